This design comes from an exercise in tuning for small area, a short achievable clock period and few clock cycles on the open sky130 flow, not from production work.
Only simulation tests tie the RTL to the original design; equivalence was not proved.
Order is by start time. A run may have started before the one above it ended, and the first run may already hold edits.
Not every run is shown, and edits may drop behaviour that the tests do not exercise.

File: flow/design.v
`default_nettype none
module alu (
    input wire [31:0] rs1,
    input wire [31:0] rs2,
    input wire [31:0] imm,
    input wire [ 5:0] instr_id,
    input wire [31:0] pc_input,
    output reg [31:0] ALUoutput
);
localparam [5:0] INSTR_ADD   = 6'h01;
localparam [5:0] INSTR_SUB   = 6'h02;
localparam [5:0] INSTR_XOR   = 6'h03;
localparam [5:0] INSTR_OR    = 6'h04;
localparam [5:0] INSTR_AND   = 6'h05;
localparam [5:0] INSTR_SLL   = 6'h06;
localparam [5:0] INSTR_SRL   = 6'h07;
localparam [5:0] INSTR_SRA   = 6'h08;
localparam [5:0] INSTR_SLT   = 6'h09;
localparam [5:0] INSTR_SLTU  = 6'h0A;
localparam [5:0] INSTR_ADDI  = 6'h0B;
localparam [5:0] INSTR_XORI  = 6'h0C;
localparam [5:0] INSTR_ORI   = 6'h0D;
localparam [5:0] INSTR_ANDI  = 6'h0E;
localparam [5:0] INSTR_SLLI  = 6'h0F;
localparam [5:0] INSTR_SRLI  = 6'h10;
localparam [5:0] INSTR_SRAI  = 6'h11;
localparam [5:0] INSTR_SLTI  = 6'h12;
localparam [5:0] INSTR_SLTIU = 6'h13;
localparam [5:0] INSTR_LB    = 6'h14;
localparam [5:0] INSTR_LH    = 6'h15;
localparam [5:0] INSTR_LW    = 6'h16;
localparam [5:0] INSTR_LBU   = 6'h17;
localparam [5:0] INSTR_LHU   = 6'h18;
localparam [5:0] INSTR_SB    = 6'h19;
localparam [5:0] INSTR_SH    = 6'h1A;
localparam [5:0] INSTR_SW    = 6'h1B;
localparam [5:0] INSTR_BEQ   = 6'h1C;
localparam [5:0] INSTR_BNE   = 6'h1D;
localparam [5:0] INSTR_BLT   = 6'h1E;
localparam [5:0] INSTR_BGE   = 6'h1F;
localparam [5:0] INSTR_BLTU  = 6'h20;
localparam [5:0] INSTR_BGEU  = 6'h21;
localparam [5:0] INSTR_JAL   = 6'h22;
localparam [5:0] INSTR_JALR  = 6'h23;
localparam [5:0] INSTR_LUI   = 6'h24;
localparam [5:0] INSTR_AUIPC = 6'h25;
localparam [5:0] INSTR_FENCE_I = 6'h26;
localparam [5:0] INSTR_CSRRW  = 6'h27;
localparam [5:0] INSTR_CSRRS  = 6'h28;
localparam [5:0] INSTR_CSRRC  = 6'h29;
localparam [5:0] INSTR_CSRRWI = 6'h2A;
localparam [5:0] INSTR_CSRRSI = 6'h2B;
localparam [5:0] INSTR_CSRRCI = 6'h2C;
localparam [5:0] INSTR_MRET    = 6'h2D;
localparam [5:0] INSTR_ECALL   = 6'h2E;
localparam [5:0] INSTR_EBREAK  = 6'h2F;
localparam [5:0] INSTR_INVALID = 6'h00;
    always @(*) begin
        case (instr_id)
            INSTR_ADD:   ALUoutput = $signed(rs1) + $signed(rs2);    
            INSTR_SUB:   ALUoutput = $signed(rs1) - $signed(rs2);    
            INSTR_XOR:   ALUoutput = rs1 ^ rs2;    
            INSTR_OR:    ALUoutput = rs1 | rs2;    
            INSTR_AND:   ALUoutput = rs1 & rs2;    
            INSTR_SLL:   ALUoutput = rs1 << rs2[4:0];   
            INSTR_SRL:   ALUoutput = rs1 >> rs2[4:0];   
            INSTR_SRA:   ALUoutput = $signed(rs1) >>> rs2[4:0];   
            INSTR_SLT:   ALUoutput = {31'b0, $signed(rs1) < $signed(rs2)};   
            INSTR_SLTU:  ALUoutput = {31'b0, rs1 < rs2};   
            INSTR_ADDI:  ALUoutput = $signed(rs1) + $signed(imm);   
            INSTR_XORI:  ALUoutput = rs1 ^ imm;   
            INSTR_ORI:   ALUoutput = rs1 | imm;   
            INSTR_ANDI:  ALUoutput = rs1 & imm;   
            INSTR_SLLI:  ALUoutput = rs1 << imm[4:0];   
            INSTR_SRLI:  ALUoutput = rs1 >> imm[4:0];   
            INSTR_SRAI:  ALUoutput = $signed(rs1) >>> imm[4:0];   
            INSTR_SLTI:  ALUoutput = {31'b0, $signed(rs1) < $signed(imm)};   
            INSTR_SLTIU: ALUoutput = {31'b0, rs1 < imm};   
            default:     ALUoutput = 0;   
        endcase
    end
endmodule
`default_nettype none
module csr_exec (
    input wire [5:0] instr_id,
    input wire [31:0] rs1_value,
    input wire [4:0] rs1_addr,      
    input wire [31:0] csr_read_data,
    output reg [31:0] csr_write_data,
    output reg csr_write_enable,
    output reg [31:0] rd_value
);
localparam [5:0] INSTR_ADD   = 6'h01;
localparam [5:0] INSTR_SUB   = 6'h02;
localparam [5:0] INSTR_XOR   = 6'h03;
localparam [5:0] INSTR_OR    = 6'h04;
localparam [5:0] INSTR_AND   = 6'h05;
localparam [5:0] INSTR_SLL   = 6'h06;
localparam [5:0] INSTR_SRL   = 6'h07;
localparam [5:0] INSTR_SRA   = 6'h08;
localparam [5:0] INSTR_SLT   = 6'h09;
localparam [5:0] INSTR_SLTU  = 6'h0A;
localparam [5:0] INSTR_ADDI  = 6'h0B;
localparam [5:0] INSTR_XORI  = 6'h0C;
localparam [5:0] INSTR_ORI   = 6'h0D;
localparam [5:0] INSTR_ANDI  = 6'h0E;
localparam [5:0] INSTR_SLLI  = 6'h0F;
localparam [5:0] INSTR_SRLI  = 6'h10;
localparam [5:0] INSTR_SRAI  = 6'h11;
localparam [5:0] INSTR_SLTI  = 6'h12;
localparam [5:0] INSTR_SLTIU = 6'h13;
localparam [5:0] INSTR_LB    = 6'h14;
localparam [5:0] INSTR_LH    = 6'h15;
localparam [5:0] INSTR_LW    = 6'h16;
localparam [5:0] INSTR_LBU   = 6'h17;
localparam [5:0] INSTR_LHU   = 6'h18;
localparam [5:0] INSTR_SB    = 6'h19;
localparam [5:0] INSTR_SH    = 6'h1A;
localparam [5:0] INSTR_SW    = 6'h1B;
localparam [5:0] INSTR_BEQ   = 6'h1C;
localparam [5:0] INSTR_BNE   = 6'h1D;
localparam [5:0] INSTR_BLT   = 6'h1E;
localparam [5:0] INSTR_BGE   = 6'h1F;
localparam [5:0] INSTR_BLTU  = 6'h20;
localparam [5:0] INSTR_BGEU  = 6'h21;
localparam [5:0] INSTR_JAL   = 6'h22;
localparam [5:0] INSTR_JALR  = 6'h23;
localparam [5:0] INSTR_LUI   = 6'h24;
localparam [5:0] INSTR_AUIPC = 6'h25;
localparam [5:0] INSTR_FENCE_I = 6'h26;
localparam [5:0] INSTR_CSRRW  = 6'h27;
localparam [5:0] INSTR_CSRRS  = 6'h28;
localparam [5:0] INSTR_CSRRC  = 6'h29;
localparam [5:0] INSTR_CSRRWI = 6'h2A;
localparam [5:0] INSTR_CSRRSI = 6'h2B;
localparam [5:0] INSTR_CSRRCI = 6'h2C;
localparam [5:0] INSTR_MRET    = 6'h2D;
localparam [5:0] INSTR_ECALL   = 6'h2E;
localparam [5:0] INSTR_EBREAK  = 6'h2F;
localparam [5:0] INSTR_INVALID = 6'h00;
    wire [31:0] uimm = {27'b0, rs1_addr};  
    always @(*) begin
        csr_write_data = 32'b0;
        csr_write_enable = 1'b0;
        rd_value = csr_read_data;  
        case (instr_id)
            INSTR_CSRRW: begin
                csr_write_data = rs1_value;
                csr_write_enable = 1'b1;
            end
            INSTR_CSRRS: begin
                csr_write_data = csr_read_data | rs1_value;
                csr_write_enable = (rs1_addr != 5'b0);  
            end
            INSTR_CSRRC: begin
                csr_write_data = csr_read_data & (~rs1_value);
                csr_write_enable = (rs1_addr != 5'b0);  
            end
            INSTR_CSRRWI: begin
                csr_write_data = uimm;
                csr_write_enable = 1'b1;
            end
            INSTR_CSRRSI: begin
                csr_write_data = csr_read_data | uimm;
                csr_write_enable = (rs1_addr != 5'b0);  
            end
            INSTR_CSRRCI: begin
                csr_write_data = csr_read_data & (~uimm);
                csr_write_enable = (rs1_addr != 5'b0);  
            end
            default: begin
                csr_write_data = 32'b0;  
                csr_write_enable = 1'b0;  
            end
        endcase
    end
endmodule
`default_nettype none
module csr_file (
    input wire clk,
    input wire rst,
    input wire [11:0] csr_addr,
    input wire [31:0] write_data,
    input wire write_enable,
    input wire read_enable,
    output reg [31:0] read_data,
    output wire csr_valid,
    input wire [31:0] exception_pc_in,
    input wire mret_instruction,
    input wire ecall_exception,
    input wire ebreak_exception,
    output wire [31:0] mtvec_out,
    output wire [31:0] mepc_out
);
    localparam CSR_MSTATUS   = 12'h300;
    localparam CSR_MISA      = 12'h301;
    localparam CSR_MIE       = 12'h304;
    localparam CSR_MTVEC     = 12'h305;
    localparam CSR_MSCRATCH  = 12'h340;
    localparam CSR_MEPC      = 12'h341;
    localparam CSR_MCAUSE    = 12'h342;
    localparam CSR_MTVAL     = 12'h343;
    localparam CSR_MIP       = 12'h344;
    reg [31:0] mstatus;
    reg [31:0] misa;
    reg [31:0] mie;
    reg [31:0] mtvec;
    reg [31:0] mscratch;
    reg [31:0] mepc;
    reg [31:0] mcause;
    reg [31:0] mtval;
    reg [31:0] mip;
    assign mtvec_out = mtvec;
    assign mepc_out = mepc;
    assign csr_valid = (csr_addr == CSR_MSTATUS) || (csr_addr == CSR_MISA) ||
                       (csr_addr == CSR_MIE) || (csr_addr == CSR_MTVEC) ||
                       (csr_addr == CSR_MSCRATCH) || (csr_addr == CSR_MEPC) ||
                       (csr_addr == CSR_MCAUSE) || (csr_addr == CSR_MTVAL) ||
                       (csr_addr == CSR_MIP);
    always @(posedge clk or posedge rst) begin
        if (rst) begin
            mstatus <= 32'h00001800;   
            misa <= 32'h40000100;      
            mie <= 32'h0;
            mtvec <= 32'h0;
            mscratch <= 32'h0;
            mepc <= 32'h0;
            mcause <= 32'h0;
            mtval <= 32'h0;
            mip <= 32'h0;
        end else begin
            if (mret_instruction) begin
                mstatus[3] <= mstatus[7];         
                mstatus[7] <= 1'b1;               
            end
            else if (ecall_exception) begin
                mepc <= exception_pc_in;          
                mcause <= 32'h0000000B;           
                mstatus[7] <= mstatus[3];         
                mstatus[3] <= 1'b0;               
            end
            else if (ebreak_exception) begin
                mepc <= exception_pc_in;          
                mcause <= 32'h00000003;           
                mstatus[7] <= mstatus[3];         
                mstatus[3] <= 1'b0;               
            end
            else if (write_enable && csr_valid) begin
                case (csr_addr)
                    CSR_MSTATUS:  mstatus <= write_data;
                    CSR_MIE:      mie <= write_data;
                    CSR_MTVEC:    mtvec <= write_data;
                    CSR_MSCRATCH: mscratch <= write_data;
                    CSR_MEPC:     mepc <= write_data;
                    CSR_MCAUSE:   mcause <= write_data;
                    CSR_MTVAL:    mtval <= write_data;
                    CSR_MIP:      mip <= (mip & 32'h888) | (write_data & 32'h777);
                    default: ;
                endcase
            end
        end
    end
    always @(*) begin
        if (read_enable && csr_valid) begin
            case (csr_addr)
                CSR_MSTATUS:  read_data = mstatus;
                CSR_MISA:     read_data = misa;
                CSR_MIE:      read_data = mie;
                CSR_MTVEC:    read_data = mtvec;
                CSR_MSCRATCH: read_data = mscratch;
                CSR_MEPC:     read_data = mepc;
                CSR_MCAUSE:   read_data = mcause;
                CSR_MTVAL:    read_data = mtval;
                CSR_MIP:      read_data = mip;
                default:      read_data = 32'h0;
            endcase
        end else begin
            read_data = 32'h0;
        end
    end
endmodule
`default_nettype none
module decoder (
    input  wire [31:0] instr,
    output wire [ 4:0] rs2,
    output wire [ 4:0] rs1,
    output wire [31:0] imm,
    output wire [ 4:0] rd,
    output wire rs1_valid,
    output wire rs2_valid,
    output wire rd_valid,
    output wire [6:0] opcode,
    output reg  [5:0] instr_id   
);
localparam [5:0] INSTR_ADD   = 6'h01;
localparam [5:0] INSTR_SUB   = 6'h02;
localparam [5:0] INSTR_XOR   = 6'h03;
localparam [5:0] INSTR_OR    = 6'h04;
localparam [5:0] INSTR_AND   = 6'h05;
localparam [5:0] INSTR_SLL   = 6'h06;
localparam [5:0] INSTR_SRL   = 6'h07;
localparam [5:0] INSTR_SRA   = 6'h08;
localparam [5:0] INSTR_SLT   = 6'h09;
localparam [5:0] INSTR_SLTU  = 6'h0A;
localparam [5:0] INSTR_ADDI  = 6'h0B;
localparam [5:0] INSTR_XORI  = 6'h0C;
localparam [5:0] INSTR_ORI   = 6'h0D;
localparam [5:0] INSTR_ANDI  = 6'h0E;
localparam [5:0] INSTR_SLLI  = 6'h0F;
localparam [5:0] INSTR_SRLI  = 6'h10;
localparam [5:0] INSTR_SRAI  = 6'h11;
localparam [5:0] INSTR_SLTI  = 6'h12;
localparam [5:0] INSTR_SLTIU = 6'h13;
localparam [5:0] INSTR_LB    = 6'h14;
localparam [5:0] INSTR_LH    = 6'h15;
localparam [5:0] INSTR_LW    = 6'h16;
localparam [5:0] INSTR_LBU   = 6'h17;
localparam [5:0] INSTR_LHU   = 6'h18;
localparam [5:0] INSTR_SB    = 6'h19;
localparam [5:0] INSTR_SH    = 6'h1A;
localparam [5:0] INSTR_SW    = 6'h1B;
localparam [5:0] INSTR_BEQ   = 6'h1C;
localparam [5:0] INSTR_BNE   = 6'h1D;
localparam [5:0] INSTR_BLT   = 6'h1E;
localparam [5:0] INSTR_BGE   = 6'h1F;
localparam [5:0] INSTR_BLTU  = 6'h20;
localparam [5:0] INSTR_BGEU  = 6'h21;
localparam [5:0] INSTR_JAL   = 6'h22;
localparam [5:0] INSTR_JALR  = 6'h23;
localparam [5:0] INSTR_LUI   = 6'h24;
localparam [5:0] INSTR_AUIPC = 6'h25;
localparam [5:0] INSTR_FENCE_I = 6'h26;
localparam [5:0] INSTR_CSRRW  = 6'h27;
localparam [5:0] INSTR_CSRRS  = 6'h28;
localparam [5:0] INSTR_CSRRC  = 6'h29;
localparam [5:0] INSTR_CSRRWI = 6'h2A;
localparam [5:0] INSTR_CSRRSI = 6'h2B;
localparam [5:0] INSTR_CSRRCI = 6'h2C;
localparam [5:0] INSTR_MRET    = 6'h2D;
localparam [5:0] INSTR_ECALL   = 6'h2E;
localparam [5:0] INSTR_EBREAK  = 6'h2F;
localparam [5:0] INSTR_INVALID = 6'h00;
    wire is_r_instr, is_u_instr, is_s_instr, is_b_instr, is_j_instr, is_i_instr, is_csr_instr;
    wire [2:0] func3;
    wire [6:0] func7;
    assign opcode = instr[6:0];
    assign is_i_instr = (opcode == 7'b0000011) || (opcode == 7'b0010011) || (opcode == 7'b1100111) ? 1'b1 : 1'b0;
    assign is_u_instr = (opcode == 7'b0010111) || (opcode == 7'b0110111) ? 1'b1 : 1'b0;
    assign is_b_instr = (opcode == 7'b1100011) ? 1'b1 : 1'b0;
    assign is_j_instr = (opcode == 7'b1101111) ? 1'b1 : 1'b0;
    assign is_s_instr = (opcode == 7'b0100011) ? 1'b1 : 1'b0;
    assign is_r_instr = (opcode == 7'b0110011) || (opcode == 7'b0100111) || (opcode == 7'b1010011) ? 1'b1 : 1'b0;
    assign is_csr_instr = (opcode == 7'b1110011) ? 1'b1 : 1'b0;   
    assign rs2 = (is_r_instr || is_s_instr || is_b_instr) ? instr[24:20] : 5'b0;
    assign rs1 = (is_r_instr || is_s_instr || is_b_instr || is_i_instr || is_csr_instr) ? instr[19:15] : 5'b0;
    assign rd = (is_r_instr || is_u_instr || is_j_instr || is_i_instr || is_csr_instr) ? instr[11:7] : 5'b0;
    assign func3 = instr[14:12];
    assign func7 = is_r_instr ? instr[31:25] : 7'b0;
    assign rs1_valid = is_r_instr || is_i_instr || is_s_instr || is_b_instr || 
                      (is_csr_instr && (func3[2] == 1'b0));   
    assign rs2_valid = is_r_instr || is_s_instr || is_b_instr;   
    assign rd_valid = is_r_instr || is_u_instr || is_j_instr || is_i_instr || is_csr_instr;   
    assign imm = 
        is_i_instr ? { {21{instr[31]}}, instr[30:20] } :
        is_s_instr ? { {21{instr[31]}}, instr[30:25], instr[11:7] } :
        is_b_instr ? { {20{instr[31]}}, instr[7], instr[30:25], instr[11:8], 1'b0 } :
        is_u_instr ? { instr[31:12], 12'b0 } :
        is_j_instr ? { {12{instr[31]}}, instr[19:12], instr[20], instr[30:25], instr[24:21], 1'b0 } :
        is_csr_instr ? { 20'b0, instr[31:20] } :   
        32'b0;
    always @(*) begin
        case (opcode)
            7'b0110011: begin   
                case ({
                    func7, func3
                })
                    {7'h00, 3'h0} : instr_id = INSTR_ADD;
                    {7'h20, 3'h0} : instr_id = INSTR_SUB;
                    {7'h00, 3'h4} : instr_id = INSTR_XOR;
                    {7'h00, 3'h6} : instr_id = INSTR_OR;
                    {7'h00, 3'h7} : instr_id = INSTR_AND;
                    {7'h00, 3'h1} : instr_id = INSTR_SLL;
                    {7'h00, 3'h5} : instr_id = INSTR_SRL;
                    {7'h20, 3'h5} : instr_id = INSTR_SRA;
                    {7'h00, 3'h2} : instr_id = INSTR_SLT;
                    {7'h00, 3'h3} : instr_id = INSTR_SLTU;
                    default:        instr_id = INSTR_INVALID;
                endcase
            end
            7'b0010011: begin   
                case (func3)
                    3'h0: instr_id = INSTR_ADDI;
                    3'h4: instr_id = INSTR_XORI;
                    3'h6: instr_id = INSTR_ORI;
                    3'h7: instr_id = INSTR_ANDI;
                    3'h1: instr_id = (imm[11:5] == 7'h00) ? INSTR_SLLI : INSTR_INVALID;
                    3'h5:
                    instr_id = (imm[11:5] == 7'h00) ? INSTR_SRLI : 
                              (imm[11:5] == 7'h20) ? INSTR_SRAI : INSTR_INVALID;
                    3'h2: instr_id = INSTR_SLTI;
                    3'h3: instr_id = INSTR_SLTIU;
                    default: instr_id = INSTR_INVALID;
                endcase
            end
            7'b0000011: begin   
                case (func3)
                    3'h0: instr_id = INSTR_LB;
                    3'h1: instr_id = INSTR_LH;
                    3'h2: instr_id = INSTR_LW;
                    3'h4: instr_id = INSTR_LBU;
                    3'h5: instr_id = INSTR_LHU;
                    default: instr_id = INSTR_INVALID;
                endcase
            end
            7'b0100011: begin   
                case (func3)
                    3'h0: instr_id = INSTR_SB;
                    3'h1: instr_id = INSTR_SH;
                    3'h2: instr_id = INSTR_SW;
                    default: instr_id = INSTR_INVALID;
                endcase
            end
            7'b1100011: begin   
                case (func3)
                    3'h0: instr_id = INSTR_BEQ;
                    3'h1: instr_id = INSTR_BNE;
                    3'h4: instr_id = INSTR_BLT;
                    3'h5: instr_id = INSTR_BGE;
                    3'h6: instr_id = INSTR_BLTU;
                    3'h7: instr_id = INSTR_BGEU;
                    default: instr_id = INSTR_INVALID;
                endcase
            end
            7'b1101111: instr_id = INSTR_JAL;
            7'b1100111: instr_id = INSTR_JALR;
            7'b0110111: instr_id = INSTR_LUI;
            7'b0010111: instr_id = INSTR_AUIPC;
            7'b0001111: begin
                case (func3)
                    3'h1: instr_id = INSTR_FENCE_I;
                    default: instr_id = INSTR_INVALID;
                endcase
            end
            7'b1110011: begin   
                if (instr == 32'h30200073) begin       
                    instr_id = INSTR_MRET;
                end else if (instr == 32'h00000073) begin   
                    instr_id = INSTR_ECALL;
                end else if (instr == 32'h00100073) begin   
                    instr_id = INSTR_EBREAK;
                end else begin
                    case (func3)
                        3'h1: instr_id = INSTR_CSRRW;
                        3'h2: instr_id = INSTR_CSRRS;
                        3'h3: instr_id = INSTR_CSRRC;
                        3'h5: instr_id = INSTR_CSRRWI;
                        3'h6: instr_id = INSTR_CSRRSI;
                        3'h7: instr_id = INSTR_CSRRCI;
                        default: instr_id = INSTR_INVALID;
                    endcase
                end
            end
            default:    instr_id = INSTR_INVALID;
        endcase
    end
endmodule
module pc(
   input clk,
   input rst,
   input j_signal,
   input stall,          
   input [31:0] jump,
   output[31:0] out
);
   reg [31:0] next_pc;
    always @ (posedge clk) begin
        if(rst)
            next_pc <= 32'b0;
        else if(j_signal) begin
            next_pc <= jump;
        end
        else if(stall) begin
            next_pc <= next_pc;
        end
        else begin
            next_pc <= next_pc + 32'h4;
        end
    end
    assign out = next_pc;
endmodule
module registerfile (
    input clk,
    input [4:0] rs1,
    input [4:0] rs2,
    input rs1_valid,
    input rs2_valid,
    input [4:0] rd,
    input wr_en,
    input [31:0] rd_value,
    output reg [31:0] rs1_value,
    output reg [31:0] rs2_value
);
    reg [31:0] register_file[31:0];
    always @(*) begin
        if (rs1_valid) begin
            if(rs1 == rd && wr_en && rd != 5'b0) begin
                rs1_value = rd_value;  
            end else begin
                rs1_value = register_file[rs1];
            end
        end else begin
            rs1_value = 32'b0;  
        end
        if (rs2_valid) begin
            if(rs2 == rd && wr_en && rd != 5'b0) begin
                rs2_value = rd_value;  
            end else begin
                rs2_value = register_file[rs2];
            end
        end else begin
            rs2_value = 32'b0;  
        end
    end
    always @(posedge clk) begin
        register_file[0] <= 0;
        if (wr_en && rd[4:0] != 0) begin
            register_file[rd[4:0]] <= rd_value;
        end
    end
endmodule
`default_nettype none
module execution_unit(
    input wire [31:0] rs1,
    input wire [31:0] rs2,
    input wire [31:0] imm,
    input wire [4:0] rs1_addr,
    input wire [4:0] rs2_addr,
    input wire [6:0] opcode,
    input wire [5:0] instr_id,
    input wire rs1_valid,
    input wire rs2_valid,
    input wire [31:0] pc_input,
    input wire [1:0] forward_a,
    input wire [1:0] forward_b,
    input wire [31:0] ex_mem_result,
    input wire [31:0] mem_wb_result,
    input wire [31:0] csr_read_data,
    input wire csr_valid,
    output wire [11:0] csr_addr,
    output wire csr_read_enable,
    output wire [31:0] csr_write_data,
    output wire csr_write_enable,
    output reg [31:0] exec_output,
    output reg jump_signal,
    output reg [31:0] jump_addr,
    output reg [31:0] mem_addr,
    output wire [31:0] rs1_value_out,
    output wire [31:0] rs2_value_out,
    output reg flush_pipeline,
    input wire [31:0] mtvec,
    input wire [31:0] mepc,
    output reg mret_instruction,
    output reg ecall_exception,
    output reg ebreak_exception
);
localparam [5:0] INSTR_ADD   = 6'h01;
localparam [5:0] INSTR_SUB   = 6'h02;
localparam [5:0] INSTR_XOR   = 6'h03;
localparam [5:0] INSTR_OR    = 6'h04;
localparam [5:0] INSTR_AND   = 6'h05;
localparam [5:0] INSTR_SLL   = 6'h06;
localparam [5:0] INSTR_SRL   = 6'h07;
localparam [5:0] INSTR_SRA   = 6'h08;
localparam [5:0] INSTR_SLT   = 6'h09;
localparam [5:0] INSTR_SLTU  = 6'h0A;
localparam [5:0] INSTR_ADDI  = 6'h0B;
localparam [5:0] INSTR_XORI  = 6'h0C;
localparam [5:0] INSTR_ORI   = 6'h0D;
localparam [5:0] INSTR_ANDI  = 6'h0E;
localparam [5:0] INSTR_SLLI  = 6'h0F;
localparam [5:0] INSTR_SRLI  = 6'h10;
localparam [5:0] INSTR_SRAI  = 6'h11;
localparam [5:0] INSTR_SLTI  = 6'h12;
localparam [5:0] INSTR_SLTIU = 6'h13;
localparam [5:0] INSTR_LB    = 6'h14;
localparam [5:0] INSTR_LH    = 6'h15;
localparam [5:0] INSTR_LW    = 6'h16;
localparam [5:0] INSTR_LBU   = 6'h17;
localparam [5:0] INSTR_LHU   = 6'h18;
localparam [5:0] INSTR_SB    = 6'h19;
localparam [5:0] INSTR_SH    = 6'h1A;
localparam [5:0] INSTR_SW    = 6'h1B;
localparam [5:0] INSTR_BEQ   = 6'h1C;
localparam [5:0] INSTR_BNE   = 6'h1D;
localparam [5:0] INSTR_BLT   = 6'h1E;
localparam [5:0] INSTR_BGE   = 6'h1F;
localparam [5:0] INSTR_BLTU  = 6'h20;
localparam [5:0] INSTR_BGEU  = 6'h21;
localparam [5:0] INSTR_JAL   = 6'h22;
localparam [5:0] INSTR_JALR  = 6'h23;
localparam [5:0] INSTR_LUI   = 6'h24;
localparam [5:0] INSTR_AUIPC = 6'h25;
localparam [5:0] INSTR_FENCE_I = 6'h26;
localparam [5:0] INSTR_CSRRW  = 6'h27;
localparam [5:0] INSTR_CSRRS  = 6'h28;
localparam [5:0] INSTR_CSRRC  = 6'h29;
localparam [5:0] INSTR_CSRRWI = 6'h2A;
localparam [5:0] INSTR_CSRRSI = 6'h2B;
localparam [5:0] INSTR_CSRRCI = 6'h2C;
localparam [5:0] INSTR_MRET    = 6'h2D;
localparam [5:0] INSTR_ECALL   = 6'h2E;
localparam [5:0] INSTR_EBREAK  = 6'h2F;
localparam [5:0] INSTR_INVALID = 6'h00;
reg [31:0] rs1_value;
reg [31:0] rs2_value;
assign rs1_value_out = rs1_value;
assign rs2_value_out = rs2_value;
localparam NO_FORWARDING = 2'b00;
localparam FORWARD_FROM_MEM = 2'b01;
localparam FORWARD_FROM_WB = 2'b10;
assign csr_addr = imm[11:0];   
assign csr_read_enable = (instr_id == INSTR_CSRRW) || (instr_id == INSTR_CSRRS) || 
                        (instr_id == INSTR_CSRRC) || (instr_id == INSTR_CSRRWI) || 
                        (instr_id == INSTR_CSRRSI) || (instr_id == INSTR_CSRRCI);
wire [31:0] csr_rd_value;
csr_exec csr_exec_inst (
    .instr_id(instr_id),
    .rs1_value(rs1_value),
    .rs1_addr(rs1_addr),
    .csr_read_data(csr_read_data),
    .csr_write_data(csr_write_data),
    .csr_write_enable(csr_write_enable),
    .rd_value(csr_rd_value)
);
always @(*) begin
    case (forward_a)
        NO_FORWARDING: rs1_value = rs1;
        FORWARD_FROM_MEM: rs1_value = ex_mem_result;
        FORWARD_FROM_WB: rs1_value = mem_wb_result;
        default: rs1_value = rs1;
    endcase
    case (forward_b)
        NO_FORWARDING: rs2_value = rs2;
        FORWARD_FROM_MEM: rs2_value = ex_mem_result;
        FORWARD_FROM_WB: rs2_value = mem_wb_result;
        default: rs2_value = rs2;
    endcase
end
wire [31:0] alu_output;
alu alu_inst(
    .rs1(rs1_value),
    .rs2(rs2_value),
    .imm(imm),
    .instr_id(instr_id),
    .pc_input(jump_addr),
    .ALUoutput(alu_output)
);
always @(*) begin
    exec_output = 0;
    jump_signal = 0;
    jump_addr = 0;
    mem_addr = 0;
    flush_pipeline = 0;
    mret_instruction = 0;
    ecall_exception = 0;
    ebreak_exception = 0;
    begin
        case (opcode)
            7'b0110011: begin  
            exec_output = alu_output;
            end
            7'b0010011: begin  
            exec_output = alu_output;
            end
            7'b0000011: begin  
            mem_addr = rs1_value + imm;
            end
            7'b0100011: begin  
            mem_addr = rs1_value + imm;
            end
            7'b1100011: begin  
            case (instr_id)
                6'h1C: begin  
                    if (rs1_value == rs2_value) begin
                        jump_signal = 1;
                        jump_addr = pc_input + imm;
                        flush_pipeline = 1;
                    end
                end
                6'h1D: begin  
                    if (rs1_value != rs2_value) begin
                        jump_signal = 1;
                        jump_addr = pc_input + imm;
                        flush_pipeline = 1;
                    end
                end
                6'h1E: begin  
                    if ($signed(rs1_value) < $signed(rs2_value)) begin
                        jump_signal = 1;
                        jump_addr = pc_input + imm;
                        flush_pipeline = 1;
                    end
                end
                6'h1F: begin  
                    if ($signed(rs1_value) >= $signed(rs2_value)) begin
                        jump_signal = 1;
                        jump_addr = pc_input + imm;
                        flush_pipeline = 1;
                    end
                end
                6'h20: begin  
                    if (rs1_value < rs2_value) begin
                        jump_signal = 1;
                        jump_addr = pc_input + imm;
                        flush_pipeline = 1;
                    end
                end
                6'h21: begin  
                    if (rs1_value >= rs2_value) begin
                        jump_signal = 1;
                        jump_addr = pc_input + imm;
                        flush_pipeline = 1;
                    end
                end
                default: begin
                end
            endcase
            end
            7'b1101111: begin  
            jump_signal = 1;
            jump_addr = pc_input + imm;
            exec_output = pc_input + 4;
            flush_pipeline = 1;
            end
            7'b1100111: begin  
            jump_signal = 1;
            jump_addr = (rs1_value + imm) & 32'hFFFFFFFE;
            exec_output = pc_input + 4;
            flush_pipeline = 1;
            end
            7'b0110111: begin  
            exec_output = imm;
            end
            7'b0010111: begin  
            exec_output = pc_input + imm;
            end
            7'b1110011: begin  
            case (instr_id)
                INSTR_MRET: begin
                    jump_signal = 1;
                    jump_addr = mepc;   
                    flush_pipeline = 1;
                    mret_instruction = 1;
                end
                INSTR_ECALL: begin
                    jump_signal = 1;
                    jump_addr = mtvec;   
                    flush_pipeline = 1;
                    ecall_exception = 1;
                end
                INSTR_EBREAK: begin
                    jump_signal = 1;
                    jump_addr = mtvec;   
                    flush_pipeline = 1;
                    ebreak_exception = 1;
                end
                default: begin
                    exec_output = csr_rd_value;   
                end
            endcase
            end
            7'b0001111: begin  
            end
            default: begin
            end
        endcase
    end
end
endmodule
`default_nettype none
module memory_unit (
    input wire [5:0] instr_id,
    input wire [31:0] rs2_value,
    input wire [31:0] mem_addr,
    output wire wr_enable,
    output wire read_enable,
    output wire [31:0] wr_data,
    output wire [31:0] read_addr,
    output wire [31:0] wr_addr,
    output wire [3:0] write_byte_enable,   
    output wire [2:0] load_type            
);
localparam [5:0] INSTR_ADD   = 6'h01;
localparam [5:0] INSTR_SUB   = 6'h02;
localparam [5:0] INSTR_XOR   = 6'h03;
localparam [5:0] INSTR_OR    = 6'h04;
localparam [5:0] INSTR_AND   = 6'h05;
localparam [5:0] INSTR_SLL   = 6'h06;
localparam [5:0] INSTR_SRL   = 6'h07;
localparam [5:0] INSTR_SRA   = 6'h08;
localparam [5:0] INSTR_SLT   = 6'h09;
localparam [5:0] INSTR_SLTU  = 6'h0A;
localparam [5:0] INSTR_ADDI  = 6'h0B;
localparam [5:0] INSTR_XORI  = 6'h0C;
localparam [5:0] INSTR_ORI   = 6'h0D;
localparam [5:0] INSTR_ANDI  = 6'h0E;
localparam [5:0] INSTR_SLLI  = 6'h0F;
localparam [5:0] INSTR_SRLI  = 6'h10;
localparam [5:0] INSTR_SRAI  = 6'h11;
localparam [5:0] INSTR_SLTI  = 6'h12;
localparam [5:0] INSTR_SLTIU = 6'h13;
localparam [5:0] INSTR_LB    = 6'h14;
localparam [5:0] INSTR_LH    = 6'h15;
localparam [5:0] INSTR_LW    = 6'h16;
localparam [5:0] INSTR_LBU   = 6'h17;
localparam [5:0] INSTR_LHU   = 6'h18;
localparam [5:0] INSTR_SB    = 6'h19;
localparam [5:0] INSTR_SH    = 6'h1A;
localparam [5:0] INSTR_SW    = 6'h1B;
localparam [5:0] INSTR_BEQ   = 6'h1C;
localparam [5:0] INSTR_BNE   = 6'h1D;
localparam [5:0] INSTR_BLT   = 6'h1E;
localparam [5:0] INSTR_BGE   = 6'h1F;
localparam [5:0] INSTR_BLTU  = 6'h20;
localparam [5:0] INSTR_BGEU  = 6'h21;
localparam [5:0] INSTR_JAL   = 6'h22;
localparam [5:0] INSTR_JALR  = 6'h23;
localparam [5:0] INSTR_LUI   = 6'h24;
localparam [5:0] INSTR_AUIPC = 6'h25;
localparam [5:0] INSTR_FENCE_I = 6'h26;
localparam [5:0] INSTR_CSRRW  = 6'h27;
localparam [5:0] INSTR_CSRRS  = 6'h28;
localparam [5:0] INSTR_CSRRC  = 6'h29;
localparam [5:0] INSTR_CSRRWI = 6'h2A;
localparam [5:0] INSTR_CSRRSI = 6'h2B;
localparam [5:0] INSTR_CSRRCI = 6'h2C;
localparam [5:0] INSTR_MRET    = 6'h2D;
localparam [5:0] INSTR_ECALL   = 6'h2E;
localparam [5:0] INSTR_EBREAK  = 6'h2F;
localparam [5:0] INSTR_INVALID = 6'h00;
assign read_enable = (instr_id == INSTR_LB) || (instr_id == INSTR_LH) || (instr_id == INSTR_LW) || (instr_id == INSTR_LBU) || (instr_id == INSTR_LHU) ? 1'b1 : 1'b0;
assign wr_enable = (instr_id == INSTR_SB) || (instr_id == INSTR_SH) || (instr_id == INSTR_SW) ? 1'b1 : 1'b0;
assign wr_addr = mem_addr;
assign read_addr = mem_addr;
assign write_byte_enable = 
    (instr_id == INSTR_SB) ? 4'b0001 :   
    (instr_id == INSTR_SH) ? (
        (mem_addr[0] == 1'b0) ? 4'b0011 : 4'b0000   
    ) :
    (instr_id == INSTR_SW) ? (
        (mem_addr[1:0] == 2'b00) ? 4'b1111 : 4'b0000   
    ) : 4'b0000;
assign load_type = 
    (instr_id == INSTR_LB)  ? 3'b000 :
    (instr_id == INSTR_LH)  ? 3'b001 :
    (instr_id == INSTR_LW)  ? 3'b010 :
    (instr_id == INSTR_LBU) ? 3'b100 :
    (instr_id == INSTR_LHU) ? 3'b101 :
    3'b111;
assign wr_data = 
    (instr_id == INSTR_SB) ? {24'b0, rs2_value[7:0]} :
    (instr_id == INSTR_SH) ? {16'b0, rs2_value[15:0]} :
    (instr_id == INSTR_SW) ? rs2_value :
    32'b0;
endmodule
`default_nettype none
module writeback (
    input wire rd_valid_in,
    input wire [4:0] rd_addr_in,
    input wire [31:0] rd_value_in,         
    input wire [31:0] mem_data_in,         
    input wire [5:0] instr_id_in,          
    output wire [4:0] rd_addr_out,
    output wire [31:0] rd_value_out,
    output wire wr_en_out
);
localparam [5:0] INSTR_ADD   = 6'h01;
localparam [5:0] INSTR_SUB   = 6'h02;
localparam [5:0] INSTR_XOR   = 6'h03;
localparam [5:0] INSTR_OR    = 6'h04;
localparam [5:0] INSTR_AND   = 6'h05;
localparam [5:0] INSTR_SLL   = 6'h06;
localparam [5:0] INSTR_SRL   = 6'h07;
localparam [5:0] INSTR_SRA   = 6'h08;
localparam [5:0] INSTR_SLT   = 6'h09;
localparam [5:0] INSTR_SLTU  = 6'h0A;
localparam [5:0] INSTR_ADDI  = 6'h0B;
localparam [5:0] INSTR_XORI  = 6'h0C;
localparam [5:0] INSTR_ORI   = 6'h0D;
localparam [5:0] INSTR_ANDI  = 6'h0E;
localparam [5:0] INSTR_SLLI  = 6'h0F;
localparam [5:0] INSTR_SRLI  = 6'h10;
localparam [5:0] INSTR_SRAI  = 6'h11;
localparam [5:0] INSTR_SLTI  = 6'h12;
localparam [5:0] INSTR_SLTIU = 6'h13;
localparam [5:0] INSTR_LB    = 6'h14;
localparam [5:0] INSTR_LH    = 6'h15;
localparam [5:0] INSTR_LW    = 6'h16;
localparam [5:0] INSTR_LBU   = 6'h17;
localparam [5:0] INSTR_LHU   = 6'h18;
localparam [5:0] INSTR_SB    = 6'h19;
localparam [5:0] INSTR_SH    = 6'h1A;
localparam [5:0] INSTR_SW    = 6'h1B;
localparam [5:0] INSTR_BEQ   = 6'h1C;
localparam [5:0] INSTR_BNE   = 6'h1D;
localparam [5:0] INSTR_BLT   = 6'h1E;
localparam [5:0] INSTR_BGE   = 6'h1F;
localparam [5:0] INSTR_BLTU  = 6'h20;
localparam [5:0] INSTR_BGEU  = 6'h21;
localparam [5:0] INSTR_JAL   = 6'h22;
localparam [5:0] INSTR_JALR  = 6'h23;
localparam [5:0] INSTR_LUI   = 6'h24;
localparam [5:0] INSTR_AUIPC = 6'h25;
localparam [5:0] INSTR_FENCE_I = 6'h26;
localparam [5:0] INSTR_CSRRW  = 6'h27;
localparam [5:0] INSTR_CSRRS  = 6'h28;
localparam [5:0] INSTR_CSRRC  = 6'h29;
localparam [5:0] INSTR_CSRRWI = 6'h2A;
localparam [5:0] INSTR_CSRRSI = 6'h2B;
localparam [5:0] INSTR_CSRRCI = 6'h2C;
localparam [5:0] INSTR_MRET    = 6'h2D;
localparam [5:0] INSTR_ECALL   = 6'h2E;
localparam [5:0] INSTR_EBREAK  = 6'h2F;
localparam [5:0] INSTR_INVALID = 6'h00;
    wire is_load_instr;
    assign is_load_instr = (instr_id_in == INSTR_LB) || 
                           (instr_id_in == INSTR_LH) || 
                           (instr_id_in == INSTR_LW) || 
                           (instr_id_in == INSTR_LBU) || 
                           (instr_id_in == INSTR_LHU);
    assign rd_addr_out = rd_addr_in;
    assign rd_value_out = is_load_instr ? mem_data_in : rd_value_in;
    assign wr_en_out = rd_valid_in;
endmodule
module EX_MEM (
    input wire clk,
    input wire rst,
    input wire [4:0] rs1_addr_in,
    input wire [4:0] rs2_addr_in,
    input wire [4:0] rd_addr_in,
    input wire [31:0] rs1_value_in,
    input wire [31:0] rs2_value_in,
    input wire [31:0] pc_in,
    input wire [31:0] mem_addr_in,
    input wire [31:0] exec_output_in,
    input wire jump_signal_in,
    input wire [31:0] jump_addr_in,
    input wire [5:0] instr_id_in,
    input wire rd_valid_in,
    output reg [4:0] rs1_addr_out,
    output reg [4:0] rs2_addr_out,
    output reg [4:0] rd_addr_out,
    output reg [31:0] rs1_value_out,
    output reg [31:0] rs2_value_out,
    output reg [31:0] pc_out,
    output reg [31:0] mem_addr_out,
    output reg [31:0] exec_output_out,
    output reg jump_signal_out,
    output reg [31:0] jump_addr_out,
    output reg [5:0] instr_id_out,
    output reg rd_valid_out
);
    always @(posedge clk or posedge rst) begin
        if (rst) begin
            rs1_addr_out <= 5'b0;
            rs2_addr_out <= 5'b0;
            rd_addr_out <= 5'b0;
            rs1_value_out <= 32'b0;
            rs2_value_out <= 32'b0;
            pc_out <= 32'b0;
            mem_addr_out <= 32'b0;
            exec_output_out <= 32'b0;
            jump_signal_out <= 1'b0;
            jump_addr_out <= 32'b0;
            instr_id_out <= 6'b0;
            rd_valid_out <= 1'b0;
        end else begin
            rs1_addr_out <= rs1_addr_in;
            rs2_addr_out <= rs2_addr_in;
            rd_addr_out <= rd_addr_in;
            rs1_value_out <= rs1_value_in;
            rs2_value_out <= rs2_value_in;
            pc_out <= pc_in;
            mem_addr_out <= mem_addr_in;
            exec_output_out <= exec_output_in;
            jump_signal_out <= jump_signal_in;
            jump_addr_out <= jump_addr_in;
            instr_id_out <= instr_id_in;    
            rd_valid_out <= rd_valid_in;   
        end
    end
endmodule
module ID_EX(
    input wire clk,
    input wire rst,
    input wire rs1_valid_in,
    input wire rs2_valid_in,
    input wire rd_valid_in,
    input wire [31:0] imm_in,
    input wire [4:0] rs1_addr_in,
    input wire [4:0] rs2_addr_in,
    input wire [4:0] rd_addr_in,
    input wire [6:0] opcode_in,
    input wire [5:0] instr_id_in,
    input wire [31:0] pc_in,
    input wire [31:0] rs1_value_in,
    input wire [31:0] rs2_value_in,
    input wire stall,                
    output reg rs1_valid_out,
    output reg rs2_valid_out,
    output reg rd_valid_out,
    output reg [31:0] imm_out,
    output reg [4:0] rs1_addr_out,
    output reg [4:0] rs2_addr_out,
    output reg [4:0] rd_addr_out,
    output reg [6:0] opcode_out,
    output reg [5:0] instr_id_out,
    output reg [31:0] pc_out,
    output reg [31:0] rs1_value_out,
    output reg [31:0] rs2_value_out
);
    always @(posedge clk or posedge rst) begin
        if (rst) begin
            rs1_valid_out <= 1'b0;
            rs2_valid_out <= 1'b0;
            rd_valid_out <= 1'b0;
            imm_out <= 32'b0;
            rs1_addr_out <= 5'b0;
            rs2_addr_out <= 5'b0;
            rd_addr_out <= 5'b0;
            opcode_out <= 7'b0;
            instr_id_out <= 6'b0;
            pc_out <= 32'b0;
            rs1_value_out <= 32'b0;
            rs2_value_out <= 32'b0;
        end else if (stall) begin
            rs1_valid_out <= 1'b0;
            rs2_valid_out <= 1'b0;
            rd_valid_out <= 1'b0;
            imm_out <= 32'b0;
            rs1_addr_out <= 5'b0;
            rs2_addr_out <= 5'b0;
            rd_addr_out <= 5'b0;
            opcode_out <= 7'b0;
            instr_id_out <= 6'b0;
            pc_out <= pc_in;         
            rs1_value_out <= 32'b0;
            rs2_value_out <= 32'b0;
        end else begin
            rs1_valid_out <= rs1_valid_in;
            rs2_valid_out <= rs2_valid_in;
            rd_valid_out <= rd_valid_in;
            imm_out <= imm_in;
            rs1_addr_out <= rs1_addr_in;
            rs2_addr_out <= rs2_addr_in;
            rd_addr_out <= rd_addr_in;
            opcode_out <= opcode_in;
            instr_id_out <= instr_id_in;
            pc_out <= pc_in;
            rs1_value_out <= rs1_value_in;
            rs2_value_out <= rs2_value_in;
        end
    end
endmodule
module IF_ID(
    input wire clk,
    input wire rst,
    input wire [31:0] pc_in,
    input wire [31:0] instruction_in,
    input wire stall,                    
    output reg [31:0] pc_out,
    output reg [31:0] instruction_out
);
    always @(posedge clk or posedge rst) begin
        if (rst) begin
            pc_out <= 32'b0;
            instruction_out <= 32'b0;
        end else if (stall) begin
            pc_out <= pc_out;
            instruction_out <= instruction_out;
        end else begin
            pc_out <= pc_in;
            instruction_out <= instruction_in;
        end
    end
endmodule
`default_nettype none
module MEM_WB (
    input wire clk,
    input wire rst,
    input wire [4:0] rs1_addr_in,
    input wire [4:0] rs2_addr_in,
    input wire [4:0] rd_addr_in,
    input wire [31:0] rs1_value_in,
    input wire [31:0] rs2_value_in,
    input wire [31:0] pc_in,
    input wire [31:0] mem_addr_in,
    input wire [31:0] exec_output_in,
    input wire jump_signal_in,
    input wire [31:0] jump_addr_in,
    input wire [5:0] instr_id_in,
    input wire rd_valid_in,
    input wire [31:0] mem_data_in,   
    input wire store_load_hazard,     
    input wire [31:0] store_data,     
    output reg [4:0] rs1_addr_out,
    output reg [4:0] rs2_addr_out,
    output reg [4:0] rd_addr_out,
    output reg [31:0] rs1_value_out,
    output reg [31:0] rs2_value_out,
    output reg [31:0] pc_out,
    output reg [31:0] mem_addr_out,
    output reg [31:0] exec_output_out,
    output reg jump_signal_out,
    output reg [31:0] jump_addr_out,
    output reg [5:0] instr_id_out,
    output reg rd_valid_out,
    output reg [31:0] mem_data_out    
);
    always @(posedge clk or posedge rst) begin
        if (rst) begin
            rs1_addr_out <= 5'b0;
            rs2_addr_out <= 5'b0;
            rd_addr_out <= 5'b0;
            rs1_value_out <= 32'b0;
            rs2_value_out <= 32'b0;
            pc_out <= 32'b0;
            mem_addr_out <= 32'b0;
            exec_output_out <= 32'b0;
            jump_signal_out <= 1'b0;
            jump_addr_out <= 32'b0;
            instr_id_out <= 6'b0;
            rd_valid_out <= 1'b0;
            mem_data_out <= 32'b0;
        end
        else begin
            rs1_addr_out <= rs1_addr_in;
            rs2_addr_out <= rs2_addr_in;
            rd_addr_out <= rd_addr_in;
            rs1_value_out <= rs1_value_in;
            rs2_value_out <= rs2_value_in;
            pc_out <= pc_in;
            mem_addr_out <= mem_addr_in;
            exec_output_out <= exec_output_in;
            jump_signal_out <= jump_signal_in;
            jump_addr_out <= jump_addr_in;
            instr_id_out <= instr_id_in;
            rd_valid_out <= rd_valid_in;
            mem_data_out <= store_load_hazard ? store_data : mem_data_in;
        end
    end
endmodule
`default_nettype none
module forwarding_unit (
    input wire [4:0] rs1_addr_ex,
    input wire [4:0] rs2_addr_ex,
    input wire rs1_valid_ex,
    input wire rs2_valid_ex,
    input wire [4:0] rd_addr_mem,
    input wire rd_valid_mem,
    input wire [5:0] instr_id_mem,
    input wire [4:0] rd_addr_wb,
    input wire rd_valid_wb,
    input wire wr_en_wb,
    output reg [1:0] forward_a,  
    output reg [1:0] forward_b   
);
localparam [5:0] INSTR_ADD   = 6'h01;
localparam [5:0] INSTR_SUB   = 6'h02;
localparam [5:0] INSTR_XOR   = 6'h03;
localparam [5:0] INSTR_OR    = 6'h04;
localparam [5:0] INSTR_AND   = 6'h05;
localparam [5:0] INSTR_SLL   = 6'h06;
localparam [5:0] INSTR_SRL   = 6'h07;
localparam [5:0] INSTR_SRA   = 6'h08;
localparam [5:0] INSTR_SLT   = 6'h09;
localparam [5:0] INSTR_SLTU  = 6'h0A;
localparam [5:0] INSTR_ADDI  = 6'h0B;
localparam [5:0] INSTR_XORI  = 6'h0C;
localparam [5:0] INSTR_ORI   = 6'h0D;
localparam [5:0] INSTR_ANDI  = 6'h0E;
localparam [5:0] INSTR_SLLI  = 6'h0F;
localparam [5:0] INSTR_SRLI  = 6'h10;
localparam [5:0] INSTR_SRAI  = 6'h11;
localparam [5:0] INSTR_SLTI  = 6'h12;
localparam [5:0] INSTR_SLTIU = 6'h13;
localparam [5:0] INSTR_LB    = 6'h14;
localparam [5:0] INSTR_LH    = 6'h15;
localparam [5:0] INSTR_LW    = 6'h16;
localparam [5:0] INSTR_LBU   = 6'h17;
localparam [5:0] INSTR_LHU   = 6'h18;
localparam [5:0] INSTR_SB    = 6'h19;
localparam [5:0] INSTR_SH    = 6'h1A;
localparam [5:0] INSTR_SW    = 6'h1B;
localparam [5:0] INSTR_BEQ   = 6'h1C;
localparam [5:0] INSTR_BNE   = 6'h1D;
localparam [5:0] INSTR_BLT   = 6'h1E;
localparam [5:0] INSTR_BGE   = 6'h1F;
localparam [5:0] INSTR_BLTU  = 6'h20;
localparam [5:0] INSTR_BGEU  = 6'h21;
localparam [5:0] INSTR_JAL   = 6'h22;
localparam [5:0] INSTR_JALR  = 6'h23;
localparam [5:0] INSTR_LUI   = 6'h24;
localparam [5:0] INSTR_AUIPC = 6'h25;
localparam [5:0] INSTR_FENCE_I = 6'h26;
localparam [5:0] INSTR_CSRRW  = 6'h27;
localparam [5:0] INSTR_CSRRS  = 6'h28;
localparam [5:0] INSTR_CSRRC  = 6'h29;
localparam [5:0] INSTR_CSRRWI = 6'h2A;
localparam [5:0] INSTR_CSRRSI = 6'h2B;
localparam [5:0] INSTR_CSRRCI = 6'h2C;
localparam [5:0] INSTR_MRET    = 6'h2D;
localparam [5:0] INSTR_ECALL   = 6'h2E;
localparam [5:0] INSTR_EBREAK  = 6'h2F;
localparam [5:0] INSTR_INVALID = 6'h00;
    localparam NO_FORWARDING = 2'b00;    
    localparam FORWARD_FROM_MEM = 2'b01;  
    localparam FORWARD_FROM_WB = 2'b10;   
    wire is_mem_load;
    assign is_mem_load = (instr_id_mem == INSTR_LB) || 
                         (instr_id_mem == INSTR_LH) || 
                         (instr_id_mem == INSTR_LW) || 
                         (instr_id_mem == INSTR_LBU) || 
                         (instr_id_mem == INSTR_LHU);
    always @(*) begin
        forward_a = NO_FORWARDING;
        forward_b = NO_FORWARDING;
        if (rs1_valid_ex) begin
            if (rd_valid_mem && (rd_addr_mem != 5'b0) && (rd_addr_mem == rs1_addr_ex) && !is_mem_load) begin
                forward_a = FORWARD_FROM_MEM;
            end
            else if (rd_valid_wb && wr_en_wb && (rd_addr_wb != 5'b0) && (rd_addr_wb == rs1_addr_ex)) begin
                forward_a = FORWARD_FROM_WB;
            end
        end
        if (rs2_valid_ex) begin
            if (rd_valid_mem && (rd_addr_mem != 5'b0) && (rd_addr_mem == rs2_addr_ex) && !is_mem_load) begin
                forward_b = FORWARD_FROM_MEM;
            end
            else if (rd_valid_wb && wr_en_wb && (rd_addr_wb != 5'b0) && (rd_addr_wb == rs2_addr_ex)) begin
                forward_b = FORWARD_FROM_WB;
            end
        end
    end
endmodule
`default_nettype none
module load_use_detector (
    input wire [4:0] rs1_id,
    input wire [4:0] rs2_id,
    input wire rs1_valid_id,
    input wire rs2_valid_id,
    input wire [5:0] instr_id_ex,
    input wire [4:0] rd_ex,
    input wire rd_valid_ex,
    output reg stall_pipeline
);
localparam [5:0] INSTR_ADD   = 6'h01;
localparam [5:0] INSTR_SUB   = 6'h02;
localparam [5:0] INSTR_XOR   = 6'h03;
localparam [5:0] INSTR_OR    = 6'h04;
localparam [5:0] INSTR_AND   = 6'h05;
localparam [5:0] INSTR_SLL   = 6'h06;
localparam [5:0] INSTR_SRL   = 6'h07;
localparam [5:0] INSTR_SRA   = 6'h08;
localparam [5:0] INSTR_SLT   = 6'h09;
localparam [5:0] INSTR_SLTU  = 6'h0A;
localparam [5:0] INSTR_ADDI  = 6'h0B;
localparam [5:0] INSTR_XORI  = 6'h0C;
localparam [5:0] INSTR_ORI   = 6'h0D;
localparam [5:0] INSTR_ANDI  = 6'h0E;
localparam [5:0] INSTR_SLLI  = 6'h0F;
localparam [5:0] INSTR_SRLI  = 6'h10;
localparam [5:0] INSTR_SRAI  = 6'h11;
localparam [5:0] INSTR_SLTI  = 6'h12;
localparam [5:0] INSTR_SLTIU = 6'h13;
localparam [5:0] INSTR_LB    = 6'h14;
localparam [5:0] INSTR_LH    = 6'h15;
localparam [5:0] INSTR_LW    = 6'h16;
localparam [5:0] INSTR_LBU   = 6'h17;
localparam [5:0] INSTR_LHU   = 6'h18;
localparam [5:0] INSTR_SB    = 6'h19;
localparam [5:0] INSTR_SH    = 6'h1A;
localparam [5:0] INSTR_SW    = 6'h1B;
localparam [5:0] INSTR_BEQ   = 6'h1C;
localparam [5:0] INSTR_BNE   = 6'h1D;
localparam [5:0] INSTR_BLT   = 6'h1E;
localparam [5:0] INSTR_BGE   = 6'h1F;
localparam [5:0] INSTR_BLTU  = 6'h20;
localparam [5:0] INSTR_BGEU  = 6'h21;
localparam [5:0] INSTR_JAL   = 6'h22;
localparam [5:0] INSTR_JALR  = 6'h23;
localparam [5:0] INSTR_LUI   = 6'h24;
localparam [5:0] INSTR_AUIPC = 6'h25;
localparam [5:0] INSTR_FENCE_I = 6'h26;
localparam [5:0] INSTR_CSRRW  = 6'h27;
localparam [5:0] INSTR_CSRRS  = 6'h28;
localparam [5:0] INSTR_CSRRC  = 6'h29;
localparam [5:0] INSTR_CSRRWI = 6'h2A;
localparam [5:0] INSTR_CSRRSI = 6'h2B;
localparam [5:0] INSTR_CSRRCI = 6'h2C;
localparam [5:0] INSTR_MRET    = 6'h2D;
localparam [5:0] INSTR_ECALL   = 6'h2E;
localparam [5:0] INSTR_EBREAK  = 6'h2F;
localparam [5:0] INSTR_INVALID = 6'h00;
    wire is_load_in_ex;
    assign is_load_in_ex = (instr_id_ex == INSTR_LB) || 
                           (instr_id_ex == INSTR_LH) || 
                           (instr_id_ex == INSTR_LW) || 
                           (instr_id_ex == INSTR_LBU) || 
                           (instr_id_ex == INSTR_LHU);
    always @(*) begin
        stall_pipeline = 1'b0;
        if (is_load_in_ex && rd_valid_ex && (rd_ex != 5'b0)) begin
            if ((rs1_valid_id && (rs1_id == rd_ex)) || 
                (rs2_valid_id && (rs2_id == rd_ex))) begin
                stall_pipeline = 1'b1;
            end
        end
    end
endmodule
`default_nettype none
module riscv_cpu (
    input wire clk,
    input wire rst,
    input wire [31:0] module_instr_in,
    input wire [31:0] module_read_data_in,
    output wire [31:0] module_pc_out,
    output wire [31:0] module_wr_data_out,
    output wire module_mem_wr_en,
    output wire module_mem_rd_en,
    output wire [31:0] module_read_addr,
    output wire [31:0] module_write_addr,
    output wire [3:0] module_write_byte_enable,   
    output wire [2:0] module_load_type            
);
    wire [31:0] pc_inst0_out;
    wire pc_inst0_j_signal;
    wire [31:0] pc_inst0_jump;
    wire stall_pipeline;  
    assign pc_inst0_j_signal = ex_inst0_jump_signal_out;
    assign pc_inst0_jump = ex_inst0_jump_addr_out;
    pc pc_inst0 (
        .clk(clk),
        .rst(rst),
        .j_signal(pc_inst0_j_signal),
        .jump(pc_inst0_jump),
        .stall(stall_pipeline),  
        .out(pc_inst0_out)
    );
    assign module_pc_out = pc_inst0_out;
    wire [31:0] if_id_pc_out;
    wire [31:0] if_id_instr_out;
    wire branch_flush;
    assign branch_flush = ex_inst0_jump_signal_out;  
    IF_ID if_id_inst0 (
        .clk(clk),
        .rst(rst),
        .pc_in(pc_inst0_out),
        .instruction_in(branch_flush ? 32'h13 : module_instr_in),
        .stall(stall_pipeline),  
        .pc_out(if_id_pc_out),
        .instruction_out(if_id_instr_out)
    );
    wire [4:0] decoder_inst0_rs1_out;
    wire [4:0] decoder_inst0_rs2_out;
    wire [4:0] decoder_inst0_rd_out;
    wire [31:0] decoder_inst0_imm_out;
    wire decoder_inst0_rs1_valid_out;
    wire decoder_inst0_rs2_valid_out;
    wire decoder_inst0_rd_valid_out;
    wire [6:0] decoder_inst0_opcode_out;
    wire [5:0] decoder_inst0_instr_id_out;
    decoder decoder_inst0 (
        .instr(if_id_instr_out),
        .rs2(decoder_inst0_rs2_out),
        .rs1(decoder_inst0_rs1_out),
        .imm(decoder_inst0_imm_out),
        .rd(decoder_inst0_rd_out),
        .rs1_valid(decoder_inst0_rs1_valid_out),
        .rs2_valid(decoder_inst0_rs2_valid_out),
        .rd_valid(decoder_inst0_rd_valid_out),
        .opcode(decoder_inst0_opcode_out),
        .instr_id(decoder_inst0_instr_id_out)
    );
    load_use_detector load_use_detector_inst0 (
        .rs1_id(decoder_inst0_rs1_out),
        .rs2_id(decoder_inst0_rs2_out),
        .rs1_valid_id(decoder_inst0_rs1_valid_out),
        .rs2_valid_id(decoder_inst0_rs2_valid_out),
        .instr_id_ex(id_ex_inst0_instr_id_out),
        .rd_ex(id_ex_inst0_rd_addr_out),
        .rd_valid_ex(id_ex_inst0_rd_valid_out),
        .stall_pipeline(stall_pipeline)
    );
    wire [31:0] rf_inst0_rs1_value_out;
    wire [31:0] rf_inst0_rs2_value_out;
    wire [4:0] rf_inst0_rd_in;
    wire rf_inst0_wr_en;
    wire [31:0] rf_inst0_rd_value_in;
    registerfile rf_inst0 (
        .clk(clk),
        .rs1(decoder_inst0_rs1_out),
        .rs2(decoder_inst0_rs2_out),
        .rs1_valid(decoder_inst0_rs1_valid_out),
        .rs2_valid(decoder_inst0_rs2_valid_out),
        .rd(rf_inst0_rd_in),
        .wr_en(rf_inst0_wr_en),
        .rd_value(rf_inst0_rd_value_in),
        .rs1_value(rf_inst0_rs1_value_out),
        .rs2_value(rf_inst0_rs2_value_out)
    );
    wire id_ex_inst0_rs1_valid_out;
    wire id_ex_inst0_rs2_valid_out;
    wire id_ex_inst0_rd_valid_out;
    wire [31:0] id_ex_inst0_imm_out;
    wire [4:0] id_ex_inst0_rs1_addr_out;
    wire [4:0] id_ex_inst0_rs2_addr_out;
    wire [4:0] id_ex_inst0_rd_addr_out;
    wire [6:0] id_ex_inst0_opcode_out;
    wire [5:0] id_ex_inst0_instr_id_out;
    wire [31:0] id_ex_inst0_pc_out;
    wire [31:0] id_ex_inst0_rs1_value_out;
    wire [31:0] id_ex_inst0_rs2_value_out;
    wire execution_flush;
    wire pipeline_flush;
    assign pipeline_flush = branch_flush || execution_flush;
    ID_EX id_ex_inst0 (
        .clk(clk),
        .rst(rst),
        .rs1_valid_in(decoder_inst0_rs1_valid_out),
        .rs2_valid_in(decoder_inst0_rs2_valid_out),
        .rd_valid_in(decoder_inst0_rd_valid_out),
        .imm_in(decoder_inst0_imm_out),
        .rs1_addr_in(decoder_inst0_rs1_out),
        .rs2_addr_in(decoder_inst0_rs2_out),
        .rd_addr_in(decoder_inst0_rd_out),
        .opcode_in(decoder_inst0_opcode_out),
        .instr_id_in(decoder_inst0_instr_id_out),
        .pc_in(if_id_pc_out),
        .rs1_value_in(rf_inst0_rs1_value_out),
        .rs2_value_in(rf_inst0_rs2_value_out),
        .stall(pipeline_flush || stall_pipeline),  
        .rs1_valid_out(id_ex_inst0_rs1_valid_out),
        .rs2_valid_out(id_ex_inst0_rs2_valid_out),
        .rd_valid_out(id_ex_inst0_rd_valid_out),
        .imm_out(id_ex_inst0_imm_out),
        .rs1_addr_out(id_ex_inst0_rs1_addr_out),
        .rs2_addr_out(id_ex_inst0_rs2_addr_out),
        .rd_addr_out(id_ex_inst0_rd_addr_out),
        .opcode_out(id_ex_inst0_opcode_out),
        .instr_id_out(id_ex_inst0_instr_id_out),
        .pc_out(id_ex_inst0_pc_out),
        .rs1_value_out(id_ex_inst0_rs1_value_out),
        .rs2_value_out(id_ex_inst0_rs2_value_out)
    );
    wire [31:0] ex_inst0_exec_output_out;
    wire ex_inst0_jump_signal_out;
    wire [31:0] ex_inst0_jump_addr_out;
    wire [31:0] ex_inst0_mem_addr_out;
    wire [31:0] ex_inst0_rs1_value_out;
    wire [31:0] ex_inst0_rs2_value_out;
    wire [1:0] forward_a;
    wire [1:0] forward_b;
    forwarding_unit forwarding_unit_inst0 (
        .rs1_addr_ex(id_ex_inst0_rs1_addr_out),
        .rs2_addr_ex(id_ex_inst0_rs2_addr_out),
        .rs1_valid_ex(id_ex_inst0_rs1_valid_out),
        .rs2_valid_ex(id_ex_inst0_rs2_valid_out),
        .rd_addr_mem(ex_mem_inst0_rd_addr_out),
        .rd_valid_mem(ex_mem_inst0_rd_valid_out),
        .instr_id_mem(ex_mem_inst0_instr_id_out),
        .rd_addr_wb(mem_wb_inst0_rd_addr_out),
        .rd_valid_wb(mem_wb_inst0_rd_valid_out),
        .wr_en_wb(wb_inst0_wr_en_out),
        .forward_a(forward_a),
        .forward_b(forward_b)
    );
    wire [11:0] csr_addr;
    wire [31:0] csr_read_data;
    wire [31:0] csr_write_data;
    wire csr_write_enable;
    wire csr_read_enable;
    wire csr_valid;
    wire mret_instruction;
    wire ecall_exception;
    wire ebreak_exception;
    wire [31:0] csr_mtvec;
    wire [31:0] csr_mepc;
    csr_file csr_file_inst (
        .clk(clk),
        .rst(rst),
        .csr_addr(csr_addr),
        .write_data(csr_write_data),
        .write_enable(csr_write_enable),
        .read_enable(csr_read_enable),
        .read_data(csr_read_data),
        .csr_valid(csr_valid),
        .exception_pc_in(id_ex_inst0_pc_out),
        .mret_instruction(mret_instruction),
        .ecall_exception(ecall_exception),
        .ebreak_exception(ebreak_exception),
        .mtvec_out(csr_mtvec),
        .mepc_out(csr_mepc)
    );
    execution_unit ex_unit_inst0 (
        .rs1(id_ex_inst0_rs1_value_out),
        .rs2(id_ex_inst0_rs2_value_out),
        .imm(id_ex_inst0_imm_out),
        .rs1_addr(id_ex_inst0_rs1_addr_out),
        .rs2_addr(id_ex_inst0_rs2_addr_out),
        .opcode(id_ex_inst0_opcode_out),
        .instr_id(id_ex_inst0_instr_id_out),
        .rs1_valid(id_ex_inst0_rs1_valid_out),
        .rs2_valid(id_ex_inst0_rs2_valid_out),
        .pc_input(id_ex_inst0_pc_out),
        .forward_a(forward_a),
        .forward_b(forward_b),
        .ex_mem_result(ex_mem_inst0_exec_output_out),
        .mem_wb_result(wb_inst0_rd_value_out),
        .csr_read_data(csr_read_data),
        .csr_valid(csr_valid),
        .csr_addr(csr_addr),
        .csr_read_enable(csr_read_enable),
        .csr_write_data(csr_write_data),
        .csr_write_enable(csr_write_enable),
        .exec_output(ex_inst0_exec_output_out),
        .jump_signal(ex_inst0_jump_signal_out),
        .jump_addr(ex_inst0_jump_addr_out),
        .mem_addr(ex_inst0_mem_addr_out),
        .rs1_value_out(ex_inst0_rs1_value_out),
        .rs2_value_out(ex_inst0_rs2_value_out),
        .flush_pipeline(execution_flush),
        .mtvec(csr_mtvec),
        .mepc(csr_mepc),
        .mret_instruction(mret_instruction),
        .ecall_exception(ecall_exception),
        .ebreak_exception(ebreak_exception)
    );
    wire [4:0] ex_mem_inst0_rs1_addr_out;
    wire [4:0] ex_mem_inst0_rs2_addr_out;
    wire [4:0] ex_mem_inst0_rd_addr_out;
    wire [31:0] ex_mem_inst0_rs1_value_out;
    wire [31:0] ex_mem_inst0_rs2_value_out;
    wire [31:0] ex_mem_inst0_pc_out;
    wire [31:0] ex_mem_inst0_mem_addr_out;
    wire [31:0] ex_mem_inst0_exec_output_out;
    wire ex_mem_inst0_jump_signal_out;
    wire [31:0] ex_mem_inst0_jump_addr_out;
    wire [5:0] ex_mem_inst0_instr_id_out;
    wire ex_mem_inst0_rd_valid_out;
    EX_MEM ex_mem_inst0 (
        .clk(clk),
        .rst(rst),
        .rs1_addr_in(id_ex_inst0_rs1_addr_out),
        .rs2_addr_in(id_ex_inst0_rs2_addr_out),
        .rd_addr_in(id_ex_inst0_rd_addr_out),
        .rs1_value_in(ex_inst0_rs1_value_out),
        .rs2_value_in(ex_inst0_rs2_value_out),
        .pc_in(id_ex_inst0_pc_out),
        .mem_addr_in(ex_inst0_mem_addr_out),
        .exec_output_in(ex_inst0_exec_output_out),
        .jump_signal_in(ex_inst0_jump_signal_out),
        .jump_addr_in(ex_inst0_jump_addr_out),
        .instr_id_in(id_ex_inst0_instr_id_out),
        .rd_valid_in(id_ex_inst0_rd_valid_out),
        .rs1_addr_out(ex_mem_inst0_rs1_addr_out),
        .rs2_addr_out(ex_mem_inst0_rs2_addr_out),
        .rd_addr_out(ex_mem_inst0_rd_addr_out),
        .rs1_value_out(ex_mem_inst0_rs1_value_out),
        .rs2_value_out(ex_mem_inst0_rs2_value_out),
        .pc_out(ex_mem_inst0_pc_out),
        .mem_addr_out(ex_mem_inst0_mem_addr_out),
        .exec_output_out(ex_mem_inst0_exec_output_out),
        .jump_signal_out(ex_mem_inst0_jump_signal_out),
        .jump_addr_out(ex_mem_inst0_jump_addr_out),
        .instr_id_out(ex_mem_inst0_instr_id_out),
        .rd_valid_out(ex_mem_inst0_rd_valid_out)
    );
    wire mem_unit_inst0_wr_enable_out;
    wire mem_unit_inst0_read_enable_out;
    wire [31:0] mem_unit_inst0_wr_data_out;
    wire [31:0] mem_unit_inst0_read_addr_out;
    wire [31:0] mem_unit_inst0_wr_addr_out;
    wire [3:0] mem_unit_inst0_write_byte_enable_out;   
    wire [2:0] mem_unit_inst0_load_type_out;           
    assign module_mem_wr_en = mem_unit_inst0_wr_enable_out;
    assign module_mem_rd_en = mem_unit_inst0_read_enable_out;
    assign module_write_addr = mem_unit_inst0_wr_addr_out;
    assign module_read_addr = mem_unit_inst0_read_addr_out;
    assign module_wr_data_out = mem_unit_inst0_wr_data_out;
    assign module_write_byte_enable = mem_unit_inst0_write_byte_enable_out;
    assign module_load_type = mem_unit_inst0_load_type_out;
    memory_unit mem_unit_inst0 (
        .instr_id(ex_mem_inst0_instr_id_out),
        .rs2_value(ex_mem_inst0_rs2_value_out),
        .mem_addr(ex_mem_inst0_mem_addr_out),
        .wr_enable(mem_unit_inst0_wr_enable_out),
        .read_enable(mem_unit_inst0_read_enable_out),
        .wr_data(mem_unit_inst0_wr_data_out),
        .read_addr(mem_unit_inst0_read_addr_out),
        .wr_addr(mem_unit_inst0_wr_addr_out),
        .write_byte_enable(mem_unit_inst0_write_byte_enable_out),
        .load_type(mem_unit_inst0_load_type_out)
    );
    wire [4:0] mem_wb_inst0_rs1_addr_out;
    wire [4:0] mem_wb_inst0_rs2_addr_out;
    wire [4:0] mem_wb_inst0_rd_addr_out;
    wire [31:0] mem_wb_inst0_rs1_value_out;
    wire [31:0] mem_wb_inst0_rs2_value_out;
    wire [31:0] mem_wb_inst0_pc_out;
    wire [31:0] mem_wb_inst0_mem_addr_out;
    wire [31:0] mem_wb_inst0_exec_output_out;
    wire mem_wb_inst0_jump_signal_out;
    wire [31:0] mem_wb_inst0_jump_addr_out;
    wire [5:0] mem_wb_inst0_instr_id_out;
    wire mem_wb_inst0_rd_valid_out;
    wire [31:0] mem_wb_inst0_mem_data_out;
    wire store_load_hazard = 1'b0;
    wire [31:0] forwarded_store_data = 32'b0;
    MEM_WB mem_wb_inst0 (
        .clk(clk),
        .rst(rst),
        .rs1_addr_in(ex_mem_inst0_rs1_addr_out),
        .rs2_addr_in(ex_mem_inst0_rs2_addr_out),
        .rd_addr_in(ex_mem_inst0_rd_addr_out),
        .rs1_value_in(ex_mem_inst0_rs1_value_out),
        .rs2_value_in(ex_mem_inst0_rs2_value_out),
        .pc_in(ex_mem_inst0_pc_out),
        .mem_addr_in(ex_mem_inst0_mem_addr_out),
        .exec_output_in(ex_mem_inst0_exec_output_out),
        .jump_signal_in(ex_mem_inst0_jump_signal_out),
        .jump_addr_in(ex_mem_inst0_jump_addr_out),
        .instr_id_in(ex_mem_inst0_instr_id_out),
        .rd_valid_in(ex_mem_inst0_rd_valid_out),
        .mem_data_in(module_read_data_in),   
        .store_load_hazard(store_load_hazard),
        .store_data(forwarded_store_data),
        .rs1_addr_out(mem_wb_inst0_rs1_addr_out),
        .rs2_addr_out(mem_wb_inst0_rs2_addr_out),
        .rd_addr_out(mem_wb_inst0_rd_addr_out),
        .rs1_value_out(mem_wb_inst0_rs1_value_out),
        .rs2_value_out(mem_wb_inst0_rs2_value_out),
        .pc_out(mem_wb_inst0_pc_out),
        .mem_addr_out(mem_wb_inst0_mem_addr_out),
        .exec_output_out(mem_wb_inst0_exec_output_out),
        .jump_signal_out(mem_wb_inst0_jump_signal_out),
        .jump_addr_out(mem_wb_inst0_jump_addr_out),
        .instr_id_out(mem_wb_inst0_instr_id_out),
        .rd_valid_out(mem_wb_inst0_rd_valid_out),
        .mem_data_out(mem_wb_inst0_mem_data_out)   
    );
    wire wb_inst0_wr_en_out;
    wire [4:0] wb_inst0_rd_addr_out;
    wire [31:0] wb_inst0_rd_value_out;
    assign rf_inst0_rd_in = wb_inst0_rd_addr_out;
    assign rf_inst0_wr_en = wb_inst0_wr_en_out;
    assign rf_inst0_rd_value_in = wb_inst0_rd_value_out;
    writeback wb_inst0 (
        .rd_valid_in(mem_wb_inst0_rd_valid_out),
        .rd_addr_in(mem_wb_inst0_rd_addr_out),
        .rd_value_in(mem_wb_inst0_exec_output_out),
        .mem_data_in(mem_wb_inst0_mem_data_out),   
        .instr_id_in(mem_wb_inst0_instr_id_out),
        .rd_addr_out(wb_inst0_rd_addr_out),
        .rd_value_out(wb_inst0_rd_value_out),
        .wr_en_out(wb_inst0_wr_en_out)
    );
endmodule
localparam [5:0] INSTR_ADD   = 6'h01;
localparam [5:0] INSTR_SUB   = 6'h02;
localparam [5:0] INSTR_XOR   = 6'h03;
localparam [5:0] INSTR_OR    = 6'h04;
localparam [5:0] INSTR_AND   = 6'h05;
localparam [5:0] INSTR_SLL   = 6'h06;
localparam [5:0] INSTR_SRL   = 6'h07;
localparam [5:0] INSTR_SRA   = 6'h08;
localparam [5:0] INSTR_SLT   = 6'h09;
localparam [5:0] INSTR_SLTU  = 6'h0A;
localparam [5:0] INSTR_ADDI  = 6'h0B;
localparam [5:0] INSTR_XORI  = 6'h0C;
localparam [5:0] INSTR_ORI   = 6'h0D;
localparam [5:0] INSTR_ANDI  = 6'h0E;
localparam [5:0] INSTR_SLLI  = 6'h0F;
localparam [5:0] INSTR_SRLI  = 6'h10;
localparam [5:0] INSTR_SRAI  = 6'h11;
localparam [5:0] INSTR_SLTI  = 6'h12;
localparam [5:0] INSTR_SLTIU = 6'h13;
localparam [5:0] INSTR_LB    = 6'h14;
localparam [5:0] INSTR_LH    = 6'h15;
localparam [5:0] INSTR_LW    = 6'h16;
localparam [5:0] INSTR_LBU   = 6'h17;
localparam [5:0] INSTR_LHU   = 6'h18;
localparam [5:0] INSTR_SB    = 6'h19;
localparam [5:0] INSTR_SH    = 6'h1A;
localparam [5:0] INSTR_SW    = 6'h1B;
localparam [5:0] INSTR_BEQ   = 6'h1C;
localparam [5:0] INSTR_BNE   = 6'h1D;
localparam [5:0] INSTR_BLT   = 6'h1E;
localparam [5:0] INSTR_BGE   = 6'h1F;
localparam [5:0] INSTR_BLTU  = 6'h20;
localparam [5:0] INSTR_BGEU  = 6'h21;
localparam [5:0] INSTR_JAL   = 6'h22;
localparam [5:0] INSTR_JALR  = 6'h23;
localparam [5:0] INSTR_LUI   = 6'h24;
localparam [5:0] INSTR_AUIPC = 6'h25;
localparam [5:0] INSTR_FENCE_I = 6'h26;
localparam [5:0] INSTR_CSRRW  = 6'h27;
localparam [5:0] INSTR_CSRRS  = 6'h28;
localparam [5:0] INSTR_CSRRC  = 6'h29;
localparam [5:0] INSTR_CSRRWI = 6'h2A;
localparam [5:0] INSTR_CSRRSI = 6'h2B;
localparam [5:0] INSTR_CSRRCI = 6'h2C;
localparam [5:0] INSTR_MRET    = 6'h2D;
localparam [5:0] INSTR_ECALL   = 6'h2E;
localparam [5:0] INSTR_EBREAK  = 6'h2F;
localparam [5:0] INSTR_INVALID = 6'h00;
File: flow/run.sh
#!/bin/bash
# synth_recipe.tcl (not shown) runs the flow's synth.tcl, then flattens the netlist and writes it again
# the make line also repeats each setting of config.mk as NAME=value (left out here)
make -C /OpenROAD-flow-scripts/flow DESIGN_CONFIG=/design/flow/config.mk WORK_HOME=/design/flow/orfs CLKGATE_MAP_FILE= SYNTH_SCRIPT=/design/flow/synth_recipe.tcl finish
File: flow/config.mk
export PLATFORM = sky130hd
export DESIGN_NAME = riscv_cpu
export DESIGN_NICKNAME = riscv_cpu
export VERILOG_FILES = /design/flow/design.v
export SDC_FILE = /design/flow/constraint.sdc
export NUM_CORES = 4
export LEC_CHECK = 0
export CAP_MARGIN = 20
export CORE_MARGIN = 2
export CORE_UTILIZATION = 40
export SLEW_MARGIN = 20
File: flow/constraint.sdc
create_clock -name core_clock -period 11.0 [get_ports {clk}]
set_input_delay 2.2000 -clock core_clock [delete_from_list [all_inputs] [get_ports {clk}]]
set_output_delay 2.2000 -clock core_clock [all_outputs]
set_load 0.01 [all_outputs]
==> results.json, run 1 <==
{
  "status": "timing/DRC/antenna clean",
  "die_area_um2": 248000,
  "maxSlewViolCount": 0,
  "ant_nets": 0,
  "crit-reg2reg-launch": "ex_mem_inst0.rd_addr_out[1]",
  "rsz0062_at_grt": "false",
  "die_w_um": 498.0,
  "rrSetupSlack_ns": 1.46,
  "hpwl_mm": 339.5,
  "drt_first_pass_iters": 10,
  "slew_headroom_pct": 8.138,
  "synth_area_leader_cell": "edfxtp_1",
  "cp_data_required_time_ns": 11.76,
  "grt_pass1_wl_mm": 667.7,
  "end_kind": "flip-flop",
  "antenna_found_initial": 34,
  "cts_resized": 0,
  "regArea_um2": 47110,
  "syn_area_um2": 97620,
  "crit_type": "reg2reg",
  "ios": 203,
  "cp_slowest_cell": "nand2_1",
  "coreArea_um2": 243000,
  "synth_top_area_share_pct": 30.52,
  "yosys_warnings": 13,
  "grtUsageTotal_pct": 38.19,
  "globalplace.congestion": 1.051,
  "drtIter0Drc": 11630,
  "cts_tree": "yes",
  "vias": 86030,
  "path_clk_slew_ns": 0.06,
  "post-cts-setup-buffer-count": 0,
  "synth_edf_count": 992,
  "numCtsBuffers": 185,
  "htree_levels": 4,
  "multi_input_area_um2": 47550,
  "drc": 0,
  "final_core_util_pct": 45.53,
  "area_growth_pct": 13.35,
  "yosysUniqueCellTypes": 118,
  "crit_path_end": "id_ex_inst0.rd_addr_out[4]",
  "first_global_vias": 81490,
  "root_buffer": "clkbuf_16",
  "finalClockSkew_ns": 0.06637,
  "worstPathMaxFanout": 63,
  "arrival_ns": 10.29,
  "largest_register_ffs": 1024,
  "start_util_pct": 40.17,
  "cp_top_family": "simple AND/OR/NAND/NOR gates",
  "drive_gt1_share_pct": 12.07,
  "setup_viol": 0,
  "min_from": "if_id_inst0.pc_out[12]",
  "max_freq_mhz": 104.9,
  "n_fill_cell": 22740,
  "numPortBuffers": 202,
  "r2r_cells": 25,
  "postSynthRegisterBits": 1696,
  "crit_cells": 25,
  "ctsHoldBuffers": 0,
  "crit_start": "ex_mem_inst0.rd_addr_out[1]",
  "cap_violations": 0,
  "hold_violations": 0,
  "wl_per_cell_um": 37.89,
  "period_share_pct": 86.70,
  "worst_pin_slew_ns": 1.364,
  "synth_area_leaders": "edfxtp_1 31%, dfrtp_1 16%, mux2i_1 6.9%",
  "fp-row-count": 181,
  "grt_max_degree": 165,
  "min_period_ns": 9.537,
  "clkSinkCount": 1696,
  "synth_area_per_cell_um2": 10.24,
  "syn_inst": 9532,
  "worstHoldPathType": "reg2reg",
  "grt_overflow": 0,
  "nets": 9753,
  "cp-start-kind": "flip-flop",
  "largest-register": "rf_inst0.register_file",
  "synth_ff_type": "edfxtp_1",
  "yosysMostFrequentCell": "nand2_1",
  "yosys-top-cells-count": "1332 x nand2_1, 992 x edfxtp_1, 675 x mux2i_1",
  "ys_seq_area_share_pct": 48.24,
  "cp_slowest_stage_delay_ns": 0.73,
  "synthArstFlopShare_pct": 37.74,
  "die_h_um": 498.0,
  "routed_wl_mm": 489.3,
  "vias_per_cell": 6.663,
  "r2r_end": "id_ex_inst0.rd_addr_out[4]",
  "cp.buffers_inverters": 3,
  "clk_path_buf_depth": 3,
  "clk-insertion-delay-late_ns": 0.87
}
-- logic make-up (layout without fill, tap and decap cells) --
logic type | count (synthesis) | after routing | share of synthesized area, %
buf+inv | 948 | 1069 | 3.873
simple gates | 2822 | 2822 | 13.04
flops | 1696 | 1696 | 48.24
other cells | 1 | 58 | 0.003842
compound gates | 2717 | 2717 | 18.93
fa+ha+maj | 165 | 165 | 2.146
xor+xnor | 208 | 208 | 1.866
mux | 975 | 975 | 11.90
-- metrics by stage --
step	cell area [um2]	std cells	TNS (ns)	hold slack [ns]	setup slack, ns
after detailed placement	104000	12540	0	0.3522	1.750
final	110600	12910	0	0.3429	1.463
after global placement	103900	12530	0	0.3528	1.878
after floorplan	97740	9563	-102.08	0.3465	-1.195
after CTS	110600	12880	0	0.3325	1.673
after global routing	110600	12890	0	0.3553	0.9533
-- layer usage --
| metal | global-route usage (%) | vias up | routed length [um] |
|---|---|---|---|
| met5 | 0 | - | 112 |
| met1 | 47.85 | 43500 | 187600 |
| met3 | 6.931 | 1302 | 40830 |
| met2 | 59.84 | 5087 | 220100 |
| met4 | 26.58 | 18 | 40550 |
| li1 | - | 36120 | - |
-- layout by cell type (no fill, tap or decap), drive strengths merged, types with 105 or more instances in the layout --
master,synthesis,layout
a211oi,262,262
a21oi,530,530
a221oi,217,217
a31oi,232,232
and3,172,172
buf,179,338
clkbuf,590,250
clkdlybuf4s50,0,202
dfrtp,638,638
edfxtp,992,992
ha,161,161
inv,175,179
mux2,168,168
mux2i,678,678
mux4,129,129
nand2,1332,1332
nand3,260,260
nor2,537,537
nor3,105,105
o21ai,624,624
xnor2,135,135
-- worst min path at each step --
stage                              endpoint  cells after the start  slack [ns]
4_1_cts              id_ex_inst0.pc_out[25]                      0        0.33
3_3_place_gp          id_ex_inst0.pc_out[2]                      0        0.35
2_1_floorplan  mem_wb_inst0.instr_id_out[4]                      0        0.35
5_1_grt              id_ex_inst0.pc_out[25]                      0        0.36
6_report             id_ex_inst0.pc_out[12]                      0        0.34
3_5_place_dp   mem_wb_inst0.instr_id_out[4]                      0        0.35
-- cell type report --
class,instances,share of cell area [%]
clock buffers,249,4.711
multi-input cells,6919,42.98
repair buffers,541,4.245
flip-flops and latches,1696,42.57
diodes,26,0.05880
clock inverters,100,1.202
inverters,179,0.6118
well taps,3202,3.621
Testbench counts, summed over its fixed seeds: cycles 68,030.
Power of run 1 is not shown: the default activity estimate is doubtful for this run.
==> run 2: changes to the inputs <==
==> flow/design.v (replaced) <==
`default_nettype none
module riscv_cpu (
    input wire clk,
    input wire rst,
    input wire [31:0] module_instr_in,
    input wire [31:0] module_read_data_in,
    output wire [31:0] module_pc_out,
    output wire [31:0] module_wr_data_out,
    output wire module_mem_wr_en,
    output wire module_mem_rd_en,
    output wire [31:0] module_read_addr,
    output wire [31:0] module_write_addr,
    output wire [3:0] module_write_byte_enable,
    output wire [2:0] module_load_type
);
    reg        d_valid;
    reg [31:0] d_ins;
    reg [31:2] d_pc;
    reg [31:2] f_pc;      
    reg [31:0] e_a;       
    reg [31:0] e_b;       
    reg [11:0] e_imm;     
    reg [31:2] e_aux;     
    reg [4:0]  e_rd;
    reg        e_wen;     
    reg        e_load, e_store, e_branch, e_jalr, e_trap, e_mret, e_csr;
    reg        e_pred;    
    reg        e_ebreak;
    reg        e_auxres;  
    reg        e_alt;     
    reg        e_csr_nz;  
    reg [2:0]  e_f3;
    reg [31:0] mstatus, mie, mtvec, mscratch, mepc, mcause, mtval;
    reg [10:0] mip_r;
    reg [31:0] rf [1:31];
    wire [31:0] imm_x = {{20{e_imm[11]}}, e_imm};
    wire [31:0] addr = e_a + imm_x;
    wire eq   = (e_a == e_b);
    wire lt_s = ($signed(e_a) < $signed(e_b));
    wire lt_u = (e_a < e_b);
    wire cond = e_f3[2] ? (e_f3[1] ? lt_u : lt_s) : eq;
    wire taken = cond ^ e_f3[0];
    wire br_redirect = e_branch & (taken ^ e_pred);
    wire ex_redirect = br_redirect | e_jalr | e_trap | e_mret;
    wire [31:2] ex_target = e_jalr ? addr[31:2] :
                            e_trap ? mtvec[31:2] :
                            e_mret ? mepc[31:2] : e_aux;
    wire [31:0] addsub = e_alt ? (e_a - e_b) : (e_a + e_b);
    wire [31:0] sll = e_a << e_b[4:0];
    wire [32:0] srx_w = $signed({e_alt & e_a[31], e_a}) >>> e_b[4:0];
    wire [31:0] srx = srx_w[31:0];
    reg  [31:0] alu;
    always @(*) begin
        case (e_f3)
            3'd0: alu = addsub;
            3'd1: alu = sll;
            3'd2: alu = {31'b0, lt_s};
            3'd3: alu = {31'b0, lt_u};
            3'd4: alu = e_a ^ e_b;
            3'd5: alu = srx;
            3'd6: alu = e_a | e_b;
            default: alu = e_a & e_b;
        endcase
    end
    reg [31:0] csr_rd;
    always @(*) begin
        case (e_imm)
            12'h300: csr_rd = mstatus;
            12'h301: csr_rd = 32'h40000100;
            12'h304: csr_rd = mie;
            12'h305: csr_rd = mtvec;
            12'h340: csr_rd = mscratch;
            12'h341: csr_rd = mepc;
            12'h342: csr_rd = mcause;
            12'h343: csr_rd = mtval;
            12'h344: csr_rd = {21'b0, mip_r};
            default: csr_rd = 32'b0;
        endcase
    end
    wire [31:0] csr_wd = (e_f3[1:0] == 2'b01) ? e_a :
                         (e_f3[1:0] == 2'b10) ? (csr_rd | e_a) : (csr_rd & ~e_a);
    wire csr_we = e_csr & ((e_f3[1:0] == 2'b01) | e_csr_nz);
    wire [31:0] ex_result = e_load ? module_read_data_in :
                            e_csr ? csr_rd :
                            e_auxres ? {e_aux, 2'b00} : alu;
    assign module_mem_rd_en = e_load;
    assign module_mem_wr_en = e_store;
    assign module_read_addr = addr;
    assign module_write_addr = addr;
    assign module_load_type = e_f3;
    assign module_wr_data_out = e_b;
    assign module_write_byte_enable =
        (e_f3[1:0] == 2'b00) ? 4'b0001 :
        (e_f3[1:0] == 2'b01) ? (addr[0] ? 4'b0000 : 4'b0011) :
        ((addr[1:0] == 2'b00) ? 4'b1111 : 4'b0000);
    wire [4:0] op = d_ins[6:2];
    wire [2:0] f3 = d_ins[14:12];
    wire [4:0] rs1 = d_ins[19:15];
    wire [4:0] rs2 = d_ins[24:20];
    wire [4:0] rd  = d_ins[11:7];
    wire is_load   = (op == 5'b00000);
    wire is_store  = (op == 5'b01000);
    wire is_branch = (op == 5'b11000);
    wire is_jalr   = (op == 5'b11001);
    wire is_jal    = (op == 5'b11011);
    wire is_opimm  = (op == 5'b00100);
    wire is_op     = (op == 5'b01100);
    wire is_lui    = (op == 5'b01101);
    wire is_auipc  = (op == 5'b00101);
    wire is_sys    = (op == 5'b11100);
    wire is_priv   = is_sys & (f3 == 3'b000);
    wire is_csr    = is_sys & (f3 != 3'b000);
    wire [31:0] imm_i = {{20{d_ins[31]}}, d_ins[31:20]};
    wire [11:0] imm_s = {d_ins[31:25], d_ins[11:7]};
    wire [31:2] imm_b = {{20{d_ins[31]}}, d_ins[7], d_ins[30:25], d_ins[11:9]};
    wire [31:2] imm_j = {{12{d_ins[31]}}, d_ins[19:12], d_ins[20], d_ins[30:22]};
    wire [31:2] imm_u = {d_ins[31:12], 10'b0};
    wire [31:2] id_target = d_pc + (is_jal ? imm_j : is_branch ? imm_b : imm_u);
    wire id_pred = d_valid & (is_jal | (is_branch & d_ins[31]));
    wire id_wen = (rd != 5'b0) & (is_op | is_opimm | is_load | is_lui | is_auipc |
                                  is_jal | is_jalr | is_csr);
    wire [31:0] rf1 = (rs1 == 5'b0) ? 32'b0 : rf[rs1];
    wire [31:0] rf2 = (rs2 == 5'b0) ? 32'b0 : rf[rs2];
    wire byp1 = e_wen & (e_rd == rs1);
    wire byp2 = e_wen & (e_rd == rs2);
    wire [31:0] id_a = (is_csr & f3[2]) ? {27'b0, rs1} : byp1 ? ex_result : rf1;
    wire [31:0] id_b = (is_opimm | is_load) ? imm_i : byp2 ? ex_result : rf2;
    wire id_go = d_valid & ~ex_redirect;
    wire [31:2] next_pc = ex_redirect ? ex_target : id_pred ? id_target : f_pc;
    assign module_pc_out = {next_pc, 2'b00};
    always @(posedge clk or posedge rst) begin
        if (rst) begin
            d_valid <= 1'b0;
            f_pc <= 30'b0;
        end else begin
            d_valid <= 1'b1;
            f_pc <= next_pc + 30'd1;
        end
    end
    always @(posedge clk) begin
        d_ins <= module_instr_in;
        d_pc <= next_pc;
    end
    always @(posedge clk or posedge rst) begin
        if (rst) begin
            e_wen <= 1'b0;
            e_load <= 1'b0;
            e_store <= 1'b0;
            e_branch <= 1'b0;
            e_jalr <= 1'b0;
            e_trap <= 1'b0;
            e_mret <= 1'b0;
            e_csr <= 1'b0;
        end else begin
            e_wen <= id_go & id_wen;
            e_load <= id_go & is_load;
            e_store <= id_go & is_store;
            e_branch <= id_go & is_branch;
            e_jalr <= id_go & is_jalr;
            e_trap <= id_go & is_priv & ~d_ins[29];
            e_mret <= id_go & is_priv & d_ins[29];
            e_csr <= id_go & is_csr;
        end
    end
    always @(posedge clk) begin
        e_a <= id_a;
        e_b <= id_b;
        e_imm <= is_store ? imm_s : imm_i[11:0];
        e_rd <= rd;
        e_pred <= d_ins[31];
        e_ebreak <= d_ins[20];
        e_auxres <= is_lui | is_auipc | is_jal | is_jalr;
        e_alt <= d_ins[30] & (is_op | (f3 == 3'b101));
        e_csr_nz <= (rs1 != 5'b0);
        e_f3 <= f3;
        e_aux <= is_lui ? imm_u :
                 is_auipc ? id_target :
                 is_branch ? (d_ins[31] ? f_pc : id_target) :
                 is_priv ? d_pc : f_pc;
    end
    always @(posedge clk) begin
        if (e_wen)
            rf[e_rd] <= ex_result;
    end
    always @(posedge clk or posedge rst) begin
        if (rst) begin
            mstatus <= 32'h00001800;
            mie <= 32'b0;
            mtvec <= 32'b0;
            mscratch <= 32'b0;
            mepc <= 32'b0;
            mcause <= 32'b0;
            mtval <= 32'b0;
            mip_r <= 11'b0;
        end else if (e_mret) begin
            mstatus[3] <= mstatus[7];
            mstatus[7] <= 1'b1;
        end else if (e_trap) begin
            mepc <= {e_aux, 2'b00};
            mcause <= e_ebreak ? 32'd3 : 32'd11;
            mstatus[7] <= mstatus[3];
            mstatus[3] <= 1'b0;
        end else if (csr_we) begin
            case (e_imm)
                12'h300: mstatus <= csr_wd;
                12'h304: mie <= csr_wd;
                12'h305: mtvec <= csr_wd;
                12'h340: mscratch <= csr_wd;
                12'h341: mepc <= csr_wd;
                12'h342: mcause <= csr_wd;
                12'h343: mtval <= csr_wd;
                12'h344: mip_r <= csr_wd[10:0] & 11'h777;
                default: ;
            endcase
        end
    end
endmodule
==> results.json, run 2 <==
{
  "wl_met1_mm": 109.6,
  "cap_violations": 0,
  "slew_headroom_pct": 15.37,
  "routed_wl_mm": 288.1,
  "root_buffer": "clkbuf_16",
  "maxSlewViolCount": 0,
  "coreArea_um2": 194600,
  "met2_length_mm": 134.6,
  "wl_per_cell_um": 32.51,
  "postSynthRegisterBits": 1442,
  "synth_area_leader_cell": "edfxtp_1",
  "drc": 0,
  "setup_viol": 0,
  "syn_area_um2": 78260,
  "end_kind": "primary output",
  "n_fill_cell": 17270,
  "hold_violations": 0,
  "worstPathMaxFanout": 35,
  "post-cts-setup-buffer-count": 0,
  "yosys-top-cells-count": "992 x edfxtp_1, 618 x mux4_2, 516 x nand2_1",
  "placed_cell_area_um2": 83230,
  "die_w_um": 446.3,
  "synth_top_area_share_pct": 38.06,
  "postLayoutCellArea_um2": 88600,
  "cts_resized": 0,
  "clk_path_buf_depth": 3,
  "yosysMostFrequentCell": "edfxtp_1",
  "ant_nets": 0,
  "largest_register_ffs": 992,
  "vias": 57610,
  "cp_slowest_stage_delay_ns": 0.82,
  "clkSinkCount": 1442,
  "worstPathCellList": "inv_1, ha_1, inv_1, a221oi_1, a31oi_1, o21a_1, o31a_1, o21ai_2, nand2_2, and3_1, a21oi_1, clkdlybuf4s50_1",
  "crit_type": "reg2out",
  "synth_edf_count": 992,
  "wl_met3_mm": 26.86,
  "max_freq_mhz": 108.7,
  "antenna_found_initial": 15,
  "grtUsageTotal_pct": 28.52,
  "cp-start-kind": "flip-flop",
  "maxUsedRoutingLayer": "met5",
  "cp.buffers_inverters": 3,
  "numPortBuffers": 198,
  "grt_overflow": 0,
  "final_cell_mix": "992 x edfxtp_1, 618 x mux4_2, 512 x nand2_1",
  "drive_gt1_share_pct": 19.23,
  "cts_tree": "yes",
  "globalplace.congestion": 0.9615,
  "fp-row-count": 162,
  "die_area_um2": 199200,
  "period_share_pct": 83.64,
  "vias_per_cell": 6.499,
  "finalClockSkew_ns": 0.05410,
  "rsz0062_at_grt": "false",
  "rrSetupSlack_ns": 3.84,
  "timing.hold.ws_ns": 0.4501,
  "fin_ws_ns": 1.799,
  "preCtsSetupSlack_ns": 2.778,
  "hpwl_mm": 183.1,
  "worst_pin_slew_ns": 1.267,
  "first_global_vias": 55090,
  "ctsHoldBuffers": 0,
  "syn_inst": 6169,
  "multi_input_area_um2": 35940,
  "cp_data_required_time_ns": 8.80,
  "start_util_pct": 40.22,
  "status": "timing/DRC/antenna clean",
  "min_period_ns": 9.201,
  "drt_first_pass_iters": 6,
  "numCtsBuffers": 158,
  "synth_ff_type": "edfxtp_1",
  "drtIter0Drc": 7837,
  "regArea_um2": 40220,
  "worstHoldPathType": "reg2reg",
  "synth_area_leaders": "edfxtp_1 38%, mux4_2 18%, dfrtp_1 8.6%",
  "cp_top_family": "compound AO/OA/AOI/OAI gates",
  "fin_tns_setup_ns": 0,
  "synth_area_per_cell_um2": 12.69,
  "largest-register": "rf",
  "cp_slowest_cell": "dfxtp_1",
  "layout_commonest_cell": "edfxtp_1",
  "htree_levels": 4,
  "yosysUniqueCellTypes": 100,
  "clk-insertion-delay-late_ns": 0.84,
  "synthArstFlopShare_pct": 18.86,
  "area_growth_pct": 13.21,
  "yosys_warnings": 1,
  "arrival_ns": 7.00,
  "ys_seq_area_share_pct": 51.31,
  "critPathMostFrequentCell": "inv_1",
  "nets": 6413,
  "grt_pass1_wl_mm": 407.1,
  "die_h_um": 446.3,
  "grt_max_degree": 153,
  "path_clk_slew_ns": 0.06,
  "ios": 203
}
run 2: changes by cell type after synthesis, sizes merged, moves of 186 or more:
cell,before,now
a31oi,232,46
nand3,260,54
dfrtp,638,270
mux2i,678,195
o21ai,624,434
mux4,129,618
nand2,1332,517
a211oi,262,64
clkbuf,590,379
run 2: cell type report:
class                           instances  share of cell area, %
Sequential cell                      1442                  45.39
Antenna cell                           10                0.02824
Multi-Input combinational cell       4067                  40.56
Tap cell                             2542                  3.590
Clock inverter                         80                  1.087
Timing Repair Buffer                  376                  3.845
Inverter                              140                 0.6072
Clock buffer                          207                  4.889
run 2: cell families (layout without fill, tap and decap cells):
group | count (synthesis) | count (layout) | synth area share (%)
muxes | 856 | 856 | 20.90
other | 2 | 13 | 0.009596
DFF | 1442 | 1442 | 51.31
xor gates and xnor gates | 145 | 145 | 1.623
AOI/OAI and AO/OA | 1550 | 1550 | 12.55
buffers and inverters | 661 | 803 | 3.372
and+or+nand+nor | 1351 | 1351 | 7.605
adders and majority gates | 162 | 162 | 2.628
run 2: final timing paths:
path / cells after the start / from / endpoint
setup / recovery: 12 / e_a[14] / module_pc_out[18]
hold / removal: 0 / d_ins[8] / e_rd[1]
setup reg to reg: 18 / e_a[14] / f_pc[18]
hold reg to reg: 0 / d_ins[8] / e_rd[1]
max in group asynchronous: 3 / rst / mepc[27]
min in group asynchronous: 2 / rst / f_pc[8]
run 2: layer usage:
metal	vias to the layer above	global-route usage (%)
li1	24090	-
met4	8	14.74
met3	679	5.155
met2	3427	45.36
met5	-	0
met1	29400	37.36
run 2: through the flow:
step                      instances  util (%)
after global routing           8859     45.53
final                          8864     45.53
after floorplan                6170         -
after global placement         8565     42.77
after detailed placement       8565     42.77
after CTS                      8852     45.49
Testbench counts for the RTL of run 2, summed over its fixed seeds: cycles 49,076.
Power of run 2 is not shown: the default activity estimate is doubtful for this run.
==> run 3: changes to the inputs <==
--- a/flow/design.v
+++ b/flow/design.v
@@ -13,12 +13,15 @@
     output wire [3:0] module_write_byte_enable,
     output wire [2:0] module_load_type
 );
+    reg [31:2] pc;
     reg        d_valid;
     reg [31:0] d_ins;
     reg [31:2] d_pc;
-    reg [31:2] f_pc;      
+    reg [31:2] d_tgt;     
+    reg        d_pred;    
     reg [31:0] e_a;       
     reg [31:0] e_b;       
+    reg        e_fa, e_fb;  
     reg [11:0] e_imm;     
     reg [31:2] e_aux;     
     reg [4:0]  e_rd;
@@ -30,14 +33,34 @@
     reg        e_alt;     
     reg        e_csr_nz;  
     reg [2:0]  e_f3;
+    reg        m_load, m_store, m_wen;
+    reg [4:0]  m_rd;
+    reg [31:0] m_res;
+    reg [31:0] m_addr;
+    reg [31:0] m_wdata;
+    reg [3:0]  m_be;
+    reg [2:0]  m_lt;
     reg [31:0] mstatus, mie, mtvec, mscratch, mepc, mcause, mtval;
     reg [10:0] mip_r;
     reg [31:0] rf [1:31];
-    wire [31:0] imm_x = {{20{e_imm[11]}}, e_imm};
-    wire [31:0] addr = e_a + imm_x;
-    wire eq   = (e_a == e_b);
-    wire lt_s = ($signed(e_a) < $signed(e_b));
-    wire lt_u = (e_a < e_b);
+    assign module_mem_rd_en = m_load;
+    assign module_mem_wr_en = m_store;
+    assign module_read_addr = m_addr;
+    assign module_write_addr = m_addr;
+    assign module_load_type = m_lt;
+    assign module_wr_data_out = m_wdata;
+    assign module_write_byte_enable = m_be;
+    wire [31:0] mem_result = m_load ? module_read_data_in : m_res;
+    always @(posedge clk) begin
+        if (m_wen)
+            rf[m_rd] <= mem_result;
+    end
+    wire [31:0] a = e_fa ? module_read_data_in : e_a;
+    wire [31:0] b = e_fb ? module_read_data_in : e_b;
+    wire [31:0] addr = a + {{20{e_imm[11]}}, e_imm};
+    wire eq   = (a == b);
+    wire lt_s = ($signed(a) < $signed(b));
+    wire lt_u = (a < b);
     wire cond = e_f3[2] ? (e_f3[1] ? lt_u : lt_s) : eq;
     wire taken = cond ^ e_f3[0];
     wire br_redirect = e_branch & (taken ^ e_pred);
@@ -45,9 +68,9 @@
     wire [31:2] ex_target = e_jalr ? addr[31:2] :
                             e_trap ? mtvec[31:2] :
                             e_mret ? mepc[31:2] : e_aux;
-    wire [31:0] addsub = e_alt ? (e_a - e_b) : (e_a + e_b);
-    wire [31:0] sll = e_a << e_b[4:0];
-    wire [32:0] srx_w = $signed({e_alt & e_a[31], e_a}) >>> e_b[4:0];
+    wire [31:0] addsub = e_alt ? (a - b) : (a + b);
+    wire [31:0] sll = a << b[4:0];
+    wire [32:0] srx_w = $signed({e_alt & a[31], a}) >>> b[4:0];
     wire [31:0] srx = srx_w[31:0];
     reg  [31:0] alu;
     always @(*) begin
@@ -56,10 +79,10 @@
             3'd1: alu = sll;
             3'd2: alu = {31'b0, lt_s};
             3'd3: alu = {31'b0, lt_u};
-            3'd4: alu = e_a ^ e_b;
+            3'd4: alu = a ^ b;
             3'd5: alu = srx;
-            3'd6: alu = e_a | e_b;
-            default: alu = e_a & e_b;
+            3'd6: alu = a | b;
+            default: alu = a & b;
         endcase
     end
     reg [31:0] csr_rd;
@@ -77,22 +100,34 @@
             default: csr_rd = 32'b0;
         endcase
     end
-    wire [31:0] csr_wd = (e_f3[1:0] == 2'b01) ? e_a :
-                         (e_f3[1:0] == 2'b10) ? (csr_rd | e_a) : (csr_rd & ~e_a);
+    wire [31:0] csr_wd = (e_f3[1:0] == 2'b01) ? a :
+                         (e_f3[1:0] == 2'b10) ? (csr_rd | a) : (csr_rd & ~a);
     wire csr_we = e_csr & ((e_f3[1:0] == 2'b01) | e_csr_nz);
-    wire [31:0] ex_result = e_load ? module_read_data_in :
-                            e_csr ? csr_rd :
+    wire [31:0] ex_result = e_csr ? csr_rd :
                             e_auxres ? {e_aux, 2'b00} : alu;
-    assign module_mem_rd_en = e_load;
-    assign module_mem_wr_en = e_store;
-    assign module_read_addr = addr;
-    assign module_write_addr = addr;
-    assign module_load_type = e_f3;
-    assign module_wr_data_out = e_b;
-    assign module_write_byte_enable =
+    wire [3:0] ex_be =
         (e_f3[1:0] == 2'b00) ? 4'b0001 :
         (e_f3[1:0] == 2'b01) ? (addr[0] ? 4'b0000 : 4'b0011) :
         ((addr[1:0] == 2'b00) ? 4'b1111 : 4'b0000);
+    always @(posedge clk or posedge rst) begin
+        if (rst) begin
+            m_load <= 1'b0;
+            m_store <= 1'b0;
+            m_wen <= 1'b0;
+        end else begin
+            m_load <= e_load;
+            m_store <= e_store;
+            m_wen <= e_wen;
+        end
+    end
+    always @(posedge clk) begin
+        m_rd <= e_rd;
+        m_res <= ex_result;
+        m_addr <= addr;
+        m_wdata <= b;
+        m_be <= ex_be;
+        m_lt <= e_f3;
+    end
     wire [4:0] op = d_ins[6:2];
     wire [2:0] f3 = d_ins[14:12];
     wire [4:0] rs1 = d_ins[19:15];
@@ -112,35 +147,30 @@
     wire is_csr    = is_sys & (f3 != 3'b000);
     wire [31:0] imm_i = {{20{d_ins[31]}}, d_ins[31:20]};
     wire [11:0] imm_s = {d_ins[31:25], d_ins[11:7]};
-    wire [31:2] imm_b = {{20{d_ins[31]}}, d_ins[7], d_ins[30:25], d_ins[11:9]};
-    wire [31:2] imm_j = {{12{d_ins[31]}}, d_ins[19:12], d_ins[20], d_ins[30:22]};
     wire [31:2] imm_u = {d_ins[31:12], 10'b0};
-    wire [31:2] id_target = d_pc + (is_jal ? imm_j : is_branch ? imm_b : imm_u);
-    wire id_pred = d_valid & (is_jal | (is_branch & d_ins[31]));
     wire id_wen = (rd != 5'b0) & (is_op | is_opimm | is_load | is_lui | is_auipc |
                                   is_jal | is_jalr | is_csr);
-    wire [31:0] rf1 = (rs1 == 5'b0) ? 32'b0 : rf[rs1];
-    wire [31:0] rf2 = (rs2 == 5'b0) ? 32'b0 : rf[rs2];
-    wire byp1 = e_wen & (e_rd == rs1);
-    wire byp2 = e_wen & (e_rd == rs2);
-    wire [31:0] id_a = (is_csr & f3[2]) ? {27'b0, rs1} : byp1 ? ex_result : rf1;
-    wire [31:0] id_b = (is_opimm | is_load) ? imm_i : byp2 ? ex_result : rf2;
+    wire uses_rs2 = is_op | is_store | is_branch;
+    wire [31:2] d_pc1 = d_pc + 30'd1;
+    reg [31:0] rf1, rf2;
+    integer k;
+    always @(*) begin
+        rf1 = 32'b0;
+        rf2 = 32'b0;
+        for (k = 1; k < 32; k = k + 1) begin
+            rf1 = rf1 | (rf[k] & {32{rs1 == k[4:0]}});
+            rf2 = rf2 | (rf[k] & {32{rs2 == k[4:0]}});
+        end
+    end
+    wire ex1 = e_wen & (e_rd == rs1);
+    wire ex2 = e_wen & (e_rd == rs2);
+    wire mem1 = m_wen & (m_rd == rs1);
+    wire mem2 = m_wen & (m_rd == rs2);
+    wire [31:0] id_a = (is_csr & f3[2]) ? {27'b0, rs1} :
+                       ex1 ? ex_result : mem1 ? mem_result : rf1;
+    wire [31:0] id_b = (is_opimm | is_load) ? imm_i :
+                       ex2 ? ex_result : mem2 ? mem_result : rf2;
     wire id_go = d_valid & ~ex_redirect;
-    wire [31:2] next_pc = ex_redirect ? ex_target : id_pred ? id_target : f_pc;
-    assign module_pc_out = {next_pc, 2'b00};
-    always @(posedge clk or posedge rst) begin
-        if (rst) begin
-            d_valid <= 1'b0;
-            f_pc <= 30'b0;
-        end else begin
-            d_valid <= 1'b1;
-            f_pc <= next_pc + 30'd1;
-        end
-    end
-    always @(posedge clk) begin
-        d_ins <= module_instr_in;
-        d_pc <= next_pc;
-    end
     always @(posedge clk or posedge rst) begin
         if (rst) begin
             e_wen <= 1'b0;
@@ -165,22 +195,45 @@
     always @(posedge clk) begin
         e_a <= id_a;
         e_b <= id_b;
+        e_fa <= e_load & ex1 & ~(is_csr & f3[2]);
+        e_fb <= e_load & ex2 & uses_rs2;
         e_imm <= is_store ? imm_s : imm_i[11:0];
         e_rd <= rd;
-        e_pred <= d_ins[31];
+        e_pred <= d_pred;
         e_ebreak <= d_ins[20];
         e_auxres <= is_lui | is_auipc | is_jal | is_jalr;
         e_alt <= d_ins[30] & (is_op | (f3 == 3'b101));
         e_csr_nz <= (rs1 != 5'b0);
         e_f3 <= f3;
         e_aux <= is_lui ? imm_u :
-                 is_auipc ? id_target :
-                 is_branch ? (d_ins[31] ? f_pc : id_target) :
-                 is_priv ? d_pc : f_pc;
-    end
-    always @(posedge clk) begin
-        if (e_wen)
-            rf[e_rd] <= ex_result;
+                 is_auipc ? d_tgt :
+                 is_branch ? (d_pred ? d_pc1 : d_tgt) :
+                 is_priv ? d_pc : d_pc1;
+    end
+    assign module_pc_out = {pc, 2'b00};
+    wire [31:0] fi = module_instr_in;
+    wire [4:0]  f_op = fi[6:2];
+    wire f_jal = (f_op == 5'b11011);
+    wire f_br  = (f_op == 5'b11000);
+    wire [31:2] f_imm_b = {{20{fi[31]}}, fi[7], fi[30:25], fi[11:9]};
+    wire [31:2] f_imm_j = {{12{fi[31]}}, fi[19:12], fi[20], fi[30:22]};
+    wire [31:2] f_imm_u = {fi[31:12], 10'b0};
+    wire [31:2] f_tgt = pc + (f_jal ? f_imm_j : f_br ? f_imm_b : f_imm_u);
+    wire f_pred = f_jal | (f_br & fi[31]);
+    always @(posedge clk or posedge rst) begin
+        if (rst) begin
+            pc <= 30'b0;
+            d_valid <= 1'b0;
+        end else begin
+            pc <= ex_redirect ? ex_target : f_pred ? f_tgt : pc + 30'd1;
+            d_valid <= ~ex_redirect;
+        end
+    end
+    always @(posedge clk) begin
+        d_ins <= fi;
+        d_pc <= pc;
+        d_tgt <= f_tgt;
+        d_pred <= f_pred;
     end
     always @(posedge clk or posedge rst) begin
         if (rst) begin
--- a/flow/config.mk
+++ b/flow/config.mk
@@ -5,7 +5,9 @@
 export SDC_FILE = /design/flow/constraint.sdc
 export NUM_CORES = 4
 export LEC_CHECK = 0
+export ABC_CLOCK_PERIOD_IN_PS = 4000
 export CAP_MARGIN = 20
 export CORE_MARGIN = 2
 export CORE_UTILIZATION = 40
+export SETUP_SLACK_MARGIN = 5
 export SLEW_MARGIN = 20
==> results.json, run 3 <==
{
  "synth_ff_type": "edfxtp_1",
  "drt_first_pass_iters": 14,
  "worstPathMaxFanout": 54,
  "maxSlewViolCount": 0,
  "die_area_um2": 198000,
  "preCtsSetupSlack_ns": 2.873,
  "regArea_um2": 43080,
  "cp_top_family": "buffers and inverters",
  "hold_depth": 0,
  "drc": 0,
  "fin_tns_setup_ns": 0,
  "min_period_ns": 6.036,
  "status": "timing/DRC/antenna clean",
  "cts_tree": "yes",
  "r2r_cells": 13,
  "cp_slowest_cell": "clkdlybuf4s50_1",
  "setup_viol": 0,
  "synth_edf_count": 992,
  "coreArea_um2": 193000,
  "grt_overflow": 0,
  "end_kind": "flip-flop",
  "period_share_pct": 54.88,
  "hold_violations": 0,
  "antenna_found_initial": 16,
  "largest_register_ffs": 992,
  "max_freq_mhz": 165.7,
  "ios": 203,
  "worst_pin_slew_ns": 1.219,
  "yosys-top-cells-count": "992 x edfxtp_1, 601 x nand2_1, 472 x a22oi_1",
  "cp-start-kind": "primary input",
  "final_cell_mix": "992 x edfxtp_1, 597 x nand2_1, 472 x a22oi_1",
  "yosysUniqueCellTypes": 101,
  "syn_area_um2": 77790,
  "area_growth_pct": 15.46,
  "ys_seq_area_share_pct": 55.35,
  "start_util_pct": 40.31,
  "clkSinkCount": 1586,
  "path_clk_slew_ns": 0.06,
  "synthArstFlopShare_pct": 17.34,
  "vias_per_cell": 7.092,
  "synth_area_per_cell_um2": 11.08,
  "cap_violations": 0,
  "cp_data_required_time_ns": 11.74,
  "ant_nets": 0,
  "syn_inst": 7019,
  "worstHoldPathType": "reg2reg",
  "cp_slowest_stage_delay_ns": 0.69,
  "fp-row-count": 161,
  "routed_wl_mm": 383.3,
  "grtUsageTotal_pct": 37.27,
  "hpwl_mm": 244.6,
  "synth_area_leader_cell": "edfxtp_1",
  "synth_area_leaders": "edfxtp_1 38%, dfrtp_1 8.8%, dfxtp_1 8.2%",
  "fin_ws_ns": 4.964,
  "worstPathCellList": "clkdlybuf4s50_1, mux2i_4, buf_4, inv_1, ha_1, inv_1, a21oi_1, o21ai_0, a31oi_1, a211oi_1, a211o_2, mux2i_1, o311a_2, buf_12, and2_4, nand2_2, nor4_1",
  "first_global_vias": 64450,
  "globalplace.congestion": 0.9997,
  "finalClockSkew_ns": 0.08067,
  "crit_cells": 17,
  "rsz0062_at_grt": "true",
  "nets": 7330,
  "numCtsBuffers": 170,
  "clk-insertion-delay-late_ns": 0.88,
  "crit_type": "in2reg",
  "postSynthRegisterBits": 1586,
  "grt_max_degree": 77,
  "multi_input_area_um2": 33230,
  "die_h_um": 445,
  "drive_gt1_share_pct": 12.12,
  "wl_per_cell_um": 39.19,
  "root_buffer": "clkbuf_16",
  "yosys_warnings": 1,
  "critPathMostFrequentCell": "inv_1",
  "numPortBuffers": 198,
  "synth_top_area_share_pct": 38.29,
  "die_w_um": 445,
  "slew_headroom_pct": 18.09,
  "clk_path_buf_depth": 3,
  "yosysMostFrequentCell": "edfxtp_1",
  "layout_commonest_cell": "edfxtp_1",
  "grt_pass1_wl_mm": 519.5,
  "htree_levels": 4,
  "largest-register": "rf",
  "n_fill_cell": 17590,
  "cp.buffers_inverters": 5,
  "arrival_ns": 6.78,
  "vias": 69370,
  "timing.hold.ws_ns": 0.3541,
  "drtIter0Drc": 13750
}
## run 3: changes by cell type after synthesis, sizes merged, moves of 136 or more
cell,change
mux4,-610
a22oi,+409
a22o,+235
a221oi,+198
dfxtp,+141
nand3,+136
## run 3: routing by layer
layer / track usage (%) / vias up / routed length (um)
met1: 45.80 / 33780 / 134300
met5: 1.172 / - / 461
li1: - / 27500 / -
met3: 13.89 / 1792 / 55400
met4: 25.71 / 20 / 34140
met2: 54.06 / 6283 / 158900
## run 3: logic make-up (layout without fill, tap and decap cells)
family / Yosys count / in the layout / share of synthesized area, %
and+or+nand+nor: 1694 / 1694 / 9.982
DFF: 1586 / 1586 / 55.35
AOI/OAI and AO/OA: 2395 / 2395 / 21.93
xor gates and xnor gates: 189 / 189 / 2.128
muxes: 298 / 298 / 4.265
other: 1 / 11 / 0.004820
adders and majority gates: 163 / 163 / 2.660
buffers and inverters: 693 / 919 / 3.683
## run 3: area by class of cell
class | count | share of cell area, %
Timing Repair Buffer | 453 | 4.387
Sequential cell | 1586 | 47.96
Antenna cell | 9 | 0.02507
Tap cell | 2526 | 3.519
Inverter | 149 | 0.6478
Clock inverter | 88 | 1.119
Multi-Input combinational cell | 4741 | 37.00
Clock buffer | 229 | 5.345
## run 3: final timing paths
| kind | start | end | slack, ns |
|---|---|---|---|
| worst max-delay path | module_read_data_in[17] | e_jalr | 4.96 |
| worst min-delay path | d_pred | e_pred | 0.35 |
| worst max register to register | e_fb | e_b[12] | 5.58 |
| worst min register to register | d_pred | e_pred | 0.35 |
| max in group asynchronous | rst | mie[21] | 6.84 |
| min in group asynchronous | rst | mtvec[10] | 1.89 |
## run 3: timing repair
| item | 4_1_cts | 5_1_grt |
|---|---|---|
| hold buffers | 0 | 0 |
| gates resized for setup | 90 | 47 |
| hold endpoints to repair | 0 | 0 |
| endpoints found under the setup margin | 113 | 44 |
| pin swaps | 4 | 8 |
| setup buffers | 14 | 12 |
## run 3: per-stage QoR
| stage | cells | cell area (um2) | utilization, % |
|---|---|---|---|
| 4_1_cts | 9758 | 89420 | 46.34 |
| 3_3_place_gp | 9427 | 83160 | 43.09 |
| 6_report | 9781 | 89820 | 46.54 |
| 3_5_place_dp | 9427 | 83160 | 43.09 |
| 2_1_floorplan | 7020 | 77800 | - |
| 5_1_grt | 9772 | 89800 | 46.53 |
Testbench counts for the RTL of run 3, summed over its fixed seeds: cycles 51,898.
Power of run 3 is not shown: the default activity estimate is doubtful for this run.
==> run 4: changes to the inputs <==
--- a/flow/design.v
+++ b/flow/design.v
@@ -16,18 +16,27 @@
     reg [31:2] pc;
     reg        d_valid;
     reg [31:0] d_ins;
-    reg [31:2] d_pc;
-    reg [31:2] d_tgt;     
+    reg [31:2] d_alt;     
     reg        d_pred;    
     reg [31:0] e_a;       
     reg [31:0] e_b;       
-    reg        e_fa, e_fb;  
+    reg        e_fsd;     
     reg [11:0] e_imm;     
     reg [31:2] e_aux;     
     reg [4:0]  e_rd;
-    reg        e_wen;     
-    reg        e_load, e_store, e_branch, e_jalr, e_trap, e_mret, e_csr;
+    reg        e_wen_q;   
+    reg        e_load_q, e_store_q, e_branch_q, e_jalr_q, e_trap_q, e_mret_q, e_csr_q;
+    reg        e_kill;
+    wire e_wen    = e_wen_q & ~e_kill;
+    wire e_load   = e_load_q & ~e_kill;
+    wire e_store  = e_store_q & ~e_kill;
+    wire e_branch = e_branch_q & ~e_kill;
+    wire e_jalr   = e_jalr_q & ~e_kill;
+    wire e_trap   = e_trap_q & ~e_kill;
+    wire e_mret   = e_mret_q & ~e_kill;
+    wire e_csr    = e_csr_q & ~e_kill;
     reg        e_pred;    
+    reg        e_skip1;   
     reg        e_ebreak;
     reg        e_auxres;  
     reg        e_alt;     
@@ -35,8 +44,7 @@
     reg [2:0]  e_f3;
     reg        m_load, m_store, m_wen;
     reg [4:0]  m_rd;
-    reg [31:0] m_res;
-    reg [31:0] m_addr;
+    reg [31:0] m_res;     
     reg [31:0] m_wdata;
     reg [3:0]  m_be;
     reg [2:0]  m_lt;
@@ -45,8 +53,8 @@
     reg [31:0] rf [1:31];
     assign module_mem_rd_en = m_load;
     assign module_mem_wr_en = m_store;
-    assign module_read_addr = m_addr;
-    assign module_write_addr = m_addr;
+    assign module_read_addr = m_res;
+    assign module_write_addr = m_res;
     assign module_load_type = m_lt;
     assign module_wr_data_out = m_wdata;
     assign module_write_byte_enable = m_be;
@@ -55,19 +63,20 @@
         if (m_wen)
             rf[m_rd] <= mem_result;
     end
-    wire [31:0] a = e_fa ? module_read_data_in : e_a;
-    wire [31:0] b = e_fb ? module_read_data_in : e_b;
+    wire [31:0] a = e_a;
+    wire [31:0] b = e_b;
     wire [31:0] addr = a + {{20{e_imm[11]}}, e_imm};
     wire eq   = (a == b);
     wire lt_s = ($signed(a) < $signed(b));
     wire lt_u = (a < b);
     wire cond = e_f3[2] ? (e_f3[1] ? lt_u : lt_s) : eq;
     wire taken = cond ^ e_f3[0];
-    wire br_redirect = e_branch & (taken ^ e_pred);
+    wire skip_ok = e_skip1 & ~d_pred;
+    wire br_redirect = e_branch & (taken ^ e_pred) & ~skip_ok;
+    wire skip_null = e_branch & taken & skip_ok;
     wire ex_redirect = br_redirect | e_jalr | e_trap | e_mret;
     wire [31:2] ex_target = e_jalr ? addr[31:2] :
-                            e_trap ? mtvec[31:2] :
-                            e_mret ? mepc[31:2] : e_aux;
+                            e_trap ? mtvec[31:2] : mepc[31:2];
     wire [31:0] addsub = e_alt ? (a - b) : (a + b);
     wire [31:0] sll = a << b[4:0];
     wire [32:0] srx_w = $signed({e_alt & a[31], a}) >>> b[4:0];
@@ -122,9 +131,8 @@
     end
     always @(posedge clk) begin
         m_rd <= e_rd;
-        m_res <= ex_result;
-        m_addr <= addr;
-        m_wdata <= b;
+        m_res <= (e_load_q | e_store_q) ? addr : ex_result;
+        m_wdata <= e_fsd ? module_read_data_in : b;
         m_be <= ex_be;
         m_lt <= e_f3;
     end
@@ -150,8 +158,9 @@
     wire [31:2] imm_u = {d_ins[31:12], 10'b0};
     wire id_wen = (rd != 5'b0) & (is_op | is_opimm | is_load | is_lui | is_auipc |
                                   is_jal | is_jalr | is_csr);
-    wire uses_rs2 = is_op | is_store | is_branch;
-    wire [31:2] d_pc1 = d_pc + 30'd1;
+    wire uses_rs1 = ~(is_lui | is_auipc | is_jal | (is_csr & f3[2]));
+    wire uses_rs2 = is_op | is_branch;    
+    wire stall = e_load & ((ex1 & uses_rs1) | (ex2 & uses_rs2));
     reg [31:0] rf1, rf2;
     integer k;
     always @(*) begin
@@ -170,45 +179,44 @@
                        ex1 ? ex_result : mem1 ? mem_result : rf1;
     wire [31:0] id_b = (is_opimm | is_load) ? imm_i :
                        ex2 ? ex_result : mem2 ? mem_result : rf2;
-    wire id_go = d_valid & ~ex_redirect;
-    always @(posedge clk or posedge rst) begin
-        if (rst) begin
-            e_wen <= 1'b0;
-            e_load <= 1'b0;
-            e_store <= 1'b0;
-            e_branch <= 1'b0;
-            e_jalr <= 1'b0;
-            e_trap <= 1'b0;
-            e_mret <= 1'b0;
-            e_csr <= 1'b0;
+    wire id_ok = d_valid & ~stall;
+    always @(posedge clk or posedge rst) begin
+        if (rst) begin
+            e_kill <= 1'b0;
+            e_wen_q <= 1'b0;
+            e_load_q <= 1'b0;
+            e_store_q <= 1'b0;
+            e_branch_q <= 1'b0;
+            e_jalr_q <= 1'b0;
+            e_trap_q <= 1'b0;
+            e_mret_q <= 1'b0;
+            e_csr_q <= 1'b0;
         end else begin
-            e_wen <= id_go & id_wen;
-            e_load <= id_go & is_load;
-            e_store <= id_go & is_store;
-            e_branch <= id_go & is_branch;
-            e_jalr <= id_go & is_jalr;
-            e_trap <= id_go & is_priv & ~d_ins[29];
-            e_mret <= id_go & is_priv & d_ins[29];
-            e_csr <= id_go & is_csr;
+            e_kill <= ex_redirect | skip_null;
+            e_wen_q <= id_ok & id_wen;
+            e_load_q <= id_ok & is_load;
+            e_store_q <= id_ok & is_store;
+            e_branch_q <= id_ok & is_branch;
+            e_jalr_q <= id_ok & is_jalr;
+            e_trap_q <= id_ok & is_priv & ~d_ins[29];
+            e_mret_q <= id_ok & is_priv & d_ins[29];
+            e_csr_q <= id_ok & is_csr;
         end
     end
     always @(posedge clk) begin
         e_a <= id_a;
         e_b <= id_b;
-        e_fa <= e_load & ex1 & ~(is_csr & f3[2]);
-        e_fb <= e_load & ex2 & uses_rs2;
+        e_fsd <= e_load & ex2 & is_store;
         e_imm <= is_store ? imm_s : imm_i[11:0];
         e_rd <= rd;
         e_pred <= d_pred;
+        e_skip1 <= (d_ins[31:25] == 7'b0) & (d_ins[11:7] == 5'b01000);
         e_ebreak <= d_ins[20];
         e_auxres <= is_lui | is_auipc | is_jal | is_jalr;
         e_alt <= d_ins[30] & (is_op | (f3 == 3'b101));
         e_csr_nz <= (rs1 != 5'b0);
         e_f3 <= f3;
-        e_aux <= is_lui ? imm_u :
-                 is_auipc ? d_tgt :
-                 is_branch ? (d_pred ? d_pc1 : d_tgt) :
-                 is_priv ? d_pc : d_pc1;
+        e_aux <= is_lui ? imm_u : d_alt;
     end
     assign module_pc_out = {pc, 2'b00};
     wire [31:0] fi = module_instr_in;
@@ -218,22 +226,32 @@
     wire [31:2] f_imm_b = {{20{fi[31]}}, fi[7], fi[30:25], fi[11:9]};
     wire [31:2] f_imm_j = {{12{fi[31]}}, fi[19:12], fi[20], fi[30:22]};
     wire [31:2] f_imm_u = {fi[31:12], 10'b0};
-    wire [31:2] f_tgt = pc + (f_jal ? f_imm_j : f_br ? f_imm_b : f_imm_u);
+    wire f_jalr = (f_op == 5'b11001);
+    wire f_sys  = (f_op == 5'b11100);
+    wire [31:2] f_tgt_b = pc + f_imm_b;
+    wire [31:2] f_tgt_j = pc + f_imm_j;
+    wire [31:2] f_tgt_o = pc + (f_jalr ? 30'd1 : f_sys ? 30'd0 : f_imm_u);
+    wire [31:2] f_tgt = f_jal ? f_tgt_j : f_tgt_b;
+    wire [31:2] pc1 = pc + 30'd1;
     wire f_pred = f_jal | (f_br & fi[31]);
     always @(posedge clk or posedge rst) begin
         if (rst) begin
             pc <= 30'b0;
             d_valid <= 1'b0;
         end else begin
-            pc <= ex_redirect ? ex_target : f_pred ? f_tgt : pc + 30'd1;
-            d_valid <= ~ex_redirect;
-        end
-    end
-    always @(posedge clk) begin
-        d_ins <= fi;
-        d_pc <= pc;
-        d_tgt <= f_tgt;
-        d_pred <= f_pred;
+            pc <= br_redirect ? e_aux :
+                  (e_jalr | e_trap | e_mret) ? ex_target :
+                  stall ? pc : f_pred ? f_tgt : pc1;
+            if (!stall)
+                d_valid <= ~ex_redirect;
+        end
+    end
+    always @(posedge clk) begin
+        if (!stall) begin
+            d_ins <= fi;
+            d_alt <= f_pred ? pc1 : f_br ? f_tgt_b : f_tgt_o;
+            d_pred <= f_pred;
+        end
     end
     always @(posedge clk or posedge rst) begin
         if (rst) begin
==> flow/flow/run.sh (new file) <==
#!/bin/bash
set -euo pipefail
bash standard.sh SETUP_SLACK_MARGIN=7.5 finish > standard_flow.log 2>&1
==> flow/standard.sh (new file) <==
#!/bin/bash
# synth_recipe.tcl (not shown) runs the flow's synth.tcl, then flattens the netlist and writes it again
# the make line also repeats each setting of config.mk as NAME=value (left out here)
make -C /OpenROAD-flow-scripts/flow DESIGN_CONFIG=/design/flow/config.mk WORK_HOME=/design/flow/orfs CLKGATE_MAP_FILE= SYNTH_SCRIPT=/design/flow/synth_recipe.tcl "${@:-finish}"
--- a/flow/config.mk
+++ b/flow/config.mk
@@ -8,6 +8,6 @@
 export ABC_CLOCK_PERIOD_IN_PS = 4000
 export CAP_MARGIN = 20
 export CORE_MARGIN = 2
-export CORE_UTILIZATION = 40
-export SETUP_SLACK_MARGIN = 5
+export CORE_UTILIZATION = 60
 export SLEW_MARGIN = 20
+export TNS_END_PERCENT = 5
removed: flow/run.sh
==> results.json, run 4 <==
{
  "yosys-top-cells-count": "1053 x edfxtp_1, 836 x a22oi_1, 743 x nand2_1",
  "htree_levels": 4,
  "ant_nets": 0,
  "finalClockSkew_ns": 0.05408,
  "synth_ff_type": "edfxtp_1",
  "cap_violations": 0,
  "worstPathCellList": "buf_12, inv_4, ha_4, fa_2, or3_4, a31oi_1, o21bai_1, nor3b_1, a21oi_1, xnor2_1, a221oi_1, o21ai_0, buf_4, a21oi_1, o21ai_0",
  "first_global_vias": 71100,
  "syn_area_um2": 79810,
  "r2r_cells": 15,
  "drtIter0Drc": 19400,
  "slew_headroom_pct": 11.71,
  "yosysUniqueCellTypes": 105,
  "cts_tree": "yes",
  "cp_slowest_stage_delay_ns": 1.06,
  "drt_first_pass_iters": 12,
  "hold_depth": 0,
  "synth_edf_count": 1053,
  "drive_gt1_share_pct": 17.26,
  "setup_viol": 0,
  "worstPathMaxFanout": 3,
  "yosysMostFrequentCell": "edfxtp_1",
  "grtUsageTotal_pct": 56.82,
  "start_util_pct": 60.56,
  "routed_wl_mm": 397.5,
  "postSynthRegisterBits": 1525,
  "n_fill_cell": 9388,
  "r2r_end": "e_b[6]",
  "clk-insertion-delay-late_ns": 0.87,
  "wl_per_cell_um": 41.72,
  "rsz0062_at_grt": "true",
  "final_cell_mix": "1053 x edfxtp_1, 835 x a22oi_1, 733 x nand2_1",
  "die_area_um2": 136000,
  "arrival_ns": 5.16,
  "max_freq_mhz": 217.0,
  "path_clk_slew_ns": 0.07,
  "hpwl_mm": 229.2,
  "synth_area_per_cell_um2": 10.75,
  "numPortBuffers": 198,
  "nets": 7874,
  "synth_area_leader_cell": "edfxtp_1",
  "grt_pass1_wl_mm": 540.8,
  "drc": 0,
  "numCtsBuffers": 160,
  "hold_violations": 0,
  "die_w_um": 368.7,
  "synth_top_area_share_pct": 39.62,
  "crit-reg2reg-launch": "e_a[0]",
  "maxSlewViolCount": 0,
  "status": "timing/DRC/antenna clean",
  "grt_max_degree": 177,
  "globalplace.congestion": 1.051,
  "min_to": "e_pred",
  "min_period_ns": 4.609,
  "area_growth_pct": 18.32,
  "fp-row-count": 133,
  "coreArea_um2": 131800,
  "ios": 203,
  "largest-register": "rf",
  "worst_pin_slew_ns": 1.311,
  "yosys_warnings": 1,
  "antenna_found_initial": 39,
  "root_buffer": "clkbuf_16",
  "fin_tns_setup_ns": 0,
  "grt_overflow": 0,
  "crit_type": "reg2reg",
  "worstHoldPathType": "reg2reg",
  "vias_per_cell": 8.131,
  "syn_inst": 7426,
  "cp-start-kind": "flip-flop",
  "period_share_pct": 41.90,
  "synth_area_leaders": "edfxtp_1 40%, dfrtp_1 8.6%, a22oi_1 7.9%",
  "min_from": "d_pred",
  "placed_cell_area_um2": 84020,
  "cp_slowest_cell": "a221oi_1",
  "cp_data_required_time_ns": 11.55,
  "ys_seq_area_share_pct": 53.19,
  "synthArstFlopShare_pct": 18.10,
  "postLayoutCellArea_um2": 94430,
  "die_h_um": 368.7,
  "layout_commonest_cell": "edfxtp_1",
  "vias": 77470,
  "multi_input_area_um2": 37310,
  "clkSinkCount": 1525,
  "regArea_um2": 42510,
  "rrSetupSlack_ns": 6.39,
  "clk_path_buf_depth": 3,
  "largest_register_ffs": 992,
  "end_kind": "flip-flop"
}
==> run 4: changes by cell type in the layout (fill, tap and decap cells not counted), sizes merged, moves of 141 or more <==
| cell | change |
|---|---|
| a221oi | -192 |
| mux2i | -167 |
| nand2 | +141 |
| a22oi | +363 |
| buf | +184 |
| a22o | -162 |
==> run 4: repair_timing <==
item	4_1_cts	5_1_grt
cloned	10	2
buffers inserted	138	61
setup endpoints to repair	685	642
hold buffers	0	0
pin swaps	128	75
resized for setup	538	187
==> run 4: critical path: cells and delay by family (launching register included) <==
kind	cells	cell delay, ns
compound gates	7	2.22
fa+ha+maj	2	0.58
simple gates	2	0.55
buf+inv	3	0.46
flops	1	0.36
xor+xnor	1	0.12
==> run 4: routing by layer <==
metal,part of all wire [%],track usage (%)
met1,31,66.85
met2,38,75.25
met3,19,31.47
met4,11,46.05
met5,0.25,3.134
==> run 4: worst max-delay path by stage <==
stage	start	to	slack [ns]
after floorplan	rst	d_valid	5.15
after global placement	module_instr_in[5]	d_alt[24]	4.34
after detailed placement	module_instr_in[5]	d_alt[24]	4.33
after CTS	module_instr_in[4]	d_alt[30]	6.48
after global routing	module_instr_in[2]	d_alt[24]	6.38
final	e_a[0]	e_b[6]	6.39
==> run 4: stage by stage <==
stage	instances	worst slack [ns]	utilization (%)	hold WS, ns
finish	9527	6.391	71.65	0.3877
global route	9502	6.381	71.60	0.4055
CTS	9437	6.485	70.63	0.3886
detailed placement	8993	4.332	63.75	0.3877
global placement	8993	4.337	63.75	0.3883
floorplan	7427	5.150	-	0.3290
==> run 4: layout make-up <==
cell class | count | area share [%]
diodes | 26 | 0.06890
clock buffers | 197 | 4.604
clock inverters | 99 | 1.386
inverters | 156 | 0.6691
multi-input cells | 5145 | 39.51
flip-flops and latches | 1525 | 45.01
well taps | 1755 | 2.325
repair buffers | 624 | 6.421
==> run 4: cells by family (layout without fill, tap and decap cells) <==
kind of cell	Yosys count	count (layout)	synth area share, %
fa+ha+maj	196	196	3.120
xor+xnor	193	193	2.118
compound gates	2544	2544	22.17
other cells	1	28	0.004698
buf+inv	758	1076	3.831
flops	1525	1525	53.19
mux	227	228	4.076
simple gates	1982	1982	11.49
Testbench counts for the RTL of run 4, summed over its fixed seeds: cycles 54,020.
Power of run 4 is not shown: the default activity estimate is doubtful for this run.
==> run 5: changes to the inputs <==
--- a/flow/design.v
+++ b/flow/design.v
@@ -180,6 +180,9 @@
     wire [31:0] id_b = (is_opimm | is_load) ? imm_i :
                        ex2 ? ex_result : mem2 ? mem_result : rf2;
     wire id_ok = d_valid & ~stall;
+    wire id_jal = d_valid & is_jal;
+    wire [31:2] imm_j = {{12{d_ins[31]}}, d_ins[19:12], d_ins[20], d_ins[30:22]};
+    wire [31:2] id_jtgt = d_alt + imm_j;
     always @(posedge clk or posedge rst) begin
         if (rst) begin
             e_kill <= 1'b0;
@@ -216,7 +219,8 @@
         e_alt <= d_ins[30] & (is_op | (f3 == 3'b101));
         e_csr_nz <= (rs1 != 5'b0);
         e_f3 <= f3;
-        e_aux <= is_lui ? imm_u : d_alt;
+        e_aux <= is_lui ? imm_u : is_auipc ? {d_alt[31:12] + d_ins[31:12], d_alt[11:2]} :
+                 is_jal ? d_alt + 30'd1 : d_alt;
     end
     assign module_pc_out = {pc, 2'b00};
     wire [31:0] fi = module_instr_in;
@@ -228,12 +232,15 @@
     wire [31:2] f_imm_u = {fi[31:12], 10'b0};
     wire f_jalr = (f_op == 5'b11001);
     wire f_sys  = (f_op == 5'b11100);
-    wire [31:2] f_tgt_b = pc + f_imm_b;
-    wire [31:2] f_tgt_j = pc + f_imm_j;
-    wire [31:2] f_tgt_o = pc + (f_jalr ? 30'd1 : f_sys ? 30'd0 : f_imm_u);
-    wire [31:2] f_tgt = f_jal ? f_tgt_j : f_tgt_b;
+    wire f_auipc = (f_op == 5'b00101);
+    wire [31:12] pc_hi_p = pc[31:12] + 20'd1;
+    wire [31:12] pc_hi_m = pc[31:12] - 20'd1;
+    wire [10:0]  b_lo = {1'b0, pc[11:2]} + {1'b0, f_imm_b[11:2]};
+    wire [31:12] b_hi = fi[31] ? (b_lo[10] ? pc[31:12] : pc_hi_m) :
+                                 (b_lo[10] ? pc_hi_p : pc[31:12]);
+    wire [31:2]  f_tgt_b = {b_hi, b_lo[9:0]};
     wire [31:2] pc1 = pc + 30'd1;
-    wire f_pred = f_jal | (f_br & fi[31]);
+    wire f_pred = f_br & fi[31];        
     always @(posedge clk or posedge rst) begin
         if (rst) begin
             pc <= 30'b0;
@@ -241,16 +248,16 @@
         end else begin
             pc <= br_redirect ? e_aux :
                   (e_jalr | e_trap | e_mret) ? ex_target :
-                  stall ? pc : f_pred ? f_tgt : pc1;
+                  stall ? pc : id_jal ? id_jtgt : f_pred ? f_tgt_b : pc1;
             if (!stall)
-                d_valid <= ~ex_redirect;
+                d_valid <= ~(ex_redirect | id_jal);
         end
     end
     always @(posedge clk) begin
         if (!stall) begin
             d_ins <= fi;
-            d_alt <= f_pred ? pc1 : f_br ? f_tgt_b : f_tgt_o;
-            d_pred <= f_pred;
+            d_alt <= f_br ? (f_pred ? pc1 : f_tgt_b) : (f_sys | f_auipc | f_jal) ? pc : pc1;
+            d_pred <= f_pred | f_jal;
         end
     end
     always @(posedge clk or posedge rst) begin
==> flow/flow/run.sh (replaced) <==
#!/bin/bash
# Layout flow: the standard ORFS flow (standard.sh: unchanged synthesis,
# floorplan, placement, CTS and routing, same SDC and clock period) with two
# make variables changed:
#  - BUFFER_PORTS_ARGS: every input and output port still gets its buffer,
#    as a small buf_1 (the resizer upsizes the ones that need it).
# The full output of the flow goes to standard_flow.log; ORFS's per-step logs
# are under orfs/logs.
set -euo pipefail
bash standard.sh SETUP_SLACK_MARGIN=7.5 "BUFFER_PORTS_ARGS=-buffer_cell sky130_fd_sc_hd__buf_1" finish > standard_flow.log 2>&1
--- a/flow/config.mk
+++ b/flow/config.mk
@@ -9,5 +9,8 @@
 export CAP_MARGIN = 20
 export CORE_MARGIN = 2
 export CORE_UTILIZATION = 60
+export CTS_BUF_LIST = sky130_fd_sc_hd__clkbuf_8
+export CTS_CLUSTER_DIAMETER = 60
+export CTS_CLUSTER_SIZE = 12
 export SLEW_MARGIN = 20
 export TNS_END_PERCENT = 5
==> results.json, run 5 <==
{
  "grtUsageTotal_pct": 55.94,
  "drt_first_pass_iters": 15,
  "yosys_warnings": 1,
  "ant_nets": 0,
  "synthArstFlopShare_pct": 18.10,
  "dp_cells": 8872,
  "cap_violations": 0,
  "drtIter0Drc": 18650,
  "cp_slowest_stage_delay_ns": 0.79,
  "routed_wl_mm": 391.7,
  "largest_register_ffs": 992,
  "ios": 203,
  "arrival_ns": 4.87,
  "rsz0062_at_grt": "true",
  "maxSlewViolCount": 0,
  "clk-insertion-delay-late_ns": 1.01,
  "cp.buffers_inverters": 2,
  "wl_per_cell_um": 41.86,
  "numCtsBuffers": 157,
  "die_h_um": 368.1,
  "synth_ff_type": "edfxtp_1",
  "root_buffer": "clkbuf_8",
  "area_growth_pct": 13.42,
  "yosysMostFrequentCell": "edfxtp_1",
  "worstPathCellList": "buf_6, and2_2, nand2_1, buf_4, o211ai_1, nand3_2, a211oi_1, a21oi_2",
  "drive_gt1_share_pct": 18.48,
  "syn_area_um2": 79560,
  "setup_viol": 0,
  "final_cell_mix": "1053 x edfxtp_1, 583 x a22oi_1, 557 x nand2_1",
  "period_share_pct": 37.00,
  "syn_inst": 7299,
  "yosysUniqueCellTypes": 103,
  "status": "timing/DRC/antenna clean",
  "clkSinkCount": 1525,
  "numPortBuffers": 198,
  "antenna_found_initial": 34,
  "vias_per_cell": 8.153,
  "worst_pin_slew_ns": 1.308,
  "ys_seq_area_share_pct": 53.36,
  "cp-start-kind": "flip-flop",
  "grt_pass1_wl_mm": 531.0,
  "drc": 0,
  "die_w_um": 368.1,
  "crit_type": "reg2reg",
  "nets": 7750,
  "synth_area_leaders": "edfxtp_1 40%, dfrtp_1 8.6%, a22oi_1 5.5%",
  "hold_violations": 0,
  "final_cells": 9357,
  "largest-register": "rf",
  "worstHoldPathType": "reg2reg",
  "start_util_pct": 60.52,
  "synth_area_leader_cell": "edfxtp_1",
  "path_clk_slew_ns": 0.08,
  "htree_levels": 4,
  "die_area_um2": 135500,
  "fp-row-count": 133,
  "worstPathMaxFanout": 31,
  "slew_headroom_pct": 12.61,
  "ctsHoldBuffers": 0,
  "cp_slowest_cell": "o211ai_1",
  "layout_commonest_cell": "edfxtp_1",
  "synth_area_per_cell_um2": 10.90,
  "finalClockSkew_ns": 0.07142,
  "synth_top_area_share_pct": 39.75,
  "fin_tns_setup_ns": 0,
  "yosys-top-cells-count": "1053 x edfxtp_1, 586 x a22oi_1, 574 x nand2_1",
  "cp_top_family": "compound AO/OA/AOI/OAI gates",
  "synth_edf_count": 1053,
  "max_freq_mhz": 245.7,
  "vias": 76290,
  "postSynthRegisterBits": 1525,
  "coreArea_um2": 131500,
  "cp_data_required_time_ns": 11.80,
  "grt_max_degree": 69,
  "end_kind": "flip-flop",
  "globalplace.congestion": 1.041,
  "first_global_vias": 69730,
  "hpwl_mm": 227.1,
  "min_period_ns": 4.070,
  "clk_path_buf_depth": 3,
  "cts_tree": "yes",
  "grt_overflow": 0
}
## run 5: worst paths after layout
check                        start  endpoint  slack, ns  cells past startpoint
min reg2reg                e_rd[2]   m_rd[2]       0.40                      0
max reg2reg                e_f3[0]    e_b[3]       6.93                      8
max in group asynchronous      rst    m_load       7.54                      4
min in group asynchronous      rst     pc[7]       1.41                      2
min                        e_rd[2]   m_rd[2]       0.40                      0
max                        e_f3[0]    e_b[3]       6.93                      8
## run 5: routing by layer
| layer | vias to the layer above | global-route usage (%) | wire length (um) |
|---|---|---|---|
| met5 | - | 1.389 | 583 |
| met4 | 37 | 46.06 | 44570 |
| met3 | 2795 | 27.85 | 72400 |
| met2 | 8931 | 75.24 | 152200 |
| met1 | 35680 | 66.74 | 121900 |
| li1 | 28850 | - | - |
## run 5: cells by family (layout without fill, tap and decap cells)
| kind of cell | count (synthesis) | count (layout) | synth area share, % |
|---|---|---|---|
| other | 1 | 30 | 0.004714 |
| adders and majority gates | 188 | 188 | 3.013 |
| buffers and inverters | 737 | 1011 | 3.774 |
| muxes | 251 | 251 | 4.300 |
| and+or+nand+nor | 1921 | 1921 | 11.21 |
| DFF | 1525 | 1525 | 53.36 |
| AOI/OAI and AO/OA | 2441 | 2441 | 21.75 |
| xor gates and xnor gates | 235 | 235 | 2.587 |
## run 5: timing repair
| item | in CTS | in global routing |
|---|---|---|
| pin swaps | 115 | 74 |
| gates resized for setup | 525 | 170 |
| endpoints found under the hold margin | 0 | 0 |
| setup endpoints to repair | 713 | 529 |
| gates cloned | 13 | 1 |
| buffers inserted | 145 | 60 |
## run 5: stage by stage
| stage | utilization (%) | setup WS [ns] | hold WS (ns) | cell area [um2] |
|---|---|---|---|---|
| 2_1_floorplan | - | 5.150 | 0.3290 | 79570 |
| 3_3_place_gp | 62.74 | 5.523 | 0.3986 | 82480 |
| 3_5_place_dp | 62.74 | 5.459 | 0.3918 | 82490 |
| 4_1_cts | 67.64 | 7.148 | 0.4072 | 88920 |
| 5_1_grt | 68.59 | 7.020 | 0.4222 | 90170 |
| 6_report | 68.64 | 6.930 | 0.3982 | 90230 |
## run 5: layout make-up
| type | instances | area, um2 |
|---|---|---|
| fill | 9975 | 41230 |
| sequential | 1525 | 42570 |
| tap | 1755 | 2196 |
| timing repair inverter | 1 | 5.005 |
| inverter | 137 | 598.1 |
| clock buffer | 160 | 2202 |
| multi-input combinational | 5038 | 37010 |
| antenna | 28 | 70.07 |
| timing repair buffer | 636 | 4975 |
| clock inverter | 77 | 603.1 |
Testbench counts for the RTL of run 5, summed over its fixed seeds: cycles 54,124.
Power of run 5 is not shown: the default activity estimate is doubtful for this run.
==> run 6: changes to the inputs <==
--- a/flow/config.mk
+++ b/flow/config.mk
@@ -8,7 +8,7 @@
 export ABC_CLOCK_PERIOD_IN_PS = 4000
 export CAP_MARGIN = 20
 export CORE_MARGIN = 2
-export CORE_UTILIZATION = 60
+export CORE_UTILIZATION = 45
 export CTS_BUF_LIST = sky130_fd_sc_hd__clkbuf_8
 export CTS_CLUSTER_DIAMETER = 60
 export CTS_CLUSTER_SIZE = 12
==> results.json, run 6 <==
{
  "grt_overflow": 0,
  "crit_type": "reg2reg",
  "r2r_cells": 11,
  "die_w_um": 424.5,
  "first_global_vias": 68480,
  "layout_commonest_cell": "edfxtp_1",
  "syn_area_um2": 79560,
  "drt_first_pass_iters": 14,
  "hpwl_mm": 253.6,
  "path_clk_slew_ns": 0.09,
  "ctsHoldBuffers": 0,
  "hold_violations": 0,
  "grt_max_degree": 84,
  "fin_tns_setup_ns": 0,
  "ios": 203,
  "synth_area_leaders": "edfxtp_1 40%, dfrtp_1 8.6%, a22oi_1 5.5%",
  "drc": 0,
  "yosysMostFrequentCell": "edfxtp_1",
  "cp_slowest_cell": "a211oi_1",
  "max_freq_mhz": 247.1,
  "die_h_um": 424.5,
  "yosys-top-cells-count": "1053 x edfxtp_1, 586 x a22oi_1, 574 x nand2_1",
  "setup_viol": 0,
  "largest-register": "rf",
  "worst_pin_slew_ns": 1.353,
  "cp_data_required_time_ns": 11.77,
  "synth_area_per_cell_um2": 10.90,
  "htree_levels": 4,
  "cp_slowest_stage_delay_ns": 0.57,
  "clk_path_buf_depth": 3,
  "postLayoutCellArea_um2": 90650,
  "arrival_ns": 4.82,
  "largest_register_ffs": 992,
  "die_area_um2": 180200,
  "clkSinkCount": 1525,
  "vias": 74570,
  "grt_pass1_wl_mm": 559.0,
  "synth_edf_count": 1053,
  "preCtsSetupSlack_ns": 5.256,
  "hold_depth": 0,
  "synthArstFlopShare_pct": 18.10,
  "postSynthRegisterBits": 1525,
  "yosysUniqueCellTypes": 103,
  "critPathMostFrequentCell": "o21ai_1",
  "synth_area_leader_cell": "edfxtp_1",
  "worstPathMaxFanout": 40,
  "synth_top_area_share_pct": 39.75,
  "rsz0062_at_grt": "true",
  "antenna_found_initial": 26,
  "wl_per_cell_um": 41.90,
  "start_util_pct": 45.22,
  "syn_inst": 7299,
  "cp-start-kind": "flip-flop",
  "globalplace.congestion": 1.049,
  "drtIter0Drc": 15210,
  "nets": 7735,
  "final_cells": 9924,
  "vias_per_cell": 7.514,
  "numCtsBuffers": 166,
  "cts_tree": "yes",
  "worstHoldPathType": "reg2reg",
  "placed_cell_area_um2": 83310,
  "dp_cells": 9467,
  "area_growth_pct": 13.94,
  "cap_violations": 0,
  "end_kind": "flip-flop",
  "root_buffer": "clkbuf_8",
  "coreArea_um2": 175900,
  "final_cell_mix": "1053 x edfxtp_1, 585 x a22oi_1, 555 x nand2_1",
  "min_period_ns": 4.047,
  "maxSlewViolCount": 0,
  "period_share_pct": 36.79,
  "numPortBuffers": 198,
  "yosys_warnings": 1,
  "fp-row-count": 154,
  "finalClockSkew_ns": 0.1127,
  "clk-insertion-delay-late_ns": 1.04,
  "worstPathCellList": "buf_12, mux2_2, mux4_2, nand2_1, o21ai_1, or2_2, o311a_1, a211oi_1, o221ai_2, a21oi_1, o21ai_1",
  "fin_ws_ns": 6.953,
  "ys_seq_area_share_pct": 53.36,
  "routed_wl_mm": 415.8,
  "slew_headroom_pct": 9.129,
  "grtUsageTotal_pct": 44.49,
  "drive_gt1_share_pct": 18.04,
  "ant_nets": 0,
  "status": "timing/DRC/antenna clean",
  "synth_ff_type": "edfxtp_1"
}
[run 6: cell counts after synthesis]
Identical to the previous run, type by type.
[run 6: final cells by class]
type / instances / area (um2)
clock buffer: 177 / 2436
fill: 15590 / 85270
inverter: 137 / 583.1
timing repair buffer: 612 / 4592
antenna: 19 / 47.55
clock inverter: 75 / 614.3
timing repair inverter: 1 / 5.005
sequential: 1525 / 42540
multi-input combinational: 5038 / 36900
tap: 2340 / 2928
[run 6: cell families (layout without fill, tap and decap cells)]
group / count (synthesis) / count (layout) / synth area share, %
XOR/XNOR: 235 / 235 / 2.587
AO/OA/AOI/OAI: 2441 / 2441 / 21.75
other: 1 / 21 / 0.004714
AND/OR/NAND/NOR: 1921 / 1921 / 11.21
adder cells (fa/ha/maj): 188 / 188 / 3.013
buffers and inverters: 737 / 1002 / 3.774
multiplexers: 251 / 251 / 4.300
flip-flops: 1525 / 1525 / 53.36
[run 6: path summary, 6_finish.rpt]
check / endpoint / start / slack [ns]
min in group asynchronous: mepc[4] / rst / 1.27
min: m_rd[1] / e_rd[1] / 0.40
max reg2reg: e_b[2] / e_b[0] / 6.95
max in group asynchronous: mie[25] / rst / 7.72
max: e_b[2] / e_b[0] / 6.95
min reg2reg: m_rd[1] / e_rd[1] / 0.40
[run 6: per-layer routing]
| metal | up-vias | routed length, um | global-route usage [%] |
|---|---|---|---|
| met4 | 16 | 42000 | 33.94 |
| met1 | 35960 | 138600 | 54.07 |
| met3 | 2172 | 65200 | 17.04 |
| met2 | 7598 | 169900 | 63.65 |
| li1 | 28820 | - | - |
| met5 | - | 113 | 0 |
[run 6: per-stage QoR]
step                      util [%]  hold slack (ns)
final                        51.53           0.3997
after CTS                    50.68           0.4035
after global routing         51.51           0.4025
after floorplan                  -           0.3290
after detailed placement     47.35           0.3885
after global placement       47.35           0.3894
[run 6: repair_timing]
action                                  CTS  global route
setup buffers                           122            55
endpoints found under the hold margin     0             0
pin swaps                                77            70
endpoints found under the setup margin  591           519
gates cloned                              6             3
resized for setup                       412           202
[run 6: worst max-delay path: cells and delay by family, from the launching register on]
| kind | cells | cell delay, ns |
|---|---|---|
| mux | 2 | 0.90 |
| compound gates | 6 | 1.72 |
| flops | 1 | 0.43 |
| simple gates | 2 | 0.40 |
| buf+inv | 1 | 0.28 |
Power of run 6 is not shown: the default activity estimate is doubtful for this run.
==> run 7: changes to the inputs <==
--- a/flow/config.mk
+++ b/flow/config.mk
@@ -13,4 +13,4 @@
 export CTS_CLUSTER_DIAMETER = 60
 export CTS_CLUSTER_SIZE = 12
 export SLEW_MARGIN = 20
-export TNS_END_PERCENT = 5
+export TNS_END_PERCENT = 1
==> results.json, run 7 <==
{
  "status": "timing/DRC/antenna clean",
  "cts_tree": "yes",
  "synth_top_area_share_pct": 39.75,
  "min_period_ns": 4.154,
  "yosys_warnings": 1,
  "fin_tns_setup_ns": 0,
  "fp-row-count": 154,
  "synthSimpleGateAreaFrac_pct": 11.21,
  "clk_path_buf_depth": 3,
  "worstPathMaxFanout": 27,
  "nets": 7698,
  "rsz0062_at_grt": "true",
  "antenna_found_initial": 26,
  "crit_type": "reg2reg",
  "first_global_vias": 67790,
  "layout_commonest_cell": "edfxtp_1",
  "synth_compound_area_share_pct": 21.75,
  "hold_violations": 0,
  "ctsHoldBuffers": 0,
  "regArea_um2": 42540,
  "die_w_um": 424.5,
  "cap_violations": 0,
  "worstHoldPathType": "reg2reg",
  "drive_gt1_share_pct": 16.60,
  "grt_pass1_wl_mm": 552.6,
  "clk-insertion-delay-late_ns": 1.01,
  "preCtsSetupSlack_ns": 5.256,
  "synth_top_family_by_area": "compound AO/OA/AOI/OAI gates",
  "vias_per_cell": 7.522,
  "period_share_pct": 37.76,
  "syn_area_um2": 79560,
  "vias": 74420,
  "drc": 0,
  "grt_overflow": 0,
  "slew_headroom_pct": 15.80,
  "grt_max_degree": 84,
  "globalplace.congestion": 1.049,
  "largest_register_ffs": 992,
  "final_cell_mix": "1053 x edfxtp_1, 585 x a22oi_1, 558 x nand2_1",
  "yosys-top-cells-count": "1053 x edfxtp_1, 586 x a22oi_1, 574 x nand2_1",
  "wl_per_cell_um": 41.67,
  "syn_inst": 7299,
  "numCtsBuffers": 166,
  "drt_first_pass_iters": 13,
  "ios": 203,
  "arrival_ns": 4.94,
  "end_kind": "flip-flop",
  "htree_levels": 4,
  "cp-start-kind": "flip-flop",
  "yosysUniqueCellTypes": 103,
  "numPortBuffers": 198,
  "coreArea_um2": 175900,
  "synth_area_leader_cell": "edfxtp_1",
  "cp_slowest_cell": "buf_4",
  "cp_data_required_time_ns": 11.78,
  "root_buffer": "clkbuf_8",
  "path_clk_slew_ns": 0.09,
  "maxSlewViolCount": 0,
  "ant_nets": 0,
  "ys_seq_area_share_pct": 53.36,
  "synthArstFlopShare_pct": 18.10,
  "synth_fa_ha_area_share_pct": 3.013,
  "synthXorXnorAreaFrac_pct": 2.587,
  "multi_input_area_um2": 36420,
  "n_fill_cell": 15710,
  "synth_ff_type": "edfxtp_1",
  "area_growth_pct": 12.75,
  "start_util_pct": 45.22,
  "clkSinkCount": 1525,
  "postSynthRegisterBits": 1525,
  "synth_area_leaders": "edfxtp_1 40%, dfrtp_1 8.6%, a22oi_1 5.5%",
  "grtUsageTotal_pct": 44.04,
  "synth_area_per_cell_um2": 10.90,
  "finalClockSkew_ns": 0.09872,
  "max_freq_mhz": 240.7,
  "drtIter0Drc": 15910,
  "fin_ws_ns": 6.846,
  "setup_viol": 0,
  "die_area_um2": 180200,
  "muxShareOfSynthArea_pct": 4.300,
  "cp_slowest_stage_delay_ns": 0.73,
  "routed_wl_mm": 412.2,
  "largest-register": "rf",
  "synth_edf_count": 1053,
  "worstPathCellList": "buf_6, or3b_2, nor2_4, buf_4, a22o_1, a221oi_1, nand4_1, nor3_2, a211oi_1, a21oi_1, o21ai_1",
  "hpwl_mm": 253.6,
  "yosysMostFrequentCell": "edfxtp_1",
  "die_h_um": 424.5,
  "worst_pin_slew_ns": 1.250
}
run 7: changes by cell type in the layout (fill, tap and decap cells not counted), sizes merged, moves of 2 or more:
| cell | before | now |
|---|---|---|
| buf | 604 | 568 |
| clkbuf | 182 | 180 |
| clkinvlp | 24 | 21 |
| diode | 19 | 25 |
| inv | 169 | 171 |
run 7: logic make-up after synthesis:
kind of cell	count (synthesis)
compound gates	2441
flops	1525
simple gates	1921
other cells	1
mux	251
fa+ha+maj	188
buf+inv	737
xor+xnor	235
run 7: cell type report:
type | instances | area share (%)
clock buffers | 177 | 2.716
repair buffers | 575 | 4.591
diodes | 25 | 0.06974
inverters | 137 | 0.6444
clock inverters | 75 | 0.6849
multi-input cells | 5039 | 40.60
well taps | 2340 | 3.264
flip-flops and latches | 1525 | 47.43
run 7: final timing paths:
check	from	endpoint	slack (ns)	cells past startpoint
worst max-delay path	d_ins[20]	e_b[2]	6.85	11
worst min-delay path	e_rd[1]	m_rd[1]	0.40	0
worst max register to register	d_ins[20]	e_b[2]	6.85	11
worst min register to register	e_rd[1]	m_rd[1]	0.40	0
max in group asynchronous	rst	mscratch[25]	7.71	4
min in group asynchronous	rst	mepc[4]	1.29	2
run 7: routing by layer:
layer	wire, um	share of wire (%)	up-vias	track usage, %
met5	91	0.022	-	0.1058
met4	42830	10	14	33.70
met3	63690	15	2232	17.09
met2	167100	41	7528	62.49
met1	138500	34	35910	53.79
li1	-	-	28740	-
run 7: repair_timing:
action	in CTS	in global routing
setup buffers	64	79
pin swaps	37	48
gates cloned	4	2
setup endpoints to repair	591	600
gates resized for setup	317	156
run 7: critical path: cells and delay by family (launching register included):
kind	cells	cell delay, ns
AO/OA/AOI/OAI	5	1.21
buffers and inverters	2	0.93
flip-flops	1	0.38
AND/OR/NAND/NOR	4	1.34
run 7: metrics by stage:
| stage | hold slack (ns) | utilization [%] | std cells | cell area [um2] |
|---|---|---|---|---|
| final | 0.4008 | 50.99 | 9893 | 89700 |
| after global routing | 0.4003 | 50.96 | 9871 | 89640 |
| after CTS | 0.4035 | 50.18 | 9787 | 88280 |
| after detailed placement | 0.3885 | 47.35 | 9467 | 83310 |
| after global placement | 0.3894 | 47.35 | 9466 | 83300 |
| after floorplan | 0.3290 | - | 7300 | 79570 |
Power of run 7 is not shown: the default activity estimate is doubtful for this run.

[separate check: timing with driven ports]
No port has a modelled driver above. Below, the same layouts with a new extraction and two added sets of constraints.
Step 1: set_driving_cell puts a clkbuf_16 on clk and a buf_2 on each other input, an assumption about the parent block.
Step 2 times the ports against the registers' clock, not the clock port: input delays grow and output delays shrink by t, the midpoint of the rising clock arrivals with the driver on.
a / b / c = no drivers / after step 1 / after step 2; a / b = the first two.
run | t, ns | slack for setup (ns) | hold slack, ns | slew at the worst register clock pin (ns) | worst slew at a driven data input, ns
run 1 | 0.939 | 1.463 / 1.463 / 1.463 | 0.343 / 0.343 / 0.343 | 0.09 / 0.09 | 0.12
run 2 | 0.901 | 1.799 / 1.714 / 2.615 | 0.450 / 0.450 / 0.450 | 0.07 / 0.07 | 0.05
run 3 | 0.919 | 4.964 / 5.023 / 4.104 | 0.354 / 0.354 / 0.354 | 0.07 / 0.07 | 0.04
run 4 | 0.926 | 6.391 / 6.391 / 5.601 | 0.388 / 0.388 / 0.388 | 0.07 / 0.07 | 0.06
run 5 | 1.047 | 6.930 / 6.930 / 6.123 | 0.398 / 0.398 / 0.398 | 0.10 / 0.10 | 0.05
run 6 | 1.067 | 6.953 / 6.864 / 6.101 | 0.400 / 0.400 / 0.400 | 0.10 / 0.10 | 0.05
run 7 | 1.044 | 6.846 / 6.846 / 6.085 | 0.401 / 0.401 / 0.401 | 0.10 / 0.10 | 0.04
After both steps setup and hold are still met in every run listed. The setup slack of run 3, which loses most, moves by +0.059 ns with the drivers and by -0.860 ns with both steps.
